What follows belongs to an exercise in optimizing a design on an open flow for small area, a short achievable clock period and few clock cycles; a production flow would make more cautious choices.
RTL that was checked went through simulation tests only; none was proved equivalent to the original.
The runs stand in the order in which they began. Some may have run side by side, so a run need not build on the results above it, and the first need not be the original design.
Some runs may be left out. An edit can pass the tests and still lose a function that they never use.
The RTL of runs 10, 11 and 19 was laid out without a check of its function.
Power is estimated from default activity; no workload was simulated.

===== flow/run.sh =====
#!/bin/bash
# synth_recipe.tcl (not shown) runs the flow's synth.tcl, then flattens the netlist and writes it again
# the make line also repeats each setting of config.mk as NAME=value (left out here)
make -C /OpenROAD-flow-scripts/flow DESIGN_CONFIG=/design/flow/config.mk WORK_HOME=/design/flow/orfs CLKGATE_MAP_FILE= SYNTH_SCRIPT=/design/flow/synth_recipe.tcl finish

===== flow/config.mk =====
export PLATFORM = sky130hd
export DESIGN_NAME = half_dot_v_m
export DESIGN_NICKNAME = half_dot_v_m
export VERILOG_FILES = /design/flow/design.v
export SDC_FILE = /design/flow/constraint.sdc
export NUM_CORES = 8
export LEC_CHECK = 0
export CAP_MARGIN = 20
export CORE_MARGIN = 2
export CORE_UTILIZATION = 40
export SLEW_MARGIN = 20

===== flow/constraint.sdc =====
create_clock -name core_clock -period 11.0 [get_ports {clk}]
set_input_delay 2.2000 -clock core_clock [delete_from_list [all_inputs] [get_ports {clk}]]
set_output_delay 2.2000 -clock core_clock [all_outputs]
set_load 0.01 [all_outputs]

===== flow/design.v =====
`timescale 1ns / 1ps
module leading_zero_count
#
(
parameter WIDTH = 64
)
(
input [WIDTH-1:0] a,
output reg [$clog2(WIDTH):0] c
);
integer i;
always @(a)
  begin
    c = WIDTH;
    for (i = 0; i < WIDTH; i = i + 1)
      if (a[i]) c = WIDTH - 1 - i;
  end
endmodule
`timescale 1ns / 1ps
module half_add(
input rstn,
input clk,
input in_valid,
input [15:0] a,
input [15:0] b,
output reg out_valid,
output wire [15:0] c
);
localparam SUM_SHIFT = 24 - 12;
reg [15:0] c_int;
wire [23:0] sum;
wire a_zero;
wire b_zero;
wire expa_gt_expb;
wire expb_gt_expa;
wire mana_gt_manb;
wire manb_gt_mana;
wire a_gt_b;
wire [3:0] ashift;
wire [3:0] bshift;
wire minus;
wire extra_leading_zero_bit_for_exact_power_of_two;
wire [4:0] leading_zeros;
assign c = c_int;
assign a_zero = (a[14:10] == 5'b0) ? 1 : 0; 
assign b_zero = (b[14:10] == 5'b0) ? 1 : 0;     
assign expa_gt_expb = (a[14:10] > b[14:10]) ? 1 : 0;
assign expb_gt_expa = (b[14:10] > a[14:10]) ? 1 : 0;
assign mana_gt_manb = (a[9:0] > b[9:0]) ? 1 : 0;
assign manb_gt_mana = (b[9:0] > a[9:0]) ? 1 : 0;
assign a_gt_b = (expa_gt_expb | (!expb_gt_expa & mana_gt_manb));
assign ashift = expb_gt_expa ? 
                    (b[14:10] - a[14:10] < 11) ? b[14:10] - a[14:10] : 11
                    : 0;
assign bshift = expa_gt_expb ? 
                    (a[14:10] - b[14:10] < 11) ? a[14:10] - b[14:10] : 11                     
                    : 0;                    
assign minus = ((a[15] != b[15]) & (!a_zero & !b_zero));  
always @(posedge clk)
  out_valid <= in_valid;                    
always @(posedge clk)
  if (!rstn)
    c_int[15] <= 0;
  else
    c_int[15] <= (a[15] == b[15]) ? a[15] :
             expa_gt_expb ? a[15] :
             expb_gt_expa ? b[15] :
             mana_gt_manb ? a[15] : 
             manb_gt_mana ? b[15] : 0;
always @(posedge clk)
  if (!rstn)
    c_int[14:10] <= 0;
  else             
    c_int[14:10] <= (leading_zeros < 20) ?
                    expb_gt_expa ?
                    b[14:10] + (5'b1 - leading_zeros):
                    a[14:10] + (5'b1 - leading_zeros):
                    0;
always @(posedge clk)
  if (!rstn)
    c_int[9:0] <= 0;
  else
    c_int[9:0] <= (leading_zeros < 24) ?
                       (leading_zeros < 13) ?
                            sum >> (13 - leading_zeros):
                            sum << (leading_zeros - 13): 
                       0;
assign sum = (minus) ?
                (a_gt_b) ?
                    ({1'b1,a[9:0]} << (SUM_SHIFT - ashift)) - ({1'b1,b[9:0]} << (SUM_SHIFT - bshift)) :
                    ({1'b1,b[9:0]} << (SUM_SHIFT - bshift)) - ({1'b1,a[9:0]} << (SUM_SHIFT - ashift)) :
                (a_zero) ?
                    (b_zero) ?
                         0 :
                    ({1'b1,b[9:0]} << (SUM_SHIFT - bshift)) :
                (b_zero) ?
                    ({1'b1,a[9:0]} << (SUM_SHIFT - ashift)) :
                    ({1'b1,a[9:0]} << (SUM_SHIFT - ashift)) + ({1'b1,b[9:0]} << (SUM_SHIFT - bshift));            
leading_zero_count #(.WIDTH(24))
leading_zero_count1
(
.a(sum),
.c({extra_leading_zero_bit_for_exact_power_of_two,leading_zeros})
);
endmodule
`timescale 1ns / 1ps
module half_multiply(
input rstn,
input clk,
input in_valid,
input [15:0] a,
input [15:0] b,
output reg out_valid,
output reg [15:0] c
);
reg [21:0] temp;
reg sign;
reg [5:0] exp;
reg in_valid_d;
wire [5:0] exp_minus_E;
wire [5:0] exp_minus_F;
always @(posedge clk)
  in_valid_d <= in_valid;
always @(posedge clk)
  out_valid <= in_valid_d;
always @(posedge clk)
  if ((a == 0) | (b==0))
    temp <= 0;
  else
    temp <= {10'b1,a[9:0]} * {10'b1,b[9:0]};
always @(posedge clk)
  sign <= a[15] ^ b[15];
always @(posedge clk)
  if (!rstn)
    c[15] <= 0;
  else
    c[15] <= sign;
always @(posedge clk)
  exp <= {1'b0,a[14:10]} + {1'b0,b[14:10]};
assign exp_minus_E = exp - 6'h0E;
assign exp_minus_F = exp - 6'h0F;
always @(posedge clk)
  if (!rstn)
    c[14:10] <= 0;
  else
    if (temp[21])
      c[14:10] <= (exp < 5'he) ? 5'h0 : (exp > (6'b011111 + 6'h0E)) ? 5'b11111 : exp_minus_E[4:0]; 
    else
      if (temp == 0)
        c[14:10] <= 0;
      else
        c[14:10] <= (exp < 5'hf) ? 5'h0 : (exp > (6'b011111 + 6'h0F)) ? 5'b11111 : exp_minus_F[4:0];    
always @(posedge clk)
  if (!rstn)
    c[9:0] <= 0;
  else
    if (temp[21])
      c[9:0] <= (exp < 5'hE) ? 10'h0 : (exp > (6'b011111 + 6'h0E)) ? 10'h3FF : temp  >> 11;
    else
      c[9:0] <= (exp < 5'hF) ? 10'h0 : (exp > (6'b011111 + 6'h0F)) ? 10'h3FF : temp  >> 10;
endmodule
`timescale 1ns / 1ps
module half_multiply_accumulate(
input rstn,
input clk,
input clear,
input in_valid,
input [15:0] a,
input [15:0] b,
output reg [15:0] c
);
wire [15:0] product;
wire [15:0] sum;
wire out_valid_mult;
wire out_valid_sum;
wire [15:0] a_in;
assign a_in = (out_valid_sum) ? sum : c;
always @(posedge clk)
  if (!rstn | clear)
    c <= 0;
  else
    if (out_valid_sum)
      c <= sum;
    else
      c <= c;
half_multiply half_multiply1(
.rstn(rstn),
.clk(clk),
.in_valid(in_valid),
.a(a),
.b(b),
.out_valid(out_valid_mult),
.c(product)
);      
half_add half_add1(
.rstn(rstn),
.clk(clk),
.in_valid(out_valid_mult),
.a(a_in),
.b(product),
.out_valid(out_valid_sum),
.c(sum)
);
endmodule
`timescale 1ns / 1ps
module half_dot_v_v
#(
parameter WIDTH = 10
)
(
input rstn,
input clk,
input start,
input [WIDTH*16-1:0] vector_a,
input [WIDTH*16-1:0] vector_b,
output done,
output [15:0] c
);
reg [$clog2(WIDTH):0] count;
reg [15:0] a;
reg [15:0] b;
reg clear;
reg in_valid;
reg [2:0] done_count;
assign done = (done_count == 4);
always @(posedge clk)
  if (start)
    clear <= 1;
  else
    clear <= 0;
always @(posedge clk)
  if (count < WIDTH)
    in_valid <= 1;
  else
    in_valid <= 0;
always @(posedge clk)
  if (count < WIDTH)
    a <= vector_a[count*16 +: 16];
  else
    a <= 0;    
always @(posedge clk)
  if (count < WIDTH)
    b <= vector_b[count*16 +: 16];
  else
    b <= 0;      
always @(posedge clk)
  if (!rstn)
    count <= WIDTH + 1;
  else
    if (start)
      count <= 0;
    else
      begin
        count <= count;
        if (count < WIDTH)
          count <= count + 1;
      end
always @(posedge clk)
  if (!rstn)
    done_count <= 0;      
  else
    begin
      done_count <= done_count;
      if (start)
        done_count <= 0;
      else
        if (count == WIDTH)
          if (done_count < 4)
            done_count <= done_count +1;
    end
half_multiply_accumulate half_multiply_accumulate1(
.rstn(rstn),
.clk(clk),
.clear(clear),
.in_valid(in_valid),
.a(a),
.b(b),
.c(c)
);
endmodule
`timescale 1ns / 1ps
module half_transpose
#(
parameter WIDTH = 10,
parameter HEIGHT = 10
)
(
input [WIDTH*HEIGHT*16-1:0] m_in,
output [HEIGHT*WIDTH*16-1:0] m_out
);
generate
  genvar i, j;
  for (i = 0; i < WIDTH; i = i + 1)
    for (j = 0; j < HEIGHT; j = j + 1)
      assign m_out[(j*WIDTH+i)*16 +: 16] = m_in[(i*HEIGHT+j)*16 +: 16];
endgenerate
endmodule
`timescale 1ns / 1ps
module half_dot_v_m
#(
parameter WIDTH = 10,
parameter HEIGHT = 10
)
(
input rstn,
input clk,
input start,
input [WIDTH*16-1:0] vector,
input [WIDTH*HEIGHT*16-1:0] matrix,
output done,
output [HEIGHT*16-1:0] vector_out
);
wire [HEIGHT*WIDTH*16-1:0] matrixT;
wire [HEIGHT-1:0] done_array;
assign done = done_array[0];
generate
  genvar g;
  for (g = 0; g < HEIGHT; g = g + 1)
    half_dot_v_v #(.WIDTH(WIDTH))
    half_dot_v_v_array
    (
        .rstn(rstn),
        .clk(clk),
        .start(start),
        .vector_a(vector),
        .vector_b(matrixT[g*WIDTH*16 +: WIDTH*16]),
        .done(done_array[g]),
        .c(vector_out[g*16 +: 16])
    );
endgenerate
half_transpose #(.WIDTH(WIDTH), .HEIGHT(HEIGHT))
half_transpose1
(
.m_in(matrix),
.m_out(matrixT)
);
endmodule

==> results.py, run 1 <==
metrics = {
    "finish": {
        "multi_input_area_mm2": 0.1473,
        "nFillCells": 45840,
        "syn_to_final_growth_pct": 18.68,
        "post-route-util_pct": 47.72,
        "drive_above_1_share_pct": 9.658,
        "instances_no_fill": 31070,
        "nets": 28820,
        "seq_area_mm2": 0.02381,
    },
    "synth": {
        "yosysSeqAreaShare_pct": 12.80,
        "async_flop_share_pct": 0,
        "synth_top_area_share_pct": 12.80,
        "synthMostInstantiatedCell": "inv_1",
        "syn_area_mm2": 0.1852,
        "ys_warn_count": 5,
        "synth_edf_count": 0,
        "synthTopCellsByCount": "inv_1 (2,461), ha_1 (1,710), nor2_1 (1,678)",
        "avgSynthCellArea_um2": 8.060,
        "synth.distinct_cells": 114,
        "syn-instance-count": 22970,
        "ys_seq_elements": 1184,
        "synth_top_area_cell": "dfxtp_1",
        "synth_flop_cell": "dfxtp_1",
        "syn_nets": 27310,
        "synth_area_leaders": "dfxtp_1 (13%), ha_1 (12%), fa_1 (9.4%), mux4_2 (9.1%), mux2i_1 (6.8%)",
    },
    "global_routing": {
        "grt_first_pass_wirelength_um": 1374000,
        "grt_usage_pct": 40.52,
        "grt-ovfl-total": 0,
        "grt_start_max_net_pins": 72,
        "antenna_found_initial": 453,
        "grt_pass1_vias": 179100,
    },
    "setup_path": {
        "crit_type": "flip-flop to flip-flop",
        "critical_path.max_stage_delay_ps": 680,
        "cp.required_ps": 11790,
        "cp.arrival_ps": 11370,
        "crit_fanout": 6,
        "critPathSlowestCell": "o21ai_0",
        "critPathCaptureType": "flip-flop",
        "path_common_cell": "inv_1",
        "crit_path_start_kind": "flip-flop",
    },
    "cts": {
        "cts_hold_buf": 0,
        "htree_levels": 4,
        "cts_buffers": 156,
        "clk_root_buffer_cell": "clkbuf_16",
        "clk_latency_ps": 910,
        "cts_buffer_depth": 4,
        "path_clk_slew_ps": 60,
        "cts_tree": "done",
        "cts.sinks": 1184,
    },
    "floorplanning": {
        "die_w_um": 684.4,
        "coreArea_mm2": 0.4605,
        "num_rows": 249,
        "start_util_pct": 40.21,
        "boundaryPins": 1924,
        "die_y_um": 684.4,
        "die_area_mm2": 0.4684,
    },
    "sta": {
        "fmax_mhz": 94.55,
        "fin_ws_ps": 423.0,
        "skew_ps": 62.74,
        "max_slew_margin_pct": 15.91,
        "period_share_pct": 96.15,
        "worstMarginPinSlew_ps": 1257,
        "maxSlewViolCount": 0,
        "finalHoldViolations": 0,
        "setup_violations": 0,
        "hold_slack_ps": 295.8,
        "period_needed_ps": 10580,
    },
    "place": {
        "dp_slack_ps": 72.59,
        "port_buffers": 1923,
        "hpwl_um": 826800,
        "dp.cells": 30460,
        "place_congestion": 1.106,
    },
    "route": {
        "drc_errors": 0,
        "first_pass_iters": 9,
        "vias": 192000,
        "antenna_left": 0,
        "wl_per_cell_um": 31.95,
        "routed_wl_um": 992700,
        "first_iter_violations": 22460,
        "viasPerCell": 6.180,
    },
    "outcome": {
        "status": "timing/DRC/antenna clean",
    },
    "flow_run": {
        "drv_cap": 0,
    },
    "worst_hold_path": {
        "min_path_type": "flip-flop to flip-flop",
    },
}
-- final cells by class --
type / instances / share of cell area, %
clock buffers: 204 / 1.973
well taps: 6149 / 3.501
multi-input cells: 17910 / 67.05
inverters: 2499 / 4.274
clock inverters: 73 / 0.4578
flip-flops and latches: 1184 / 10.84
repair buffers: 2734 / 11.55
diodes: 317 / 0.3610
-- final timing paths --
| check | startpoint | end | slack, ps | cells past startpoint |
|---|---|---|---|---|
| hold / removal | flip-flop | flip-flop | 300 | 0 |
| setup reg to reg | flip-flop | flip-flop | 420 | 42 |
| hold reg to reg | flip-flop | flip-flop | 300 | 0 |
| setup / recovery | flip-flop | flip-flop | 420 | 42 |
-- metrics by stage --
step                      TNS [ps]  area [um^2]
final                            0       219800
after global routing        -22.26       219400
after CTS                        0       218600
after detailed placement         0       213300
after global placement           0       213300
after floorplan                  0       185200
-- layer usage --
metal	share of wire [%]	track usage, %	vias to the layer above
li1	-	-	85140
met1	39	50.10	93850
met2	42	59.49	10650
met3	12	15.60	2188
met4	6.9	24.06	176
met5	0.11	0.5612	-
-- layout by cell type, fill, tap and decap left out, types with 495 or more instances in the layout --
cell             Yosys  layout
mux2i_1           1257    1247
a21oi_1           1621    1613
dfxtp_1           1184    1140
clkdlybuf4s50_1      0    1921
nor2_1            1678    1662
buf_4                3     803
nor3_1             502     495
o21ai_0           1340    1319
and2_1            1132    1131
mux4_2             748     748
nand2_1           1474    1467
ha_1              1710    1704
inv_1             2461    2457
fa_1               867     867
-- cells by family after synthesis --
logic type | after synthesis | synth area share, %
DFF | 1184 | 12.80
AOI/OAI and AO/OA | 6131 | 21.34
xor gates and xnor gates | 678 | 3.215
and+or+nand+nor | 6334 | 16.80
muxes | 2187 | 17.00
buffers and inverters | 3882 | 7.912
adders and majority gates | 2577 | 20.93
-- worst max-delay path: cells and delay by family (launching register included) --
kind	cells	cell delay, ps
XOR/XNOR	3	570
AO/OA/AOI/OAI	14	4130
adder cells (fa/ha/maj)	6	1760
buffers and inverters	10	1410
flip-flops	1	570
multiplexers	1	140
AND/OR/NAND/NOR	8	1900
-- timing repair --
item,4_1_cts,5_1_grt
gates resized for setup,0,72
buffers inserted,0,8
setup endpoints to repair,0,100
Testbench counts, summed over its fixed seeds: cycles 27,000.
Power of run 1 is left out: the tool's default activity adds up to more than one toggle a clock period on the data nets, which glitch-free logic cannot reach.
==> run 2, diff against run 1 <==
==> flow/design.v (replaced) <==
module hdvm_lzc12(
input [11:0] a,
output reg [3:0] c
);
integer i;
always @* begin
  c = 4'd12;
  for (i = 0; i < 12; i = i + 1)
    if (a[i]) c = 11 - i;
end
endmodule
module hdvm_add_s1(
input [15:0] a,
input [15:0] b,
output [11:0] x,
output [11:0] y,
output sticky,
output [4:0] emax,
output s,
output sub,
output near
);
wire [4:0] ea = a[14:10];
wire [4:0] eb = b[14:10];
wire az = ~|ea;
wire bz = ~|eb;
wire [10:0] ma = {1'b1, a[9:0]};
wire [10:0] mb = {1'b1, b[9:0]};
wire [5:0] dab = {1'b0, ea} - {1'b0, eb};
wire [5:0] dba = {1'b0, eb} - {1'b0, ea};
wire bgt = dab[5];
wire agt = dba[5];
wire [10:0] mbig = bgt ? mb : ma;
wire [10:0] msml = bgt ? ma : mb;
wire [4:0] d = bgt ? dba[4:0] : dab[4:0];
wire [3:0] sh = (d > 5'd11) ? 4'd11 : d[3:0];
wire mgt = a[9:0] > b[9:0];
wire mlt = b[9:0] > a[9:0];
wire sdiff = a[15] ^ b[15];
assign s = ~sdiff ? a[15] : agt ? a[15] : bgt ? b[15] : mgt ? a[15] : mlt ? b[15] : 1'b0;
assign sub = sdiff & ~az & ~bz;
assign near = sub & (d[4:1] == 4'd0);
assign emax = (az & bz) ? 5'd0 : bgt ? eb : ea;
wire [11:0] yf = {msml, 1'b0} >> sh;
wire [10:0] lowmask = 11'h7ff >> (4'd12 - sh);
wire stf = (sh >= 4'd2) & |(msml & lowmask);
wire [11:0] d0ab = {1'b0, a[9:0], 1'b0} - {1'b0, b[9:0], 1'b0};
wire [11:0] d0ba = {1'b0, b[9:0], 1'b0} - {1'b0, a[9:0], 1'b0};
wire [11:0] d1ab = {ma, 1'b0} - {1'b0, mb};
wire [11:0] d1ba = {mb, 1'b0} - {1'b0, ma};
wire [11:0] d0 = mgt ? d0ab : d0ba;
wire [11:0] d1 = bgt ? d1ba : d1ab;
wire [11:0] nr = (ea == eb) ? d0 : d1;
assign x = near ? nr : (az & bz) ? 12'd0 : {mbig, 1'b0};
assign y = (near | az | bz) ? 12'd0 : yf;
assign sticky = ~near & ~az & ~bz & stf;
endmodule
module hdvm_add_s2(
input [11:0] x,
input [11:0] y,
input sticky,
input [4:0] emax,
input s,
input sub,
input near,
output [15:0] c
);
wire [12:0] r = sub ? ({1'b0, x} - {1'b0, y} - {12'd0, sticky}) : ({1'b0, x} + {1'b0, y});
reg [4:0] fexp;
reg [9:0] fman;
always @* begin
  if (~sub) begin
    if (r[12]) begin fexp = emax + 5'd1; fman = r[11:2]; end
    else begin fexp = emax; fman = r[10:1]; end
  end else begin
    if (r[11]) begin fexp = emax; fman = r[10:1]; end
    else begin fexp = emax - 5'd1; fman = r[9:0]; end
  end
end
wire [3:0] l;
hdvm_lzc12 lzc(.a(x), .c(l));
wire [11:0] xs = x << l;
wire [4:0] nexp = (x == 12'd0) ? 5'd0 : emax - {1'b0, l};
assign c = near ? {s, nexp, xs[10:1]} : {s, fexp, fman};
endmodule
module hdvm_mul_s1(
input [15:0] a,
input [15:0] b,
output [21:0] r0,
output [21:0] r1,
output [5:0] e,
output s,
output z
);
hdvm_mul_tree tree(.a(a[9:0]), .b(b[9:0]), .r0(r0), .r1(r1));
assign e = {1'b0, a[14:10]} + {1'b0, b[14:10]};
assign s = a[15] ^ b[15];
assign z = (a == 16'd0) | (b == 16'd0);
endmodule
module hdvm_mul_s2(
input [21:0] r0,
input [21:0] r1,
input [5:0] e,
input s,
input z,
output [15:0] c
);
wire [21:0] t = r0 + r1;
wire [6:0] en0 = {1'b0, e} - 7'd15;
wire [6:0] en1 = {1'b0, e} - 7'd14;
wire [15:0] c0 = (z | en0[6]) ? {s, 15'd0} : en0[5] ? {s, 15'h7fff} : {s, en0[4:0], t[19:10]};
wire [15:0] c1 = (z | en1[6]) ? {s, 15'd0} : en1[5] ? {s, 15'h7fff} : {s, en1[4:0], t[20:11]};
assign c = t[21] ? c1 : c0;
endmodule
module hdvm_mul_tree(input [9:0] a, input [9:0] b, output [21:0] r0, output [21:0] r1);
wire pp_0_0 = a[0] & b[0];
wire pp_0_1 = a[0] & b[1];
wire pp_0_2 = a[0] & b[2];
wire pp_0_3 = a[0] & b[3];
wire pp_0_4 = a[0] & b[4];
wire pp_0_5 = a[0] & b[5];
wire pp_0_6 = a[0] & b[6];
wire pp_0_7 = a[0] & b[7];
wire pp_0_8 = a[0] & b[8];
wire pp_0_9 = a[0] & b[9];
wire pp_1_0 = a[1] & b[0];
wire pp_1_1 = a[1] & b[1];
wire pp_1_2 = a[1] & b[2];
wire pp_1_3 = a[1] & b[3];
wire pp_1_4 = a[1] & b[4];
wire pp_1_5 = a[1] & b[5];
wire pp_1_6 = a[1] & b[6];
wire pp_1_7 = a[1] & b[7];
wire pp_1_8 = a[1] & b[8];
wire pp_1_9 = a[1] & b[9];
wire pp_2_0 = a[2] & b[0];
wire pp_2_1 = a[2] & b[1];
wire pp_2_2 = a[2] & b[2];
wire pp_2_3 = a[2] & b[3];
wire pp_2_4 = a[2] & b[4];
wire pp_2_5 = a[2] & b[5];
wire pp_2_6 = a[2] & b[6];
wire pp_2_7 = a[2] & b[7];
wire pp_2_8 = a[2] & b[8];
wire pp_2_9 = a[2] & b[9];
wire pp_3_0 = a[3] & b[0];
wire pp_3_1 = a[3] & b[1];
wire pp_3_2 = a[3] & b[2];
wire pp_3_3 = a[3] & b[3];
wire pp_3_4 = a[3] & b[4];
wire pp_3_5 = a[3] & b[5];
wire pp_3_6 = a[3] & b[6];
wire pp_3_7 = a[3] & b[7];
wire pp_3_8 = a[3] & b[8];
wire pp_3_9 = a[3] & b[9];
wire pp_4_0 = a[4] & b[0];
wire pp_4_1 = a[4] & b[1];
wire pp_4_2 = a[4] & b[2];
wire pp_4_3 = a[4] & b[3];
wire pp_4_4 = a[4] & b[4];
wire pp_4_5 = a[4] & b[5];
wire pp_4_6 = a[4] & b[6];
wire pp_4_7 = a[4] & b[7];
wire pp_4_8 = a[4] & b[8];
wire pp_4_9 = a[4] & b[9];
wire pp_5_0 = a[5] & b[0];
wire pp_5_1 = a[5] & b[1];
wire pp_5_2 = a[5] & b[2];
wire pp_5_3 = a[5] & b[3];
wire pp_5_4 = a[5] & b[4];
wire pp_5_5 = a[5] & b[5];
wire pp_5_6 = a[5] & b[6];
wire pp_5_7 = a[5] & b[7];
wire pp_5_8 = a[5] & b[8];
wire pp_5_9 = a[5] & b[9];
wire pp_6_0 = a[6] & b[0];
wire pp_6_1 = a[6] & b[1];
wire pp_6_2 = a[6] & b[2];
wire pp_6_3 = a[6] & b[3];
wire pp_6_4 = a[6] & b[4];
wire pp_6_5 = a[6] & b[5];
wire pp_6_6 = a[6] & b[6];
wire pp_6_7 = a[6] & b[7];
wire pp_6_8 = a[6] & b[8];
wire pp_6_9 = a[6] & b[9];
wire pp_7_0 = a[7] & b[0];
wire pp_7_1 = a[7] & b[1];
wire pp_7_2 = a[7] & b[2];
wire pp_7_3 = a[7] & b[3];
wire pp_7_4 = a[7] & b[4];
wire pp_7_5 = a[7] & b[5];
wire pp_7_6 = a[7] & b[6];
wire pp_7_7 = a[7] & b[7];
wire pp_7_8 = a[7] & b[8];
wire pp_7_9 = a[7] & b[9];
wire pp_8_0 = a[8] & b[0];
wire pp_8_1 = a[8] & b[1];
wire pp_8_2 = a[8] & b[2];
wire pp_8_3 = a[8] & b[3];
wire pp_8_4 = a[8] & b[4];
wire pp_8_5 = a[8] & b[5];
wire pp_8_6 = a[8] & b[6];
wire pp_8_7 = a[8] & b[7];
wire pp_8_8 = a[8] & b[8];
wire pp_8_9 = a[8] & b[9];
wire pp_9_0 = a[9] & b[0];
wire pp_9_1 = a[9] & b[1];
wire pp_9_2 = a[9] & b[2];
wire pp_9_3 = a[9] & b[3];
wire pp_9_4 = a[9] & b[4];
wire pp_9_5 = a[9] & b[5];
wire pp_9_6 = a[9] & b[6];
wire pp_9_7 = a[9] & b[7];
wire pp_9_8 = a[9] & b[8];
wire pp_9_9 = a[9] & b[9];
wire n1 = pp_0_9 ^ pp_1_8;
wire n2 = pp_0_9 & pp_1_8;
wire n3 = pp_1_9 ^ pp_2_8 ^ pp_3_7;
wire n4 = (pp_1_9 & pp_2_8) | (pp_1_9 & pp_3_7) | (pp_2_8 & pp_3_7);
wire n5 = pp_4_6 ^ pp_5_5;
wire n6 = pp_4_6 & pp_5_5;
wire n7 = pp_2_9 ^ pp_3_8 ^ pp_4_7;
wire n8 = (pp_2_9 & pp_3_8) | (pp_2_9 & pp_4_7) | (pp_3_8 & pp_4_7);
wire n9 = pp_5_6 ^ pp_6_5;
wire n10 = pp_5_6 & pp_6_5;
wire n11 = pp_3_9 ^ pp_4_8 ^ pp_5_7;
wire n12 = (pp_3_9 & pp_4_8) | (pp_3_9 & pp_5_7) | (pp_4_8 & pp_5_7);
wire n13 = pp_0_6 ^ pp_1_5;
wire n14 = pp_0_6 & pp_1_5;
wire n15 = pp_0_7 ^ pp_1_6 ^ pp_2_5;
wire n16 = (pp_0_7 & pp_1_6) | (pp_0_7 & pp_2_5) | (pp_1_6 & pp_2_5);
wire n17 = pp_3_4 ^ pp_4_3;
wire n18 = pp_3_4 & pp_4_3;
wire n19 = pp_0_8 ^ pp_1_7 ^ pp_2_6;
wire n20 = (pp_0_8 & pp_1_7) | (pp_0_8 & pp_2_6) | (pp_1_7 & pp_2_6);
wire n21 = pp_3_5 ^ pp_4_4 ^ pp_5_3;
wire n22 = (pp_3_5 & pp_4_4) | (pp_3_5 & pp_5_3) | (pp_4_4 & pp_5_3);
wire n23 = pp_6_2 ^ pp_7_1;
wire n24 = pp_6_2 & pp_7_1;
wire n25 = n1 ^ pp_2_7 ^ pp_3_6;
wire n26 = (n1 & pp_2_7) | (n1 & pp_3_6) | (pp_2_7 & pp_3_6);
wire n27 = pp_4_5 ^ pp_5_4 ^ pp_6_3;
wire n28 = (pp_4_5 & pp_5_4) | (pp_4_5 & pp_6_3) | (pp_5_4 & pp_6_3);
wire n29 = pp_7_2 ^ pp_8_1 ^ pp_9_0;
wire n30 = (pp_7_2 & pp_8_1) | (pp_7_2 & pp_9_0) | (pp_8_1 & pp_9_0);
wire n31 = n2 ^ n3 ^ n5;
wire n32 = (n2 & n3) | (n2 & n5) | (n3 & n5);
wire n33 = pp_6_4 ^ pp_7_3 ^ pp_8_2;
wire n34 = (pp_6_4 & pp_7_3) | (pp_6_4 & pp_8_2) | (pp_7_3 & pp_8_2);
wire n35 = pp_9_1 ^ a[0] ^ b[0];
wire n36 = (pp_9_1 & a[0]) | (pp_9_1 & b[0]) | (a[0] & b[0]);
wire n37 = n4 ^ n6 ^ n7;
wire n38 = (n4 & n6) | (n4 & n7) | (n6 & n7);
wire n39 = n9 ^ pp_7_4 ^ pp_8_3;
wire n40 = (n9 & pp_7_4) | (n9 & pp_8_3) | (pp_7_4 & pp_8_3);
wire n41 = pp_9_2 ^ a[1] ^ b[1];
wire n42 = (pp_9_2 & a[1]) | (pp_9_2 & b[1]) | (a[1] & b[1]);
wire n43 = n8 ^ n10 ^ n11;
wire n44 = (n8 & n10) | (n8 & n11) | (n10 & n11);
wire n45 = pp_6_6 ^ pp_7_5 ^ pp_8_4;
wire n46 = (pp_6_6 & pp_7_5) | (pp_6_6 & pp_8_4) | (pp_7_5 & pp_8_4);
wire n47 = pp_9_3 ^ a[2] ^ b[2];
wire n48 = (pp_9_3 & a[2]) | (pp_9_3 & b[2]) | (a[2] & b[2]);
wire n49 = n12 ^ pp_4_9 ^ pp_5_8;
wire n50 = (n12 & pp_4_9) | (n12 & pp_5_8) | (pp_4_9 & pp_5_8);
wire n51 = pp_6_7 ^ pp_7_6 ^ pp_8_5;
wire n52 = (pp_6_7 & pp_7_6) | (pp_6_7 & pp_8_5) | (pp_7_6 & pp_8_5);
wire n53 = pp_9_4 ^ a[3] ^ b[3];
wire n54 = (pp_9_4 & a[3]) | (pp_9_4 & b[3]) | (a[3] & b[3]);
wire n55 = pp_5_9 ^ pp_6_8 ^ pp_7_7;
wire n56 = (pp_5_9 & pp_6_8) | (pp_5_9 & pp_7_7) | (pp_6_8 & pp_7_7);
wire n57 = pp_8_6 ^ pp_9_5 ^ a[4];
wire n58 = (pp_8_6 & pp_9_5) | (pp_8_6 & a[4]) | (pp_9_5 & a[4]);
wire n59 = pp_6_9 ^ pp_7_8 ^ pp_8_7;
wire n60 = (pp_6_9 & pp_7_8) | (pp_6_9 & pp_8_7) | (pp_7_8 & pp_8_7);
wire n61 = pp_0_4 ^ pp_1_3;
wire n62 = pp_0_4 & pp_1_3;
wire n63 = pp_0_5 ^ pp_1_4 ^ pp_2_3;
wire n64 = (pp_0_5 & pp_1_4) | (pp_0_5 & pp_2_3) | (pp_1_4 & pp_2_3);
wire n65 = pp_3_2 ^ pp_4_1;
wire n66 = pp_3_2 & pp_4_1;
wire n67 = n13 ^ pp_2_4 ^ pp_3_3;
wire n68 = (n13 & pp_2_4) | (n13 & pp_3_3) | (pp_2_4 & pp_3_3);
wire n69 = pp_4_2 ^ pp_5_1 ^ pp_6_0;
wire n70 = (pp_4_2 & pp_5_1) | (pp_4_2 & pp_6_0) | (pp_5_1 & pp_6_0);
wire n71 = n14 ^ n15 ^ n17;
wire n72 = (n14 & n15) | (n14 & n17) | (n15 & n17);
wire n73 = pp_5_2 ^ pp_6_1 ^ pp_7_0;
wire n74 = (pp_5_2 & pp_6_1) | (pp_5_2 & pp_7_0) | (pp_6_1 & pp_7_0);
wire n75 = n16 ^ n18 ^ n19;
wire n76 = (n16 & n18) | (n16 & n19) | (n18 & n19);
wire n77 = n21 ^ n23 ^ pp_8_0;
wire n78 = (n21 & n23) | (n21 & pp_8_0) | (n23 & pp_8_0);
wire n79 = n20 ^ n22 ^ n24;
wire n80 = (n20 & n22) | (n20 & n24) | (n22 & n24);
wire n81 = n25 ^ n27 ^ n29;
wire n82 = (n25 & n27) | (n25 & n29) | (n27 & n29);
wire n83 = n26 ^ n28 ^ n30;
wire n84 = (n26 & n28) | (n26 & n30) | (n28 & n30);
wire n85 = n31 ^ n33 ^ n35;
wire n86 = (n31 & n33) | (n31 & n35) | (n33 & n35);
wire n87 = n32 ^ n34 ^ n36;
wire n88 = (n32 & n34) | (n32 & n36) | (n34 & n36);
wire n89 = n37 ^ n39 ^ n41;
wire n90 = (n37 & n39) | (n37 & n41) | (n39 & n41);
wire n91 = n38 ^ n40 ^ n42;
wire n92 = (n38 & n40) | (n38 & n42) | (n40 & n42);
wire n93 = n43 ^ n45 ^ n47;
wire n94 = (n43 & n45) | (n43 & n47) | (n45 & n47);
wire n95 = n44 ^ n46 ^ n48;
wire n96 = (n44 & n46) | (n44 & n48) | (n46 & n48);
wire n97 = n49 ^ n51 ^ n53;
wire n98 = (n49 & n51) | (n49 & n53) | (n51 & n53);
wire n99 = n50 ^ n52 ^ n54;
wire n100 = (n50 & n52) | (n50 & n54) | (n52 & n54);
wire n101 = n55 ^ n57 ^ b[4];
wire n102 = (n55 & n57) | (n55 & b[4]) | (n57 & b[4]);
wire n103 = n56 ^ n58 ^ n59;
wire n104 = (n56 & n58) | (n56 & n59) | (n58 & n59);
wire n105 = pp_9_6 ^ a[5] ^ b[5];
wire n106 = (pp_9_6 & a[5]) | (pp_9_6 & b[5]) | (a[5] & b[5]);
wire n107 = n60 ^ pp_7_9 ^ pp_8_8;
wire n108 = (n60 & pp_7_9) | (n60 & pp_8_8) | (pp_7_9 & pp_8_8);
wire n109 = pp_9_7 ^ a[6] ^ b[6];
wire n110 = (pp_9_7 & a[6]) | (pp_9_7 & b[6]) | (a[6] & b[6]);
wire n111 = pp_8_9 ^ pp_9_8 ^ a[7];
wire n112 = (pp_8_9 & pp_9_8) | (pp_8_9 & a[7]) | (pp_9_8 & a[7]);
wire n113 = pp_0_3 ^ pp_1_2;
wire n114 = pp_0_3 & pp_1_2;
wire n115 = n61 ^ pp_2_2 ^ pp_3_1;
wire n116 = (n61 & pp_2_2) | (n61 & pp_3_1) | (pp_2_2 & pp_3_1);
wire n117 = n62 ^ n63 ^ n65;
wire n118 = (n62 & n63) | (n62 & n65) | (n63 & n65);
wire n119 = n64 ^ n66 ^ n67;
wire n120 = (n64 & n66) | (n64 & n67) | (n66 & n67);
wire n121 = n68 ^ n70 ^ n71;
wire n122 = (n68 & n70) | (n68 & n71) | (n70 & n71);
wire n123 = n72 ^ n74 ^ n75;
wire n124 = (n72 & n74) | (n72 & n75) | (n74 & n75);
wire n125 = n76 ^ n78 ^ n79;
wire n126 = (n76 & n78) | (n76 & n79) | (n78 & n79);
wire n127 = n80 ^ n82 ^ n83;
wire n128 = (n80 & n82) | (n80 & n83) | (n82 & n83);
wire n129 = n84 ^ n86 ^ n87;
wire n130 = (n84 & n86) | (n84 & n87) | (n86 & n87);
wire n131 = n88 ^ n90 ^ n91;
wire n132 = (n88 & n90) | (n88 & n91) | (n90 & n91);
wire n133 = n92 ^ n94 ^ n95;
wire n134 = (n92 & n94) | (n92 & n95) | (n94 & n95);
wire n135 = n96 ^ n98 ^ n99;
wire n136 = (n96 & n98) | (n96 & n99) | (n98 & n99);
wire n137 = n100 ^ n102 ^ n103;
wire n138 = (n100 & n102) | (n100 & n103) | (n102 & n103);
wire n139 = n104 ^ n106 ^ n107;
wire n140 = (n104 & n106) | (n104 & n107) | (n106 & n107);
wire n141 = n108 ^ n110 ^ n111;
wire n142 = (n108 & n110) | (n108 & n111) | (n110 & n111);
wire n143 = n112 ^ pp_9_9 ^ a[8];
wire n144 = (n112 & pp_9_9) | (n112 & a[8]) | (pp_9_9 & a[8]);
wire n145 = pp_0_2 ^ pp_1_1;
wire n146 = pp_0_2 & pp_1_1;
wire n147 = n113 ^ pp_2_1 ^ pp_3_0;
wire n148 = (n113 & pp_2_1) | (n113 & pp_3_0) | (pp_2_1 & pp_3_0);
wire n149 = n114 ^ n115 ^ pp_4_0;
wire n150 = (n114 & n115) | (n114 & pp_4_0) | (n115 & pp_4_0);
wire n151 = n116 ^ n117 ^ pp_5_0;
wire n152 = (n116 & n117) | (n116 & pp_5_0) | (n117 & pp_5_0);
wire n153 = n118 ^ n119 ^ n69;
wire n154 = (n118 & n119) | (n118 & n69) | (n119 & n69);
wire n155 = n120 ^ n121 ^ n73;
wire n156 = (n120 & n121) | (n120 & n73) | (n121 & n73);
wire n157 = n122 ^ n123 ^ n77;
wire n158 = (n122 & n123) | (n122 & n77) | (n123 & n77);
wire n159 = n124 ^ n125 ^ n81;
wire n160 = (n124 & n125) | (n124 & n81) | (n125 & n81);
wire n161 = n126 ^ n127 ^ n85;
wire n162 = (n126 & n127) | (n126 & n85) | (n127 & n85);
wire n163 = n128 ^ n129 ^ n89;
wire n164 = (n128 & n129) | (n128 & n89) | (n129 & n89);
wire n165 = n130 ^ n131 ^ n93;
wire n166 = (n130 & n131) | (n130 & n93) | (n131 & n93);
wire n167 = n132 ^ n133 ^ n97;
wire n168 = (n132 & n133) | (n132 & n97) | (n133 & n97);
wire n169 = n134 ^ n135 ^ n101;
wire n170 = (n134 & n135) | (n134 & n101) | (n135 & n101);
wire n171 = n136 ^ n137 ^ n105;
wire n172 = (n136 & n137) | (n136 & n105) | (n137 & n105);
wire n173 = n138 ^ n139 ^ n109;
wire n174 = (n138 & n139) | (n138 & n109) | (n139 & n109);
wire n175 = n140 ^ n141 ^ b[7];
wire n176 = (n140 & n141) | (n140 & b[7]) | (n141 & b[7]);
wire n177 = n142 ^ n143 ^ b[8];
wire n178 = (n142 & n143) | (n142 & b[8]) | (n143 & b[8]);
wire n179 = n144 ^ a[9] ^ b[9];
wire n180 = (n144 & a[9]) | (n144 & b[9]) | (a[9] & b[9]);
assign r0 = {1'b0, n180, n178, n176, n174, n172, n170, n168, n166, n164, n162, n160, n158, n156, n154, n152, n150, n148, n146, n145, pp_0_1, pp_0_0};
assign r1 = {1'b0, 1'b1, n179, n177, n175, n173, n171, n169, n167, n165, n163, n161, n159, n157, n155, n153, n151, n149, n147, pp_2_0, pp_1_0, 1'b0};
endmodule
module hdvm_mac(
input clk,
input [15:0] v,
input [15:0] m,
input clear,
input wr0,
input wr1,
output reg [15:0] out0,
output reg [15:0] out1
);
wire [21:0] q0, q1;
wire [5:0] qe;
wire qs, qz;
hdvm_mul_s1 mul1(.a(v), .b(m), .r0(q0), .r1(q1), .e(qe), .s(qs), .z(qz));
reg [21:0] m_r0, m_r1;
reg [5:0] m_e;
reg m_s, m_z;
always @(posedge clk) begin
  m_r0 <= q0;
  m_r1 <= q1;
  m_e <= qe;
  m_s <= qs;
  m_z <= qz;
end
wire [15:0] prod;
hdvm_mul_s2 mul2(.r0(m_r0), .r1(m_r1), .e(m_e), .s(m_s), .z(m_z), .c(prod));
reg [15:0] p;
always @(posedge clk)
  p <= prod;
reg [15:0] acc_q;
wire [11:0] ax, ay;
wire [4:0] aemax;
wire asticky, as, asub, anear;
hdvm_add_s1 add1(.a(acc_q), .b(p), .x(ax), .y(ay), .sticky(asticky), .emax(aemax),
                 .s(as), .sub(asub), .near(anear));
reg [11:0] a_x, a_y;
reg [4:0] a_emax;
reg a_sticky, a_s, a_sub, a_near;
always @(posedge clk) begin
  a_x <= ax;
  a_y <= ay;
  a_emax <= aemax;
  a_sticky <= asticky;
  a_s <= as;
  a_sub <= asub;
  a_near <= anear;
end
wire [15:0] sum;
hdvm_add_s2 add2(.x(a_x), .y(a_y), .sticky(a_sticky), .emax(a_emax), .s(a_s),
                 .sub(a_sub), .near(a_near), .c(sum));
always @(posedge clk) begin
  acc_q <= clear ? 16'd0 : sum;
  if (wr0)
    out0 <= sum;
  if (wr1)
    out1 <= sum;
end
endmodule
module hdvm_select #(
parameter N = 10
)(
input [N-1:0] sel,
input [16*N-1:0] d,
output reg [15:0] q
);
integer k;
always @* begin
  q = 16'd0;
  for (k = 0; k < N; k = k + 1)
    q = q | (d[16*k +: 16] & {16{sel[k]}});
end
endmodule
module half_dot_v_m(
input rstn,
input clk,
input start,
input [159:0] vector,
input [1599:0] matrix,
output done,
output [159:0] vector_out
);
reg [19:0] sel;
always @(posedge clk)
  if (!rstn)
    sel <= 20'd1;
  else if (start)
    sel <= 20'd2;
  else if (!sel[0])
    sel <= {sel[18:0], sel[19]};
wire fetch = start | ~sel[0];
wire [9:0] row_sel;
wire col_sel = |(sel & 20'haaaaa);
genvar i, j;
generate
  for (i = 0; i < 10; i = i + 1) begin : rows
    assign row_sel[i] = sel[2*i] | sel[2*i+1];
  end
endgenerate
wire [15:0] v_mux;
wire [15:0] m_mux [0:4];
hdvm_select #(.N(10)) vsel(.sel(row_sel), .d(vector), .q(v_mux));
generate
  for (j = 0; j < 5; j = j + 1) begin : msel
    wire [319:0] d;
    for (i = 0; i < 20; i = i + 1) begin : e
      assign d[16*i +: 16] = matrix[16*(10*(i/2) + 2*j + (i%2)) +: 16];
    end
    hdvm_select #(.N(20)) s(.sel(sel), .d(d), .q(m_mux[j]));
  end
endgenerate
reg [15:0] op_v;
reg [15:0] op_m [0:4];
integer u;
always @(posedge clk) begin
  op_v <= v_mux;
  for (u = 0; u < 5; u = u + 1)
    op_m[u] <= m_mux[u];
end
reg [3:0] tag_op, tag_m, tag_p, tag_a;
always @(posedge clk)
  if (!rstn) begin
    tag_op <= 4'd0;
    tag_m <= 4'd0;
    tag_p <= 4'd0;
    tag_a <= 4'd0;
  end else begin
    tag_op <= {fetch, row_sel[0], row_sel[9], col_sel};
    tag_m <= tag_op;
    tag_p <= tag_m;
    tag_a <= tag_p;
  end
wire clear = tag_m[2];
wire wr0 = tag_a[3] & tag_a[1] & ~tag_a[0];
wire wr1 = tag_a[3] & tag_a[1] & tag_a[0];
reg done_q;
always @(posedge clk)
  if (!rstn | start)
    done_q <= 1'b0;
  else if (wr1)
    done_q <= 1'b1;
assign done = done_q;
genvar g;
generate
  for (g = 0; g < 5; g = g + 1) begin : unit
    hdvm_mac mac(
      .clk(clk),
      .v(op_v),
      .m(op_m[g]),
      .clear(clear),
      .wr0(wr0),
      .wr1(wr1),
      .out0(vector_out[32*g +: 16]),
      .out1(vector_out[32*g+16 +: 16])
    );
  end
endgenerate
endmodule
==> results.py, run 2 <==
metrics = {
    "outcome": {
        "status": "stopped before the end",
        "stop_stage": "I/O pin placement",
        "firstError": "[ERROR PPL-0024] Number of IO pins (1924) exceeds maximum number of available positions (1608). Increase the die perimeter from 1776.34um to 2616.64um.",
    },
    "synth": {
        "synth_edf_count": 160,
        "syn_nets": 11860,
        "synthMostInstantiatedCell": "inv_1",
        "syn-instance-count": 8993,
        "synthTopCellsByCount": "inv_1 (942), dfxtp_1 (691), ha_1 (645)",
        "synth_top_area_share_pct": 17.86,
        "ys_warn_count": 8,
        "async_flop_share_pct": 0,
        "syn_area_mm2": 0.07747,
        "avgSynthCellArea_um2": 8.614,
        "ys_seq_elements": 851,
        "synth.distinct_cells": 114,
        "synth_flop_cell": "dfxtp_1",
        "synth_area_leaders": "dfxtp_1 (18%), fa_1 (12%), ha_1 (10%), edfxtp_1 (6.2%), inv_1 (4.6%)",
        "yosysSeqAreaShare_pct": 24.06,
        "synth_top_area_cell": "dfxtp_1",
    },
    "floorplanning": {
        "die_w_um": 444.1,
        "die_y_um": 444.1,
        "num_rows": 161,
        "start_util_pct": 40.23,
    },
}
==> run 2: kinds of logic after synthesis <==
logic type,share of synthesized area [%]
AO/OA/AOI/OAI,24.14
AND/OR/NAND/NOR,15.79
buffers and inverters,7.244
adder cells (fa/ha/maj),22.18
flip-flops,24.06
XOR/XNOR,3.776
multiplexers,2.813
Testbench counts for the RTL of run 2, summed over its fixed seeds: cycles 43,200.
==> run 3, diff against run 2 <==
--- a/flow/config.mk
+++ b/flow/config.mk
@@ -7,5 +7,5 @@
 export LEC_CHECK = 0
 export CAP_MARGIN = 20
-export CORE_MARGIN = 2
-export CORE_UTILIZATION = 40
+export CORE_AREA = 5 5 695 695
+export DIE_AREA = 0 0 700 700
 export SLEW_MARGIN = 20
==> results.py, run 3 <==
metrics = {
    "finish": {
        "final_cell_area_mm2": 0.1098,
        "top_regs": "unit.mac.m_r0 (100), unit.mac.m_r1 (95)",
        "layout_commonest_cell": "clkdlybuf4s50_1",
        "top_register": "unit.mac.m_r0",
        "syn_to_final_growth_pct": 41.78,
        "drive_above_1_share_pct": 4.839,
        "largest_reg_flops": 100,
        "layout_common_cells": "clkdlybuf4s50_1 (1,923), inv_1 (941), dfxtp_1 (660)",
        "nets": 13540,
        "nFillCells": 51900,
        "post-route-util_pct": 23.15,
    },
    "cts": {
        "cts_hold_buf": 0,
        "clk_latency_ps": 890,
        "post_cts_buffers": 0,
        "cts_buffers": 110,
        "clk_root_buffer_cell": "clkbuf_16",
        "cts_buffer_depth": 4,
        "htree_levels": 3,
        "path_clk_slew_ps": 70,
        "post_cts_resize_count": 0,
        "cts_tree": "done",
        "cts.sinks": 851,
    },
    "synth": {
        "yosys.area_share.adder_pct": 22.18,
        "syn-instance-count": 8993,
        "synth_top_area_share_pct": 17.86,
        "synthMostInstantiatedCell": "inv_1",
        "synth_area_leaders": "dfxtp_1 (18%), fa_1 (12%), ha_1 (10%), edfxtp_1 (6.2%), inv_1 (4.6%)",
        "avgSynthCellArea_um2": 8.614,
        "synth_top_area_cell": "dfxtp_1",
        "async_flop_share_pct": 0,
        "ys_seq_elements": 851,
        "synth.distinct_cells": 114,
        "syn_area_mm2": 0.07747,
        "ys_warn_count": 8,
        "synth_top_family_by_area": "compound AO/OA/AOI/OAI gates",
        "synth-xor-area-share_pct": 3.776,
        "syn_nets": 11860,
        "synth_compound_area_share_pct": 24.14,
        "synth_edf_count": 160,
        "synth-simple-area-share_pct": 15.79,
        "yosysSeqAreaShare_pct": 24.06,
        "synth_flop_cell": "dfxtp_1",
        "synth_mux_area_share_pct": 2.813,
        "synthTopCellsByCount": "inv_1 (942), dfxtp_1 (691), ha_1 (645)",
    },
    "route": {
        "wl_per_cell_um": 41.91,
        "wl_met2_um": 308900,
        "first_iter_violations": 10120,
        "drc_errors": 0,
        "top_layer_used": "met5",
        "antenna_left": 0,
        "wl_met1_um": 281200,
        "viasPerCell": 4.833,
        "routed_wl_um": 745700,
        "first_pass_iters": 7,
        "vias": 86000,
        "met3_wirelength_um": 97480,
    },
    "sta": {
        "max_slew_margin_pct": 19.52,
        "period_needed_ps": 5245,
        "finalHoldViolations": 0,
        "setup_violations": 0,
        "maxSlewViolCount": 0,
        "period_share_pct": 47.69,
        "skew_ps": 78.90,
        "fmax_mhz": 190.6,
        "worstMarginPinSlew_ps": 1207,
        "fin_ws_ps": 5755,
        "rsz0062_at_grt": "false",
        "fin_setup_tns_ps": 0,
    },
    "setup_path": {
        "critPathCaptureType": "flip-flop",
        "cp.arrival_ps": 5970,
        "cp.required_ps": 11720,
        "crit_fanout": 41,
        "crit_path_start_kind": "flip-flop",
        "crit_type": "flip-flop to flip-flop",
    },
    "place": {
        "port_buffers": 1923,
        "dp_slack_ps": 5877,
        "hpwl_um": 650300,
        "place_congestion": 1.056,
        "place_area_mm2": 0.1039,
    },
    "worst_hold_path": {
        "min_path_type": "flip-flop to flip-flop",
    },
    "floorplanning": {
        "num_rows": 253,
        "start_util_pct": 16.33,
        "boundaryPins": 1924,
        "die_y_um": 700,
        "die_area_mm2": 0.4900,
        "coreArea_mm2": 0.4745,
        "die_w_um": 700,
    },
    "global_routing": {
        "grt_first_pass_wirelength_um": 915300,
        "grt_start_max_net_pins": 62,
        "grt_usage_pct": 29.01,
        "grt_pass1_vias": 79080,
        "antenna_found_initial": 794,
        "grt-ovfl-total": 0,
    },
    "outcome": {
        "status": "timing/DRC/antenna clean",
    },
    "power_and_ir_drop": {
        "power.density_mw_per_mm2": 317.8,
        "cellLeakagePower_nw": 43.21,
        "ir_worst_vdd_v": 0.0002438,
    },
    "flow_run": {
        "drv_cap": 0,
    },
}
run 3: cell counts after synthesis:
No cell type changed its count.
run 3: metrics by stage:
step | power, W | hold WS, ps | std cells
floorplan | 0.02238 | 309.6 | 8993
global placement | 0.03026 | 315.8 | 16810
detailed placement | 0.03034 | 312.1 | 16810
CTS | 0.03465 | 325.3 | 17010
global route | 0.03758 | 333.3 | 17410
finish | 0.03491 | 326.3 | 17790
run 3: final timing paths:
kind | from | end | slack [ps] | cells after the start
min | unit[0].mac.m_s$_DFF_P_ | unit[0].mac.p[15]$_DFF_P_ | 330 | 0
max | unit[0].mac.p[13]$_DFF_P_ | unit[0].mac.a_sticky$_DFF_P_ | 5750 | 18
max reg2reg | unit[0].mac.p[13]$_DFF_P_ | unit[0].mac.a_sticky$_DFF_P_ | 5750 | 18
min reg2reg | unit[0].mac.m_s$_DFF_P_ | unit[0].mac.p[15]$_DFF_P_ | 330 | 0
run 3: layer usage:
layer | GRT usage (%) | vias to the layer above
li1 | - | 36490
met1 | 33.44 | 42240
met2 | 42.08 | 5320
met3 | 14.74 | 1639
met4 | 18.74 | 314
met5 | 0 | -
run 3: worst max-delay path: stages (launching register included):
cell and delay, ps:
dfxtp_1 390, inv_1 60, ha_1 470, o21ai_2 130, a21oi_4 220, o21ai_1 140, nand2_1 100, buf_4 410
mux2i_1 550, o211a_1 750, ha_1 320, ha_1 280, nor2_1 120, a211oi_1 60, a2111oi_0 430, nand4_1 200
nand4b_1 240, a22oi_1 140, a2111oi_0 80
run 3: final cells by class:
| cell class | instances | area (um^2) | area share [%] |
|---|---|---|---|
| inverter | 955 | 3591 | 3.269 |
| tap | 6247 | 7816 | 7.116 |
| timing repair buffer | 2075 | 20470 | 18.64 |
| sequential | 851 | 18730 | 17.05 |
| clock inverter | 72 | 1007 | 0.9170 |
| clock buffer | 131 | 2953 | 2.688 |
| antenna | 780 | 1952 | 1.777 |
| multi-input combinational | 6682 | 53320 | 48.54 |
run 3: kinds of logic after synthesis:
group	Yosys count
simple gates	2410
mux	209
compound gates	2629
flops	851
buf+inv	1460
xor+xnor	334
fa+ha+maj	1100
run 3: power breakdown:
| part | switching [W] | leakage (nW) | internal (W) | total [W] |
|---|---|---|---|---|
| combinational | 0.0155 | 34.0 | 0.00940 | 0.0249 |
| clock | 0.00172 | 1.92 | 0.00239 | 0.00411 |
| sequential | 0.00131 | 7.24 | 0.00460 | 0.00591 |
| total | 0.0185 | 43.2 | 0.0164 | 0.0349 |
==> run 4, diff against run 3 <==
--- a/flow/design.v
+++ b/flow/design.v
@@ -10,4 +10,15 @@
 end
 endmodule
+module hdvm_tzc10(
+input [9:0] a,
+output reg [3:0] c
+);
+integer i;
+always @* begin
+  c = 4'd10;
+  for (i = 9; i >= 0; i = i - 1)
+    if (a[i]) c = i;
+end
+endmodule
 module hdvm_add_s1(
 input [15:0] a,
@@ -34,5 +45,4 @@
 wire [10:0] msml = bgt ? ma : mb;
 wire [4:0] d = bgt ? dba[4:0] : dab[4:0];
-wire [3:0] sh = (d > 5'd11) ? 4'd11 : d[3:0];
 wire mgt = a[9:0] > b[9:0];
 wire mlt = b[9:0] > a[9:0];
@@ -42,7 +52,13 @@
 assign near = sub & (d[4:1] == 4'd0);
 assign emax = (az & bz) ? 5'd0 : bgt ? eb : ea;
-wire [11:0] yf = {msml, 1'b0} >> sh;
-wire [10:0] lowmask = 11'h7ff >> (4'd12 - sh);
-wire stf = (sh >= 4'd2) & |(msml & lowmask);
+wire [11:0] yf = (d[4] | (d[3] & d[2])) ? 12'd1 : ({msml, 1'b0} >> d[3:0]);
+wire [3:0] tza, tzb;
+hdvm_tzc10 tzc_a(.a(a[9:0]), .c(tza));
+hdvm_tzc10 tzc_b(.a(b[9:0]), .c(tzb));
+wire [6:0] ka = {2'b0, ea} + {3'b0, tza} + 7'd2;
+wire [6:0] kb = {2'b0, eb} + {3'b0, tzb} + 7'd2;
+wire st_ab = (tzb != 4'd10) & ({2'b0, ea} >= kb);
+wire st_ba = (tza != 4'd10) & ({2'b0, eb} >= ka);
+wire stf = bgt ? st_ba : st_ab;
 wire [11:0] d0ab = {1'b0, a[9:0], 1'b0} - {1'b0, b[9:0], 1'b0};
 wire [11:0] d0ba = {1'b0, b[9:0], 1'b0} - {1'b0, a[9:0], 1'b0};
==> flow/flow/run.sh (new file) <==
#!/bin/bash
set -uo pipefail
export BUFFER_PORTS_ARGS="-buffer_cell sky130_fd_sc_hd__buf_1"
bash standard.sh SETUP_SLACK_MARGIN=7.0 finish > standard.log 2>&1
==> flow/standard.sh (new file) <==
#!/bin/bash
# synth_recipe.tcl (not shown) runs the flow's synth.tcl, then flattens the netlist and writes it again
# the make line also repeats each setting of config.mk as NAME=value (left out here)
make -C /OpenROAD-flow-scripts/flow DESIGN_CONFIG=/design/flow/config.mk WORK_HOME=/design/flow/orfs CLKGATE_MAP_FILE= SYNTH_SCRIPT=/design/flow/synth_recipe.tcl "${@:-finish}"
removed: flow/run.sh
==> results.py, run 4 <==
metrics = {
    "outcome": {
        "status": "timing/DRC/antenna clean",
    },
    "route": {
        "antenna_left": 0,
        "first_pass_iters": 6,
        "viasPerCell": 4.846,
        "routed_wl_um": 733300,
        "wl_per_cell_um": 41.13,
        "drc_errors": 0,
        "vias": 86400,
        "first_iter_violations": 9338,
    },
    "sta": {
        "period_needed_ps": 3925,
        "setup_violations": 0,
        "maxSlewViolCount": 0,
        "period_share_pct": 35.68,
        "rsz0062_at_grt": "false",
        "fin_setup_tns_ps": 0,
        "worstMarginPinSlew_ps": 1169,
        "skew_ps": 74.36,
        "fmax_mhz": 254.8,
        "max_slew_margin_pct": 21.45,
        "finalHoldViolations": 0,
    },
    "flow_run": {
        "drv_cap": 0,
    },
    "finish": {
        "syn_to_final_growth_pct": 25.94,
        "drive_above_1_share_pct": 5.535,
        "nets": 13830,
        "nFillCells": 53260,
        "top_regs": "unit.mac.m_r0 (100), unit.mac.m_r1 (95)",
        "layout_commonest_cell": "buf_1",
        "largest_reg_flops": 100,
        "instances_no_fill": 17830,
        "final_cell_area_mm2": 0.1001,
        "layout_common_cells": "buf_1 (1,923), inv_1 (950), ha_1 (745)",
        "top_register": "unit.mac.m_r0",
    },
    "power_and_ir_drop": {
        "total_power_w": 0.03320,
        "power.density_mw_per_mm2": 331.8,
        "ir_worst_vdd_v": 0.0002114,
        "cellLeakagePower_nw": 39.21,
    },
    "synth": {
        "synth-simple-area-share_pct": 15.31,
        "synth_top_area_cell": "dfxtp_1",
        "syn_area_mm2": 0.07945,
        "syn-instance-count": 9139,
        "async_flop_share_pct": 0,
        "ys_warn_count": 9,
        "synth_mux_area_share_pct": 3.776,
        "yosysSeqAreaShare_pct": 23.46,
        "synth_top_family_by_area": "adder cells",
        "avgSynthCellArea_um2": 8.694,
        "synthMostInstantiatedCell": "inv_1",
        "yosys.area_share.adder_pct": 23.47,
        "synthTopCellsByCount": "inv_1 (952), ha_1 (745), dfxtp_1 (691)",
        "synth_flop_cell": "dfxtp_1",
        "synth_compound_area_share_pct": 22.96,
        "synth-xor-area-share_pct": 4.069,
        "synth_edf_count": 160,
        "synth_top_area_share_pct": 17.41,
        "synth.distinct_cells": 106,
        "synth_area_leaders": "dfxtp_1 (17%), ha_1 (12%), fa_1 (12%), edfxtp_1 (6.0%), inv_1 (4.5%)",
        "ys_seq_elements": 851,
        "syn_nets": 12110,
    },
    "setup_path": {
        "crit_type": "flip-flop to flip-flop",
        "crit_fanout": 28,
        "cp.arrival_ps": 4670,
        "cp.required_ps": 11740,
        "critPathCaptureType": "flip-flop",
        "crit_path_start_kind": "flip-flop",
        "rr_worst_depth": 10,
    },
    "place": {
        "hpwl_um": 639500,
        "dp.cells": 16980,
        "place_area_mm2": 0.09408,
        "place_congestion": 1.066,
        "port_buffers": 1923,
    },
    "cts": {
        "cts_hold_buf": 0,
        "clk_root_buffer_cell": "clkbuf_16",
        "cts_tree": "done",
        "htree_levels": 3,
        "clk_latency_ps": 900,
        "cts_buffer_depth": 4,
        "cts_buffers": 113,
        "cts.sinks": 851,
        "path_clk_slew_ps": 60,
    },
    "global_routing": {
        "grt_usage_pct": 28.52,
        "antenna_found_initial": 694,
        "grt_first_pass_wirelength_um": 901900,
        "grt_start_max_net_pins": 61,
        "grt-ovfl-total": 0,
        "grt_pass1_vias": 80340,
    },
    "floorplanning": {
        "die_area_mm2": 0.4900,
        "num_rows": 253,
        "coreArea_mm2": 0.4745,
        "die_w_um": 700,
        "die_y_um": 700,
        "start_util_pct": 16.74,
        "boundaryPins": 1924,
    },
    "worst_hold_path": {
        "holdPathStages": 0,
        "min_path_type": "flip-flop to flip-flop",
    },
}
==> run 4: cell count changes in the layout (fill, tap and decap cells not counted), sizes merged, moves of 29 or more <==
cell | previous run | this run
diode | 780 | 635
mux2i | 172 | 246
nor2b | 113 | 172
buf | 151 | 2098
xor2 | 105 | 141
clkdlybuf4s50 | 1923 | 0
nor2 | 517 | 574
ha | 645 | 745
and2 | 433 | 385
a21boi | 47 | 18
nand2 | 551 | 481
==> run 4: cell type report <==
type,count,area (um^2),share of cell area [%]
diodes,635,1589,1.588
clock buffers,141,3129,3.127
clock inverters,66,748.2,0.7478
inverters,961,3610,3.608
multi-input cells,6830,55760,55.73
flip-flops and latches,851,18760,18.75
well taps,6247,7816,7.812
repair buffers,2099,8650,8.644
==> run 4: where the power goes <==
| group | internal (W) | total (W) | switching (W) |
|---|---|---|---|
| Sequential | 0.00454 | 0.00606 | 0.00152 |
| Clock | 0.00228 | 0.00399 | 0.00171 |
| Combinational | 0.00911 | 0.0231 | 0.0140 |
| Total | 0.0159 | 0.0332 | 0.0173 |
==> run 4: path summary, 6_finish.rpt <==
check,from,endpoint,slack [ps]
min,unit[0].mac.m_s$_DFF_P_,unit[0].mac.p[15]$_DFF_P_,330
max,op_v[7]$_DFF_P_,unit[4].mac.m_r1[15]$_DFF_P_,7070
max reg2reg,op_v[7]$_DFF_P_,unit[4].mac.m_r1[15]$_DFF_P_,7070
min reg2reg,unit[0].mac.m_s$_DFF_P_,unit[0].mac.p[15]$_DFF_P_,330
==> run 4: metrics by stage <==
stage          utilization (%)  hold WS (ps)  setup slack, ps
6_report                 21.09         326.2             7075
5_1_grt                  20.96         329.8             6993
4_1_cts                  20.66         325.6             7023
3_5_place_dp             19.83         312.1             6482
3_3_place_gp             19.82         313.1             6515
2_1_floorplan                -         309.6             7253
==> run 4: layer usage <==
metal	global-route usage, %	up-vias	routed length, um
met4	16.52	384	48270
met1	33.40	42420	280900
met3	15.07	1564	99190
li1	-	36960	-
met5	0	-	2445
met2	41.19	5082	302500
==> run 4: kinds of logic after synthesis <==
| kind of cell | count (synthesis) |
|---|---|
| flops | 851 |
| compound gates | 2567 |
| mux | 286 |
| fa+ha+maj | 1212 |
| buf+inv | 1458 |
| xor+xnor | 367 |
| simple gates | 2398 |
==> run 4: timing repair <==
item | 4_1_cts | 5_1_grt
resized for setup | 21 | 91
endpoints found under the setup margin | 98 | 209
pin swaps | 0 | 4
buffers inserted | 0 | 9
==> run 4: critical path: stages (launching register included) <==
cell and delay (ps):
dfxtp_2 640, buf_6 370, inv_1 300, buf_4 310, nor2_1 180, fa_1 460
fa_1 400, inv_1 80, fa_1 420, inv_1 90, fa_1 420
Testbench counts for the RTL of run 4, summed over its fixed seeds: cycles 43,200.
==> run 5, diff against run 4 <==
==> flow/flow/run.sh (replaced) <==
#!/bin/bash
set -uo pipefail
export BUFFER_PORTS_ARGS="-buffer_cell sky130_fd_sc_hd__buf_1"
bash standard.sh SETUP_SLACK_MARGIN=7.5 finish > standard.log 2>&1
--- a/flow/config.mk
+++ b/flow/config.mk
@@ -7,5 +7,5 @@
 export LEC_CHECK = 0
 export CAP_MARGIN = 20
-export CORE_AREA = 5 5 695 695
-export DIE_AREA = 0 0 700 700
+export CORE_AREA = 5 5 1105 215
+export DIE_AREA = 0 0 1110 220
 export SLEW_MARGIN = 20
==> results.py, run 5 <==
metrics = {
    "setup_path": {
        "crit_fanout": 8,
        "crit_type": "input pin to flip-flop",
        "cp_num_buf_inv": 2,
        "path_cells": "buf_1 > a221oi_1 > buf_4 > and3_1 > nand4_1",
        "critPathCaptureType": "flip-flop",
        "critical_path.max_stage_delay_ps": 690,
        "critPathTopFamily": "simple AND/OR/NAND/NOR gates",
        "critPathSlowestCell": "buf_1",
        "cp.required_ps": 11700,
        "crit_path_start_kind": "input pin",
        "cp.arrival_ps": 4660,
    },
    "floorplanning": {
        "coreArea_mm2": 0.2304,
        "boundaryPins": 1924,
        "die_y_um": 220,
        "die_w_um": 1110,
        "die_area_mm2": 0.2442,
        "num_rows": 77,
        "start_util_pct": 34.49,
    },
    "cts": {
        "cts_hold_buf": 0,
        "cts.sinks": 851,
        "htree_levels": 3,
        "path_clk_slew_ps": 90,
        "clk_latency_ps": 930,
        "cts_buffers": 77,
        "cts_tree": "done",
        "cts_buffer_depth": 4,
        "clk_root_buffer_cell": "clkbuf_16",
    },
    "synth": {
        "synth_flop_cell": "dfxtp_1",
        "synth_top_area_share_pct": 17.41,
        "synthMostInstantiatedCell": "inv_1",
        "synth_area_leaders": "dfxtp_1 (17%), ha_1 (12%), fa_1 (12%), edfxtp_1 (6.0%), inv_1 (4.5%)",
        "synth_top_area_cell": "dfxtp_1",
        "syn-instance-count": 9139,
        "synth_edf_count": 160,
        "avgSynthCellArea_um2": 8.694,
        "async_flop_share_pct": 0,
        "synthTopCellsByCount": "inv_1 (952), ha_1 (745), dfxtp_1 (691)",
        "syn_nets": 12110,
        "yosysSeqAreaShare_pct": 23.46,
        "ys_warn_count": 9,
        "syn_area_mm2": 0.07945,
        "ys_seq_elements": 851,
        "synth.distinct_cells": 106,
    },
    "sta": {
        "max_slew_margin_pct": -21.33,
        "hold_slack_ps": 333.7,
        "period_needed_ps": 3960,
        "rsz0062_at_grt": "true",
        "period_share_pct": 36.00,
        "skew_ps": 113.5,
        "setup_violations": 0,
        "worstMarginPinSlew_ps": 1820,
        "fin_setup_tns_ps": 0,
        "maxSlewViolCount": 48,
        "fmax_mhz": 252.5,
        "finalHoldViolations": 0,
    },
    "finish": {
        "nets": 14050,
        "syn_to_final_growth_pct": 27.84,
        "post-route-util_pct": 44.09,
        "top_register": "unit.mac.m_r0",
        "drive_above_1_share_pct": 13.59,
        "top_regs": "unit.mac.m_r0 (100), unit.mac.m_r1 (95)",
        "instances_no_fill": 15120,
        "final_cell_area_mm2": 0.1016,
        "largest_reg_flops": 100,
        "layout_common_cells": "buf_1 (1,758), inv_1 (894), ha_1 (694)",
        "layout_commonest_cell": "buf_1",
    },
    "route": {
        "wl_per_cell_um": 48.74,
        "viasPerCell": 6.816,
        "first_pass_iters": 17,
        "drc_errors": 0,
        "antenna_left": 0,
        "first_iter_violations": 21160,
        "vias": 103100,
        "routed_wl_um": 737000,
    },
    "place": {
        "hpwl_um": 596400,
        "place_congestion": 1.327,
        "port_buffers": 1923,
        "place_area_mm2": 0.09038,
        "dp.cells": 13870,
    },
    "outcome": {
        "so_faults": "capacitance limit, slew limit",
        "status": "complete, but fails checks",
    },
    "global_routing": {
        "grt_first_pass_wirelength_um": 896400,
        "grt-ovfl-total": 0,
        "grt_pass1_vias": 86470,
        "grt_usage_pct": 56.14,
        "antenna_found_initial": 439,
        "grt_start_max_net_pins": 65,
    },
    "power_and_ir_drop": {
        "cellLeakagePower_nw": 41.06,
        "power.density_mw_per_mm2": 388.1,
        "ir_worst_vdd_v": 0.0003668,
    },
    "worst_hold_path": {
        "min_path_type": "flip-flop to flip-flop",
    },
    "flow_run": {
        "drv_cap": 7,
    },
}
[run 5: cell type report]
| class | instances | area (um^2) |
|---|---|---|
| Inverter | 961 | 3671 |
| Multi-Input combinational cell | 6834 | 58400 |
| Antenna cell | 866 | 2167 |
| Clock inverter | 43 | 426.7 |
| Clock buffer | 94 | 2136 |
| Tap cell | 3120 | 3904 |
| Sequential cell | 851 | 19090 |
| Timing Repair Buffer | 2351 | 11780 |
| Fill cell | 21750 | 128800 |
[run 5: worst paths after layout]
path | start | endpoint | cells after the start | slack [ps]
max | matrix[724] | op_m[2][4]$_DFF_P_ | 5 | 7040
min | unit[4].mac.m_s$_DFF_P_ | unit[4].mac.p[15]$_DFF_P_ | 0 | 330
max reg2reg | sel[7]$_SDFFE_PP0N_ | op_v[0]$_DFF_P_ | 5 | 7150
min reg2reg | unit[4].mac.m_s$_DFF_P_ | unit[4].mac.p[15]$_DFF_P_ | 0 | 330
[run 5: worst register-to-register path, stage by stage, from the launching register on]
cell	delay [ps]
dfxtp_4	860
buf_4	610
buf_4	740
or2_2	730
a22oi_1	550
nand4_1	260
[run 5: metal layers]
metal	vias to the layer above	GRT usage, %	wire length (um)
met5	-	39.94	8922
met4	224	13.19	29050
met3	2448	49.78	160000
met2	11760	62.17	234300
met1	50940	72.54	304800
li1	37690	-	-
[run 5: where the power goes]
part | switching, W | total (W) | internal [W]
Combinational | 0.0183 | 0.0298 | 0.0115
Sequential | 0.00175 | 0.00638 | 0.00463
Clock | 0.00172 | 0.00323 | 0.00151
[run 5: stage by stage]
stage,setup slack (ps),total power (W)
detailed placement,6590,0.02978
finish,7040,0.03942
global placement,6137,0.02888
CTS,7141,0.03476
global route,7116,0.04091
floorplan,7431,0.02174
[run 5: cell families (layout without fill, tap and decap cells)]
logic type      count (synthesis)  after routing  synth area share (%)
buf+inv                      1458           3449                 6.946
other cells                     0            866                     0
mux                           286            286                 3.776
simple gates                 2398           2401                 15.31
xor+xnor                      367            367                 4.069
compound gates               2567           2568                 22.96
fa+ha+maj                    1212           1212                 23.47
flops                         851            851                 23.46
[run 5: timing repair]
item	CTS	global route
endpoints found under the setup margin	622	563
endpoints found under the hold margin	0	0
resized for setup	623	591
setup buffers	78	139
gates cloned	11	12
pin swaps	55	168
==> run 6, diff against run 5 <==
--- a/flow/config.mk
+++ b/flow/config.mk
@@ -7,5 +7,5 @@
 export LEC_CHECK = 0
 export CAP_MARGIN = 20
-export CORE_AREA = 5 5 1105 215
-export DIE_AREA = 0 0 1110 220
+export CORE_AREA = 5 5 695 695
+export DIE_AREA = 0 0 700 700
 export SLEW_MARGIN = 20
==> results.py, run 6 <==
metrics = {
    "outcome": {
        "status": "timing/DRC/antenna clean",
    },
    "cts": {
        "path_clk_slew_ps": 80,
        "clk_root_buffer_cell": "clkbuf_16",
        "cts_buffers": 114,
        "cts.sinks": 851,
        "htree_levels": 3,
        "clk_latency_ps": 910,
        "cts_tree": "done",
        "cts_buffer_depth": 4,
        "cts_hold_buf": 0,
    },
    "setup_path": {
        "cp.required_ps": 8800,
        "critical_path.max_stage_delay_ps": 490,
        "endpoint": "vector_out[118]",
        "cp.arrival_ps": 1570,
        "path_cells": "buf_1",
        "crit_path_start": "unit[3].mac.out1[6]$_DFFE_PP_",
        "crit_type": "flip-flop to output port",
        "rr_worst_depth": 14,
        "crit_path_start_kind": "flip-flop",
        "crit_fanout": 1,
        "critPathCaptureType": "output port",
        "crit_cells": 1,
        "rr_endpoint": "unit[2].mac.acc_q[13]$_SDFF_PP0_",
        "rrSetupSlack_ps": 7490,
        "cp_num_buf_inv": 1,
        "critPathSlowestCell": "edfxtp_1",
        "critPathTopFamily": "flip-flops",
        "reg2reg_from": "unit[2].mac.a_sticky$_DFF_P_",
    },
    "worst_hold_path": {
        "min_path_type": "flip-flop to flip-flop",
    },
    "synth": {
        "async_flop_share_pct": 0,
        "ys_seq_elements": 851,
        "synth_flop_cell": "dfxtp_1",
        "synthMostInstantiatedCell": "inv_1",
        "synth_top_family_by_area": "adder cells",
        "synth_area_leaders": "dfxtp_1 (17%), ha_1 (12%), fa_1 (12%), edfxtp_1 (6.0%), inv_1 (4.5%)",
        "syn_area_mm2": 0.07945,
        "synth_mux_area_share_pct": 3.776,
        "syn_nets": 12110,
        "synthTopCellsByCount": "inv_1 (952), ha_1 (745), dfxtp_1 (691)",
        "yosysSeqAreaShare_pct": 23.46,
        "synth-simple-area-share_pct": 15.31,
        "avgSynthCellArea_um2": 8.694,
        "synth.distinct_cells": 106,
        "yosys.area_share.adder_pct": 23.47,
        "synth_top_area_cell": "dfxtp_1",
        "synth_compound_area_share_pct": 22.96,
        "synth_edf_count": 160,
        "synth-xor-area-share_pct": 4.069,
        "syn-instance-count": 9139,
        "synth_top_area_share_pct": 17.41,
        "ys_warn_count": 9,
    },
    "place": {
        "hpwl_um": 641700,
        "port_buffers": 1923,
        "place_congestion": 1.074,
        "place_area_mm2": 0.09405,
    },
    "route": {
        "first_iter_violations": 10120,
        "antenna_left": 0,
        "viasPerCell": 4.860,
        "first_pass_iters": 7,
        "vias": 88840,
        "routed_wl_um": 748800,
        "drc_errors": 0,
        "wl_per_cell_um": 40.96,
    },
    "sta": {
        "skew_ps": 84.16,
        "hold_slack_ps": 267.7,
        "fmax_mhz": 265.5,
        "finalHoldViolations": 0,
        "worstMarginPinSlew_ps": 1413,
        "setup_violations": 0,
        "rsz0062_at_grt": "true",
        "maxSlewViolCount": 0,
        "fin_setup_tns_ps": 0,
        "period_share_pct": 34.25,
        "max_slew_margin_pct": 5.809,
        "period_needed_ps": 3767,
    },
    "finish": {
        "top_register": "unit.mac.m_r0",
        "syn_to_final_growth_pct": 32.13,
        "final_cell_area_mm2": 0.1050,
        "largest_reg_flops": 100,
        "nFillCells": 52750,
        "top_regs": "unit.mac.m_r0 (100), unit.mac.m_r1 (95)",
        "nets": 14010,
        "layout_common_cells": "buf_1 (1,784), inv_1 (901), ha_1 (703)",
        "drive_above_1_share_pct": 12.23,
        "layout_commonest_cell": "buf_1",
    },
    "floorplanning": {
        "die_w_um": 700,
        "start_util_pct": 16.74,
        "boundaryPins": 1924,
        "die_y_um": 700,
        "coreArea_mm2": 0.4745,
        "die_area_mm2": 0.4900,
        "num_rows": 253,
    },
    "power_and_ir_drop": {
        "power.density_mw_per_mm2": 339.6,
        "internal_power_w": 0.01743,
        "power.clock.fraction_pct": 11.1,
        "ir_worst_vdd_v": 0.0002196,
        "power_frac_seq_pct": 17.4,
        "cellLeakagePower_nw": 40.98,
        "p_switching_w": 0.01822,
        "comb_power_share_pct": 71.5,
        "p_sw_share_pct": 51.11,
    },
    "flow_run": {
        "drv_cap": 0,
    },
    "global_routing": {
        "grt_first_pass_wirelength_um": 915300,
        "grt_usage_pct": 28.93,
        "antenna_found_initial": 672,
        "grt-ovfl-total": 0,
        "grt_start_max_net_pins": 62,
        "grt_pass1_vias": 81300,
    },
}
run 6: cell counts after synthesis:
No cell type changed its count.
run 6: through the flow:
step	utilization, %	cells	setup WS (ps)	power (W)
2_1_floorplan	-	9139	7431	0.02174
3_3_place_gp	19.81	16970	6331	0.02816
3_5_place_dp	19.82	16970	6361	0.02831
4_1_cts	21.09	17260	7148	0.03368
5_1_grt	21.94	17930	7197	0.03832
6_report	22.12	18280	7233	0.03565
run 6: how the worst min path moves through the flow:
stage,start,slack [ps],cells past startpoint,to
2_1_floorplan,unit[0].mac.m_s$_DFF_P_,310,0,unit[0].mac.p[15]$_DFF_P_
3_3_place_gp,unit[0].mac.m_s$_DFF_P_,310,0,unit[0].mac.p[15]$_DFF_P_
3_5_place_dp,unit[1].mac.m_s$_DFF_P_,320,0,unit[1].mac.p[15]$_DFF_P_
4_1_cts,unit[3].mac.m_s$_DFF_P_,280,0,unit[3].mac.p[15]$_DFF_P_
5_1_grt,unit[3].mac.m_s$_DFF_P_,270,0,unit[3].mac.p[15]$_DFF_P_
6_report,unit[3].mac.m_s$_DFF_P_,270,0,unit[3].mac.p[15]$_DFF_P_
run 6: logic make-up after synthesis:
family | after synthesis
multiplexers | 286
flip-flops | 851
AO/OA/AOI/OAI | 2567
adder cells (fa/ha/maj) | 1212
XOR/XNOR | 367
buffers and inverters | 1458
AND/OR/NAND/NOR | 2398
run 6: what timing repair did:
item / 4_1_cts / 5_1_grt
pin swaps: 51 / 132
endpoints found under the setup margin: 617 / 545
gates resized for setup: 363 / 568
cloned: 15 / 10
setup buffers: 70 / 103
run 6: power by group through the flow:
stage          clock, W  sequential, W  combinational (W)
5_1_grt         0.00418        0.00627             0.0279
3_3_place_gp          0        0.00607             0.0221
2_1_floorplan         0        0.00528             0.0165
4_1_cts         0.00409        0.00607             0.0235
6_report        0.00397        0.00620             0.0255
3_5_place_dp          0        0.00607             0.0222
run 6: final cells by class:
| type | instances | area [um^2] | area share (%) |
|---|---|---|---|
| Inverter | 961 | 3645 | 3.472 |
| Antenna cell | 909 | 2275 | 2.167 |
| Multi-Input combinational cell | 6835 | 57550 | 54.82 |
| Sequential cell | 851 | 19010 | 18.11 |
| Clock inverter | 67 | 765.7 | 0.7294 |
| Clock buffer | 137 | 3103 | 2.956 |
| Tap cell | 6247 | 7816 | 7.446 |
| Timing Repair inverter | 1 | 6.256 | 0.005959 |
| Timing Repair Buffer | 2272 | 10800 | 10.29 |
run 6: metal layers:
| metal | vias to the layer above | track usage (%) | wire length, um |
|---|---|---|---|
| li1 | 37640 | - | - |
| met4 | 306 | 18.21 | 51140 |
| met1 | 43780 | 33.77 | 287000 |
| met5 | - | 0.009709 | 1968 |
| met2 | 5550 | 42.21 | 315000 |
| met3 | 1554 | 14.01 | 93730 |
==> run 7, diff against run 6 <==
--- a/flow/config.mk
+++ b/flow/config.mk
@@ -8,4 +8,5 @@
 export CAP_MARGIN = 20
 export CORE_AREA = 5 5 695 695
+export CTS_BUF_LIST = sky130_fd_sc_hd__clkbuf_8
 export DIE_AREA = 0 0 700 700
 export SLEW_MARGIN = 20
==> results.py, run 7 <==
metrics = {
    "route": {
        "antenna_left": 0,
        "first_iter_violations": 9852,
        "first_pass_iters": 7,
        "routed_wl_um": 750400,
        "drc_errors": 0,
        "vias": 89380,
        "viasPerCell": 4.858,
        "wl_per_cell_um": 40.78,
    },
    "finish": {
        "layout_common_cells": "buf_1 (1,784), inv_1 (940), ha_1 (709)",
        "nFillCells": 52820,
        "syn_to_final_growth_pct": 32.36,
        "layout_commonest_cell": "buf_1",
        "nets": 14080,
        "top_register": "unit.mac.m_r0",
        "top_regs": "unit.mac.m_r0 (100), unit.mac.m_r1 (95)",
        "instances_no_fill": 18400,
        "drive_above_1_share_pct": 12.81,
        "largest_reg_flops": 100,
        "multi_input_area_mm2": 0.05770,
        "seq_area_mm2": 0.01904,
    },
    "synth": {
        "ys_seq_elements": 851,
        "async_flop_share_pct": 0,
        "synth.distinct_cells": 106,
        "syn_nets": 12110,
        "synthMostInstantiatedCell": "inv_1",
        "syn_area_mm2": 0.07945,
        "syn-instance-count": 9139,
        "synth_flop_cell": "dfxtp_1",
        "avgSynthCellArea_um2": 8.694,
        "yosysSeqAreaShare_pct": 23.46,
        "synthTopCellsByCount": "inv_1 (952), ha_1 (745), dfxtp_1 (691)",
        "synth_area_leaders": "dfxtp_1 (17%), ha_1 (12%), fa_1 (12%), edfxtp_1 (6.0%), inv_1 (4.5%)",
        "synth_top_area_cell": "dfxtp_1",
        "synth_top_area_share_pct": 17.41,
        "ys_warn_count": 9,
        "synth_edf_count": 160,
    },
    "sta": {
        "finalHoldViolations": 0,
        "fin_ws_ps": 7122,
        "fmax_mhz": 257.8,
        "fin_setup_tns_ps": 0,
        "rsz0062_at_grt": "true",
        "skew_ps": 144.3,
        "hold_slack_ps": 330.5,
        "maxSlewViolCount": 0,
        "period_share_pct": 35.26,
        "worstMarginPinSlew_ps": 1274,
        "period_needed_ps": 3878,
        "max_slew_margin_pct": 15.04,
        "setup_violations": 0,
    },
    "floorplanning": {
        "coreArea_mm2": 0.4745,
        "die_w_um": 700,
        "num_rows": 253,
        "die_y_um": 700,
        "start_util_pct": 16.74,
        "die_area_mm2": 0.4900,
        "boundaryPins": 1924,
    },
    "setup_path": {
        "crit_path_start_kind": "flip-flop",
        "critical_path.max_stage_delay_ps": 490,
        "cp.arrival_ps": 1680,
        "cp.required_ps": 8800,
        "crit_type": "flip-flop to output port",
        "path_cells": "buf_1",
        "cp_num_buf_inv": 1,
        "critPathSlowestCell": "edfxtp_1",
        "crit_fanout": 1,
        "critPathTopFamily": "flip-flops",
        "critPathCaptureType": "output port",
    },
    "place": {
        "port_buffers": 1923,
        "place_congestion": 1.074,
        "dp_slack_ps": 6361,
        "hpwl_um": 641700,
        "dp.cells": 16970,
    },
    "global_routing": {
        "grt_first_pass_wirelength_um": 915000,
        "grt_usage_pct": 28.90,
        "grt-ovfl-total": 0,
        "grt_pass1_vias": 81720,
        "antenna_found_initial": 675,
        "grt_start_max_net_pins": 62,
    },
    "cts": {
        "cts_buffers": 173,
        "cts_buffer_depth": 4,
        "clk_latency_ps": 1110,
        "cts_hold_buf": 0,
        "cts_tree": "done",
        "cts.sinks": 851,
        "htree_levels": 4,
        "path_clk_slew_ps": 60,
        "clk_root_buffer_cell": "clkbuf_8",
    },
    "worst_hold_path": {
        "min_path_type": "flip-flop to flip-flop",
    },
    "power_and_ir_drop": {
        "total_power_w": 0.03569,
        "ir_worst_vdd_v": 0.0002136,
        "power.density_mw_per_mm2": 339.4,
        "cellLeakagePower_nw": 41.27,
    },
    "flow_run": {
        "drv_cap": 0,
    },
    "outcome": {
        "status": "timing/DRC/antenna clean",
    },
}
## run 7: metal layers
layer  up-vias  track usage, %  wire length (um)
met3      1598           14.59             96920
li1      37820               -                 -
met2      5774           42.50            316400
met1     43890           33.46            283800
met5         -               0              1980
met4       304           17.18             51280
## run 7: report_power, final
group | leakage (nW) | total [W] | internal [W] | switching (W)
Combinational | 32.0 | 0.0257 | 0.0107 | 0.0150
Sequential | 7.27 | 0.00622 | 0.00463 | 0.00160
Clock | 2.00 | 0.00376 | 0.00203 | 0.00173
## run 7: cell families after synthesis
group | share of synthesized area [%]
AND/OR/NAND/NOR | 15.31
adder cells (fa/ha/maj) | 23.47
multiplexers | 3.776
AO/OA/AOI/OAI | 22.96
XOR/XNOR | 4.069
buffers and inverters | 6.946
flip-flops | 23.46
## run 7: through the flow
step / cell area [um^2] / utilization [%]
floorplan: 79460 / -
global placement: 94020 / 19.81
detailed placement: 94050 / 19.82
CTS: 99780 / 21.03
global route: 104200 / 21.96
finish: 105200 / 22.16
## run 7: area by class of cell
| class | instances | area share [%] |
|---|---|---|
| antenna | 907 | 2.158 |
| timing repair buffer | 2288 | 10.42 |
| clock inverter | 108 | 0.8959 |
| inverter | 961 | 3.484 |
| clock buffer | 201 | 2.631 |
| sequential | 851 | 18.10 |
| multi-input combinational | 6835 | 54.87 |
| timing repair inverter | 1 | 0.004759 |
| tap | 6247 | 7.433 |
## run 7: path summary, 6_finish.rpt
kind | endpoint | cells after the start | slack (ps) | startpoint
min | unit[1].mac.p[15]$_DFF_P_ | 0 | 330 | unit[1].mac.m_s$_DFF_P_
max | vector_out[118] | 1 | 7120 | unit[3].mac.out1[6]$_DFFE_PP_
min reg2reg | unit[1].mac.p[15]$_DFF_P_ | 0 | 330 | unit[1].mac.m_s$_DFF_P_
max reg2reg | unit[2].mac.out0[13]$_DFFE_PP_ | 13 | 7440 | unit[2].mac.a_y[0]$_SDFF_PP0_
## run 7: repair_timing
action                     in CTS  in global routing
gates cloned                   12                 14
setup endpoints to repair     599                539
pin swaps                      51                126
setup buffers                  59                129
gates resized for setup       372                579
==> run 8, diff against run 7 <==
--- a/flow/config.mk
+++ b/flow/config.mk
@@ -7,6 +7,5 @@
 export LEC_CHECK = 0
 export CAP_MARGIN = 20
-export CORE_AREA = 5 5 695 695
-export CTS_BUF_LIST = sky130_fd_sc_hd__clkbuf_8
+export CORE_AREA = 100 100 600 600
 export DIE_AREA = 0 0 700 700
 export SLEW_MARGIN = 20
==> results.py, run 8 <==
metrics = {
    "synth": {
        "synth_edf_count": 160,
        "syn_area_mm2": 0.07945,
        "synth_top_area_cell": "dfxtp_1",
        "avgSynthCellArea_um2": 8.694,
        "synth_top_area_share_pct": 17.41,
        "synthMostInstantiatedCell": "inv_1",
        "async_flop_share_pct": 0,
        "synth.distinct_cells": 106,
        "synth_area_leaders": "dfxtp_1 (17%), ha_1 (12%), fa_1 (12%), edfxtp_1 (6.0%), inv_1 (4.5%)",
        "synthTopCellsByCount": "inv_1 (952), ha_1 (745), dfxtp_1 (691)",
        "yosysSeqAreaShare_pct": 23.46,
        "syn-instance-count": 9139,
        "syn_nets": 12110,
        "ys_seq_elements": 851,
        "ys_warn_count": 9,
        "synth_flop_cell": "dfxtp_1",
    },
    "power_and_ir_drop": {
        "power.density_mw_per_mm2": 345.1,
        "ir_worst_vdd_v": 0.0002208,
        "cellLeakagePower_nw": 40.63,
    },
    "place": {
        "port_buffers": 1923,
        "dp.cells": 14010,
        "hpwl_um": 700000,
        "dp_slack_ps": 6307,
        "place_congestion": 1.044,
    },
    "global_routing": {
        "grt-ovfl-total": 0,
        "grt_first_pass_wirelength_um": 964500,
        "grt_start_max_net_pins": 57,
        "grt_usage_pct": 28.35,
        "grt_pass1_vias": 80270,
        "antenna_found_initial": 1355,
    },
    "finish": {
        "drive_above_1_share_pct": 10.91,
        "layout_commonest_cell": "buf_1",
        "layout_common_cells": "buf_1 (1,762), inv_1 (907), ha_1 (705)",
        "post-route-util_pct": 40.63,
        "top_register": "unit.mac.m_r0",
        "largest_reg_flops": 100,
        "nFillCells": 26160,
        "nets": 13900,
        "top_regs": "unit.mac.m_r0 (100), unit.mac.m_r1 (95)",
        "instances_no_fill": 15360,
        "syn_to_final_growth_pct": 27.18,
    },
    "route": {
        "routed_wl_um": 798300,
        "antenna_left": 0,
        "viasPerCell": 5.981,
        "first_pass_iters": 6,
        "drc_errors": 0,
        "vias": 91840,
        "wl_per_cell_um": 51.98,
        "first_iter_violations": 12760,
    },
    "floorplanning": {
        "die_y_um": 700,
        "boundaryPins": 1924,
        "die_area_mm2": 0.4900,
        "die_w_um": 700,
        "coreArea_mm2": 0.2487,
        "num_rows": 183,
        "start_util_pct": 31.95,
    },
    "sta": {
        "maxSlewViolCount": 0,
        "skew_ps": 49.45,
        "period_needed_ps": 3649,
        "fin_setup_tns_ps": 0,
        "finalHoldViolations": 0,
        "hold_slack_ps": 334.4,
        "period_share_pct": 33.17,
        "setup_violations": 0,
        "fin_ws_ps": 7351,
        "worstMarginPinSlew_ps": 1371,
        "max_slew_margin_pct": 8.597,
        "fmax_mhz": 274.0,
        "rsz0062_at_grt": "true",
    },
    "cts": {
        "cts.sinks": 851,
        "clk_root_buffer_cell": "clkbuf_16",
        "cts_tree": "done",
        "htree_levels": 3,
        "cts_buffers": 100,
        "clk_latency_ps": 780,
        "cts_buffer_depth": 3,
        "cts_hold_buf": 0,
        "path_clk_slew_ps": 60,
    },
    "flow_run": {
        "drv_cap": 0,
    },
    "setup_path": {
        "rrSetupSlack_ps": 7470,
        "path_cells": "buf_6",
        "crit_path_start_kind": "flip-flop",
        "critPathSlowestCell": "edfxtp_1",
        "cp_num_buf_inv": 1,
        "critPathTopFamily": "flip-flops",
        "critical_path.max_stage_delay_ps": 490,
        "crit_type": "flip-flop to output port",
        "cp.arrival_ps": 1450,
        "crit_fanout": 1,
        "cp.required_ps": 8800,
        "critPathCaptureType": "output port",
    },
    "outcome": {
        "status": "timing/DRC/antenna clean",
    },
    "worst_hold_path": {
        "min_path_type": "flip-flop to flip-flop",
    },
}
run 8: cell counts after synthesis:
Identical to the previous run, type by type.
run 8: logic make-up (layout without fill, tap and decap cells):
| family | Yosys count | in the layout | share of synthesized area (%) |
|---|---|---|---|
| AO/OA/AOI/OAI | 2567 | 2568 | 22.96 |
| XOR/XNOR | 367 | 367 | 4.069 |
| adder cells (fa/ha/maj) | 1212 | 1212 | 23.47 |
| buffers and inverters | 1458 | 3329 | 6.946 |
| flip-flops | 851 | 851 | 23.46 |
| multiplexers | 286 | 286 | 3.776 |
| other | 0 | 1014 | 0 |
| AND/OR/NAND/NOR | 2398 | 2400 | 15.31 |
run 8: final cells by class:
cell class / count / area, um^2 / share of cell area [%]
sequential: 851 / 19010 / 18.81
clock inverter: 58 / 604.3 / 0.5981
tap: 3330 / 4167 / 4.123
antenna: 1014 / 2537 / 2.511
inverter: 961 / 3651 / 3.613
clock buffer: 132 / 2905 / 2.875
multi-input combinational: 6833 / 57200 / 56.61
timing repair buffer: 2178 / 10970 / 10.85
run 8: final timing paths:
kind | cells past startpoint | start | endpoint
setup / recovery | 1 | unit[3].mac.out0[6]$_DFFE_PP_ | vector_out[102]
hold reg to reg | 0 | unit[4].mac.m_s$_DFF_P_ | unit[4].mac.p[15]$_DFF_P_
setup reg to reg | 13 | unit[2].mac.a_sticky$_DFF_P_ | unit[2].mac.acc_q[13]$_SDFF_PP0_
hold / removal | 0 | unit[4].mac.m_s$_DFF_P_ | unit[4].mac.p[15]$_DFF_P_
run 8: metal layers:
metal | vias to the layer above | GRT usage, % | wire length (um) | part of all wire (%)
met2 | 7209 | 43.80 | 350800 | 44
met1 | 43610 | 27.98 | 259600 | 33
li1 | 37570 | - | - | -
met3 | 2772 | 18.76 | 127700 | 16
met4 | 686 | 16.45 | 55720 | 7.0
met5 | - | 0 | 4461 | 0.56
run 8: what timing repair did:
item | CTS | global route
pin swaps | 27 | 95
setup buffers | 43 | 72
endpoints found under the hold margin | 0 | 0
gates cloned | 15 | 10
setup endpoints to repair | 582 | 515
gates resized for setup | 769 | 387
run 8: power breakdown:
part | internal, W | switching [W] | leakage, nW
sequential | 0.00461 | 0.00155 | 7.27
clock | 0.00195 | 0.00159 | 1.70
combinational | 0.0103 | 0.0148 | 31.7
total | 0.0169 | 0.0180 | 40.6
run 8: per-stage QoR:
stage / area [um^2] / power (W)
2_1_floorplan: 79460 / 0.02174
3_5_place_dp: 89990 / 0.02813
6_report: 101000 / 0.03487
3_3_place_gp: 89980 / 0.02817
5_1_grt: 99870 / 0.03738
4_1_cts: 96340 / 0.03297
==> run 9, diff against run 8 <==
--- a/flow/config.mk
+++ b/flow/config.mk
@@ -7,5 +7,6 @@
 export LEC_CHECK = 0
 export CAP_MARGIN = 20
-export CORE_AREA = 100 100 600 600
+export CORE_AREA = 5 5 695 695
 export DIE_AREA = 0 0 700 700
+export PLACE_DENSITY = 0.8
 export SLEW_MARGIN = 20
==> results.py, run 9 <==
metrics = {
    "setup_path": {
        "crit_path_start": "unit[3].mac.out1[5]$_DFFE_PP_",
        "path_cells": "clkbuf_2",
        "cp_num_buf_inv": 1,
        "crit_fanout": 1,
        "critical_path.max_stage_delay_ps": 480,
        "critPathTopFamily": "flip-flops",
        "reg2reg_from": "op_m[1][7]$_DFF_P_",
        "crit_path_start_kind": "flip-flop",
        "rr_worst_depth": 9,
        "crit_type": "flip-flop to output port",
        "cp.required_ps": 8800,
        "critPathSlowestCell": "edfxtp_1",
        "critPathCaptureType": "output port",
        "cp.arrival_ps": 1580,
        "crit_cells": 1,
    },
    "sta": {
        "period_needed_ps": 3779,
        "worstMarginPinSlew_ps": 1143,
        "finalHoldViolations": 0,
        "fmax_mhz": 264.6,
        "period_share_pct": 34.36,
        "max_slew_margin_pct": 23.78,
        "maxSlewViolCount": 0,
        "setup_violations": 0,
        "skew_ps": 77.09,
        "rsz0062_at_grt": "true",
        "fin_setup_tns_ps": 0,
    },
    "outcome": {
        "status": "timing/DRC/antenna clean",
    },
    "finish": {
        "post-route-util_pct": 22.08,
        "top_register": "unit.mac.m_r0",
        "nets": 14000,
        "top_regs": "unit.mac.m_r0 (100), unit.mac.m_r1 (95)",
        "layout_commonest_cell": "buf_1",
        "drive_above_1_share_pct": 12.21,
        "syn_to_final_growth_pct": 31.89,
        "layout_common_cells": "buf_1 (1,783), inv_1 (890), ha_1 (705)",
        "largest_reg_flops": 100,
    },
    "route": {
        "first_iter_violations": 11620,
        "wl_per_cell_um": 40.91,
        "drc_errors": 0,
        "first_pass_iters": 6,
        "routed_wl_um": 744800,
        "vias": 90160,
        "antenna_left": 0,
        "viasPerCell": 4.953,
    },
    "synth": {
        "synth_area_leaders": "dfxtp_1 (17%), ha_1 (12%), fa_1 (12%), edfxtp_1 (6.0%), inv_1 (4.5%)",
        "ys_warn_count": 9,
        "synth_top_area_cell": "dfxtp_1",
        "synth.distinct_cells": 106,
        "syn_nets": 12110,
        "ys_seq_elements": 851,
        "syn_area_mm2": 0.07945,
        "synthMostInstantiatedCell": "inv_1",
        "syn-instance-count": 9139,
        "synth_top_area_share_pct": 17.41,
        "async_flop_share_pct": 0,
        "synth_edf_count": 160,
        "avgSynthCellArea_um2": 8.694,
        "yosysSeqAreaShare_pct": 23.46,
        "synthTopCellsByCount": "inv_1 (952), ha_1 (745), dfxtp_1 (691)",
        "synth_flop_cell": "dfxtp_1",
    },
    "cts": {
        "htree_levels": 3,
        "cts.sinks": 851,
        "clk_latency_ps": 900,
        "cts_buffer_depth": 4,
        "path_clk_slew_ps": 80,
        "clk_root_buffer_cell": "clkbuf_16",
        "cts_buffers": 112,
        "cts_tree": "done",
    },
    "floorplanning": {
        "boundaryPins": 1924,
        "die_area_mm2": 0.4900,
        "die_w_um": 700,
        "num_rows": 253,
        "die_y_um": 700,
        "start_util_pct": 16.74,
        "coreArea_mm2": 0.4745,
    },
    "global_routing": {
        "grt_pass1_vias": 82840,
        "grt_usage_pct": 28.80,
        "grt-ovfl-total": 0,
        "grt_start_max_net_pins": 60,
        "grt_first_pass_wirelength_um": 912800,
        "antenna_found_initial": 690,
    },
    "worst_hold_path": {
        "holdPathStages": 0,
        "min_path_type": "flip-flop to flip-flop",
        "hp-start": "unit[3].mac.m_s$_DFF_P_",
    },
    "power_and_ir_drop": {
        "ir_worst_vdd_v": 0.0002309,
        "p_switching_w": 0.01855,
        "internal_power_w": 0.01747,
        "power.density_mw_per_mm2": 343.8,
        "power_frac_seq_pct": 17.2,
        "power.clock.fraction_pct": 11.1,
        "cellLeakagePower_nw": 40.95,
        "comb_power_share_pct": 71.7,
        "p_sw_share_pct": 51.50,
    },
    "place": {
        "hpwl_um": 636700,
        "port_buffers": 1923,
        "place_congestion": 1.122,
    },
    "flow_run": {
        "drv_cap": 0,
    },
}
## run 9: cell types whose count changed in the layout (fill, tap and decap cells not counted), moves of 10 or more
cell | previous run | this run
buf_6 | 173 | 25
fa_1 | 463 | 437
buf_4 | 201 | 268
a21oi_1 | 473 | 458
buf_1 | 1762 | 1783
fa_2 | 2 | 28
clkbuf_2 | 4 | 131
inv_2 | 37 | 52
inv_1 | 907 | 890
diode_2 | 1014 | 840
a21oi_2 | 32 | 42
## run 9: per-layer routing
| metal | GRT usage [%] | vias to the layer above | share of wire, % |
|---|---|---|---|
| met5 | 0.2816 | - | 0.35 |
| met4 | 20.29 | 354 | 8.6 |
| met3 | 16.56 | 2028 | 15 |
| met2 | 41.30 | 6361 | 41 |
| met1 | 31.75 | 43850 | 36 |
| li1 | - | 37570 | - |
## run 9: area by class of cell
cell class / instances / area [um^2]
clock buffers: 141 / 3109
fillers: 52280 / 369700
repair buffers: 2266 / 10800
repair inverters: 1 / 5.005
inverters: 961 / 3659
clock inverters: 65 / 773.2
flip-flops and latches: 851 / 19020
diodes: 840 / 2102
well taps: 6247 / 7816
multi-input cells: 6833 / 57500
## run 9: path summary, 6_finish.rpt
| check | endpoint | slack (ps) |
|---|---|---|
| setup / recovery | vector_out[117] | 7220 |
| hold / removal | unit[3].mac.p[15]$_DFF_P_ | 330 |
| setup reg to reg | unit[1].mac.m_r1[11]$_DFF_P_ | 7440 |
| hold reg to reg | unit[3].mac.p[15]$_DFF_P_ | 330 |
## run 9: stage by stage
stage | std cells | setup slack, ps | power, W | hold slack, ps | instance area, um^2
final | 18210 | 7221 | 0.03603 | 326.7 | 104800
after global routing | 17880 | 7173 | 0.03854 | 335.0 | 104000
after detailed placement | 16980 | 6462 | 0.02839 | 313.6 | 94130
after CTS | 17280 | 7121 | 0.03383 | 328.0 | 100200
after global placement | 16980 | 6483 | 0.02807 | 313.9 | 94120
after floorplan | 9139 | 7431 | 0.02174 | 309.6 | 79460
## run 9: kinds of logic after synthesis
family	share of synthesized area, %
adder cells (fa/ha/maj)	23.47
multiplexers	3.776
XOR/XNOR	4.069
buffers and inverters	6.946
flip-flops	23.46
AO/OA/AOI/OAI	22.96
AND/OR/NAND/NOR	15.31
## run 9: power by group through the flow
| stage | Combinational, W | Clock, W | Sequential, W |
|---|---|---|---|
| floorplan | 0.0165 | 0 | 0.00528 |
| global placement | 0.0220 | 0 | 0.00603 |
| detailed placement | 0.0223 | 0 | 0.00605 |
| CTS | 0.0237 | 0.00408 | 0.00604 |
| global route | 0.0281 | 0.00418 | 0.00628 |
| finish | 0.0258 | 0.00399 | 0.00621 |
## run 9: timing repair
action	in CTS	in global routing
setup endpoints to repair	586	577
setup buffers	71	75
gates cloned	15	11
hold buffers	0	0
endpoints found under the hold margin	0	0
gates resized for setup	342	591
pin swaps	44	139
==> run 10, diff against run 9 <==
--- a/flow/design.v
+++ b/flow/design.v
@@ -415,4 +415,5 @@
 module hdvm_mac(
 input clk,
+input rstn,
 input [15:0] v,
 input [15:0] m,
@@ -463,11 +464,16 @@
 hdvm_add_s2 add2(.x(a_x), .y(a_y), .sticky(a_sticky), .emax(a_emax), .s(a_s),
                  .sub(a_sub), .near(a_near), .c(sum));
-always @(posedge clk) begin
+always @(posedge clk)
   acc_q <= clear ? 16'd0 : sum;
-  if (wr0)
-    out0 <= sum;
-  if (wr1)
-    out1 <= sum;
-end
+always @(posedge clk or negedge rstn)
+  if (!rstn) begin
+    out0 <= 16'd0;
+    out1 <= 16'd0;
+  end else begin
+    if (wr0)
+      out0 <= sum;
+    if (wr1)
+      out1 <= sum;
+  end
 endmodule
 module hdvm_select #(
@@ -559,4 +565,5 @@
     hdvm_mac mac(
       .clk(clk),
+      .rstn(rstn),
       .v(op_v),
       .m(op_m[g]),
--- a/flow/config.mk
+++ b/flow/config.mk
@@ -7,6 +7,5 @@
 export LEC_CHECK = 0
 export CAP_MARGIN = 20
-export CORE_AREA = 5 5 695 695
+export CORE_AREA = 100 100 600 600
 export DIE_AREA = 0 0 700 700
-export PLACE_DENSITY = 0.8
 export SLEW_MARGIN = 20
==> results.py, run 10 <==
metrics = {
    "global_routing": {
        "grt_pass1_vias": 83050,
        "antenna_found_initial": 1446,
        "grt_usage_pct": 29.45,
        "grt_start_max_net_pins": 80,
        "grt_first_pass_wirelength_um": 1003000,
        "grt-ovfl-total": 0,
    },
    "place": {
        "hpwl_um": 729500,
        "place_area_mm2": 0.09158,
        "place_congestion": 1.055,
        "port_buffers": 1923,
    },
    "floorplanning": {
        "start_util_pct": 32.70,
        "boundaryPins": 1924,
        "num_rows": 183,
        "die_area_mm2": 0.4900,
        "die_y_um": 700,
        "coreArea_mm2": 0.2487,
        "die_w_um": 700,
    },
    "setup_path": {
        "rr_worst_depth": 13,
        "critical_path.max_stage_delay_ps": 460,
        "rrSetupSlack_ps": 7510,
        "path_cells": "buf_6",
        "crit_path_start_kind": "flip-flop",
        "critPathCaptureType": "output port",
        "rr_endpoint": "unit[3].mac.a_x[3]$_DFF_P_",
        "critPathTopFamily": "flip-flops",
        "cp_num_buf_inv": 1,
        "cp.required_ps": 8800,
        "reg2reg_from": "unit[3].mac.p[11]$_DFF_P_",
        "crit_type": "flip-flop to output port",
        "critPathSlowestCell": "dfrtp_2",
        "crit_fanout": 2,
        "crit_cells": 1,
        "cp.arrival_ps": 1390,
    },
    "finish": {
        "top_regs": "unit.mac.m_r0 (100), unit.mac.m_r1 (95)",
        "syn_to_final_growth_pct": 27.39,
        "nets": 14400,
        "top_register": "unit.mac.m_r0",
        "drive_above_1_share_pct": 11.82,
        "layout_common_cells": "buf_1 (1,761), inv_1 (908), ha_1 (693)",
        "nFillCells": 25930,
        "layout_commonest_cell": "buf_1",
        "largest_reg_flops": 100,
        "final_cell_area_mm2": 0.1036,
    },
    "route": {
        "drc_errors": 0,
        "first_pass_iters": 7,
        "viasPerCell": 6.031,
        "wl_per_cell_um": 52.19,
        "vias": 96090,
        "routed_wl_um": 831700,
        "antenna_left": 3,
        "first_iter_violations": 13180,
    },
    "sta": {
        "max_slew_margin_pct": 17.08,
        "skew_ps": 42.82,
        "period_needed_ps": 3590,
        "fmax_mhz": 278.5,
        "finalHoldViolations": 0,
        "rsz0062_at_grt": "true",
        "setup_violations": 0,
        "period_share_pct": 32.64,
        "fin_setup_tns_ps": 0,
        "worstMarginPinSlew_ps": 1244,
        "hold_slack_ps": 326.7,
        "maxSlewViolCount": 0,
    },
    "cts": {
        "path_clk_slew_ps": 70,
        "cts.sinks": 851,
        "cts_hold_buf": 0,
        "clk_latency_ps": 770,
        "cts_buffers": 101,
        "cts_tree": "done",
        "cts_buffer_depth": 3,
        "clk_root_buffer_cell": "clkbuf_16",
        "htree_levels": 3,
    },
    "worst_hold_path": {
        "holdPathEnd": "unit[1].mac.p[15]$_DFF_P_",
        "min_path_type": "flip-flop to flip-flop",
        "holdPathStages": 0,
        "hp-start": "unit[1].mac.m_s$_DFF_P_",
    },
    "synth": {
        "ys_seq_elements": 851,
        "synth_top_area_share_pct": 17.01,
        "syn_nets": 12550,
        "synthTopCellsByCount": "inv_1 (956), ha_1 (745), dfxtp_1 (691)",
        "synth_area_leaders": "dfxtp_1 (17%), ha_1 (11%), fa_1 (11%), dfrtp_1 (4.9%), inv_1 (4.4%)",
        "async_flop_share_pct": 18.80,
        "syn-instance-count": 9577,
        "synth_edf_count": 0,
        "synth_flop_cell": "dfxtp_1",
        "synthMostInstantiatedCell": "inv_1",
        "avgSynthCellArea_um2": 8.489,
        "synth_top_area_cell": "dfxtp_1",
        "synth.distinct_cells": 109,
        "ys_warn_count": 9,
        "yosysSeqAreaShare_pct": 21.94,
        "syn_area_mm2": 0.08130,
    },
    "power_and_ir_drop": {
        "power.density_mw_per_mm2": 338.6,
        "total_power_w": 0.03507,
        "ir_worst_vdd_v": 0.0001942,
        "cellLeakagePower_nw": 42.73,
    },
    "outcome": {
        "status": "complete, but fails checks",
        "so_faults": "antenna rules",
    },
    "flow_run": {
        "drv_cap": 0,
    },
}
==> run 10: changes by cell type in the layout (fill, tap and decap cells not counted), moves of 65 or more <==
cell,delta
diode_2,+249
nand2_1,+168
edfxtp_1,-160
dfrtp_1,+159
buf_6,+141
clkbuf_2,-131
o21ai_0,+93
nor2_1,+67
nor2b_1,-65
==> run 10: metrics by stage <==
stage / setup slack [ps] / std cells / utilization, %
floorplan: 7506 / 9577 / -
global placement: 6821 / 14400 / 36.83
detailed placement: 6820 / 14400 / 36.83
CTS: 7319 / 14700 / 39.52
global route: 7386 / 15190 / 40.91
finish: 7410 / 15930 / 41.65
==> run 10: routing by layer <==
layer	share of wire, %	track usage, %	vias to the layer above
met2	42	43.73	7448
met1	33	28.57	45730
met3	18	23.82	2823
met5	0.73	0	-
met4	6.4	15.56	746
li1	-	-	39340
==> run 10: logic make-up after synthesis <==
family / after synthesis / share of synthesized area (%)
flops: 851 / 21.94
xor+xnor: 367 / 3.963
simple gates: 2630 / 16.06
fa+ha+maj: 1211 / 22.93
compound gates: 2714 / 23.78
buf+inv: 1507 / 7.070
mux: 297 / 4.263
==> run 10: worst max-delay path by stage <==
| stage | from | to | slack (ps) |
|---|---|---|---|
| global route | unit[1].mac.out1[7]$_DFFE_PN0P_ | vector_out[55] | 7390 |
| detailed placement | unit[3].mac.a_x[11]$_DFF_P_ | unit[3].mac.out1[14]$_DFFE_PN0P_ | 6820 |
| floorplan | op_v[3]$_DFF_P_ | unit[0].mac.m_r1[11]$_DFF_P_ | 7510 |
| CTS | unit[1].mac.out0[2]$_DFFE_PN0P_ | vector_out[34] | 7320 |
| global placement | unit[3].mac.a_x[11]$_DFF_P_ | unit[3].mac.out1[14]$_DFFE_PN0P_ | 6820 |
| finish | unit[4].mac.out1[4]$_DFFE_PN0P_ | vector_out[148] | 7410 |
==> run 10: area by class of cell <==
type / count / area (um^2) / share of cell area [%]
antenna: 1089 / 2725 / 2.631
timing repair buffer: 2282 / 11760 / 11.35
sequential: 851 / 18240 / 17.61
inverter: 966 / 3681 / 3.554
clock inverter: 63 / 699.4 / 0.6753
multi-input combinational: 7227 / 59540 / 57.49
clock buffer: 126 / 2766 / 2.671
tap: 3330 / 4167 / 4.023
==> run 10: what timing repair did <==
| action | CTS | global route |
|---|---|---|
| buffers inserted | 106 | 128 |
| pin swaps | 27 | 106 |
| cloned | 10 | 13 |
| resized for setup | 765 | 412 |
| endpoints found under the setup margin | 596 | 536 |
==> run 10: report_power, final <==
group	switching, W	internal (W)	leakage, nW
registers	0.00160	0.00421	8.06
logic	0.0151	0.0105	33.0
clock network	0.00161	0.00197	1.68
total	0.0184	0.0167	42.7
==> run 10: worst reg2reg max path, stage by stage (launching register included) <==
cell and delay [ps]:
dfxtp_4 390, inv_1 100, ha_1 350, nor2b_4 150, o31a_4 290, o21a_4 250, or2_1 300, buf_12 220
mux2i_4 210, nand2_2 140, nor4b_4 80, buf_4 190, clkbuf_16 180, o31ai_1 480
==> run 11, diff against run 10 <==
==> flow/flow/run.sh (replaced) <==
#!/bin/bash
set -uo pipefail
export BUFFER_PORTS_ARGS="-buffer_cell sky130_fd_sc_hd__buf_1"
bash standard.sh SETUP_SLACK_MARGIN=8.0 finish > standard.log 2>&1
==> results.py, run 11 <==
metrics = {
    "setup_path": {
        "crit_path_start_kind": "flip-flop",
        "crit_type": "flip-flop to output port",
        "cp.required_ps": 8800,
        "rr_worst_depth": 13,
        "crit_cells": 1,
        "cp.arrival_ps": 1400,
        "reg2reg_from": "unit[1].mac.a_x[0]$_SDFF_PP0_",
        "cp_num_buf_inv": 1,
        "rr_endpoint": "unit[1].mac.out0[11]$_DFFE_PN0P_",
        "crit_fanout": 2,
        "rrSetupSlack_ps": 7480,
        "critPathSlowestCell": "dfrtp_1",
        "critPathTopFamily": "flip-flops",
        "critPathCaptureType": "output port",
        "path_cells": "buf_6",
        "critical_path.max_stage_delay_ps": 420,
    },
    "route": {
        "first_pass_iters": 6,
        "vias": 100100,
        "drc_errors": 0,
        "antenna_left": 1,
        "routed_wl_um": 843900,
        "first_iter_violations": 13430,
        "wl_per_cell_um": 51.21,
        "viasPerCell": 6.074,
    },
    "global_routing": {
        "grt-ovfl-total": 0,
        "grt_usage_pct": 29.79,
        "grt_start_max_net_pins": 80,
        "grt_pass1_vias": 86270,
        "antenna_found_initial": 1382,
        "grt_first_pass_wirelength_um": 1019000,
    },
    "sta": {
        "maxSlewViolCount": 0,
        "period_share_pct": 32.72,
        "skew_ps": 95.02,
        "rsz0062_at_grt": "true",
        "max_slew_margin_pct": 16.44,
        "setup_violations": 0,
        "fmax_mhz": 277.9,
        "fin_setup_tns_ps": 0,
        "worstMarginPinSlew_ps": 1253,
        "period_needed_ps": 3599,
        "finalHoldViolations": 0,
    },
    "place": {
        "dp.cells": 14390,
        "place_congestion": 1.065,
        "port_buffers": 1923,
        "hpwl_um": 721000,
    },
    "cts": {
        "cts_tree": "done",
        "clk_root_buffer_cell": "clkbuf_16",
        "clk_latency_ps": 820,
        "cts.sinks": 851,
        "cts_buffer_depth": 3,
        "cts_hold_buf": 0,
        "htree_levels": 3,
        "cts_buffers": 104,
        "path_clk_slew_ps": 60,
    },
    "outcome": {
        "so_faults": "antenna rules",
        "status": "complete, but fails checks",
    },
    "synth": {
        "ys_warn_count": 9,
        "synth_top_area_cell": "dfxtp_1",
        "synthMostInstantiatedCell": "inv_1",
        "synth_area_leaders": "dfxtp_1 (17%), ha_1 (11%), fa_1 (11%), dfrtp_1 (4.9%), inv_1 (4.4%)",
        "yosysSeqAreaShare_pct": 21.94,
        "synth.distinct_cells": 109,
        "synth_flop_cell": "dfxtp_1",
        "synth_edf_count": 0,
        "avgSynthCellArea_um2": 8.489,
        "synthTopCellsByCount": "inv_1 (956), ha_1 (745), dfxtp_1 (691)",
        "syn_nets": 12550,
        "synth_top_area_share_pct": 17.01,
        "syn-instance-count": 9577,
        "syn_area_mm2": 0.08130,
        "ys_seq_elements": 851,
        "async_flop_share_pct": 18.80,
    },
    "power_and_ir_drop": {
        "power.density_mw_per_mm2": 361.4,
        "ir_worst_vdd_v": 0.0002342,
        "cellLeakagePower_nw": 46.10,
    },
    "flow_run": {
        "drv_cap": 0,
    },
    "finish": {
        "largest_reg_flops": 100,
        "top_register": "unit.mac.m_r0",
        "syn_to_final_growth_pct": 39.99,
        "seq_area_mm2": 0.01859,
        "drive_above_1_share_pct": 23.36,
        "layout_common_cells": "buf_1 (1,760), inv_1 (729), ha_1 (613)",
        "multi_input_area_mm2": 0.06431,
        "nFillCells": 24640,
        "instances_no_fill": 16480,
        "nets": 14830,
        "layout_commonest_cell": "buf_1",
        "top_regs": "unit.mac.m_r0 (100), unit.mac.m_r1 (95)",
    },
    "worst_hold_path": {
        "min_path_type": "flip-flop to flip-flop",
        "holdPathStages": 0,
        "holdPathEnd": "unit[1].mac.p[15]$_DFF_P_",
        "hp-start": "unit[1].mac.m_s$_DFF_P_",
    },
    "floorplanning": {
        "num_rows": 183,
        "die_y_um": 700,
        "start_util_pct": 32.70,
        "boundaryPins": 1924,
        "die_area_mm2": 0.4900,
        "coreArea_mm2": 0.2487,
        "die_w_um": 700,
    },
}
==> run 11: changes by cell type in the layout (fill, tap and decap cells not counted), moves of 139 or more <==
cell and delta:
inv_1 -179, fa_2 +150, inv_2 +151, o21ai_0 -139
buf_4 +221, buf_6 +141, fa_1 -150
==> run 11: per-stage QoR <==
stage	util (%)	total power, W	cell area, um^2	worst slack [ps]	hold slack (ps)
final	45.77	0.04114	113800	7401	327.6
after global routing	44.98	0.04353	111800	7367	330.2
after CTS	42.53	0.03717	105700	7334	326.9
after detailed placement	37.07	0.02861	92170	6904	312.1
after global placement	37.06	0.02859	92160	6901	310.6
after floorplan	-	0.02204	82150	7787	309.6
==> run 11: worst max path at each step <==
stage                                                   to                            start  slack, ps
after CTS                                    vector_out[7]  unit[0].mac.out0[7]$_DFFE_PN0P_       7330
after floorplan               unit[0].mac.m_r1[11]$_DFF_P_                  op_v[2]$_DFF_P_       7790
after detailed placement    unit[3].mac.a_y[10]$_SDFF_PP0_        unit[3].mac.p[12]$_DFF_P_       6900
final                                        vector_out[7]  unit[0].mac.out0[7]$_DFFE_PN0P_       7400
after global routing                         vector_out[7]  unit[0].mac.out0[7]$_DFFE_PN0P_       7370
after global placement    unit[0].mac.out0[10]$_DFFE_PN0P_      unit[0].mac.a_x[10]$_DFF_P_       6900
==> run 11: where the power goes <==
part           internal (W)  switching (W)  total [W]
sequential          0.00431        0.00159    0.00591
combinational        0.0140         0.0175     0.0316
clock               0.00201        0.00165    0.00366
total                0.0204         0.0208     0.0411
==> run 11: layer usage <==
metal	wire length (um)	vias up	track usage (%)
met4	54300	724	16.92
li1	-	40430	-
met2	361400	8215	44.21
met1	270100	47700	27.76
met5	5349	-	0.7918
met3	152700	3024	25.34
==> run 11: area by class of cell <==
class                           instances  share of cell area [%]
Antenna cell                         1201                   2.640
Clock buffer                          131                   2.550
Clock inverter                         64                  0.6211
Inverter                              966                   3.315
Multi-Input combinational cell       7232                   56.51
Sequential cell                       851                   16.34
Tap cell                             3330                   3.661
Timing Repair Buffer                 2704                   14.37
==> run 11: repair_timing <==
item | 4_1_cts | 5_1_grt
pin swaps | 384 | 400
endpoints found under the setup margin | 802 | 683
setup buffers | 430 | 214
resized for setup | 1827 | 875
gates cloned | 36 | 13
==> run 11: logic make-up after synthesis <==
group	count (synthesis)	synth area share, %
AO/OA/AOI/OAI	2714	23.78
AND/OR/NAND/NOR	2630	16.06
buffers and inverters	1507	7.070
adder cells (fa/ha/maj)	1211	22.93
flip-flops	851	21.94
XOR/XNOR	367	3.963
multiplexers	297	4.263
==> run 12, diff against run 11 <==
--- a/flow/design.v
+++ b/flow/design.v
@@ -415,5 +415,4 @@
 module hdvm_mac(
 input clk,
-input rstn,
 input [15:0] v,
 input [15:0] m,
@@ -464,16 +463,11 @@
 hdvm_add_s2 add2(.x(a_x), .y(a_y), .sticky(a_sticky), .emax(a_emax), .s(a_s),
                  .sub(a_sub), .near(a_near), .c(sum));
-always @(posedge clk)
+always @(posedge clk) begin
   acc_q <= clear ? 16'd0 : sum;
-always @(posedge clk or negedge rstn)
-  if (!rstn) begin
-    out0 <= 16'd0;
-    out1 <= 16'd0;
-  end else begin
-    if (wr0)
-      out0 <= sum;
-    if (wr1)
-      out1 <= sum;
-  end
+  if (wr0)
+    out0 <= sum;
+  if (wr1)
+    out1 <= sum;
+end
 endmodule
 module hdvm_select #(
@@ -565,5 +559,4 @@
     hdvm_mac mac(
       .clk(clk),
-      .rstn(rstn),
       .v(op_v),
       .m(op_m[g]),
==> flow/flow/run.sh (replaced) <==
#!/bin/bash
set -uo pipefail
export BUFFER_PORTS_ARGS="-buffer_cell sky130_fd_sc_hd__buf_1"
bash standard.sh SETUP_SLACK_MARGIN=7.3 finish > standard.log 2>&1
==> results.py, run 12 <==
metrics = {
    "setup_path": {
        "crit_path_start_kind": "flip-flop",
        "crit_type": "flip-flop to output port",
        "rr_worst_depth": 10,
        "path_cells": "buf_6",
        "critPathSlowestCell": "edfxtp_1",
        "rrSetupSlack_ps": 7340,
        "critical_path.max_stage_delay_ps": 490,
        "critPathTopFamily": "flip-flops",
        "critPathCaptureType": "output port",
        "cp_num_buf_inv": 1,
        "reg2reg_from": "unit[2].mac.m_r1[8]$_DFF_P_",
        "cp.required_ps": 8800,
        "crit_fanout": 1,
        "cp.arrival_ps": 1470,
        "rr_endpoint": "unit[2].mac.p[8]$_DFF_P_",
    },
    "global_routing": {
        "grt_first_pass_wirelength_um": 970300,
        "grt-ovfl-total": 0,
        "antenna_found_initial": 1410,
        "grt_usage_pct": 28.58,
        "grt_start_max_net_pins": 62,
        "grt_pass1_vias": 79750,
    },
    "finish": {
        "syn_to_final_growth_pct": 23.63,
        "layout_common_cells": "buf_1 (1,920), inv_1 (936), ha_1 (739)",
        "top_regs": "unit.mac.m_r0 (100), unit.mac.m_r1 (95)",
        "layout_commonest_cell": "buf_1",
        "seq_area_mm2": 0.01884,
        "nets": 13840,
        "multi_input_area_mm2": 0.05629,
        "largest_reg_flops": 100,
        "top_register": "unit.mac.m_r0",
        "nFillCells": 26610,
        "drive_above_1_share_pct": 6.959,
    },
    "sta": {
        "period_needed_ps": 3673,
        "fmax_mhz": 272.3,
        "fin_ws_ps": 7327,
        "period_share_pct": 33.39,
        "worstMarginPinSlew_ps": 1527,
        "fin_setup_tns_ps": 0,
        "rsz0062_at_grt": "true",
        "max_slew_margin_pct": -1.802,
        "setup_violations": 0,
        "skew_ps": 61.32,
        "maxSlewViolCount": 1,
        "finalHoldViolations": 0,
    },
    "power_and_ir_drop": {
        "p_sw_share_pct": 51.88,
        "ir_worst_vdd_v": 0.0002004,
        "power.clock.fraction_pct": 10.7,
        "power_frac_seq_pct": 18.0,
        "power.density_mw_per_mm2": 344.5,
        "internal_power_w": 0.01628,
        "comb_power_share_pct": 71.4,
        "cellLeakagePower_nw": 39.35,
        "p_switching_w": 0.01756,
    },
    "synth": {
        "synth_edf_count": 160,
        "syn_nets": 12110,
        "synth.distinct_cells": 106,
        "synth_top_area_cell": "dfxtp_1",
        "ys_seq_elements": 851,
        "synthMostInstantiatedCell": "inv_1",
        "synthTopCellsByCount": "inv_1 (952), ha_1 (745), dfxtp_1 (691)",
        "syn-instance-count": 9139,
        "synth_area_leaders": "dfxtp_1 (17%), ha_1 (12%), fa_1 (12%), edfxtp_1 (6.0%), inv_1 (4.5%)",
        "avgSynthCellArea_um2": 8.694,
        "synth_flop_cell": "dfxtp_1",
        "synth_top_area_share_pct": 17.41,
        "ys_warn_count": 9,
        "yosysSeqAreaShare_pct": 23.46,
        "async_flop_share_pct": 0,
        "syn_area_mm2": 0.07945,
    },
    "route": {
        "viasPerCell": 5.914,
        "wl_per_cell_um": 52.44,
        "drc_errors": 0,
        "first_pass_iters": 7,
        "routed_wl_um": 804900,
        "first_iter_violations": 11520,
        "vias": 90780,
        "antenna_left": 1,
    },
    "cts": {
        "clk_latency_ps": 810,
        "cts_tree": "done",
        "cts_buffer_depth": 3,
        "clk_root_buffer_cell": "clkbuf_16",
        "cts_hold_buf": 0,
        "htree_levels": 3,
        "cts_buffers": 100,
        "path_clk_slew_ps": 70,
        "cts.sinks": 851,
    },
    "place": {
        "hpwl_um": 710400,
        "port_buffers": 1923,
        "dp_slack_ps": 6700,
        "place_congestion": 1.030,
    },
    "worst_hold_path": {
        "holdPathEnd": "unit[0].mac.p[15]$_DFF_P_",
        "holdPathStages": 0,
        "hp-start": "unit[0].mac.m_s$_DFF_P_",
        "min_path_type": "flip-flop to flip-flop",
    },
    "floorplanning": {
        "boundaryPins": 1924,
        "die_y_um": 700,
        "coreArea_mm2": 0.2487,
        "die_area_mm2": 0.4900,
        "start_util_pct": 31.95,
        "num_rows": 183,
        "die_w_um": 700,
    },
    "outcome": {
        "so_faults": "antenna rules, slew limit",
        "status": "complete, but fails checks",
    },
    "flow_run": {
        "drv_cap": 0,
    },
}
## run 12: cell count changes after synthesis, moves of 21 or more
cell | previous run | this run
nand2_1 | 642 | 481
dfrtp_1 | 160 | 0
edfxtp_1 | 0 | 160
o21ai_0 | 417 | 324
nor2_1 | 643 | 574
nor2b_1 | 107 | 172
clkbuf_1 | 443 | 392
mux2i_1 | 211 | 243
mux4_2 | 31 | 6
nor3_1 | 163 | 142
## run 12: through the flow
stage	cell area, um^2	hold slack [ps]	utilization (%)	cells	power, W
finish	98230	316.6	39.50	15350	0.03384
global route	97190	333.0	39.08	14930	0.03635
CTS	94120	318.6	37.85	14220	0.03242
detailed placement	90020	313.5	36.20	14010	0.02825
global placement	90010	310.7	36.20	14010	0.02834
floorplan	79460	309.6	-	9139	0.02174
## run 12: layout make-up
| class | count | share of cell area [%] |
|---|---|---|
| Multi-Input combinational cell | 6832 | 57.31 |
| Antenna cell | 1069 | 2.723 |
| Inverter | 961 | 3.691 |
| Timing Repair Buffer | 2119 | 9.283 |
| Clock buffer | 122 | 2.807 |
| Sequential cell | 851 | 19.18 |
| Clock inverter | 65 | 0.7655 |
| Tap cell | 3330 | 4.242 |
## run 12: how the worst max path moves through the flow
stage                                        from                       endpoint  slack, ps  cells past startpoint
CTS                 unit[3].mac.out1[2]$_DFFE_PP_                vector_out[114]       7260                      1
finish              unit[3].mac.out1[2]$_DFFE_PP_                vector_out[114]       7330                      1
floorplan                         op_v[1]$_DFF_P_   unit[4].mac.m_r1[11]$_DFF_P_       7330                     10
detailed placement      unit[0].mac.p[11]$_DFF_P_  unit[0].mac.a_y[9]$_SDFF_PP0_       6700                     14
global route          unit[3].mac.m_r1[8]$_DFF_P_      unit[3].mac.p[11]$_DFF_P_       7240                     11
global placement        unit[1].mac.p[11]$_DFF_P_     unit[1].mac.a_x[3]$_DFF_P_       6740                     13
## run 12: kinds of logic (layout without fill, tap and decap cells)
kind of cell             after synthesis  in the layout  share of synthesized area [%]
AND/OR/NAND/NOR                     2398           2400                          15.31
flip-flops                           851            851                          23.46
buffers and inverters               1458           3267                          6.946
multiplexers                         286            286                          3.776
other                                  0           1069                              0
XOR/XNOR                             367            367                          4.069
AO/OA/AOI/OAI                       2567           2567                          22.96
adder cells (fa/ha/maj)             1212           1212                          23.47
## run 12: per-layer routing
| metal | global-route usage, % | share of wire [%] |
|---|---|---|
| met5 | 0.7146 | 0.65 |
| met4 | 17.28 | 7.0 |
| met2 | 43.77 | 44 |
| met3 | 19.31 | 15 |
| met1 | 27.96 | 33 |
## run 12: what timing repair did
| item | CTS | global route |
|---|---|---|
| setup buffers | 16 | 52 |
| resized for setup | 126 | 225 |
| cloned | 2 | 8 |
| pin swaps | 8 | 35 |
| setup endpoints to repair | 319 | 294 |
## run 12: power by group through the flow
| stage | combinational, W | sequential [W] | clock [W] |
|---|---|---|---|
| 6_report | 0.0241 | 0.00608 | 0.00361 |
| 5_1_grt | 0.0264 | 0.00615 | 0.00377 |
| 4_1_cts | 0.0228 | 0.00596 | 0.00366 |
| 3_5_place_dp | 0.0223 | 0.00600 | 0 |
| 3_3_place_gp | 0.0223 | 0.00600 | 0 |
| 2_1_floorplan | 0.0165 | 0.00528 | 0 |
Testbench counts for the RTL of run 12, summed over its fixed seeds: cycles 43,200.
==> run 13, diff against run 12 <==
==> flow/flow/run.sh (replaced) <==
#!/bin/bash
set -uo pipefail
export BUFFER_PORTS_ARGS="-buffer_cell sky130_fd_sc_hd__buf_1"
bash standard.sh SETUP_SLACK_MARGIN=7.5 finish > standard.log 2>&1
--- a/flow/config.mk
+++ b/flow/config.mk
@@ -7,5 +7,5 @@
 export LEC_CHECK = 0
 export CAP_MARGIN = 20
-export CORE_AREA = 100 100 600 600
+export CORE_AREA = 125 125 575 575
 export DIE_AREA = 0 0 700 700
 export SLEW_MARGIN = 20
==> results.py, run 13 <==
metrics = {
    "floorplanning": {
        "die_y_um": 700,
        "coreArea_mm2": 0.2019,
        "start_util_pct": 39.35,
        "die_w_um": 700,
        "boundaryPins": 1924,
        "num_rows": 165,
        "die_area_mm2": 0.4900,
    },
    "setup_path": {
        "critPathCaptureType": "output port",
        "crit_fanout": 1,
        "cp_num_buf_inv": 1,
        "crit_path_start_kind": "flip-flop",
        "crit_type": "flip-flop to output port",
        "path_cells": "buf_6",
        "crit_cells": 1,
        "cp.required_ps": 8800,
        "rr_worst_depth": 13,
        "critPathSlowestCell": "edfxtp_1",
        "critPathTopFamily": "flip-flops",
        "cp.arrival_ps": 1370,
        "critical_path.max_stage_delay_ps": 440,
        "rrSetupSlack_ps": 7510,
    },
    "global_routing": {
        "grt_pass1_vias": 82750,
        "grt_usage_pct": 30.26,
        "antenna_found_initial": 1655,
        "grt_first_pass_wirelength_um": 1037000,
        "grt-ovfl-total": 0,
        "grt_start_max_net_pins": 57,
    },
    "sta": {
        "period_needed_ps": 3571,
        "maxSlewViolCount": 0,
        "finalHoldViolations": 0,
        "rsz0062_at_grt": "true",
        "setup_violations": 0,
        "fmax_mhz": 280.1,
        "worstMarginPinSlew_ps": 1256,
        "max_slew_margin_pct": 16.27,
        "period_share_pct": 32.46,
        "skew_ps": 79.26,
        "fin_setup_tns_ps": 0,
    },
    "route": {
        "first_iter_violations": 14010,
        "viasPerCell": 6.566,
        "routed_wl_um": 867600,
        "vias": 97320,
        "antenna_left": 0,
        "first_pass_iters": 6,
        "drc_errors": 0,
        "wl_per_cell_um": 58.54,
    },
    "synth": {
        "yosysSeqAreaShare_pct": 23.46,
        "synthMostInstantiatedCell": "inv_1",
        "synth.distinct_cells": 106,
        "synth_top_area_cell": "dfxtp_1",
        "avgSynthCellArea_um2": 8.694,
        "syn_area_mm2": 0.07945,
        "synth_edf_count": 160,
        "async_flop_share_pct": 0,
        "syn_nets": 12110,
        "synth_flop_cell": "dfxtp_1",
        "synth_top_area_share_pct": 17.41,
        "synthTopCellsByCount": "inv_1 (952), ha_1 (745), dfxtp_1 (691)",
        "syn-instance-count": 9139,
        "synth_area_leaders": "dfxtp_1 (17%), ha_1 (12%), fa_1 (12%), edfxtp_1 (6.0%), inv_1 (4.5%)",
        "ys_seq_elements": 851,
        "ys_warn_count": 9,
    },
    "finish": {
        "post-route-util_pct": 50.01,
        "layout_commonest_cell": "buf_1",
        "top_register": "unit.mac.m_r0",
        "nets": 13920,
        "syn_to_final_growth_pct": 27.09,
        "layout_common_cells": "buf_1 (1,762), inv_1 (898), ha_1 (693)",
        "drive_above_1_share_pct": 11.71,
        "largest_reg_flops": 100,
        "final_cell_area_mm2": 0.1010,
        "top_regs": "unit.mac.m_r0 (100), unit.mac.m_r1 (95)",
    },
    "cts": {
        "path_clk_slew_ps": 60,
        "cts_buffer_depth": 3,
        "cts_tree": "done",
        "cts_buffers": 101,
        "clk_root_buffer_cell": "clkbuf_16",
        "cts_hold_buf": 0,
        "htree_levels": 3,
        "clk_latency_ps": 800,
        "cts.sinks": 851,
    },
    "worst_hold_path": {
        "min_path_type": "flip-flop to flip-flop",
        "holdPathStages": 0,
    },
    "power_and_ir_drop": {
        "p_sw_share_pct": 52.20,
        "comb_power_share_pct": 72.9,
        "p_switching_w": 0.01889,
        "ir_worst_vdd_v": 0.0002328,
        "cellLeakagePower_nw": 40.72,
        "power.density_mw_per_mm2": 358.4,
        "power.clock.fraction_pct": 9.9,
        "internal_power_w": 0.01730,
        "power_frac_seq_pct": 17.2,
    },
    "place": {
        "place_congestion": 1.069,
        "port_buffers": 1923,
        "place_area_mm2": 0.08907,
        "hpwl_um": 764500,
    },
    "outcome": {
        "status": "timing/DRC/antenna clean",
    },
    "flow_run": {
        "drv_cap": 0,
    },
}
-- run 13: layer usage --
| layer | track usage, % | vias up | routed length (um) |
|---|---|---|---|
| li1 | - | 37710 | - |
| met1 | 28.77 | 46380 | 277800 |
| met2 | 45.74 | 9080 | 366800 |
| met3 | 23.87 | 3436 | 155700 |
| met4 | 16.42 | 710 | 62470 |
| met5 | 0 | - | 4795 |
-- run 13: kinds of logic after synthesis --
group                      Yosys count  synth area share, %
DFF                                851                23.46
muxes                              286                3.776
xor gates and xnor gates           367                4.069
buffers and inverters             1458                6.946
and+or+nand+nor                   2398                15.31
adders and majority gates         1212                23.47
AOI/OAI and AO/OA                 2567                22.96
-- run 13: path summary, 6_finish.rpt --
check                                 from                               to
max          unit[3].mac.out1[4]$_DFFE_PP_                  vector_out[116]
min                unit[3].mac.m_s$_DFF_P_        unit[3].mac.p[15]$_DFF_P_
max reg2reg     unit[2].mac.a_x[3]$_DFF_P_  unit[2].mac.acc_q[8]$_SDFF_PP0_
min reg2reg        unit[3].mac.m_s$_DFF_P_        unit[3].mac.p[15]$_DFF_P_
-- run 13: metrics by stage --
step	cells	worst slack, ps	total power, W	hold slack [ps]
3_3_place_gp	13340	6484	0.02829	312.2
6_report	14820	7429	0.03619	335.9
4_1_cts	13600	7364	0.03355	327.7
3_5_place_dp	13340	6403	0.02854	312.1
5_1_grt	14080	7394	0.03828	342.7
2_1_floorplan	9139	7431	0.02174	309.6
-- run 13: layout make-up --
cell class	instances	area [um^2]
fill	19980	100900
multi-input combinational	6835	57580
sequential	851	19030
timing repair buffer	2193	11080
inverter	961	3662
tap	2672	3343
clock buffer	136	2860
antenna	1121	2805
clock inverter	52	606.8
-- run 13: power groups by stage --
stage                     registers, W  logic [W]  clock network [W]
final                          0.00624     0.0264            0.00357
after global routing           0.00628     0.0283            0.00369
after CTS                      0.00603     0.0239            0.00358
after detailed placement       0.00602     0.0225                  0
after global placement         0.00599     0.0223                  0
after floorplan                0.00528     0.0165                  0
-- run 13: what timing repair did --
item,CTS,global route
gates resized for setup,811,436
buffers inserted,55,85
gates cloned,14,14
pin swaps,48,101
setup endpoints to repair,584,503
==> run 14, diff against run 13 <==
==> flow/flow/run.sh (replaced) <==
#!/bin/bash
set -uo pipefail
export BUFFER_PORTS_ARGS="-buffer_cell sky130_fd_sc_hd__buf_1"
bash standard.sh SETUP_SLACK_MARGIN=7.4 finish > standard.log 2>&1
==> results.py, run 14 <==
metrics = {
    "route": {
        "viasPerCell": 6.587,
        "vias": 95890,
        "routed_wl_um": 871400,
        "first_iter_violations": 14230,
        "drc_errors": 0,
        "antenna_left": 0,
        "first_pass_iters": 10,
        "wl_per_cell_um": 59.87,
    },
    "synth": {
        "synthTopCellsByCount": "inv_1 (952), ha_1 (745), dfxtp_1 (691)",
        "synthMostInstantiatedCell": "inv_1",
        "async_flop_share_pct": 0,
        "yosysSeqAreaShare_pct": 23.46,
        "synth_top_area_cell": "dfxtp_1",
        "ys_seq_elements": 851,
        "synth_edf_count": 160,
        "synth_area_leaders": "dfxtp_1 (17%), ha_1 (12%), fa_1 (12%), edfxtp_1 (6.0%), inv_1 (4.5%)",
        "synth_flop_cell": "dfxtp_1",
        "synth.distinct_cells": 106,
        "synth_top_area_share_pct": 17.41,
        "avgSynthCellArea_um2": 8.694,
        "syn_area_mm2": 0.07945,
        "syn_nets": 12110,
        "ys_warn_count": 9,
        "syn-instance-count": 9139,
    },
    "global_routing": {
        "antenna_found_initial": 1655,
        "grt_pass1_vias": 83200,
        "grt_start_max_net_pins": 84,
        "grt_usage_pct": 30.42,
        "grt_first_pass_wirelength_um": 1041000,
        "grt-ovfl-total": 0,
    },
    "sta": {
        "setup_violations": 0,
        "finalHoldViolations": 0,
        "fin_setup_tns_ps": 0,
        "rsz0062_at_grt": "true",
        "worstMarginPinSlew_ps": 1284,
        "skew_ps": 69.68,
        "maxSlewViolCount": 0,
        "period_needed_ps": 3655,
        "fmax_mhz": 273.6,
        "period_share_pct": 33.23,
        "max_slew_margin_pct": 14.38,
    },
    "finish": {
        "syn_to_final_growth_pct": 23.14,
        "layout_commonest_cell": "buf_1",
        "drive_above_1_share_pct": 9.330,
        "nets": 13820,
        "nFillCells": 20080,
        "top_regs": "unit.mac.m_r0 (100), unit.mac.m_r1 (95)",
        "layout_common_cells": "buf_1 (1,768), inv_1 (926), ha_1 (728)",
        "instances_no_fill": 14560,
        "largest_reg_flops": 100,
        "top_register": "unit.mac.m_r0",
        "post-route-util_pct": 48.46,
    },
    "setup_path": {
        "cp.required_ps": 11610,
        "crit_type": "flip-flop to flip-flop",
        "crit_path_start_kind": "flip-flop",
        "cp.arrival_ps": 4260,
        "crit_fanout": 5,
        "critPathCaptureType": "flip-flop",
    },
    "floorplanning": {
        "coreArea_mm2": 0.2019,
        "start_util_pct": 39.35,
        "num_rows": 165,
        "boundaryPins": 1924,
        "die_area_mm2": 0.4900,
        "die_y_um": 700,
        "die_w_um": 700,
    },
    "cts": {
        "clk_latency_ps": 780,
        "cts_buffers": 98,
        "cts.sinks": 851,
        "htree_levels": 3,
        "cts_tree": "done",
        "cts_hold_buf": 0,
        "path_clk_slew_ps": 60,
        "clk_root_buffer_cell": "clkbuf_16",
        "cts_buffer_depth": 3,
    },
    "place": {
        "hpwl_um": 774000,
        "dp.cells": 13340,
        "place_congestion": 1.070,
        "port_buffers": 1923,
    },
    "worst_hold_path": {
        "min_path_type": "flip-flop to flip-flop",
    },
    "power_and_ir_drop": {
        "ir_worst_vdd_v": 0.0002642,
        "cellLeakagePower_nw": 39.80,
        "total_power_w": 0.03507,
        "power.density_mw_per_mm2": 358.5,
    },
    "outcome": {
        "status": "timing/DRC/antenna clean",
    },
    "flow_run": {
        "drv_cap": 0,
    },
}
run 14: cell counts after synthesis:
Identical to the previous run, type by type.
run 14: worst max-delay path: stages, from the launching register on:
cell and delay [ps]:
dfxtp_1 430, inv_1 130, a211oi_2 300, nor3_1 90, o311ai_2 340, ha_1 180, inv_1 40, ha_1 210
fa_1 560, inv_1 50, ha_1 250, nor2b_1 120, o21ai_0 170, nand2b_1 80, a21oi_1 200, a2111oi_2 60
a21oi_2 250, nor2_1 80
run 14: worst paths after layout:
check | from | end | slack (ps) | cells after the start
max | unit[1].mac.acc_q[8]$_SDFF_PP0_ | unit[1].mac.a_sticky$_DFF_P_ | 7350 | 17
min | unit[1].mac.m_s$_DFF_P_ | unit[1].mac.p[15]$_DFF_P_ | 320 | 0
max reg2reg | unit[1].mac.acc_q[8]$_SDFF_PP0_ | unit[1].mac.a_sticky$_DFF_P_ | 7350 | 17
min reg2reg | unit[1].mac.m_s$_DFF_P_ | unit[1].mac.p[15]$_DFF_P_ | 320 | 0
run 14: per-stage QoR:
step	instance area [um^2]	hold WS (ps)	setup slack, ps
after detailed placement	89060	314.6	6336
after global routing	96450	344.4	7225
after floorplan	79460	309.6	7396
final	97840	324.5	7345
after CTS	93900	323.3	7290
after global placement	89050	312.7	6302
run 14: cell families after synthesis:
| group | count (synthesis) | synth area share, % |
|---|---|---|
| and+or+nand+nor | 2398 | 15.31 |
| xor gates and xnor gates | 367 | 4.069 |
| buffers and inverters | 1458 | 6.946 |
| muxes | 286 | 3.776 |
| adders and majority gates | 1212 | 23.47 |
| DFF | 851 | 23.46 |
| AOI/OAI and AO/OA | 2567 | 22.96 |
run 14: layout make-up:
class	count	area [um^2]	share of cell area (%)
multi-input combinational	6832	56790	58.05
sequential	851	18930	19.35
timing repair buffer	2104	9239	9.443
inverter	961	3637	3.718
tap	2672	3343	3.417
clock buffer	119	2641	2.700
antenna	952	2382	2.435
clock inverter	65	869.6	0.8888
run 14: report_power, final:
group          internal (W)  total, W  switching, W
clock               0.00205   0.00361       0.00156
sequential          0.00460   0.00619       0.00159
combinational       0.00998    0.0253        0.0153
run 14: layer usage:
metal / share of wire [%] / GRT usage (%) / wire, um
met1: 31 / 27.99 / 268400
met3: 19 / 24.83 / 164700
met5: 0.60 / 1.802 / 5213
met4: 6.9 / 16.18 / 60190
met2: 43 / 46.59 / 372900
run 14: timing repair:
item | in CTS | in global routing
endpoints found under the setup margin | 524 | 336
resized for setup | 389 | 297
pin swaps | 21 | 56
setup buffers | 34 | 34
gates cloned | 3 | 12
==> run 15, diff against run 14 <==
==> flow/flow/run.sh (replaced) <==
#!/bin/bash
set -uo pipefail
export BUFFER_PORTS_ARGS="-buffer_cell sky130_fd_sc_hd__buf_1"
bash standard.sh SETUP_SLACK_MARGIN=7.5 finish > standard.log 2>&1
--- a/flow/config.mk
+++ b/flow/config.mk
@@ -6,6 +6,6 @@
 export NUM_CORES = 8
 export LEC_CHECK = 0
-export CAP_MARGIN = 20
+export CAP_MARGIN = 0
 export CORE_AREA = 125 125 575 575
 export DIE_AREA = 0 0 700 700
-export SLEW_MARGIN = 20
+export SLEW_MARGIN = 0
==> results.py, run 15 <==
metrics = {
    "outcome": {
        "status": "timing/DRC/antenna clean",
    },
    "global_routing": {
        "grt_start_max_net_pins": 57,
        "grt_first_pass_wirelength_um": 1038000,
        "grt-ovfl-total": 0,
        "antenna_found_initial": 1635,
        "grt_usage_pct": 30.29,
        "grt_pass1_vias": 82960,
    },
    "cts": {
        "cts.sinks": 851,
        "cts_buffers": 100,
        "cts_tree": "done",
        "path_clk_slew_ps": 60,
        "htree_levels": 3,
        "clk_root_buffer_cell": "clkbuf_16",
        "cts_buffer_depth": 3,
        "clk_latency_ps": 820,
        "cts_hold_buf": 0,
    },
    "sta": {
        "hold_slack_ps": 324.7,
        "fmax_mhz": 279.7,
        "maxSlewViolCount": 0,
        "skew_ps": 90.12,
        "period_share_pct": 32.51,
        "setup_violations": 0,
        "period_needed_ps": 3576,
        "max_slew_margin_pct": 7.395,
        "rsz0062_at_grt": "true",
        "finalHoldViolations": 0,
        "fin_setup_tns_ps": 0,
        "worstMarginPinSlew_ps": 1389,
    },
    "route": {
        "first_iter_violations": 13730,
        "vias": 96940,
        "antenna_left": 0,
        "routed_wl_um": 867700,
        "viasPerCell": 6.593,
        "drc_errors": 0,
        "first_pass_iters": 8,
        "wl_per_cell_um": 59.01,
    },
    "setup_path": {
        "cp_num_buf_inv": 1,
        "reg2reg_from": "unit[2].mac.a_sticky$_DFF_P_",
        "critPathSlowestCell": "edfxtp_1",
        "cp.required_ps": 8800,
        "cp.arrival_ps": 1380,
        "crit_path_start": "unit[0].mac.out0[1]$_DFFE_PP_",
        "rrSetupSlack_ps": 7440,
        "critical_path.max_stage_delay_ps": 420,
        "critPathCaptureType": "output port",
        "crit_fanout": 1,
        "crit_type": "flip-flop to output port",
        "crit_path_start_kind": "flip-flop",
        "path_cells": "buf_6",
        "critPathTopFamily": "flip-flops",
    },
    "floorplanning": {
        "boundaryPins": 1924,
        "num_rows": 165,
        "coreArea_mm2": 0.2019,
        "die_w_um": 700,
        "start_util_pct": 39.35,
        "die_area_mm2": 0.4900,
        "die_y_um": 700,
    },
    "place": {
        "place_area_mm2": 0.08906,
        "place_congestion": 1.069,
        "hpwl_um": 764400,
        "port_buffers": 1923,
    },
    "synth": {
        "synth_top_area_cell": "dfxtp_1",
        "ys_warn_count": 9,
        "syn_nets": 12110,
        "synth.distinct_cells": 106,
        "synthMostInstantiatedCell": "inv_1",
        "synth_top_area_share_pct": 17.41,
        "syn_area_mm2": 0.07945,
        "avgSynthCellArea_um2": 8.694,
        "yosysSeqAreaShare_pct": 23.46,
        "synthTopCellsByCount": "inv_1 (952), ha_1 (745), dfxtp_1 (691)",
        "synth_flop_cell": "dfxtp_1",
        "synth_area_leaders": "dfxtp_1 (17%), ha_1 (12%), fa_1 (12%), edfxtp_1 (6.0%), inv_1 (4.5%)",
        "async_flop_share_pct": 0,
        "synth_edf_count": 160,
        "syn-instance-count": 9139,
        "ys_seq_elements": 851,
    },
    "finish": {
        "post-route-util_pct": 49.79,
        "top_register": "unit.mac.m_r0",
        "drive_above_1_share_pct": 11.22,
        "layout_common_cells": "buf_1 (1,762), inv_1 (905), ha_1 (698)",
        "largest_reg_flops": 100,
        "top_regs": "unit.mac.m_r0 (100), unit.mac.m_r1 (95)",
        "nets": 13900,
        "final_cell_area_mm2": 0.1005,
        "layout_commonest_cell": "buf_1",
        "syn_to_final_growth_pct": 26.52,
    },
    "power_and_ir_drop": {
        "cellLeakagePower_nw": 40.68,
        "power.density_mw_per_mm2": 359.1,
        "ir_worst_vdd_v": 0.0002041,
    },
    "flow_run": {
        "drv_cap": 0,
    },
    "worst_hold_path": {
        "hp-start": "unit[3].mac.m_s$_DFF_P_",
        "min_path_type": "flip-flop to flip-flop",
    },
}
-- run 15: cell families after synthesis --
kind of cell               Yosys count  synth area share (%)
buffers and inverters             1458                 6.946
xor gates and xnor gates           367                 4.069
and+or+nand+nor                   2398                 15.31
adders and majority gates         1212                 23.47
DFF                                851                 23.46
muxes                              286                 3.776
AOI/OAI and AO/OA                 2567                 22.96
-- run 15: worst paths after layout --
path	end	cells past startpoint
hold / removal	unit[3].mac.p[15]$_DFF_P_	0
hold reg to reg	unit[3].mac.p[15]$_DFF_P_	0
setup reg to reg	unit[2].mac.acc_q[13]$_SDFF_PP0_	15
setup / recovery	vector_out[1]	1
-- run 15: worst register-to-register path, cell delays in order (launching register included) --
cell and delay, ps:
dfxtp_2 320, inv_2 40, fa_1 550, inv_1 50, ha_2 170, o21ai_4 160, a31oi_4 120, o32ai_4 330
o21a_1 230, o211ai_2 110, buf_6 150, or2_4 280, or4_4 440, o2111ai_2 110, o311ai_2 160, nor2b_1 200
-- run 15: final cells by class --
| cell class | count | area (um^2) |
|---|---|---|
| flip-flops and latches | 851 | 19010 |
| clock inverters | 57 | 760.7 |
| repair buffers | 2177 | 11010 |
| inverters | 961 | 3656 |
| fillers | 19920 | 101400 |
| well taps | 2672 | 3343 |
| multi-input cells | 6835 | 57400 |
| diodes | 1020 | 2552 |
| clock buffers | 131 | 2780 |
-- run 15: per-stage QoR --
| step | setup slack, ps | total power, W | instances |
|---|---|---|---|
| 6_report | 7424 | 0.03609 | 14700 |
| 5_1_grt | 7319 | 0.03818 | 14090 |
| 4_1_cts | 7376 | 0.03354 | 13600 |
| 3_5_place_dp | 6416 | 0.02855 | 13340 |
| 3_3_place_gp | 6484 | 0.02829 | 13340 |
| 2_1_floorplan | 7431 | 0.02174 | 9139 |
-- run 15: where the power goes --
group,internal (W),leakage (nW),switching (W)
Sequential,0.00462,7.27,0.00159
Clock,0.00203,1.73,0.00160
Combinational,0.0106,31.7,0.0157
Total,0.0172,40.7,0.0189
-- run 15: routing by layer --
layer | GRT usage, % | up-vias | part of all wire, % | wire length (um)
li1 | - | 37570 | - | -
met1 | 28.29 | 46140 | 32 | 274900
met2 | 46.09 | 8995 | 43 | 370900
met3 | 24.80 | 3513 | 18 | 159300
met4 | 15.68 | 724 | 6.7 | 57850
met5 | 0.8529 | - | 0.55 | 4749
-- run 15: what timing repair did --
action / CTS / global route
pin swaps: 40 / 80
setup endpoints to repair: 588 / 505
setup buffers: 49 / 77
gates resized for setup: 828 / 387
gates cloned: 16 / 11
==> run 16, diff against run 15 <==
==> flow/flow/run.sh (replaced) <==
#!/bin/bash
set -uo pipefail
export BUFFER_PORTS_ARGS="-buffer_cell sky130_fd_sc_hd__buf_1"
bash standard.sh SETUP_SLACK_MARGIN=7.65 finish > standard.log 2>&1
--- a/flow/config.mk
+++ b/flow/config.mk
@@ -6,6 +6,6 @@
 export NUM_CORES = 8
 export LEC_CHECK = 0
-export CAP_MARGIN = 0
+export CAP_MARGIN = 20
 export CORE_AREA = 125 125 575 575
 export DIE_AREA = 0 0 700 700
-export SLEW_MARGIN = 0
+export SLEW_MARGIN = 20
==> results.py, run 16 <==
metrics = {
    "global_routing": {
        "grt_start_max_net_pins": 57,
        "grt_first_pass_wirelength_um": 1040000,
        "grt_pass1_vias": 83550,
        "grt_usage_pct": 30.31,
        "antenna_found_initial": 1644,
        "grt-ovfl-total": 0,
    },
    "place": {
        "place_congestion": 1.091,
        "port_buffers": 1923,
        "dp_slack_ps": 6301,
        "hpwl_um": 764400,
    },
    "sta": {
        "period_needed_ps": 3580,
        "finalHoldViolations": 0,
        "fin_ws_ps": 7420,
        "period_share_pct": 32.54,
        "fmax_mhz": 279.3,
        "maxSlewViolCount": 0,
        "skew_ps": 61.37,
        "rsz0062_at_grt": "true",
        "fin_setup_tns_ps": 0,
        "max_slew_margin_pct": 13.60,
        "setup_violations": 0,
        "worstMarginPinSlew_ps": 1296,
    },
    "finish": {
        "layout_commonest_cell": "buf_1",
        "layout_common_cells": "buf_1 (1,761), inv_1 (870), ha_1 (676)",
        "top_regs": "unit.mac.m_r0 (100), unit.mac.m_r1 (95)",
        "nFillCells": 19530,
        "top_register": "unit.mac.m_r0",
        "drive_above_1_share_pct": 14.71,
        "nets": 14050,
        "largest_reg_flops": 100,
        "syn_to_final_growth_pct": 30.34,
    },
    "floorplanning": {
        "start_util_pct": 39.35,
        "die_area_mm2": 0.4900,
        "die_y_um": 700,
        "boundaryPins": 1924,
        "coreArea_mm2": 0.2019,
        "num_rows": 165,
        "die_w_um": 700,
    },
    "setup_path": {
        "crit_path_start": "sel[16]$_SDFFE_PP0N_",
        "rr_worst_depth": 5,
        "rrSetupSlack_ps": 7420,
        "critical_path.max_stage_delay_ps": 780,
        "crit_fanout": 29,
        "rr_endpoint": "op_v[5]$_DFF_P_",
        "critPathCaptureType": "flip-flop",
        "crit_path_start_kind": "flip-flop",
        "critPathSlowestCell": "nand4_1",
        "cp.required_ps": 11330,
        "path_cells": "buf_4 > or2_2 > a22o_1 > a221oi_1 > nand4_1",
        "reg2reg_from": "sel[16]$_SDFFE_PP0N_",
        "crit_type": "flip-flop to flip-flop",
        "endpoint": "op_v[5]$_DFF_P_",
        "cp.arrival_ps": 3910,
    },
    "route": {
        "antenna_left": 1,
        "top_layer_used": "met5",
        "met3_wirelength_um": 165000,
        "wl_per_cell_um": 58.39,
        "wl_met2_um": 370500,
        "first_pass_iters": 10,
        "drc_errors": 0,
        "routed_wl_um": 870600,
        "wl_met1_um": 272000,
        "viasPerCell": 6.527,
        "vias": 97330,
        "first_iter_violations": 13830,
    },
    "synth": {
        "synth_top_area_share_pct": 17.41,
        "yosysSeqAreaShare_pct": 23.46,
        "ys_seq_elements": 851,
        "synthMostInstantiatedCell": "inv_1",
        "synth_flop_cell": "dfxtp_1",
        "ys_warn_count": 9,
        "synth_edf_count": 160,
        "async_flop_share_pct": 0,
        "syn_nets": 12110,
        "synth.distinct_cells": 106,
        "syn_area_mm2": 0.07945,
        "synthTopCellsByCount": "inv_1 (952), ha_1 (745), dfxtp_1 (691)",
        "avgSynthCellArea_um2": 8.694,
        "syn-instance-count": 9139,
        "synth_top_area_cell": "dfxtp_1",
        "synth_area_leaders": "dfxtp_1 (17%), ha_1 (12%), fa_1 (12%), edfxtp_1 (6.0%), inv_1 (4.5%)",
    },
    "outcome": {
        "so_faults": "antenna rules",
        "status": "complete, but fails checks",
    },
    "worst_hold_path": {
        "min_path_type": "flip-flop to flip-flop",
    },
    "cts": {
        "path_clk_slew_ps": 60,
        "cts.sinks": 851,
        "cts_tree": "done",
        "htree_levels": 3,
        "clk_latency_ps": 790,
        "clk_root_buffer_cell": "clkbuf_16",
        "cts_buffers": 97,
        "cts_buffer_depth": 3,
    },
    "power_and_ir_drop": {
        "power.density_mw_per_mm2": 367.8,
        "cellLeakagePower_nw": 41.72,
        "ir_worst_vdd_v": 0.0002329,
    },
    "flow_run": {
        "drv_cap": 0,
    },
}
run 16: cell counts after synthesis:
No cell type changed its count.
run 16: power breakdown:
part           total, W  switching (W)  leakage [nW]  internal (W)
Sequential      0.00627        0.00162          7.28       0.00465
Clock           0.00345        0.00156          1.63       0.00189
Combinational    0.0284         0.0166          32.8        0.0118
Total            0.0381         0.0197          41.7        0.0183
run 16: critical path, delay by kind of cell, from the launching register on:
kind / cells / cell delay, ps
buffers and inverters: 1 / 390
flip-flops: 1 / 550
AND/OR/NAND/NOR: 2 / 1360
AO/OA/AOI/OAI: 2 / 750
run 16: kinds of logic after synthesis:
family | synth area share (%)
simple gates | 15.31
xor+xnor | 4.069
mux | 3.776
buf+inv | 6.946
compound gates | 22.96
flops | 23.46
fa+ha+maj | 23.47
run 16: worst min-delay path by stage:
stage / depth (start not counted) / start / endpoint / slack, ps
floorplan: 0 / unit[0].mac.m_s$_DFF_P_ / unit[0].mac.p[15]$_DFF_P_ / 310
global placement: 0 / unit[4].mac.m_s$_DFF_P_ / unit[4].mac.p[15]$_DFF_P_ / 310
detailed placement: 0 / unit[2].mac.m_s$_DFF_P_ / unit[2].mac.p[15]$_DFF_P_ / 320
CTS: 0 / unit[1].mac.m_s$_DFF_P_ / unit[1].mac.p[15]$_DFF_P_ / 330
global route: 0 / unit[1].mac.m_s$_DFF_P_ / unit[1].mac.p[15]$_DFF_P_ / 350
finish: 0 / unit[2].mac.m_s$_DFF_P_ / unit[2].mac.p[15]$_DFF_P_ / 330
run 16: area by class of cell:
type	instances	area (um^2)	share of cell area (%)
Tap cell	2672	3343	3.228
Sequential cell	851	19150	18.49
Clock buffer	124	2701	2.609
Inverter	961	3684	3.557
Clock inverter	59	633.1	0.6114
Multi-Input combinational cell	6837	58920	56.90
Antenna cell	1083	2710	2.617
Timing Repair Buffer	2324	12410	11.98
run 16: metrics by stage:
stage	utilization, %	area, um^2	total power (W)	instances	hold slack (ps)
after floorplan	-	79540	0.02174	9139	309.6
after global placement	44.13	89100	0.02835	13350	311.2
after detailed placement	44.13	89110	0.02867	13350	321.2
after CTS	48.02	96950	0.03439	13650	334.6
after global routing	50.48	101900	0.04012	14260	345.8
final	51.29	103600	0.03808	14910	333.2
run 16: routing by layer:
| layer | vias up | track usage (%) |
|---|---|---|
| li1 | 37970 | - |
| met1 | 46230 | 27.93 |
| met2 | 8877 | 46.00 |
| met3 | 3519 | 25.83 |
| met4 | 740 | 15.05 |
| met5 | - | 2.645 |
run 16: repair_timing:
action,CTS,global route
gates cloned,21,16
hold buffers,0,0
resized for setup,1053,599
pin swaps,77,222
setup endpoints to repair,643,555
buffers inserted,96,165
==> run 17, diff against run 16 <==
==> flow/flow/run.sh (replaced) <==
#!/bin/bash
set -uo pipefail
export BUFFER_PORTS_ARGS="-buffer_cell sky130_fd_sc_hd__buf_1"
bash standard.sh SETUP_SLACK_MARGIN=7.5 finish > standard.log 2>&1
--- a/flow/config.mk
+++ b/flow/config.mk
@@ -8,4 +8,7 @@
 export CAP_MARGIN = 20
 export CORE_AREA = 125 125 575 575
+export CTS_CLUSTER_DIAMETER = 100
+export CTS_CLUSTER_SIZE = 20
 export DIE_AREA = 0 0 700 700
 export SLEW_MARGIN = 20
+export TNS_END_PERCENT = 20
==> results.py, run 17 <==
metrics = {
    "outcome": {
        "status": "complete, but fails checks",
        "so_faults": "antenna rules",
    },
    "setup_path": {
        "crit_type": "flip-flop to flip-flop",
        "critical_path.max_stage_delay_ps": 540,
        "cp.arrival_ps": 4250,
        "crit_path_start_kind": "flip-flop",
        "cp_num_buf_inv": 2,
        "critPathSlowestCell": "fa_1",
        "critPathTopFamily": "adder cells",
        "path_common_cell": "fa_1",
        "critPathCaptureType": "flip-flop",
        "cp.required_ps": 11610,
        "crit_fanout": 56,
        "path_cells": "buf_8 > nand2_1 > fa_1 > fa_1 > fa_1 > fa_1 > inv_1 > fa_1",
    },
    "cts": {
        "htree_levels": 2,
        "cts_hold_buf": 0,
        "clk_latency_ps": 750,
        "cts_buffer_depth": 3,
        "cts_tree": "done",
        "clk_root_buffer_cell": "clkbuf_16",
        "cts.sinks": 851,
        "path_clk_slew_ps": 90,
        "cts_buffers": 56,
    },
    "finish": {
        "largest_reg_flops": 100,
        "layout_common_cells": "buf_1 (1,900), inv_1 (930), ha_1 (721)",
        "nets": 13790,
        "drive_above_1_share_pct": 7.463,
        "instances_no_fill": 14500,
        "nFillCells": 20250,
        "layout_commonest_cell": "buf_1",
        "top_register": "unit.mac.m_r0",
        "top_regs": "unit.mac.m_r0 (100), unit.mac.m_r1 (95)",
        "syn_to_final_growth_pct": 20.93,
    },
    "synth": {
        "ys_warn_count": 9,
        "yosys.area_share.adder_pct": 23.47,
        "syn-instance-count": 9139,
        "synth-simple-area-share_pct": 15.31,
        "synth_top_family_by_area": "adder cells",
        "synth_area_leaders": "dfxtp_1 (17%), ha_1 (12%), fa_1 (12%), edfxtp_1 (6.0%), inv_1 (4.5%)",
        "synth_flop_cell": "dfxtp_1",
        "syn_area_mm2": 0.07945,
        "synth-xor-area-share_pct": 4.069,
        "synthTopCellsByCount": "inv_1 (952), ha_1 (745), dfxtp_1 (691)",
        "async_flop_share_pct": 0,
        "yosysSeqAreaShare_pct": 23.46,
        "synth_edf_count": 160,
        "synth_mux_area_share_pct": 3.776,
        "syn_nets": 12110,
        "synth_compound_area_share_pct": 22.96,
        "synth_top_area_share_pct": 17.41,
        "synth_top_area_cell": "dfxtp_1",
        "ys_seq_elements": 851,
        "avgSynthCellArea_um2": 8.694,
        "synthMostInstantiatedCell": "inv_1",
        "synth.distinct_cells": 106,
    },
    "sta": {
        "period_share_pct": 33.11,
        "maxSlewViolCount": 0,
        "worstMarginPinSlew_ps": 1243,
        "rsz0062_at_grt": "true",
        "max_slew_margin_pct": 17.13,
        "period_needed_ps": 3642,
        "fin_ws_ps": 7358,
        "finalHoldViolations": 0,
        "fmax_mhz": 274.6,
        "fin_setup_tns_ps": 0,
        "setup_violations": 0,
        "skew_ps": 44.07,
    },
    "route": {
        "wl_per_cell_um": 59.79,
        "vias": 95700,
        "first_pass_iters": 7,
        "viasPerCell": 6.600,
        "drc_errors": 0,
        "routed_wl_um": 867000,
        "first_iter_violations": 14080,
        "antenna_left": 1,
    },
    "place": {
        "dp.cells": 13350,
        "port_buffers": 1923,
        "place_congestion": 1.080,
        "dp_slack_ps": 6385,
        "hpwl_um": 772100,
    },
    "floorplanning": {
        "boundaryPins": 1924,
        "die_area_mm2": 0.4900,
        "start_util_pct": 39.35,
        "die_y_um": 700,
        "die_w_um": 700,
        "num_rows": 165,
        "coreArea_mm2": 0.2019,
    },
    "global_routing": {
        "grt_pass1_vias": 83320,
        "grt_start_max_net_pins": 69,
        "antenna_found_initial": 1654,
        "grt_usage_pct": 30.38,
        "grt_first_pass_wirelength_um": 1041000,
        "grt-ovfl-total": 0,
    },
    "power_and_ir_drop": {
        "ir_worst_vdd_v": 0.0002087,
        "cellLeakagePower_nw": 38.65,
        "power.density_mw_per_mm2": 351.1,
    },
    "flow_run": {
        "drv_cap": 0,
    },
    "worst_hold_path": {
        "min_path_type": "flip-flop to flip-flop",
    },
}
-- run 17: cell counts after synthesis --
Identical to the previous run, type by type.
-- run 17: layout make-up --
| cell class | count | area (um^2) | share of cell area (%) |
|---|---|---|---|
| multi-input cells | 6834 | 56840 | 59.16 |
| inverters | 961 | 3628 | 3.777 |
| well taps | 2672 | 3343 | 3.480 |
| repair buffers | 2115 | 9161 | 9.535 |
| clock buffers | 71 | 1479 | 1.539 |
| flip-flops and latches | 851 | 18940 | 19.71 |
| diodes | 975 | 2440 | 2.539 |
| clock inverters | 21 | 251.5 | 0.2618 |
-- run 17: path summary, 6_finish.rpt --
check        slack (ps)                      endpoint               startpoint  cells after the start
max                7360  unit[0].mac.m_r1[13]$_DFF_P_          op_v[5]$_DFF_P_                      8
min reg2reg         340     unit[1].mac.p[15]$_DFF_P_  unit[1].mac.m_s$_DFF_P_                      0
max reg2reg        7360  unit[0].mac.m_r1[13]$_DFF_P_          op_v[5]$_DFF_P_                      8
min                 340     unit[1].mac.p[15]$_DFF_P_  unit[1].mac.m_s$_DFF_P_                      0
-- run 17: worst register-to-register path, cell delays in order (launching register included) --
cell and delay [ps]:
dfxtp_2 350, buf_8 400, nand2_1 210, fa_1 550, fa_1 530, fa_1 440, fa_1 540, inv_1 60
fa_1 450
-- run 17: logic make-up after synthesis --
| family | after synthesis |
|---|---|
| multiplexers | 286 |
| XOR/XNOR | 367 |
| buffers and inverters | 1458 |
| AND/OR/NAND/NOR | 2398 |
| adder cells (fa/ha/maj) | 1212 |
| AO/OA/AOI/OAI | 2567 |
| flip-flops | 851 |
-- run 17: report_power, final --
group / internal, W / total, W / switching, W
logic: 0.0101 / 0.0253 / 0.0152
registers: 0.00459 / 0.00616 / 0.00156
clock network: 0.000995 / 0.00230 / 0.00130
total: 0.0157 / 0.0337 / 0.0181
-- run 17: stage by stage --
stage                     instance area [um^2]  total power (W)  hold WS (ps)  utilization (%)
after CTS                                92310          0.03192         336.0            45.72
after floorplan                          79450          0.02174         309.6                -
after detailed placement                 89120          0.02851         314.7            44.14
after global placement                   89090          0.02811         312.8            44.13
after global routing                     94490          0.03583         347.2            46.80
final                                    96080          0.03374         335.4            47.59
-- run 17: routing by layer --
layer	track usage [%]	up-vias	wire (um)
met5	0	-	5302
met4	16.50	742	64560
met3	24.89	3591	161800
met2	46.22	8775	366100
met1	28.15	45340	269300
li1	-	37250	-
-- run 17: timing repair --
item | in CTS | in global routing
pin swaps | 31 | 49
hold endpoints to repair | 0 | 0
buffers inserted | 39 | 32
cloned | 11 | 6
resized for setup | 271 | 276
setup endpoints to repair | 582 | 571
==> run 18, diff against run 17 <==
--- a/flow/config.mk
+++ b/flow/config.mk
@@ -12,3 +12,2 @@
 export DIE_AREA = 0 0 700 700
 export SLEW_MARGIN = 20
-export TNS_END_PERCENT = 20
==> results.py, run 18 <==
metrics = {
    "global_routing": {
        "grt_pass1_vias": 81950,
        "grt_usage_pct": 30.26,
        "antenna_found_initial": 1674,
        "grt_start_max_net_pins": 57,
        "grt_first_pass_wirelength_um": 1036000,
        "grt-ovfl-total": 0,
    },
    "worst_hold_path": {
        "hp-start": "unit[0].mac.m_s$_DFF_P_",
        "min_path_type": "flip-flop to flip-flop",
    },
    "sta": {
        "maxSlewViolCount": 0,
        "period_needed_ps": 3586,
        "finalHoldViolations": 0,
        "skew_ps": 35.42,
        "fmax_mhz": 278.9,
        "setup_violations": 0,
        "fin_setup_tns_ps": 0,
        "period_share_pct": 32.60,
        "rsz0062_at_grt": "true",
        "max_slew_margin_pct": 14.67,
        "hold_slack_ps": 322.2,
        "worstMarginPinSlew_ps": 1280,
    },
    "finish": {
        "largest_reg_flops": 100,
        "final_cell_area_mm2": 0.09898,
        "top_register": "unit.mac.m_r0",
        "layout_commonest_cell": "buf_1",
        "top_regs": "unit.mac.m_r0 (100), unit.mac.m_r1 (95)",
        "layout_common_cells": "buf_1 (1,762), inv_1 (912), ha_1 (702)",
        "nets": 13860,
        "drive_above_1_share_pct": 10.54,
        "syn_to_final_growth_pct": 24.58,
    },
    "synth": {
        "avgSynthCellArea_um2": 8.694,
        "synthTopCellsByCount": "inv_1 (952), ha_1 (745), dfxtp_1 (691)",
        "synth_flop_cell": "dfxtp_1",
        "ys_warn_count": 9,
        "synth.distinct_cells": 106,
        "ys_seq_elements": 851,
        "syn_nets": 12110,
        "synth_area_leaders": "dfxtp_1 (17%), ha_1 (12%), fa_1 (12%), edfxtp_1 (6.0%), inv_1 (4.5%)",
        "synthMostInstantiatedCell": "inv_1",
        "syn_area_mm2": 0.07945,
        "syn-instance-count": 9139,
        "synth_edf_count": 160,
        "async_flop_share_pct": 0,
        "yosysSeqAreaShare_pct": 23.46,
        "synth_top_area_share_pct": 17.41,
        "synth_top_area_cell": "dfxtp_1",
    },
    "route": {
        "drc_errors": 0,
        "wl_per_cell_um": 59.19,
        "vias": 96480,
        "antenna_left": 0,
        "routed_wl_um": 867300,
        "viasPerCell": 6.585,
        "first_pass_iters": 11,
        "first_iter_violations": 14110,
    },
    "cts": {
        "cts_tree": "done",
        "htree_levels": 2,
        "path_clk_slew_ps": 90,
        "cts_buffer_depth": 3,
        "cts_hold_buf": 0,
        "cts.sinks": 851,
        "cts_buffers": 56,
        "clk_root_buffer_cell": "clkbuf_16",
        "clk_latency_ps": 750,
    },
    "setup_path": {
        "crit_type": "flip-flop to flip-flop",
        "critical_path.max_stage_delay_ps": 550,
        "crit_fanout": 5,
        "crit_path_start": "unit[2].mac.a_y[0]$_SDFF_PP0_",
        "path_cells": "inv_2 > fa_1 > inv_1 > ha_2 > o21ai_4 > a31oi_4 > o32ai_4 > o21a_1 > o211ai_2 > buf_6 > or2_4 > or4_4 > o2111ai_2 > o311ai_2 > nor2b_2",
        "crit_path_start_kind": "flip-flop",
        "cp.required_ps": 11600,
        "cp_num_buf_inv": 3,
        "reg2reg_from": "unit[2].mac.a_y[0]$_SDFF_PP0_",
        "critPathCaptureType": "flip-flop",
        "critPathSlowestCell": "fa_1",
        "cp.arrival_ps": 4180,
        "critPathTopFamily": "compound AO/OA/AOI/OAI gates",
    },
    "power_and_ir_drop": {
        "power.density_mw_per_mm2": 351.9,
        "ir_worst_vdd_v": 0.0002169,
        "cellLeakagePower_nw": 39.86,
    },
    "place": {
        "place_congestion": 1.069,
        "place_area_mm2": 0.08907,
        "hpwl_um": 764500,
        "port_buffers": 1923,
    },
    "outcome": {
        "status": "timing/DRC/antenna clean",
    },
    "floorplanning": {
        "die_y_um": 700,
        "die_area_mm2": 0.4900,
        "coreArea_mm2": 0.2019,
        "start_util_pct": 39.35,
        "boundaryPins": 1924,
        "num_rows": 165,
        "die_w_um": 700,
    },
    "flow_run": {
        "drv_cap": 0,
    },
}
run 18: cell types whose count changed in the layout (fill, tap and decap cells not counted), sizes merged:
cell    previous run  this run
bufbuf             7         9
clkbuf            81        86
buf             2098      2163
and4               5         6
clkinv            12        10
inv              963       961
bufinv             1         2
diode            975      1057
run 18: logic make-up (layout without fill, tap and decap cells):
| kind of cell | count (synthesis) | after routing | share of synthesized area, % |
|---|---|---|---|
| AO/OA/AOI/OAI | 2567 | 2567 | 22.96 |
| AND/OR/NAND/NOR | 2398 | 2403 | 15.31 |
| buffers and inverters | 1458 | 3237 | 6.946 |
| adder cells (fa/ha/maj) | 1212 | 1212 | 23.47 |
| flip-flops | 851 | 851 | 23.46 |
| XOR/XNOR | 367 | 367 | 4.069 |
| multiplexers | 286 | 286 | 3.776 |
| other | 0 | 1057 | 0 |
run 18: path summary, 6_finish.rpt:
path / end / slack (ps) / depth (start not counted)
worst max register to register: unit[2].mac.acc_q[13]$_SDFF_PP0_ / 7410 / 15
worst min register to register: unit[0].mac.p[15]$_DFF_P_ / 320 / 0
worst min-delay path: unit[0].mac.p[15]$_DFF_P_ / 320 / 0
worst max-delay path: unit[2].mac.acc_q[13]$_SDFF_PP0_ / 7410 / 15
run 18: metal layers:
metal / wire (um) / track usage, %
met1: 274800 / 28.58
met2: 369900 / 46.51
met4: 57330 / 14.23
met5: 5103 / 0
met3: 160200 / 24.54
run 18: area by class of cell:
cell class	count	area, um^2
fillers	20160	102900
multi-input cells	6835	57480
well taps	2672	3343
diodes	1057	2645
clock inverters	18	265.3
repair buffers	2182	11030
clock buffers	76	1529
flip-flops and latches	851	19020
inverters	961	3666
run 18: worst register-to-register path: stages, from the launching register on:
cell       delay (ps)
dfxtp_2           350
inv_2              40
fa_1              550
inv_1              50
ha_2              180
o21ai_4           190
a31oi_4           120
o32ai_4           330
o21a_1            220
o211ai_2           90
buf_6             150
or2_4             250
or4_4             450
o2111ai_2         110
o311ai_2          150
nor2b_2           210
run 18: what timing repair did:
action                     4_1_cts  5_1_grt
pin swaps                       42       94
gates cloned                    13       15
buffers inserted                56       73
resized for setup              821      409
setup endpoints to repair      588      495
run 18: through the flow:
step / cells / util [%] / total power (W) / setup WS [ps]
after floorplan: 9139 / - / 0.02174 / 7431
after global placement: 13340 / 44.11 / 0.02829 / 6484
after detailed placement: 13340 / 44.11 / 0.02854 / 6403
after CTS: 13510 / 46.56 / 0.03228 / 7396
after global routing: 13930 / 48.13 / 0.03690 / 7304
final: 14650 / 49.02 / 0.03483 / 7414
run 18: power breakdown:
group          internal [W]  switching (W)
sequential          0.00462        0.00160
combinational        0.0106         0.0157
clock               0.00105        0.00129
==> run 19, diff against run 18 <==
--- a/flow/design.v
+++ b/flow/design.v
@@ -419,5 +419,5 @@
 input clear,
 input wr0,
-input wr1,
+input busy,
 output reg [15:0] out0,
 output reg [15:0] out1
@@ -464,10 +464,13 @@
                  .sub(a_sub), .near(a_near), .c(sum));
 always @(posedge clk) begin
-  acc_q <= clear ? 16'd0 : sum;
+  if (clear)
+    acc_q <= 16'd0;
+  else if (busy)
+    acc_q <= sum;
   if (wr0)
     out0 <= sum;
-  if (wr1)
-    out1 <= sum;
 end
+always @*
+  out1 = acc_q;
 endmodule
 module hdvm_select #(
@@ -544,5 +547,5 @@
     tag_a <= tag_p;
   end
-wire clear = tag_m[2];
+wire clear = tag_m[3] & tag_m[2];
 wire wr0 = tag_a[3] & tag_a[1] & ~tag_a[0];
 wire wr1 = tag_a[3] & tag_a[1] & tag_a[0];
@@ -563,5 +566,5 @@
       .clear(clear),
       .wr0(wr0),
-      .wr1(wr1),
+      .busy(tag_a[3]),
       .out0(vector_out[32*g +: 16]),
       .out1(vector_out[32*g+16 +: 16])
==> results.py, run 19 <==
metrics = {
    "setup_path": {
        "crit_fanout": 1,
        "critical_path.max_stage_delay_ps": 540,
        "crit_type": "flip-flop to output port",
        "crit_path_start_kind": "flip-flop",
        "critPathSlowestCell": "edfxtp_1",
        "cp.arrival_ps": 1480,
        "critPathCaptureType": "output port",
        "crit_cells": 1,
        "critPathTopFamily": "flip-flops",
        "path_cells": "buf_6",
        "cp_num_buf_inv": 1,
        "cp.required_ps": 8800,
        "rr_worst_depth": 15,
    },
    "cts": {
        "cts_buffer_depth": 3,
        "htree_levels": 2,
        "cts_hold_buf": 0,
        "path_clk_slew_ps": 100,
        "cts_tree": "done",
        "cts_buffers": 52,
        "clk_latency_ps": 740,
        "cts.sinks": 771,
        "clk_root_buffer_cell": "clkbuf_16",
    },
    "finish": {
        "layout_common_cells": "buf_1 (1,762), inv_1 (953), ha_1 (703)",
        "multi_input_area_mm2": 0.06035,
        "top_register": "unit.mac.m_r0",
        "layout_commonest_cell": "buf_1",
        "drive_above_1_share_pct": 11.44,
        "nFillCells": 20060,
        "post-route-util_pct": 50.16,
        "syn_to_final_growth_pct": 25.40,
        "nets": 14380,
        "top_regs": "unit.mac.m_r0 (100), unit.mac.m_r1 (95)",
        "largest_reg_flops": 100,
        "seq_area_mm2": 0.01681,
    },
    "global_routing": {
        "grt_first_pass_wirelength_um": 1088000,
        "grt_pass1_vias": 87490,
        "grt-ovfl-total": 0,
        "antenna_found_initial": 1684,
        "grt_usage_pct": 31.63,
        "grt_start_max_net_pins": 64,
    },
    "route": {
        "antenna_left": 0,
        "wl_per_cell_um": 59.28,
        "first_pass_iters": 9,
        "wl_met1_um": 281200,
        "viasPerCell": 6.768,
        "met3_wirelength_um": 178500,
        "vias": 103500,
        "top_layer_used": "met5",
        "first_iter_violations": 16810,
        "routed_wl_um": 906800,
        "wl_met2_um": 380200,
        "drc_errors": 0,
    },
    "worst_hold_path": {
        "min_path_type": "flip-flop to flip-flop",
        "holdPathStages": 0,
    },
    "flow_run": {
        "drv_cap": 0,
    },
    "synth": {
        "ys_warn_count": 9,
        "syn-instance-count": 9548,
        "synth_top_area_cell": "dfxtp_1",
        "synth_area_leaders": "dfxtp_1 (17%), ha_1 (12%), fa_1 (12%), inv_1 (4.6%), a221oi_1 (3.9%)",
        "yosysSeqAreaShare_pct": 20.10,
        "synth_edf_count": 80,
        "avgSynthCellArea_um2": 8.459,
        "syn_nets": 12520,
        "syn_area_mm2": 0.08077,
        "synthMostInstantiatedCell": "inv_1",
        "ys_seq_elements": 771,
        "synthTopCellsByCount": "inv_1 (989), ha_1 (745), dfxtp_1 (691)",
        "synth_flop_cell": "dfxtp_1",
        "async_flop_share_pct": 0,
        "synth.distinct_cells": 118,
        "synth_top_area_share_pct": 17.13,
    },
    "floorplanning": {
        "num_rows": 165,
        "die_w_um": 700,
        "boundaryPins": 1924,
        "coreArea_mm2": 0.2019,
        "die_y_um": 700,
        "start_util_pct": 40.00,
        "die_area_mm2": 0.4900,
    },
    "sta": {
        "skew_ps": 36.67,
        "rsz0062_at_grt": "true",
        "fmax_mhz": 271.6,
        "finalHoldViolations": 0,
        "maxSlewViolCount": 0,
        "period_needed_ps": 3682,
        "setup_violations": 0,
        "max_slew_margin_pct": 7.832,
        "period_share_pct": 33.47,
        "fin_setup_tns_ps": 0,
        "worstMarginPinSlew_ps": 1383,
    },
    "power_and_ir_drop": {
        "power.density_mw_per_mm2": 346.0,
        "comb_power_share_pct": 77.7,
        "p_switching_w": 0.01907,
        "p_sw_share_pct": 54.42,
        "total_power_w": 0.03504,
        "internal_power_w": 0.01597,
        "power.clock.fraction_pct": 6.4,
        "power_frac_seq_pct": 15.9,
        "cellLeakagePower_nw": 41.29,
        "ir_worst_vdd_v": 0.0002262,
    },
    "place": {
        "port_buffers": 1923,
        "place_congestion": 1.124,
        "hpwl_um": 795900,
    },
    "outcome": {
        "status": "timing/DRC/antenna clean",
    },
}
-- run 19: cell types whose count changed after synthesis, moves of 31 or more --
cell      delta
inv_1       +37
mux2i_1     -40
nor2b_1     -51
mux4_2      +39
a21oi_1    -103
a31oi_1     +36
edfxtp_1    -80
a21o_1      +31
nand2_1     +94
nor2_1      +57
nand3_1     +42
clkbuf_1    +33
-- run 19: final cells by class --
type / count / share of cell area, %
tap: 2672 / 3.301
timing repair buffer: 2328 / 12.15
sequential: 771 / 16.60
antenna: 1184 / 2.925
clock inverter: 23 / 0.3162
inverter: 996 / 3.770
multi-input combinational: 7256 / 59.58
timing repair inverter: 2 / 0.01235
clock buffer: 64 / 1.349
-- run 19: metrics by stage --
stage                     cells  setup slack [ps]  instance area (um^2)  hold WS [ps]
after global placement    13750              6619                 90400         313.3
after CTS                 14000              7307                 96000         320.7
final                     15300              7318                101300         331.3
after detailed placement  13750              6486                 90400         316.4
after global routing      14470              7336                 99210         338.9
after floorplan            9548              7431                 80790         309.6
-- run 19: power groups by stage --
stage                     logic, W  registers [W]  clock network (W)
after floorplan             0.0168        0.00485                  0
after global placement      0.0231        0.00555                  0
after detailed placement    0.0234        0.00558                  0
after CTS                   0.0251        0.00540            0.00222
after global routing        0.0291        0.00558            0.00232
final                       0.0272        0.00557            0.00223
-- run 19: path summary, 6_finish.rpt --
check / startpoint / to / slack, ps
max reg2reg: unit[0].mac.acc_q[9]$_SDFFE_PP0P_ / unit[0].mac.a_sticky$_DFF_P_ / 7390
min reg2reg: unit[3].mac.m_s$_DFF_P_ / unit[3].mac.p[15]$_DFF_P_ / 330
max: unit[1].mac.out0[6]$_DFFE_PP_ / vector_out[38] / 7320
min: unit[3].mac.m_s$_DFF_P_ / unit[3].mac.p[15]$_DFF_P_ / 330
-- run 19: repair_timing --
item                                   4_1_cts  5_1_grt
pin swaps                                   37      102
gates cloned                                 6       10
setup endpoints to repair                  519      391
endpoints found under the hold margin        0        0
resized for setup                          896      318
setup buffers                              160       95
-- run 19: logic make-up after synthesis --
logic type	after synthesis	synth area share [%]
compound gates	2746	24.89
simple gates	2672	16.70
buf+inv	1523	7.234
fa+ha+maj	1211	23.08
flops	771	20.10
xor+xnor	335	3.633
mux	290	4.359
-- run 19: routing by layer --
metal / GRT usage, % / up-vias
li1: - / 39670
met4: 16.25 / 754
met1: 29.68 / 48980
met5: 0 / -
met2: 47.27 / 10500
met3: 27.05 / 3617

-- re-timing with driven ports --
The results above use ideal ports. As a check the final layouts listed here were re-extracted and re-timed, cells and wires unchanged.
Step 1 assumes that a clkbuf_16 drives the clock port and a buf_2 every other input.
Step 2, shift: input delay + t, output delay - t, t = (earliest + latest rising clock arrival at the registers) / 2. This alone moves slack from input paths to output paths.
Three values: ideal, step 1, step 2; two values: the first two.
| run | t (ns) | slack for setup (ns) | worst hold slack (ns) | max-slew violations |
|---|---|---|---|---|
| run 1 | 1.040 | 0.423 / 0.423 / 0.423 | 0.296 / 0.296 / 0.296 | 0 / 0 |
| run 3 | 0.927 | 5.755 / 5.755 / 5.755 | 0.326 / 0.326 / 0.326 | 0 / 0 |
| run 4 | 0.950 | 7.075 / 7.075 / 6.607 | 0.326 / 0.326 / 0.326 | 0 / 0 |
| run 5 | 0.990 | 7.040 / 6.951 / 6.092 | 0.334 / 0.334 / 0.334 | 48 / 50 |
| run 6 | 0.955 | 7.233 / 7.146 / 6.405 | 0.268 / 0.268 / 0.268 | 0 / 0 |
| run 7 | 1.107 | 7.122 / 7.042 / 6.504 | 0.330 / 0.330 / 0.330 | 0 / 0 |
| run 8 | 0.865 | 7.351 / 7.247 / 6.754 | 0.334 / 0.334 / 0.334 | 0 / 0 |
| run 9 | 0.954 | 7.221 / 7.136 / 6.591 | 0.327 / 0.327 / 0.327 | 0 / 0 |
| run 10 | 0.844 | 7.410 / 7.319 / 6.818 | 0.327 / 0.327 / 0.327 | 0 / 0 |
| run 11 | 0.877 | 7.401 / 7.303 / 6.833 | 0.328 / 0.328 / 0.328 | 0 / 0 |
| run 12 | 0.875 | 7.327 / 7.230 / 6.872 | 0.317 / 0.317 / 0.317 | 1 / 1 |
| run 13 | 0.846 | 7.429 / 7.346 / 6.645 | 0.336 / 0.336 / 0.336 | 0 / 0 |
| run 14 | 0.832 | 7.345 / 7.309 / 6.702 | 0.325 / 0.325 / 0.325 | 0 / 0 |
| run 15 | 0.857 | 7.424 / 7.340 / 6.569 | 0.325 / 0.325 / 0.325 | 0 / 0 |
| run 16 | 0.842 | 7.420 / 7.345 / 6.652 | 0.333 / 0.333 / 0.333 | 0 / 0 |
| run 17 | 0.810 | 7.358 / 7.299 / 6.555 | 0.335 / 0.335 / 0.335 | 0 / 0 |
| run 18 | 0.813 | 7.414 / 7.366 / 6.632 | 0.322 / 0.322 / 0.322 | 0 / 0 |
| run 19 | 0.823 | 7.318 / 7.224 / 6.737 | 0.331 / 0.331 / 0.331 | 0 / 0 |
With drivers on, slew violations rise in run 5. For run 5, which loses most, drivers alone change the setup slack by -0.089 ns; drivers and shift together by -0.948 ns.
